Background: an optimization exercise with open tools, aiming at small area. Do not read the settings as production practice. RTL that was checked went through simulation tests only; none was proved equivalent to the original. The runs stand in the order in which they began. Some may have run side by side, so a run need not build on the results above it, and the first need not be the original design. Not every run is shown, and edits may drop behaviour that the tests do not exercise. Function not checked in runs 1 to 5: the RTL went through the layout flow alone. No activity file was given, so power comes from the tool's default toggle rates.

File: flow/config.mk
export PLATFORM = sky130hd
export DESIGN_NAME = lbmem
export DESIGN_NICKNAME = lbmem
export VERILOG_FILES = /design/flow/design.v
export SDC_FILE = /design/flow/constraint.sdc
export NUM_CORES = 4
export LEC_CHECK = 0
export CAP_MARGIN = 20
export CORE_MARGIN = 2
export CORE_UTILIZATION = 40
export SETUP_SLACK_MARGIN = 0.2
export SLEW_MARGIN = 20
File: flow/run.sh
#!/bin/bash
# synth_recipe.tcl (not shown) runs the flow's synth.tcl, then flattens the netlist and writes it again
# the make line also repeats each setting of config.mk as NAME=value (left out here)
make -C /OpenROAD-flow-scripts/flow DESIGN_CONFIG=/design/flow/config.mk WORK_HOME=/design/flow/orfs CLKGATE_MAP_FILE= SYNTH_SCRIPT=/design/flow/synth_recipe.tcl finish
File: flow/constraint.sdc
create_clock -name core_clock -period 8.0 [get_ports {CLK}]
set_input_delay 1.6000 -clock core_clock [delete_from_list [all_inputs] [get_ports {CLK}]]
set_output_delay 1.6000 -clock core_clock [all_outputs]
set_load 0.01 [all_outputs]
File: flow/design.v
module lbmem(input CLK, input RESET, input [7:0] wdata, input wen, output [7:0] rdata, output valid);
  reg [7:0] data [0:63];
  reg state;
  reg [2:0] cnt;
  reg [5:0] waddr;
  wire [5:0] raddr;
  always @(posedge CLK or posedge RESET) begin
    if (RESET) begin
        state <= 1'b0;
        cnt <= 5'h0;
        waddr <= 6'h0;
    end else begin
      if (state==1'b0) begin
        cnt <= cnt + {3'h0,wen};
        state <= (cnt==3'h7 & wen);  
      end
      else begin
        cnt <= wen ? cnt : cnt-1'b1;
        state <= (cnt!=3'h1 | wen);
      end
      if (wen) begin
        data[waddr] <= wdata;
        waddr <= waddr+1'b1;
      end
    end
  end
  assign valid = (state & (cnt!=3'h1 | wen)) | (cnt == 3'h7 & wen); 
  assign raddr = waddr - {2'h0, (wen ? cnt : cnt-1'b1)};
  assign rdata = data[raddr];
endmodule
==> summary.txt, run 1 <==
Setup path
  – Beginning of the critical path: wen
  – Worst R2R Path Depth: 2
  – Origin of the critical flop-to-flop path: waddr[5]
  – R2r endpoint: data[54][6]
  – Setup crit end kind: output pin
  – Crit Path Category: in -> out
  – Crit-path max FO: 10
  – R2R setup slack: 4.72 ns
  – WP data required: 6.40 ns
  – CP Data Arrival Time: 6.27 ns
  – CP startpoint kind: input pin

Drt
  – Residual DRC count: 0
  – WL final: 78800 um
  – Via count: 14600
  – DRT Pass-1 Iters: 8
  – Starting DRC count in detailed routing: 2693
  – Mean routed wirelength per cell: 35.1 um
  – Via density: roughly 6.5
  – Routed Antenna Nets: 0

CTS
  – CTS Buf Count: 53
  – Worst-skew pair later-pin latency: 0.64 ns
  – Depth of the CTS H-tree: 2
  – Max Root-Sink Buffers: 3
  – Root Buffer: clkbuf_16
  – Hold buffers post-CTS: 0
  – CTS tree: yes
  – Worst-path clk slew: 0.06 ns
  – Clock tree sinks: 522

Yosys
  – Syn Nets: 1408
  – Sequential area share after synthesis: 74.3%
  – Post-synthesis mux area share: 2.02%
  – Yosys Warn Count: 2
  – Mapped Cells: 1384
  – XOR/XNOR Fraction of Synth Area: 0.613%
  – Ys flop type: edfxtp_1
  – Synthesized area per cell: 15.2 um2
  – Yosys reg bits: 522
  – Area leader, netlist: edfxtp_1
  – Synth async-reset ratio: 1.92%
  – Synth unique cells: 80
  – Largest cells by area after synthesis: edfxtp_1, a22oi_1, nor2_1
  – Combinational family with the most area after synthesis: compound AO/OA/AOI/OAI gates
  – Synth Area in Compound Gates: roughly 12%
  – Post-Synth Simple-Gate Area: 8.62%
  – Synth top area share: 73.1%
  – Post-Syn Area: 21000 um2
  – Post-Synth Adder-Cell Area: 0.809%
  – EDFF count, synth: 512

Placed design
  – Hpwl dp: between 50000 and 60000 um
  – Global placer's final weighted congestion: 1.02
  – Pre-CTS setup slack: -0.110 ns
  – Dpl cells: 2139
  – Buffers on Ports: 19

Global routing
  – Largest net degree at the start of global routing: 65
  – All-Layer GR Usage: 29.2%
  – First-pass GRT wire length: about 110000 um
  – Initial antenna violation count: 0
  – Vias in the first global route: 13900
  – Global route overflow: 0

STA
  – Setup slack after layout: 0.129 ns
  – Setup_tns: 0 ns
  – Final hold violation count: 0
  – Fmax: 127 MHz
  – Final Skew: 0.0572 ns
  – RSZ-0062 raised after global routing: yes
  – Worst Max-Slew Pin Slew: 1.22 ns
  – Final min period: 7.87 ns
  – Worst rel slew slack: 18.4%
  – Final setup vio count: 0
  – Period utilization: 98.4%
  – Slew Limit Fails: 0

Cells and area
  – Layout fillers: roughly 4400
  – Synthesis-to-layout area growth: 18.4%
  – Finished Layout Cells: 2245
  – Ant. Diodes: 0
  – Share of cells above drive strength 1: 19.5%
  – # nets final: roughly 1500

Floorplanning
  – Die Wd: 233 um
  – Core footprint: roughly 52000 um2
  – Die area: 54400 um2
  – # rows: 84
  – Die Y: between 200 and 250 um
  – Initial Util: 40.2%
  – Io pins: 20

Job
  – Max-capacitance violation count: 0

Status
  – Outcome: timing/DRC/antenna clean

Hold path
  – Worst Hold Class: reg -> reg
  – Hold Crit Endpoint: waddr[0]
  – Hold Startpoint: waddr[0]
  – Hold-critical path depth: 1
per-stage QoR:
| step | utilization [%] | cell area [um2] | hold WS [ns] |
|---|---|---|---|
| 4_1_cts | 47.3 | 24700 | 0.550 |
| 6_report | 47.7 | 24900 | 0.557 |
| 5_1_grt | 47.7 | 24900 | 0.572 |
| 2_1_floorplan | - | 21000 | 0.498 |
| 3_5_place_dp | 43.9 | 23000 | 0.541 |
| 3_3_place_gp | 43.9 | 22900 | 0.518 |
layout make-up:
cell class                 count  area, um2  share of cell area (%)
tap                          688        861                    3.46
clock inverter                35        353                    1.42
sequential                   522      15600                    62.8
inverter                      10       37.5                   0.151
timing repair buffer         164       1450                    5.83
multi-input combinational    763       5200                    20.9
clock buffer                  63       1360                    5.48
worst max-delay path by stage:
stage / to / slack (ns) / cells after the start
3_3_place_gp: rdata[6] / -0.13 / 15
2_1_floorplan: rdata[5] / 1.72 / 12
6_report: rdata[6] / 0.13 / 13
3_5_place_dp: rdata[6] / -0.11 / 15
5_1_grt: rdata[6] / 0.08 / 15
4_1_cts: rdata[6] / 0.11 / 15
critical path: stages:
cell	delay [ns]
clkdlybuf4s50_1	0.48
buf_4	0.17
mux2_2	0.38
fa_2	0.49
xnor2_4	0.32
buf_6	0.22
mux4_2	0.51
a222oi_1	0.45
nor3_1	0.19
nor4b_2	0.31
nand4_1	0.23
a2111o_1	0.40
clkdlybuf4s50_1	0.50
per-layer routing:
metal | wire length (um) | up-vias | share of wire [%] | track usage [%]
met4 | 4190 | 0 | 5.3 | 13.2
met5 | 0 | - | 0 | 0
li1 | - | 5811 | - | -
met3 | 10600 | 223 | 13 | 7.76
met1 | 29300 | 7304 | 37 | 39.5
met2 | 34700 | 1233 | 44 | 44.3
repair_timing:
item,CTS,global route
buffers inserted,4,4
hold endpoints to repair,0,0
endpoints found under the setup margin,8,8
gates resized for setup,8,20
pin swaps,3,8
flip-flops by register name (all words and copies together) (netlist names):
| register | flops |
|---|---|
| data | 512 |
| waddr | 6 |
| state | 1 |
| cnt | 3 |
synth_stat cells (6+ instances only):
| cell type | instances |
|---|---|
| a211oi_1 | 10 |
| a21oi_1 | 54 |
| a221oi_1 | 22 |
| a222oi_1 | 14 |
| a22o_1 | 22 |
| a22oi_1 | 67 |
| a31oi_1 | 21 |
| a32o_1 | 7 |
| a32oi_1 | 15 |
| and3_1 | 18 |
| buf_1 | 11 |
| buf_2 | 23 |
| buf_4 | 6 |
| clkbuf_1 | 48 |
| dfrtp_1 | 10 |
| edfxtp_1 | 512 |
| ha_1 | 12 |
| inv_1 | 10 |
| mux2_2 | 15 |
| mux2i_1 | 21 |
| nand2_1 | 93 |
| nand2b_1 | 6 |
| nand3_1 | 60 |
| nand4_1 | 24 |
| nor2_1 | 112 |
| nor2b_1 | 10 |
| nor3_1 | 17 |
| nor3b_1 | 6 |
| nor4_1 | 10 |
| o21ai_0 | 22 |
| o22ai_1 | 9 |
| xnor2_1 | 7 |
logic make-up (layout without fill, tap and decap cells):
group | Yosys count | in the layout
xor+xnor | 13 | 13
fa+ha+maj | 13 | 13
compound gates | 319 | 319
buf+inv | 99 | 272
flops | 522 | 522
mux | 38 | 38
simple gates | 380 | 380
cell usage in the layout (no fill, tap or decap), types with 19 or more instances in the layout:
master and instances:
clkbuf_16 53, a22oi_1 67, buf_4 128, edfxtp_1 512, o21ai_0 21, nor2_1 95
a22o_1 22, a221oi_1 21, nand3_1 60, a31oi_1 19, mux2i_1 20, nand2_1 93
nand4_1 24, a21oi_1 54
Power of run 1 is left out: the tool's default activity adds up to more than one toggle a clock period on the data nets, which glitch-free logic cannot reach.
==> run 2: changes to the inputs <==
==> flow/design.v (replaced) <==
module lbmem(input CLK, input RESET, input [7:0] wdata, input wen, output [7:0] rdata, output valid);
  reg [7:0] sr [0:63];
  reg state;
  reg [2:0] cnt;
  integer i;
  wire we = wen & ~RESET;
  always @(posedge CLK) begin
    if (we) begin
      sr[0] <= wdata;
      for (i = 1; i < 64; i = i + 1)
        sr[i] <= sr[i-1];
    end
  end
  always @(posedge CLK or posedge RESET) begin
    if (RESET) begin
      state <= 1'b0;
      cnt <= 3'h0;
    end else begin
      if (state == 1'b0) begin
        cnt <= cnt + {2'h0, wen};
        state <= (cnt == 3'h7 & wen);
      end else begin
        cnt <= wen ? cnt : cnt - 1'b1;
        state <= (cnt != 3'h1 | wen);
      end
    end
  end
  assign valid = (state & (cnt != 3'h1 | wen)) | (cnt == 3'h7 & wen);
  wire [2:0] sel = wen ? cnt - 3'd1 : cnt - 3'd2;
  reg [7:0] rd;
  always @(*) begin
    case (sel)
      3'd0: rd = sr[0];
      3'd1: rd = sr[1];
      3'd2: rd = sr[2];
      3'd3: rd = sr[3];
      3'd4: rd = sr[4];
      3'd5: rd = sr[5];
      3'd6: rd = sr[6];
      default: rd = sr[63];
    endcase
  end
  assign rdata = rd;
endmodule
==> run 2 against run 1 <==
Compared with the run above:
- still clean on timing, DRC and antenna
- via count decreased by 59%
- clock-buffer cell count decreased by 8
- maximum frequency increased by 22%
- final area decreased by 25%
- area after synthesis decreased by 21%
- setup slack improved by 1.4 ns
- global-route usage decreased by 20 points
- synthesized cell count decreased by 54%
- register-to-register slack improved by 1.6 ns
- non-clock buffer count decreased by 140
- critical path type unchanged
- largest cell class unchanged
==> summary.txt, run 2 <==
Status
  – Outcome: timing/DRC/antenna clean

Placed design
  – Dpl cells: 1188 (-44%)
  – Global placer's final weighted congestion: 0.757 (-26%)
  – Pre-CTS setup slack: 1.53 ns (+1.64 ns)
  – Hpwl dp: 9980 um (-81%)
  – Buffers on Ports: 19 (unchanged)

Setup path
  – Crit-path max FO: 22 (+12)
  – CP startpoint kind: input pin
  – CP delay by family, top: buffers and inverters
  – Slowest CP cell: ha_1
  – Setup crit end kind: output pin
  – WP buf/inv: 2 (-2)
  – CP Data Arrival Time: 4.87 ns (-1.40 ns)
  – Most common cell on crit path: clkdlybuf4s50_1
  – Critical Path, Cell by Cell: clkdlybuf4s50_1 -> ha_1 -> and3b_1 -> a32oi_1 -> o21ai_0 -> mux2i_1 -> o221ai_1 -> clkdlybuf4s50_1
  – Crit Path Category: in -> out
  – WP data required: 6.40 ns (about the same)
  – Critical path's largest stage delay: 0.93 ns (+0.42 ns)

CTS
  – Worst-skew pair later-pin latency: 0.54 ns (-0.10 ns)
  – CTS tree: yes
  – Worst-path clk slew: 0.06 ns (about the same)
  – Post-CTS Setup Inserts: 0 (-4)
  – Clock tree sinks: 516 (-1.1%)
  – Number of gates resized after cts: 0 (-8)
  – CTS Buf Count: 45 (-15%)
  – Root Buffer: clkbuf_16
  – Hold buffers post-CTS: 0 (unchanged)
  – Depth of the CTS H-tree: 2 (unchanged)
  – Max Root-Sink Buffers: 3 (unchanged)

Drt
  – Starting DRC count in detailed routing: 541 (-80%)
  – WL final: 20900 um (-73%)
  – DRT Pass-1 Iters: 5 (-3)
  – Via count: 5928 (-59%)
  – Via density: 4.68 (-28%)
  – Mean routed wirelength per cell: 16.5 um (-53%)
  – Routed Antenna Nets: 0 (unchanged)
  – Residual DRC count: 0 (unchanged)

Yosys
  – Yosys Warn Count: 2 (unchanged)
  – Synth top area share: 93.1% (+20 points)
  – Yosys reg bits: 516 (-1.1%)
  – Syn Nets: 657 (-53%)
  – Post-Syn Area: 16500 um2 (-21%)
  – EDFF count, synth: 512 (unchanged)
  – Mapped Cells: 641 (-54%)
  – Largest cells by area after synthesis: edfxtp_1, mux2i_1, mux2_2
  – Synth unique cells: 41 (-49%)
  – Ys flop type: edfxtp_1
  – Synth async-reset ratio: 0.775% (-1.1 points)
  – Synth cell count leaders: edfxtp_1, mux2i_1, mux2_2
  – Most common cell in the netlist: edfxtp_1
  – Area leader, netlist: edfxtp_1
  – Synthesized area per cell: 25.8 um2 (+70%)
  – Sequential area share after synthesis: 93.7% (+19 points)

Cells and area
  – Largest Register: sr
  – Regs by FF count: sr x512, cnt x3, state x1
  – Fin util: 46.0% (-1.7 points)
  – Most common cell after layout, fill and taps aside: edfxtp_1
  – Share of cells above drive strength 1: 11.5% (-7.9 points)
  – Synthesis-to-layout area growth: 13.7%
  – Max reg flops: 512 (unchanged)
  – Ant. Diodes: 0 (unchanged)
  – # nets final: 719 (-53%)
  – Commonest cells after routing, fill and taps aside: edfxtp_1, clkbuf_16, mux2i_1
  – Finished Layout Cells: 1268 (-44%)

Global routing
  – Vias in the first global route: 5702 (-59%)
  – First-pass GRT wire length: 32500 um (-70%)
  – Largest net degree at the start of global routing: 189 (+190%)
  – All-Layer GR Usage: 9.52% (-20 points)
  – Initial antenna violation count: 1 (+1)
  – Global route overflow: 0 (unchanged)

STA
  – Final hold slack: 0.414 ns (-0.143 ns)
  – Final min period: 6.47 ns (-1.40 ns)
  – Setup slack after layout: 1.53 ns (+1.40 ns)
  – Final setup vio count: 0 (unchanged)
  – Fmax: 154 MHz (+22%)
  – Slew Limit Fails: 0 (unchanged)
  – RSZ-0062 raised after global routing: no
  – Period utilization: 80.9% (-17 points)
  – Worst rel slew slack: 35.2% (+17 points)
  – Final Skew: 0.0144 ns (-0.0428 ns)
  – Worst Max-Slew Pin Slew: 0.972 ns (-0.247 ns)
  – Setup_tns: 0 ns (unchanged)
  – Final hold violation count: 0 (unchanged)

Floorplanning
  – Die Wd: 207 um (-11%)
  – Io pins: 20 (unchanged)
  – Die area: 42900 um2 (-21%)
  – Die Y: 207 um (-11%)
  – # rows: 74 (-12%)
  – Initial Util: 40.4% (+0.19 points)
  – Core footprint: 40800 um2 (-22%)

Pwr
  – Worst VDD drop: 0.000193 V
  – P per Cell Area: 313 nW/um2
  – Leak: 6.09 nW

Hold path
  – Worst Hold Class: reg -> reg

Job
  – Max-capacitance violation count: 0 (unchanged)
==> run 2: cell count changes in the layout (fill, tap and decap cells not counted), sizes merged, moves of 50 or more <==
cell	before	now
a22oi	67	0
nand3	60	3
buf	153	5
nand2	93	8
a21oi	54	4
nor2	113	3
==> run 2: worst paths after layout <==
check                           from         to  slack [ns]  depth (start not counted)
max                              wen   rdata[2]        1.53                          8
min                        sr[53][0]  sr[54][0]        0.41                          0
max reg2reg                   cnt[1]     cnt[1]        6.34                          4
min reg2reg                sr[53][0]  sr[54][0]        0.41                          0
max in group asynchronous      RESET     cnt[2]        6.51                          2
min in group asynchronous      RESET      state        1.34                          2
==> run 2: final cells by class <==
| class | instances | area [um2] |
|---|---|---|
| multi-input cells | 111 | 962 |
| clock buffers | 55 | 1210 |
| repair buffers | 24 | 253 |
| inverters | 5 | 18.8 |
| fillers | 3335 | 22100 |
| clock inverters | 25 | 193 |
| well taps | 532 | 666 |
| flip-flops and latches | 516 | 15500 |
==> run 2: through the flow <==
stage	power, W	cell area [um2]
6_report	0.00588	18800
5_1_grt	0.00613	18800
3_5_place_dp	0.00389	17400
3_3_place_gp	0.00388	17400
2_1_floorplan	0.00370	16500
4_1_cts	0.00597	18800
==> run 2: cell families (layout without fill, tap and decap cells) <==
kind of cell,count (synthesis),count (layout),synth area share [%]
flip-flops,516,516,93.7
buffers and inverters,14,109,0.500
AND/OR/NAND/NOR,28,28,0.985
AO/OA/AOI/OAI,36,36,1.59
adder cells (fa/ha/maj),5,5,0.379
multiplexers,38,38,2.39
XOR/XNOR,4,4,0.440
==> run 2: layer usage <==
layer / GRT usage [%] / up-vias / part of all wire, %
met4: 3.42 / 0 / 2.2
met2: 11.6 / 101 / 39
met3: 2.52 / 44 / 4.6
met1: 16.0 / 3058 / 54
met5: 0 / - / 0
li1: - / 2725 / -
==> run 2: where the power goes <==
group	total, W	internal [W]	leakage, nW	switching, W
clock	0.00205	0.00117	0.690	0.000884
combinational	0.000671	0.000306	0.544	0.000365
sequential	0.00316	0.00309	4.85	0.0000706
==> run 3: changes to the inputs <==
--- a/flow/config.mk
+++ b/flow/config.mk
@@ -7,6 +7,7 @@
 export LEC_CHECK = 0
 export CAP_MARGIN = 20
 export CORE_MARGIN = 2
-export CORE_UTILIZATION = 40
+export CORE_UTILIZATION = 60
+export CTS_BUF_LIST = sky130_fd_sc_hd__clkbuf_4 sky130_fd_sc_hd__clkbuf_8
 export SETUP_SLACK_MARGIN = 0.2
 export SLEW_MARGIN = 20
==> run 3 against run 2 <==
Compared with the run above:
- worst hold slack got worse by 0.020 ns
- clock skew is 0.016 ns higher
- largest power group unchanged
- sequential power barely moved
- critical endpoint is now rdata[5]
- critical path type unchanged
==> summary.txt, run 3 <==
CTS
  – Clock tree sinks: 516 (unchanged)
  – Post-CTS Setup Inserts: 0 (unchanged)
  – Worst-skew pair later-pin latency: 0.59 ns (+0.05 ns)
  – CTS Buf Count: 77 (+71%)
  – Root Buffer: clkbuf_8
  – Depth of the CTS H-tree: 3 (+1)
  – Number of gates resized after cts: 0 (unchanged)
  – CTS tree: yes
  – Max Root-Sink Buffers: 3 (unchanged)
  – Hold buffers post-CTS: 0 (unchanged)
  – Worst-path clk slew: 0.07 ns (about the same)

Yosys
  – Synth top area share: 93.1% (unchanged)
  – Sequential area share after synthesis: 93.7% (unchanged)
  – Synth async-reset ratio: 0.775% (unchanged)
  – Mapped Cells: 641 (unchanged)
  – Yosys Warn Count: 2 (unchanged)
  – Synth cell count leaders: edfxtp_1, mux2i_1, mux2_2
  – Syn Nets: 657 (unchanged)
  – Most common cell in the netlist: edfxtp_1
  – EDFF count, synth: 512 (unchanged)
  – Yosys reg bits: 516 (unchanged)
  – Largest cells by area after synthesis: edfxtp_1, mux2i_1, mux2_2
  – Synthesized area per cell: 25.8 um2 (unchanged)
  – Ys flop type: edfxtp_1
  – Post-Syn Area: 16500 um2 (unchanged)
  – Area leader, netlist: edfxtp_1
  – Synth unique cells: 41 (unchanged)

Setup path
  – Crit Path Category: in -> out
  – R2r endpoint: cnt[1]
  – CP Data Arrival Time: 4.78 ns (-0.09 ns)
  – Setup crit end kind: output pin
  – CP endpoint: rdata[5]
  – Worst R2R Path Depth: 4 (unchanged)
  – R2R setup slack: 6.37 ns (+0.03 ns)
  – WP data required: 6.40 ns (about the same)
  – Origin of the critical flop-to-flop path: cnt[1]
  – Beginning of the critical path: wen
  – CP startpoint kind: input pin
  – Crit-path max FO: 22 (unchanged)

Cells and area
  – Share of cells above drive strength 1: 18.2% (+6.7 points)
  – Regs by FF count: sr x512, cnt x3, state x1
  – # nets final: 750 (+4.3%)
  – Fin util: 69.3% (+23 points)
  – Synthesis-to-layout area growth: 13.1%
  – Most common cell after layout, fill and taps aside: edfxtp_1
  – Max reg flops: 512 (unchanged)
  – Ant. Diodes: 0 (unchanged)
  – Largest Register: sr
  – Commonest cells after routing, fill and taps aside: edfxtp_1, clkbuf_8, mux2i_1

Placed design
  – Buffers on Ports: 19 (unchanged)
  – Global placer's final weighted congestion: 0.787 (+4.0%)
  – Hpwl dp: 8990 um (-9.9%)

Pwr
  – Overall power: 0.00591 W (+0.45%)
  – Psw: 0.00135 W (+2.1%)
  – Worst VDD drop: 0.000202 V (+4.4%)
  – Sequential share of power: 53.5% (-0.3 points)
  – Internal Pwr Total: 0.00456 W (about the same)
  – Leak: 6.20 nW (+1.9%)
  – Clock power share: 35.3% (+0.5 points)
  – P per Cell Area: 317 nW/um2 (+0.99%)
  – Logic pwr share: 11.2% (-0.2 points)
  – Sw Share: 22.8% (+0.38 points)

STA
  – Slew Limit Fails: 0 (unchanged)
  – Final hold slack: 0.394 ns (-0.0200 ns)
  – Final Skew: 0.0305 ns (+0.0161 ns)
  – Setup_tns: 0 ns (unchanged)
  – Period utilization: 79.7% (-1.2 points)
  – Worst Max-Slew Pin Slew: 1.05 ns (+0.0798 ns)
  – Final min period: 6.38 ns (-0.0976 ns)
  – Final hold violation count: 0 (unchanged)
  – Fmax: 157 MHz (+1.5%)
  – Worst rel slew slack: 29.9% (-5.3 points)
  – RSZ-0062 raised after global routing: no
  – Final setup vio count: 0 (unchanged)

Drt
  – Routed Antenna Nets: 0 (unchanged)
  – Residual DRC count: 0 (unchanged)
  – Mean routed wirelength per cell: 18.1 um (+9.6%)
  – Via count: 6098 (+2.9%)
  – DRT Pass-1 Iters: 4 (-1)
  – WL final: 20500 um (-2.2%)
  – Starting DRC count in detailed routing: 576 (+6.5%)
  – Via density: 5.39 (+15%)

Global routing
  – First-pass GRT wire length: 32000 um (-1.5%)
  – Vias in the first global route: 5962 (+4.6%)
  – Initial antenna violation count: 0 (-1)
  – Global route overflow: 0 (unchanged)
  – Largest net degree at the start of global routing: 224 (+19%)
  – All-Layer GR Usage: 14.5% (+5.0 points)

Floorplanning
  – Die area: 28900 um2 (-33%)
  – Die Y: 170 um (-18%)
  – Die Wd: 170 um (-18%)
  – Io pins: 20 (unchanged)
  – Core footprint: 27000 um2 (-34%)
  – # rows: 60 (-19%)
  – Initial Util: 61.3% (+21 points)

Job
  – Max-capacitance violation count: 0 (unchanged)

Status
  – Outcome: timing/DRC/antenna clean

Hold path
  – Worst Hold Class: reg -> reg
-- run 3: cell counts after synthesis --
Identical to the previous run, type by type.
-- run 3: worst max-delay path: stages --
cell and delay [ns]:
clkdlybuf4s50_1 0.81, ha_1 0.92, nand3_1 0.33, o21ai_0 0.26, mux2i_1 0.10, o221ai_1 0.14, clkdlybuf4s50_1 0.61
-- run 3: worst min path at each step --
stage / slack (ns) / cells after the start / end / startpoint
2_1_floorplan: 0.40 / 0 / sr[10][0] / sr[9][0]
3_3_place_gp: 0.40 / 0 / sr[9][2] / sr[8][2]
3_5_place_dp: 0.40 / 0 / sr[18][3] / sr[17][3]
4_1_cts: 0.40 / 0 / sr[59][3] / sr[58][3]
5_1_grt: 0.40 / 0 / sr[33][1] / sr[32][1]
6_report: 0.39 / 0 / sr[59][3] / sr[58][3]
-- run 3: logic make-up (layout without fill, tap and decap cells) --
group	Yosys count	count (layout)	synth area share (%)
muxes	38	38	2.39
AOI/OAI and AO/OA	36	36	1.59
buffers and inverters	14	164	0.500
xor gates and xnor gates	4	4	0.440
adders and majority gates	5	5	0.379
and+or+nand+nor	28	28	0.985
DFF	516	516	93.7
-- run 3: final cells by class --
| type | count | area (um2) |
|---|---|---|
| Sequential cell | 516 | 15500 |
| Inverter | 5 | 18.8 |
| Multi-Input combinational cell | 111 | 962 |
| Tap cell | 341 | 427 |
| Fill cell | 1646 | 8280 |
| Clock buffer | 103 | 1270 |
| Clock inverter | 33 | 258 |
| Timing Repair Buffer | 23 | 265 |
-- run 3: through the flow --
stage | cells | worst slack (ns) | cell area, um2
4_1_cts | 1131 | 1.63 | 18600
5_1_grt | 1132 | 1.32 | 18700
6_report | 1132 | 1.62 | 18700
3_5_place_dp | 995 | 1.64 | 17100
2_1_floorplan | 641 | -1.92 | 16500
3_3_place_gp | 995 | 1.71 | 17100
-- run 3: power groups by stage --
stage / registers, W / logic [W] / clock network (W)
floorplan: 0.00321 / 0.000491 / 0
global placement: 0.00321 / 0.000653 / 0
detailed placement: 0.00322 / 0.000662 / 0
CTS: 0.00317 / 0.000666 / 0.00216
global route: 0.00317 / 0.000723 / 0.00228
finish: 0.00316 / 0.000662 / 0.00208
-- run 3: per-layer routing --
metal  vias up  global-route usage, %  part of all wire, %
met5         -                      0                    0
met4         0                   6.65                  2.1
met3        40                   4.09                  5.1
met2       128                   17.5                   40
met1      3130                   24.5                   53
li1       2800                      -                    -
==> run 4: changes to the inputs <==
--- a/flow/config.mk
+++ b/flow/config.mk
@@ -8,6 +8,8 @@
 export CAP_MARGIN = 20
 export CORE_MARGIN = 2
 export CORE_UTILIZATION = 60
-export CTS_BUF_LIST = sky130_fd_sc_hd__clkbuf_4 sky130_fd_sc_hd__clkbuf_8
+export CTS_BUF_LIST = sky130_fd_sc_hd__clkbuf_8
+export CTS_CLUSTER_DIAMETER = 50
+export CTS_CLUSTER_SIZE = 24
 export SETUP_SLACK_MARGIN = 0.2
 export SLEW_MARGIN = 20
==> run 4 against run 3 <==
Compared with the run above:
- maximum frequency up 0.11%
- clock skew fell by 0.0047 ns
- final area fell by 3.4%
- synthesized cell count did not move
- sequential power is essentially flat
- flip-flop and latch count did not move
- critical path type unchanged
- critical endpoint unchanged
==> summary.txt, run 4 <==
Yosys
  – Synthesized area per cell: 25.8 um2 (unchanged)
  – EDFF count, synth: 512 (unchanged)
  – Post-Syn Area: 16500 um2 (unchanged)
  – Synth unique cells: 41 (unchanged)
  – Largest cells by area after synthesis: edfxtp_1, mux2i_1, mux2_2
  – Area leader, netlist: edfxtp_1
  – Syn Nets: 657 (unchanged)
  – Synth top area share: 93.1% (unchanged)
  – Mapped Cells: 641 (unchanged)
  – Synth async-reset ratio: 0.775% (unchanged)
  – Ys flop type: edfxtp_1
  – Yosys reg bits: 516 (unchanged)
  – Most common cell in the netlist: edfxtp_1
  – Yosys Warn Count: 2 (unchanged)
  – Synth cell count leaders: edfxtp_1, mux2i_1, mux2_2
  – Sequential area share after synthesis: 93.7% (unchanged)

Floorplanning
  – Core footprint: 27000 um2 (unchanged)
  – Die Y: 170 um (unchanged)
  – Initial Util: 61.3% (unchanged)
  – Io pins: 20 (unchanged)
  – Die area: 28900 um2 (unchanged)
  – Die Wd: 170 um (unchanged)
  – # rows: 60 (unchanged)

Job
  – Max-capacitance violation count: 0 (unchanged)

STA
  – RSZ-0062 raised after global routing: no
  – Final Skew: 0.0258 ns (-0.00465 ns)
  – Final min period: 6.37 ns (-0.00733 ns)
  – Worst Max-Slew Pin Slew: 1.06 ns (+0.0102 ns)
  – Worst rel slew slack: 29.2% (-0.68 points)
  – Period utilization: 79.6% (-0.092 points)
  – Final setup vio count: 0 (unchanged)
  – Fmax: 157 MHz (+0.11%)
  – Setup_tns: 0 ns (unchanged)
  – Final hold violation count: 0 (unchanged)
  – Slew Limit Fails: 0 (unchanged)
  – Final hold slack: 0.404 ns (+0.00977 ns)

Drt
  – Via density: 5.46 (+1.3%)
  – Via count: 5803 (-4.8%)
  – WL final: 19600 um (-4.5%)
  – Routed Antenna Nets: 0 (unchanged)
  – Mean routed wirelength per cell: 18.4 um (+1.7%)
  – Residual DRC count: 0 (unchanged)
  – Starting DRC count in detailed routing: 552 (-4.2%)
  – DRT Pass-1 Iters: 4 (unchanged)

Setup path
  – Crit-path max FO: 22 (unchanged)
  – Crit Path Category: in -> out
  – CP startpoint kind: input pin
  – Setup crit end kind: output pin
  – WP data required: 6.40 ns (about the same)
  – R2R setup slack: 6.36 ns (about the same)
  – CP Data Arrival Time: 4.77 ns (about the same)

CTS
  – Worst-skew pair later-pin latency: 0.56 ns (-0.03 ns)
  – Root Buffer: clkbuf_8
  – Max Root-Sink Buffers: 3 (unchanged)
  – Post-CTS Setup Inserts: 0 (unchanged)
  – Hold buffers post-CTS: 0 (unchanged)
  – CTS Buf Count: 38 (-51%)
  – CTS tree: yes
  – Worst-path clk slew: 0.11 ns (+0.04 ns)
  – Number of gates resized after cts: 0 (unchanged)
  – Clock tree sinks: 516 (unchanged)
  – Depth of the CTS H-tree: 2 (-1)

Global routing
  – Initial antenna violation count: 0 (unchanged)
  – Global route overflow: 0 (unchanged)
  – Largest net degree at the start of global routing: 224 (unchanged)
  – All-Layer GR Usage: 13.5% (-1.0 points)
  – First-pass GRT wire length: 30200 um (-5.8%)
  – Vias in the first global route: 5524 (-7.3%)

Placed design
  – Global placer's final weighted congestion: 0.787 (unchanged)
  – Hpwl dp: 8990 um (unchanged)
  – Buffers on Ports: 19 (unchanged)

Cells and area
  – Share of cells above drive strength 1: 12.3% (-5.9 points)
  – Max reg flops: 512 (unchanged)
  – Largest Register: sr
  – # nets final: 711 (-5.2%)
  – Commonest cells after routing, fill and taps aside: edfxtp_1, clkbuf_8, mux2i_1
  – Regs by FF count: sr x512, cnt x3, state x1
  – Most common cell after layout, fill and taps aside: edfxtp_1
  – Fin util: 66.9% (-2.4 points)
  – Ant. Diodes: 0 (unchanged)
  – Synthesis-to-layout area growth: 9.24%

Pwr
  – Sw Share: 24.3% (+1.5 points)
  – Sequential share of power: 59.4% (+5.9 points)
  – Psw: 0.00129 W (-4.2%)
  – Logic pwr share: 12.5% (+1.3 points)
  – Internal Pwr Total: 0.00403 W (-12%)
  – Leak: 5.85 nW (-5.6%)
  – P per Cell Area: 295 nW/um2 (-6.9%)
  – Clock power share: 28.2% (-7.1 points)
  – Worst VDD drop: 0.000273 V (+35%)

Status
  – Outcome: timing/DRC/antenna clean

Hold path
  – Worst Hold Class: reg -> reg
-- run 4: cell counts after synthesis --
No cell type changed its count.
-- run 4: final timing paths --
kind	from	end	depth (start not counted)
worst max-delay path	wen	rdata[5]	8
worst min-delay path	sr[17][6]	sr[18][6]	0
worst max register to register	cnt[1]	cnt[1]	4
worst min register to register	sr[17][6]	sr[18][6]	0
max in group asynchronous	RESET	cnt[1]	2
min in group asynchronous	RESET	cnt[0]	2
-- run 4: through the flow --
stage	setup slack [ns]	instance area (um2)	power [W]	instances
final	1.63	18000	0.00532	1063
after global routing	1.31	18000	0.00554	1063
after CTS	1.63	18000	0.00539	1062
after detailed placement	1.64	17100	0.00388	995
after global placement	1.71	17100	0.00387	995
after floorplan	-1.92	16500	0.00370	641
-- run 4: area by class of cell --
type                            instances  area (um2)
Clock buffer                           41         564
Clock inverter                         26         325
Fill cell                            1675        8910
Inverter                                5        18.8
Multi-Input combinational cell        111         962
Sequential cell                       516       15500
Tap cell                              341         427
Timing Repair Buffer                   23         265
-- run 4: power by group through the flow --
stage          logic, W  clock network (W)  registers (W)
3_3_place_gp   0.000653                  0        0.00321
5_1_grt        0.000724            0.00165        0.00317
6_report       0.000663            0.00150        0.00316
3_5_place_dp   0.000662                  0        0.00322
2_1_floorplan  0.000491                  0        0.00321
4_1_cts        0.000666            0.00156        0.00316
-- run 4: cells by family (layout without fill, tap and decap cells) --
kind of cell,count (synthesis),count (layout),share of synthesized area (%)
buf+inv,14,95,0.500
fa+ha+maj,5,5,0.379
xor+xnor,4,4,0.440
simple gates,28,28,0.985
compound gates,36,36,1.59
flops,516,516,93.7
mux,38,38,2.39
-- run 4: layer usage --
layer	vias up	share of wire, %	GRT usage [%]	routed length (um)
met5	-	0	0	0
met4	0	2.4	4.68	471
met3	39	4.5	3.02	877
met2	91	40	17.1	7740
met1	2978	54	23.2	10500
li1	2695	-	-	-
-- run 4: worst max-delay path, stage by stage --
cell and delay [ns]:
clkdlybuf4s50_1 0.81, ha_1 0.93, and3b_1 0.38, a32oi_1 0.07, o21ai_0 0.12, mux2i_1 0.10, o221ai_1 0.13, clkdlybuf4s50_1 0.61
==> run 5: changes to the inputs <==
==> flow/flow/run.sh (new file) <==
#!/bin/bash
# Standard ORFS layout, with the clock tree built without dummy loads and the
# port buffers taken as the smallest buffer. Full tool output goes to flow.log;
# ORFS's per-step logs stay under orfs/logs/.
set -euo pipefail
CTS="-sink_clustering_enable -repair_clock_nets -dont_use_dummy_load -buf_list sky130_fd_sc_hd__clkbuf_16 -sink_clustering_size 30 -sink_clustering_max_diameter 60"
bash standard.sh "CTS_ARGS=$CTS" "BUFFER_PORTS_ARGS=-buffer_cell sky130_fd_sc_hd__buf_1" finish > flow.log 2>&1
==> flow/standard.sh (new file) <==
#!/bin/bash
# synth_recipe.tcl (not shown) runs the flow's synth.tcl, then flattens the netlist and writes it again
# the make line also repeats each setting of config.mk as NAME=value (left out here)
make -C /OpenROAD-flow-scripts/flow DESIGN_CONFIG=/design/flow/config.mk WORK_HOME=/design/flow/orfs CLKGATE_MAP_FILE= SYNTH_SCRIPT=/design/flow/synth_recipe.tcl "${@:-finish}"
--- a/flow/config.mk
+++ b/flow/config.mk
@@ -8,8 +8,5 @@
 export CAP_MARGIN = 20
 export CORE_MARGIN = 2
 export CORE_UTILIZATION = 60
-export CTS_BUF_LIST = sky130_fd_sc_hd__clkbuf_8
-export CTS_CLUSTER_DIAMETER = 50
-export CTS_CLUSTER_SIZE = 24
 export SETUP_SLACK_MARGIN = 0.2
 export SLEW_MARGIN = 20
removed: flow/run.sh
==> run 5 against run 4 <==
Compared with the run above:
- utilization decreased by 0.48 points
- flip-flop and latch count did not move
- clock skew up 0.018 ns
- global-route usage grew 0.69 points
- register-to-register slack got worse by 0.03 ns
- sequential power about the same
- critical path depth shrank 3
- largest power group unchanged
==> summary.txt, run 5 <==
Job
  – Max-capacitance violation count: 0 (unchanged)

STA
  – Final Skew: 0.0443 ns (+0.0184 ns)
  – Worst Max-Slew Pin Slew: 1.01 ns (-0.0538 ns)
  – Period utilization: 71.5% (-8.2 points)
  – RSZ-0062 raised after global routing: no
  – Final hold violation count: 0 (unchanged)
  – Worst rel slew slack: 32.8% (+3.6 points)
  – Slew Limit Fails: 0 (unchanged)
  – Final min period: 5.72 ns (-0.653 ns)
  – Final setup vio count: 0 (unchanged)
  – Fmax: 175 MHz (+11%)

Yosys
  – Yosys reg bits: 516 (unchanged)
  – Synth cell count leaders: edfxtp_1, mux2i_1, mux2_2
  – Largest cells by area after synthesis: edfxtp_1, mux2i_1, mux2_2
  – Post-Syn Area: 16500 um2 (unchanged)
  – Synth async-reset ratio: 0.775% (unchanged)
  – Synth top area share: 93.1% (unchanged)
  – Synthesized area per cell: 25.8 um2 (unchanged)
  – Syn Nets: 657 (unchanged)
  – Sequential area share after synthesis: 93.7% (unchanged)
  – EDFF count, synth: 512 (unchanged)
  – Area leader, netlist: edfxtp_1
  – Ys flop type: edfxtp_1
  – Most common cell in the netlist: edfxtp_1
  – Yosys Warn Count: 2 (unchanged)
  – Synth unique cells: 41 (unchanged)
  – Mapped Cells: 641 (unchanged)

Floorplanning
  – Die Wd: 170 um (unchanged)
  – # rows: 60 (unchanged)
  – Core footprint: 27000 um2 (unchanged)
  – Initial Util: 61.3% (unchanged)
  – Die area: 28900 um2 (unchanged)
  – Io pins: 20 (unchanged)
  – Die Y: 170 um (unchanged)

Drt
  – Residual DRC count: 0 (unchanged)
  – Routed Antenna Nets: 0 (unchanged)
  – Starting DRC count in detailed routing: 662 (+20%)
  – Mean routed wirelength per cell: 19.5 um (+5.8%)
  – DRT Pass-1 Iters: 5 (+1)
  – Via density: 5.63 (+3.2%)
  – WL final: 20100 um (+2.7%)
  – Via count: 5812 (+0.16%)

Cells and area
  – Layout fillers: 1650 (-1.5%)
  – Largest Register: sr
  – Multi-input logic area: 962 um2 (unchanged)
  – Reg area: 15500 um2 (unchanged)
  – # nets final: 708 (-0.42%)
  – Regs by FF count: sr x512, cnt x3, state x1
  – Share of cells above drive strength 1: 8.55% (-3.8 points)
  – Max reg flops: 512 (unchanged)
  – Finished Layout Cells: 1032 (-2.9%)
  – Commonest cells after routing, fill and taps aside: edfxtp_1, clkbuf_16, mux2i_1
  – Synthesis-to-layout area growth: 8.45%
  – Most common cell after layout, fill and taps aside: edfxtp_1

Global routing
  – All-Layer GR Usage: 14.2% (+0.69 points)
  – Routing usage on met1: 25.3% (+2.1 points)
  – First-pass GRT wire length: 31600 um (+4.8%)
  – Vias in the first global route: 5522 (-0.036%)
  – Met2 global-route usage: 17.6% (+0.44 points)
  – Met3 usage: 2.91% (-0.12 points)
  – Initial antenna violation count: 0 (unchanged)
  – Global route overflow: 0 (unchanged)
  – GR peak layer: met1
  – Largest net degree at the start of global routing: 249 (+11%)

Hold path
  – Hold Crit Endpoint: sr[62][7]
  – Worst Hold Class: reg -> reg
  – Hold-critical path depth: 0 (unchanged)
  – Hold Startpoint: sr[61][7]

CTS
  – Worst-skew pair later-pin latency: 0.51 ns (-0.05 ns)
  – Number of gates resized after cts: 0 (unchanged)
  – CTS tree: yes
  – Worst-path clk slew: 0.09 ns (-0.02 ns)
  – Root Buffer: clkbuf_16
  – CTS Buf Count: 35 (-7.9%)
  – Post-CTS Setup Inserts: 0 (unchanged)
  – Clock tree sinks: 516 (unchanged)
  – Depth of the CTS H-tree: 2 (unchanged)
  – Max Root-Sink Buffers: 3 (unchanged)
  – Hold buffers post-CTS: 0 (unchanged)

Placed design
  – Buffers on Ports: 19 (unchanged)
  – Hpwl dp: 9210 um (+2.4%)
  – Dpl cells: 995 (unchanged)
  – Global placer's final weighted congestion: 0.818 (+4.0%)

Pwr
  – Worst VDD drop: 0.000192 V (-30%)
  – Internal Pwr Total: 0.00410 W (+1.9%)
  – Leak: 5.78 nW (-1.3%)
  – Overall power: 0.00529 W (-0.60%)
  – Sequential share of power: 59.8% (+0.4 points)
  – Psw: 0.00118 W (-8.3%)
  – P per Cell Area: 295 nW/um2 (+0.12%)
  – Logic pwr share: 11.2% (-1.3 points)
  – Clock power share: 28.9% (+0.7 points)
  – Sw Share: 22.4% (-1.9 points)

Setup path
  – CP Data Arrival Time: 4.12 ns (-0.65 ns)
  – WP data required: 6.40 ns (about the same)
  – R2r endpoint: cnt[1]
  – Crit-path max FO: 20 (-9.1%)
  – CP startpoint kind: input pin
  – Origin of the critical flop-to-flop path: cnt[1]
  – R2R setup slack: 6.33 ns (-0.03 ns)
  – Setup crit end kind: output pin
  – Worst R2R Path Depth: 4 (unchanged)
  – Crit Path Category: in -> out

Status
  – Outcome: timing/DRC/antenna clean
run 5: per-layer routing:
metal  part of all wire (%)  vias up
li1                       -     2665
met1                     54     3003
met2                     40      108
met3                    4.1       36
met4                    2.2        0
met5                      0        -
run 5: power by group through the flow:
stage                     registers (W)  logic (W)  clock network, W
after global routing            0.00317   0.000649           0.00169
after detailed placement        0.00322   0.000597                 0
after floorplan                 0.00321   0.000491                 0
after CTS                       0.00316   0.000600           0.00159
final                           0.00316   0.000594           0.00153
after global placement          0.00321   0.000577                 0
run 5: per-stage QoR:
| step | setup WS (ns) | TNS (ns) | hold slack, ns | instance area (um2) | util [%] |
|---|---|---|---|---|---|
| 4_1_cts | 2.25 | 0 | 0.393 | 17900 | 66.3 |
| 3_3_place_gp | 2.43 | 0 | 0.404 | 17000 | 63.1 |
| 2_1_floorplan | -1.92 | -984.72 | 0.400 | 16500 | - |
| 6_report | 2.28 | 0 | 0.392 | 17900 | 66.4 |
| 3_5_place_dp | 2.26 | 0 | 0.405 | 17000 | 63.1 |
| 5_1_grt | 2.00 | 0 | 0.401 | 17900 | 66.4 |
run 5: critical path, cell delays in order:
cell and delay (ns):
buf_1 0.71, mux2i_1 0.86, nand2b_1 0.35, o221ai_1 0.36, buf_1 0.21
run 5: worst max-delay path by stage:
stage	from	endpoint	slack [ns]	depth (start not counted)
finish	wen	rdata[5]	2.28	5
global route	wen	rdata[5]	2.00	8
CTS	wen	rdata[5]	2.25	5
detailed placement	wen	rdata[5]	2.26	5
global placement	wen	rdata[5]	2.43	8
floorplan	wen	sr[0][0]	-1.92	3
run 5: cells by family (layout without fill, tap and decap cells):
group                    Yosys count  after routing  synth area share [%]
AND/OR/NAND/NOR                   28             28                 0.985
AO/OA/AOI/OAI                     36             36                  1.59
other                              0              1                     0
buffers and inverters             14             63                 0.500
XOR/XNOR                           4              4                 0.440
adder cells (fa/ha/maj)            5              5                 0.379
flip-flops                       516            516                  93.7
multiplexers                      38             38                  2.39
run 5: area by class of cell:
cell class | count | share of cell area [%]
Antenna cell | 1 | 0.0140
Inverter | 5 | 0.105
Timing Repair Buffer | 23 | 0.817
Tap cell | 341 | 2.38
Clock buffer | 35 | 4.89
Multi-Input combinational cell | 111 | 5.37
Sequential cell | 516 | 86.4
==> run 6: changes to the inputs <==
--- a/flow/design.v
+++ b/flow/design.v
@@ -26,19 +26,32 @@
     end
   end
   assign valid = (state & (cnt != 3'h1 | wen)) | (cnt == 3'h7 & wen);
-  wire [2:0] sel = wen ? cnt - 3'd1 : cnt - 3'd2;
+  wire [7:0] c1;   
+  genvar j;
+  generate
+    for (j = 0; j < 8; j = j + 1) begin : dec
+      assign c1[j] = (cnt == j);
+    end
+  endgenerate
+  wire [7:0] hit;
+  generate
+    for (j = 0; j < 8; j = j + 1) begin : sel
+      assign hit[j] = wen ? c1[(j + 1) % 8] : c1[(j + 2) % 8];
+    end
+  endgenerate
+  wire [7:0] w [0:7];
+  generate
+    for (j = 0; j < 7; j = j + 1) begin : src
+      assign w[j] = sr[j];
+    end
+  endgenerate
+  assign w[7] = sr[63];
   reg [7:0] rd;
+  integer k;
   always @(*) begin
-    case (sel)
-      3'd0: rd = sr[0];
-      3'd1: rd = sr[1];
-      3'd2: rd = sr[2];
-      3'd3: rd = sr[3];
-      3'd4: rd = sr[4];
-      3'd5: rd = sr[5];
-      3'd6: rd = sr[6];
-      default: rd = sr[63];
-    endcase
+    rd = 8'h00;
+    for (k = 0; k < 8; k = k + 1)
+      rd = rd | (w[k] & {8{hit[k]}});
   end
   assign rdata = rd;
 endmodule
==> flow/flow/run.sh (replaced) <==
#!/bin/bash
# Standard ORFS layout, with the clock tree built without dummy loads and the
# port buffers taken as the smallest buffer. Full tool output goes to flow.log;
# ORFS's per-step logs stay under orfs/logs/.
set -euo pipefail
CTS="-sink_clustering_enable -repair_clock_nets -dont_use_dummy_load -buf_list sky130_fd_sc_hd__clkbuf_16 -sink_clustering_size 40 -sink_clustering_max_diameter 60"
bash standard.sh "CTS_ARGS=$CTS" "BUFFER_PORTS_ARGS=-buffer_cell sky130_fd_sc_hd__buf_1" finish > flow.log 2>&1
--- a/flow/config.mk
+++ b/flow/config.mk
@@ -5,8 +5,9 @@
 export SDC_FILE = /design/flow/constraint.sdc
 export NUM_CORES = 4
 export LEC_CHECK = 0
+export ABC_AREA = 1
 export CAP_MARGIN = 20
 export CORE_MARGIN = 2
-export CORE_UTILIZATION = 60
+export CORE_UTILIZATION = 75
 export SETUP_SLACK_MARGIN = 0.2
 export SLEW_MARGIN = 20
==> run 6 against run 5 <==
Compared with the run above:
- the run now fails in clock tree synthesis
- area after synthesis shrank 1.3%
- synthesized cell count grew 7.8%
==> summary.txt, run 6 <==
Status
  – Outcome: aborted with a tool error
  – Stage reached: clock tree synthesis
  – First Error: [ERROR DPL-0033] detailed placement checks failed during check placement.

Yosys
  – Sequential area share after synthesis: 94.9% (+1.2 points)
  – Most common cell in the netlist: edfxtp_1
  – EDFF count, synth: 512 (unchanged)
  – Ys flop type: edfxtp_1
  – Yosys reg bits: 516 (unchanged)
  – Synthesized area per cell: 23.6 um2 (-8.4%)
  – Synth cell count leaders: edfxtp_1, nand2_1, nand3_1
  – Area leader, netlist: edfxtp_1
  – Synth top area share: 94.3% (+1.2 points)
  – Largest cells by area after synthesis: edfxtp_1, nand2_1, nand3_1
  – Yosys Warn Count: 2 (unchanged)
  – Synth unique cells: 15 (-63%)
  – Synth async-reset ratio: 0.775% (unchanged)
  – Post-Syn Area: 16300 um2 (-1.3%)
  – Mapped Cells: 691 (+7.8%)
  – Syn Nets: 709 (+7.9%)

Floorplanning
  – Die Y: 151 um (-11%)
  – Initial Util: 77.1% (+16 points)
  – # rows: 53 (-12%)
  – Io pins: 20 (unchanged)
  – Die Wd: 151 um (-11%)

CTS
  – Hold buffers post-CTS: 0 (unchanged)
  – Root Buffer: clkbuf_16
  – Clock tree sinks: 516 (unchanged)
  – Number of gates resized after cts: 0 (unchanged)
  – Post-CTS Setup Inserts: 0 (unchanged)
  – Max Root-Sink Buffers: 3 (unchanged)
  – Depth of the CTS H-tree: 1 (-1)
  – CTS Buf Count: 26 (-26%)

Placed design
  – Global placer's final weighted congestion: 0.753 (-7.9%)
  – Buffers on Ports: 19 (unchanged)
  – Hpwl dp: 10100 um (+9.3%)
  – Post-DP Area: 16800 um2 (-1.4%)
  – Dpl cells: 985 (-1.0%)
run 6: logic make-up after synthesis:
group	count (synthesis)	share of synthesized area (%)
buf+inv	8	0.276
fa+ha+maj	7	0.537
xor+xnor	2	0.107
flops	516	94.9
compound gates	6	0.200
simple gates	152	3.96
run 6: stage by stage:
| stage | utilization [%] | setup slack (ns) |
|---|---|---|
| global placement | 79.2 | 3.24 |
| detailed placement | 79.2 | 3.19 |
| floorplan | - | -1.71 |
run 6: worst max path at each step:
stage,cells after the start,slack (ns),endpoint
floorplan,3,-1.71,sr[0][0]
global placement,7,3.24,rdata[0]
detailed placement,7,3.19,rdata[0]
==> run 7: changes to the inputs <==
==> flow/flow/run.sh (replaced) <==
#!/bin/bash
# Standard ORFS layout, with the clock tree built without dummy loads and the
# port buffers taken as the smallest buffer. Full tool output goes to flow.log;
# ORFS's per-step logs stay under orfs/logs/.
set -euo pipefail
CTS="-sink_clustering_enable -repair_clock_nets -dont_use_dummy_load -buf_list sky130_fd_sc_hd__clkbuf_8 -sink_clustering_size 20 -sink_clustering_max_diameter 40"
bash standard.sh "CTS_ARGS=$CTS" "BUFFER_PORTS_ARGS=-buffer_cell sky130_fd_sc_hd__buf_1" finish > flow.log 2>&1
==> run 7 against run 6 <==
Compared with the run above:
- the run now finishes clean
- synthesized cell count did not move
- area after synthesis stayed put
==> summary.txt, run 7 <==
Cells and area
  – Max reg flops: 512
  – Share of cells above drive strength 1: 7.93%
  – Commonest cells after routing, fill and taps aside: edfxtp_1, nand2_1, nand3_1, clkbuf_8, buf_1
  – Most common cell after layout, fill and taps aside: edfxtp_1
  – Design area: 17400 um2
  – # nets final: 777
  – Largest Register: sr
  – Ant. Diodes: 0
  – Layout fillers: around 860
  – Regs by FF count: sr x512, cnt x3, state x1
  – Synthesis-to-layout area growth: 6.85%
  – Fin util: 82.4%

Setup path
  – Crit Path Category: in -> out
  – WP data required: about 6.4 ns
  – R2R setup slack: about 6.6 ns
  – R2r endpoint: cnt[1]
  – Setup crit end kind: output pin
  – CP Data Arrival Time: between 3 and 4 ns
  – CP startpoint kind: input pin
  – Origin of the critical flop-to-flop path: cnt[0]
  – Worst R2R Path Depth: 4
  – Crit-path max FO: 12

Hold path
  – Worst Hold Class: reg -> reg
  – Hold-critical path depth: 0
  – Hold Startpoint: sr[8][2]
  – Hold Crit Endpoint: sr[9][2]

Yosys
  – XOR/XNOR Fraction of Synth Area: 0.107% (unchanged)
  – EDFF count, synth: 512 (unchanged)
  – Synth unique cells: 15 (unchanged)
  – Mapped Cells: 691 (unchanged)
  – Syn Nets: 709 (unchanged)
  – Post-synthesis mux area share: 0% (unchanged)
  – Post-Synth Adder-Cell Area: 0.537% (unchanged)
  – Post-Syn Area: 16300 um2 (unchanged)
  – Yosys reg bits: 516 (unchanged)
  – Yosys Warn Count: 2 (unchanged)
  – Area leader, netlist: edfxtp_1
  – Combinational family with the most area after synthesis: simple AND/OR/NAND/NOR gates
  – Largest cells by area after synthesis: edfxtp_1, nand2_1, nand3_1
  – Sequential area share after synthesis: 94.9% (unchanged)
  – Most common cell in the netlist: edfxtp_1
  – Ys flop type: edfxtp_1
  – Post-Synth Simple-Gate Area: 3.96% (unchanged)
  – Synth async-reset ratio: 0.775% (unchanged)
  – Synthesized area per cell: 23.6 um2 (unchanged)
  – Synth cell count leaders: edfxtp_1, nand2_1, nand3_1
  – Synth top area share: 94.3% (unchanged)
  – Synth Area in Compound Gates: 0.200% (unchanged)

STA
  – Fmax: 207 MHz
  – RSZ-0062 raised after global routing: no
  – Worst Max-Slew Pin Slew: about 0.96 ns
  – Final setup vio count: 0
  – Final hold slack: 0.387 ns
  – Period utilization: 60.3%
  – Final hold violation count: 0
  – Slew Limit Fails: 0
  – Final Skew: 0.0371 ns
  – Final min period: 4.83 ns
  – Setup_tns: 0 ns
  – Worst rel slew slack: 35.8%

Global routing
  – Largest net degree at the start of global routing: 242
  – All-Layer GR Usage: 18.6%
  – Initial antenna violation count: 0
  – First-pass GRT wire length: around 31000 um
  – Vias in the first global route: about 6000
  – Global route overflow: 0

CTS
  – Worst-skew pair later-pin latency: 0.58 ns
  – Hold buffers post-CTS: 0 (unchanged)
  – Max Root-Sink Buffers: 3 (unchanged)
  – Worst-path clk slew: 0.09 ns
  – CTS tree: yes
  – Depth of the CTS H-tree: 2 (+1)
  – CTS Buf Count: 46 (+77%)
  – Number of gates resized after cts: 0 (unchanged)
  – Root Buffer: clkbuf_8
  – Post-CTS Setup Inserts: 0 (unchanged)
  – Clock tree sinks: 516 (unchanged)

Drt
  – Via density: between 5 and 6
  – Mean routed wirelength per cell: 20.0 um
  – Uppermost routed layer: met4
  – DRT Pass-1 Iters: 5
  – Met2 wire length: ~9200 um
  – Routed Antenna Nets: 0
  – WL final: approximately 21000 um
  – M1 wire length: 9930 um
  – Via count: 6057
  – Starting DRC count in detailed routing: 503
  – Routed met3 length: 1110 um
  – Residual DRC count: 0

Status
  – Outcome: timing/DRC/antenna clean

Placed design
  – Hpwl dp: 10100 um (unchanged)
  – Buffers on Ports: 19 (unchanged)
  – Post-DP Area: 16800 um2 (unchanged)
  – Global placer's final weighted congestion: 0.753 (unchanged)

Floorplanning
  – Die area: 22900 um2
  – Io pins: 20 (unchanged)
  – Die Y: 151 um (unchanged)
  – # rows: 53 (unchanged)
  – Initial Util: 77.1% (unchanged)
  – Die Wd: 151 um (unchanged)
  – Core footprint: 21200 um2

Pwr
  – Worst VDD drop: roughly 0.0002 V
  – Leak: between 5 and 6 nW
  – P per Cell Area: 269 nW/um2

Job
  – Max-capacitance violation count: 0
## run 7: final cells by class
| class | count | area (um2) | share of cell area [%] |
|---|---|---|---|
| Inverter | 5 | 31.3 | 0.180 |
| Sequential cell | 516 | 15500 | 88.8 |
| Multi-Input combinational cell | 167 | 791 | 4.54 |
| Tap cell | 275 | 344 | 1.98 |
| Timing Repair Buffer | 23 | 146 | 0.840 |
| Clock buffer | 46 | 633 | 3.63 |
## run 7: cell families after synthesis
logic type      count (synthesis)
compound gates                  6
xor+xnor                        2
fa+ha+maj                       7
simple gates                  152
flops                         516
buf+inv                         8
## run 7: power breakdown
part | switching (W) | internal, W | total [W] | leakage, nW
Combinational | 0.000212 | 0.0000818 | 0.000294 | 0.550
Clock | 0.000727 | 0.000513 | 0.00124 | 0.331
Sequential | 0.0000547 | 0.00309 | 0.00315 | 4.85
Total | 0.000994 | 0.00369 | 0.00468 | 5.73
## run 7: metal layers
metal | vias to the layer above | global-route usage [%]
li1 | 2777 | -
met1 | 3060 | 29.7
met2 | 175 | 26.6
met3 | 45 | 4.61
met4 | 0 | 5.65
met5 | - | 0
## run 7: how the worst max path moves through the flow
stage,to,start,cells past startpoint
6_report,rdata[0],wen,7
5_1_grt,rdata[0],wen,7
4_1_cts,rdata[0],wen,7
3_5_place_dp,rdata[0],wen,7
3_3_place_gp,rdata[0],wen,7
2_1_floorplan,sr[0][0],wen,3
## run 7: critical path, cell delays in order
cell,delay [ns]
buf_1,0.66
nand2_1,0.38
nand3_1,0.15
nand2_1,0.06
nor2_1,0.12
nand2_1,0.09
buf_1,0.15
## run 7: metrics by stage
step / power (W) / cells / setup WS (ns)
global placement: 0.00347 / 985 / 3.24
floorplan: 0.00342 / 691 / -1.71
finish: 0.00468 / 1032 / 3.17
detailed placement: 0.00349 / 985 / 3.19
global route: 0.00487 / 1032 / 3.04
CTS: 0.00471 / 1031 / 3.21
==> run 8: changes to the inputs <==
==> flow/flow/run.sh (replaced) <==
#!/bin/bash
# Standard ORFS layout with three changes:
#  - synthesis maps the logic with an area-oriented ABC script and without
#    Yosys's adder extraction (registers are unchanged: same synthesis script,
#    only the combinational mapping differs);
#  - the clock tree is built without dummy loads, from one buffer size;
#  - the port buffers are the smallest buffer.
# Full tool output goes to flow.log; ORFS's per-step logs stay under orfs/logs/.
set -euo pipefail
W=$PWD
rm -rf "$W/myscripts"
cp -r "$FLOW_HOME/scripts" "$W/myscripts"
printf 'strash\ndch\namap\ntopo\n' > "$W/myscripts/abc_area.script"
CTS="-sink_clustering_enable -repair_clock_nets -dont_use_dummy_load -buf_list sky130_fd_sc_hd__clkbuf_16 -sink_clustering_size 26 -sink_clustering_max_diameter 45"
bash standard.sh "SCRIPTS_DIR=$W/myscripts" "ADDER_MAP_FILE=" "ABC_AREA=1" "CTS_ARGS=$CTS" \
  "BUFFER_PORTS_ARGS=-buffer_cell sky130_fd_sc_hd__buf_1" finish > "$W/flow.log" 2>&1
--- a/flow/config.mk
+++ b/flow/config.mk
@@ -8,6 +8,6 @@
 export ABC_AREA = 1
 export CAP_MARGIN = 20
 export CORE_MARGIN = 2
-export CORE_UTILIZATION = 75
+export CORE_UTILIZATION = 70
 export SETUP_SLACK_MARGIN = 0.2
 export SLEW_MARGIN = 20
==> run 8 against run 7 <==
Compared with the run above:
- critical path depth unchanged
- total power rose by 9.3%
- via count is 7.6% lower
- sequential share of layout area shrank 0.22 points
- register-to-register slack got worse by 0.03 ns
- cell count fell by 8.7%
- synthesized cell count fell by 14%
- clock power rose by 35%
- critical path type unchanged
==> summary.txt, run 8 <==
STA
  – RSZ-0062 raised after global routing: no
  – Slew Limit Fails: 0 (unchanged)
  – Worst Max-Slew Pin Slew: 1.08 ns (+0.122 ns)
  – Setup_tns: 0 ns (unchanged)
  – Worst rel slew slack: 27.1% (-8.7 points)
  – Final setup vio count: 0 (unchanged)
  – Period utilization: 72.0% (+12 points)
  – Final hold violation count: 0 (unchanged)
  – Final min period: 5.76 ns (+0.937 ns)
  – Fmax: 174 MHz (-16%)
  – Final Skew: 0.0313 ns (-0.00580 ns)

Yosys
  – Synth cell count leaders: edfxtp_1, a22oi_1, nand2_1
  – EDFF count, synth: 512 (unchanged)
  – Sequential area share after synthesis: 97.2% (+2.2 points)
  – Synth Area in Compound Gates: 1.68% (+1.5 points)
  – Synth top area share: 96.5% (+2.2 points)
  – Synth async-reset ratio: 0.775% (unchanged)
  – Combinational family with the most area after synthesis: compound AO/OA/AOI/OAI gates
  – Post-synthesis mux area share: 0% (unchanged)
  – Area leader, netlist: edfxtp_1
  – Syn Nets: 604 (-15%)
  – Most common cell in the netlist: edfxtp_1
  – Largest cells by area after synthesis: edfxtp_1, a22oi_1, dfrtp_1
  – Synthesized area per cell: 26.9 um2 (+14%)
  – Post-Synth Adder-Cell Area: 0% (-0.54 points)
  – Ys flop type: edfxtp_1
  – Yosys reg bits: 516 (unchanged)
  – XOR/XNOR Fraction of Synth Area: 0% (-0.11 points)
  – Post-Syn Area: 15900 um2 (-2.3%)
  – Post-Synth Simple-Gate Area: 0.998% (-3.0 points)
  – Yosys Warn Count: 2 (unchanged)
  – Mapped Cells: 593 (-14%)
  – Synth unique cells: 17 (+2)

Setup path
  – Origin of the critical flop-to-flop path: cnt[2]
  – CP delay by family, top: simple AND/OR/NAND/NOR gates
  – WP data required: 6.40 ns (about the same)
  – Most common cell on crit path: buf_1
  – Worst R2R Path Depth: 4 (unchanged)
  – Beginning of the critical path: wen
  – Setup crit end kind: output pin
  – Critical path's largest stage delay: 0.85 ns (+0.19 ns)
  – WP buf/inv: 2 (unchanged)
  – Critical Path, Cell by Cell: buf_1 -> or2_0 -> nand2_1 -> nor3_1 -> a22oi_1 -> nand4_1 -> buf_1
  – R2R setup slack: 6.60 ns (-0.03 ns)
  – CP startpoint kind: input pin
  – CP Data Arrival Time: 4.16 ns (+0.93 ns)
  – Crit Path Category: in -> out
  – Critical path depth in cells: 7 (unchanged)
  – Slowest CP cell: nor3_1
  – Crit-path max FO: 8 (-4)

CTS
  – Worst-path clk slew: 0.08 ns (about the same)
  – Max Root-Sink Buffers: 3 (unchanged)
  – Worst-skew pair later-pin latency: 0.53 ns (-0.05 ns)
  – Post-CTS Setup Inserts: 0 (unchanged)
  – Number of gates resized after cts: 0 (unchanged)
  – CTS tree: yes
  – Depth of the CTS H-tree: 2 (unchanged)
  – CTS Buf Count: 40 (-13%)
  – Hold buffers post-CTS: 0 (unchanged)
  – Clock tree sinks: 516 (unchanged)
  – Root Buffer: clkbuf_16

Cells and area
  – Largest Register: sr
  – Share of cells above drive strength 1: 7.76% (-0.16 points)
  – # nets final: 670 (-14%)
  – Most common cell after layout, fill and taps aside: edfxtp_1
  – Fin util: 77.6% (-4.7 points)
  – Synthesis-to-layout area growth: 9.65%
  – Ant. Diodes: 0 (unchanged)
  – Design area: 17500 um2 (+0.25%)
  – Commonest cells after routing, fill and taps aside: edfxtp_1, clkbuf_16, buf_1
  – Max reg flops: 512 (unchanged)
  – Regs by FF count: sr x512, cnt x3, state x1

Floorplanning
  – Die Y: 155 um (+2.3%)
  – Die Wd: 155 um (+2.3%)
  – Initial Util: 70.8% (-6.3 points)
  – Io pins: 20 (unchanged)
  – # rows: 55 (+3.8%)
  – Die area: 24000 um2 (+4.6%)
  – Core footprint: 22500 um2 (+6.4%)

Global routing
  – All-Layer GR Usage: 18.0% (-0.60 points)
  – Initial antenna violation count: 0 (unchanged)
  – Met3 usage: 3.28% (-1.3 points)
  – Met2 global-route usage: 26.3% (-0.31 points)
  – First-pass GRT wire length: 32100 um (+2.6%)
  – Global route overflow: 0 (unchanged)
  – Largest net degree at the start of global routing: 209 (-14%)
  – Vias in the first global route: 5535 (-5.5%)
  – Routing usage on met1: 29.2% (-0.50 points)
  – GR peak layer: met1

Placed design
  – Buffers on Ports: 19 (unchanged)
  – Global placer's final weighted congestion: 0.768 (+1.9%)
  – Hpwl dp: 9120 um (-9.4%)
  – Post-DP Area: 16400 um2 (-1.9%)

Pwr
  – Worst VDD drop: 0.000177 V (-12%)
  – P per Cell Area: 293 nW/um2 (+9.0%)
  – Leak: 5.55 nW (-3.3%)

Hold path
  – Worst Hold Class: reg -> reg
  – Hold Startpoint: sr[62][6]
  – Hold-critical path depth: 0 (unchanged)

Drt
  – Starting DRC count in detailed routing: 616 (+22%)
  – Via density: 5.94 (+1.3%)
  – WL final: 21400 um (+3.8%)
  – Routed Antenna Nets: 0 (unchanged)
  – DRT Pass-1 Iters: 7 (+2)
  – Via count: 5599 (-7.6%)
  – Mean routed wirelength per cell: 22.7 um (+14%)
  – Residual DRC count: 0 (unchanged)

Job
  – Max-capacitance violation count: 0 (unchanged)

Status
  – Outcome: timing/DRC/antenna clean
-- run 8: changes by cell type in the layout (fill, tap and decap cells not counted), moves of 4 or more --
| cell | before | now |
|---|---|---|
| a222oi_1 | 0 | 8 |
| a22oi_1 | 0 | 16 |
| buf_4 | 1 | 5 |
| clkbuf_16 | 0 | 40 |
| clkbuf_8 | 46 | 0 |
| clkinv_1 | 0 | 5 |
| ha_1 | 7 | 0 |
| nand2_1 | 80 | 15 |
| nand2_2 | 7 | 0 |
| nand3_1 | 46 | 1 |
| nand4_1 | 0 | 8 |
| nor2_1 | 18 | 6 |
-- run 8: path summary, 6_finish.rpt --
check                            end
setup / recovery            rdata[4]
max in group asynchronous     cnt[1]
hold / removal             sr[63][6]
setup reg to reg               state
hold reg to reg            sr[63][6]
min in group asynchronous      state
-- run 8: through the flow --
stage / setup slack [ns] / power, W / hold slack, ns / cells
2_1_floorplan: -1.60 / 0.00339 / 0.400 / 593
3_3_place_gp: 2.57 / 0.00347 / 0.406 / 902
3_5_place_dp: 2.35 / 0.00348 / 0.405 / 902
4_1_cts: 2.34 / 0.00516 / 0.393 / 942
5_1_grt: 2.05 / 0.00529 / 0.404 / 942
6_report: 2.24 / 0.00511 / 0.395 / 942
-- run 8: cell type report --
| class | instances | area [um2] |
|---|---|---|
| multi-input cells | 70 | 454 |
| clock buffers | 40 | 1000 |
| repair buffers | 25 | 129 |
| inverters | 6 | 48.8 |
| well taps | 285 | 357 |
| fillers | 1075 | 5040 |
| flip-flops and latches | 516 | 15500 |
-- run 8: worst reg2reg max path, stage by stage (launching register included) --
cell      delay, ns
dfrtp_1        0.52
clkinv_1       0.21
nand3_1        0.17
nor2_1         0.05
o21ai_0        0.33
-- run 8: cells by family (layout without fill, tap and decap cells) --
| family | count (synthesis) | in the layout |
|---|---|---|
| buffers and inverters | 7 | 71 |
| AO/OA/AOI/OAI | 35 | 35 |
| flip-flops | 516 | 516 |
| AND/OR/NAND/NOR | 35 | 35 |
-- run 8: layer usage --
metal / vias to the layer above / part of all wire [%]
met2: 111 / 45
met3: 37 / 3.6
met4: 0 / 2.1
met5: - / 0
met1: 2916 / 49
li1: 2535 / -
-- run 8: where the power goes --
| part | total [W] | switching [W] | internal [W] |
|---|---|---|---|
| registers | 0.00315 | 0.0000538 | 0.00309 |
| clock network | 0.00168 | 0.000797 | 0.000882 |
| logic | 0.000288 | 0.000204 | 0.0000841 |
| total | 0.00511 | 0.00106 | 0.00406 |
==> run 9: changes to the inputs <==
--- a/flow/flow/run.sh
+++ b/flow/flow/run.sh
@@ -11,6 +11,6 @@
 rm -rf "$W/myscripts"
 cp -r "$FLOW_HOME/scripts" "$W/myscripts"
 printf 'strash\ndch\namap\ntopo\n' > "$W/myscripts/abc_area.script"
-CTS="-sink_clustering_enable -repair_clock_nets -dont_use_dummy_load -buf_list sky130_fd_sc_hd__clkbuf_16 -sink_clustering_size 26 -sink_clustering_max_diameter 45"
+CTS="-sink_clustering_enable -repair_clock_nets -dont_use_dummy_load -buf_list sky130_fd_sc_hd__clkbuf_8 -sink_clustering_size 22 -sink_clustering_max_diameter 45"
 bash standard.sh "SCRIPTS_DIR=$W/myscripts" "ADDER_MAP_FILE=" "ABC_AREA=1" "CTS_ARGS=$CTS" \
   "BUFFER_PORTS_ARGS=-buffer_cell sky130_fd_sc_hd__buf_1" finish > "$W/flow.log" 2>&1
==> run 9 against run 8 <==
Compared with the run above:
- area after synthesis unchanged
- sequential power about the same
- flip-flop and latch count unchanged
- register-to-register slack better by 0.04 ns
- first-iteration DRC count shrank 10%
- synthesized cell count stayed put
- critical path depth is the same
- largest power group unchanged
- highest routed layer unchanged
==> summary.txt, run 9 <==
Floorplanning
  – Core footprint: 22500 um2 (unchanged)
  – Initial Util: 70.8% (unchanged)
  – Die area: 24000 um2 (unchanged)
  – Die Wd: 155 um (unchanged)
  – # rows: 55 (unchanged)
  – Io pins: 20 (unchanged)
  – Die Y: 155 um (unchanged)

STA
  – Worst Max-Slew Pin Slew: 1.15 ns (+0.0701 ns)
  – Fmax: 173 MHz (-0.37%)
  – Slew Limit Fails: 0 (unchanged)
  – Final min period: 5.78 ns (+0.0215 ns)
  – Final setup vio count: 0 (unchanged)
  – Worst rel slew slack: 22.2% (-4.9 points)
  – Final hold violation count: 0 (unchanged)
  – Period utilization: 72.3% (+0.27 points)
  – Final Skew: 0.0369 ns (+0.00555 ns)
  – RSZ-0062 raised after global routing: no

Status
  – Outcome: timing/DRC/antenna clean

Drt
  – Routed Antenna Nets: 0 (unchanged)
  – WL final: 19100 um (-11%)
  – Via density: 5.85 (-1.6%)
  – Residual DRC count: 0 (unchanged)
  – Via count: 5508 (-1.6%)
  – Mean routed wirelength per cell: 20.3 um (-11%)
  – Starting DRC count in detailed routing: 554 (-10%)
  – DRT Pass-1 Iters: 6 (-1)

Yosys
  – Largest cells by area after synthesis: edfxtp_1, a22oi_1, dfrtp_1
  – Syn Nets: 604 (unchanged)
  – Synth cell count leaders: edfxtp_1, a22oi_1, nand2_1
  – Yosys reg bits: 516 (unchanged)
  – Synthesized area per cell: 26.9 um2 (unchanged)
  – Synth top area share: 96.5% (unchanged)
  – EDFF count, synth: 512 (unchanged)
  – Yosys Warn Count: 2 (unchanged)
  – Ys flop type: edfxtp_1
  – Synth unique cells: 17 (unchanged)
  – Most common cell in the netlist: edfxtp_1
  – Area leader, netlist: edfxtp_1
  – Mapped Cells: 593 (unchanged)
  – Synth async-reset ratio: 0.775% (unchanged)
  – Sequential area share after synthesis: 97.2% (unchanged)
  – Post-Syn Area: 15900 um2 (unchanged)

Pwr
  – Sequential share of power: 68.6% (+7.1 points)
  – Leak: 5.34 nW (-3.7%)
  – Clock power share: 25.0% (-7.8 points)
  – Psw: 0.000952 W (-9.8%)
  – P per Cell Area: 269 nW/um2 (-8.2%)
  – Logic pwr share: 6.3% (+0.7 points)
  – Sw Share: 20.8% (+0.17 points)
  – Internal Pwr Total: 0.00362 W (-11%)
  – Worst VDD drop: 0.000160 V (-9.9%)

Setup path
  – CP startpoint kind: input pin
  – WP data required: 6.40 ns (about the same)
  – Crit-path max FO: 8 (unchanged)
  – Crit Path Category: in -> out
  – Setup crit end kind: output pin
  – CP Data Arrival Time: 4.18 ns (+0.02 ns)

Placed design
  – Buffers on Ports: 19 (unchanged)
  – Post-DP Area: 16400 um2 (unchanged)
  – Global placer's final weighted congestion: 0.768 (unchanged)
  – Hpwl dp: 9120 um (unchanged)

CTS
  – CTS tree: yes
  – CTS Buf Count: 40 (unchanged)
  – Hold buffers post-CTS: 0 (unchanged)
  – Post-CTS Setup Inserts: 0 (unchanged)
  – Depth of the CTS H-tree: 2 (unchanged)
  – Root Buffer: clkbuf_8
  – Clock tree sinks: 516 (unchanged)
  – Max Root-Sink Buffers: 3 (unchanged)
  – Number of gates resized after cts: 0 (unchanged)
  – Worst-skew pair later-pin latency: 0.55 ns (+0.02 ns)
  – Worst-path clk slew: 0.10 ns (+0.02 ns)

Job
  – Max-capacitance violation count: 0 (unchanged)

Hold path
  – Worst Hold Class: reg -> reg

Cells and area
  – Commonest cells after routing, fill and taps aside: edfxtp_1, clkbuf_8, buf_1
  – Largest Register: sr
  – Fin util: 75.6% (-2.0 points)
  – Design area: 17000 um2 (-2.6%)
  – Max reg flops: 512 (unchanged)
  – Ant. Diodes: 0 (unchanged)
  – # nets final: 670 (unchanged)
  – Regs by FF count: sr x512, cnt x3, state x1
  – Most common cell after layout, fill and taps aside: edfxtp_1
  – Synthesis-to-layout area growth: 6.82%
  – Share of cells above drive strength 1: 7.76% (unchanged)

Global routing
  – Met3 usage: 3.56% (+0.28 points)
  – Routing usage on met1: 27.4% (-1.7 points)
  – First-pass GRT wire length: 28900 um (-9.8%)
  – All-Layer GR Usage: 16.0% (-2.0 points)
  – Largest net degree at the start of global routing: 209 (unchanged)
  – Global route overflow: 0 (unchanged)
  – Initial antenna violation count: 0 (unchanged)
  – Vias in the first global route: 5169 (-6.6%)
  – GR peak layer: met1
  – Met2 global-route usage: 21.2% (-5.1 points)
[run 9: cell counts after synthesis]
No cell type changed its count.
[run 9: final cells by class]
class,count,area (um2)
flip-flops and latches,516,15500
inverters,6,48.8
fillers,1129,5490
clock buffers,40,551
repair buffers,25,129
well taps,285,357
multi-input cells,70,454
[run 9: stage by stage]
stage | setup slack, ns | cells | hold WS, ns | TNS [ns] | power (W)
global route | 2.05 | 942 | 0.383 | 0 | 0.00475
global placement | 2.57 | 902 | 0.406 | 0 | 0.00347
detailed placement | 2.35 | 902 | 0.405 | 0 | 0.00348
floorplan | -1.60 | 593 | 0.400 | -820.27 | 0.00339
CTS | 2.34 | 942 | 0.387 | 0 | 0.00462
finish | 2.22 | 942 | 0.384 | 0 | 0.00457
[run 9: cell families (layout without fill, tap and decap cells)]
| family | Yosys count | count (layout) | share of synthesized area [%] |
|---|---|---|---|
| DFF | 516 | 516 | 97.2 |
| AOI/OAI and AO/OA | 35 | 35 | 1.68 |
| and+or+nand+nor | 35 | 35 | 0.998 |
| buffers and inverters | 7 | 71 | 0.165 |
[run 9: final timing paths]
| check | cells past startpoint | start | to | slack (ns) |
|---|---|---|---|---|
| worst max-delay path | 7 | wen | rdata[2] | 2.22 |
| worst min-delay path | 0 | sr[14][4] | sr[15][4] | 0.38 |
| worst max register to register | 5 | cnt[1] | cnt[2] | 6.64 |
| worst min register to register | 0 | sr[14][4] | sr[15][4] | 0.38 |
| max in group asynchronous | 2 | RESET | cnt[1] | 6.84 |
| min in group asynchronous | 2 | RESET | state | 1.00 |
[run 9: power groups by stage]
stage | combinational (W) | sequential (W) | clock (W)
3_5_place_dp | 0.000283 | 0.00319 | 0
6_report | 0.000289 | 0.00314 | 0.00115
5_1_grt | 0.000320 | 0.00315 | 0.00128
3_3_place_gp | 0.000271 | 0.00319 | 0
4_1_cts | 0.000282 | 0.00314 | 0.00120
2_1_floorplan | 0.000189 | 0.00320 | 0
[run 9: per-layer routing]
layer / part of all wire, % / vias to the layer above
li1: - / 2528
met1: 52 / 2819
met2: 42 / 132
met3: 4.8 / 29
met4: 1.5 / 0
met5: 0 / -
[run 9: worst max-delay path, stage by stage]
cell	delay (ns)
buf_1	0.49
or2_0	0.45
nand2_1	0.18
nor3_1	0.88
a22oi_1	0.22
nand4_1	0.17
buf_1	0.18
==> run 10: changes to the inputs <==
--- a/flow/flow/run.sh
+++ b/flow/flow/run.sh
@@ -11,6 +11,6 @@
 rm -rf "$W/myscripts"
 cp -r "$FLOW_HOME/scripts" "$W/myscripts"
 printf 'strash\ndch\namap\ntopo\n' > "$W/myscripts/abc_area.script"
-CTS="-sink_clustering_enable -repair_clock_nets -dont_use_dummy_load -buf_list sky130_fd_sc_hd__clkbuf_8 -sink_clustering_size 22 -sink_clustering_max_diameter 45"
+CTS="-sink_clustering_enable -repair_clock_nets -dont_use_dummy_load -buf_list sky130_fd_sc_hd__clkbuf_4 -sink_clustering_size 10 -sink_clustering_max_diameter 40"
 bash standard.sh "SCRIPTS_DIR=$W/myscripts" "ADDER_MAP_FILE=" "ABC_AREA=1" "CTS_ARGS=$CTS" \
   "BUFFER_PORTS_ARGS=-buffer_cell sky130_fd_sc_hd__buf_1" finish > "$W/flow.log" 2>&1
==> run 10 against run 9 <==
Compared with the run above:
- synthesized cell count is the same
- sequential share of layout area increased by 0.57 points
- non-clock buffer count is the same
- final area is 0.62% lower
- flip-flop and latch count unchanged
- worst hold slack worse by 0.031 ns
- still clean on timing, DRC and antenna
- area after synthesis did not move
- clock power down 9.6%
- sequential power hardly changed
- setup slack gained 0.0099 ns
==> summary.txt, run 10 <==
Cells and area
  – Synthesis-to-layout area growth: 6.16%
  – Share of cells above drive strength 1: 10.4% (+2.6 points)
  – Max reg flops: 512 (unchanged)
  – Most common cell after layout, fill and taps aside: edfxtp_1
  – Regs by FF count: sr x512, cnt x3, state x1
  – Largest Register: sr
  – Layout fillers: 1159 (+2.7%)
  – # nets final: 689 (+2.8%)
  – Commonest cells after routing, fill and taps aside: edfxtp_1, clkbuf_4, buf_1

CTS
  – Root Buffer: clkbuf_4
  – Depth of the CTS H-tree: 2 (unchanged)
  – Post-CTS Setup Inserts: 0 (unchanged)
  – Clock tree sinks: 516 (unchanged)
  – Hold buffers post-CTS: 0 (unchanged)
  – Worst-skew pair later-pin latency: 0.70 ns (+0.15 ns)
  – Number of gates resized after cts: 0 (unchanged)
  – CTS tree: yes
  – CTS Buf Count: 59 (+48%)
  – Worst-path clk slew: 0.10 ns (about the same)
  – Max Root-Sink Buffers: 3 (unchanged)

STA
  – Fmax: 173 MHz (+0.17%)
  – Final min period: 5.77 ns (-0.00992 ns)
  – Final hold violation count: 0 (unchanged)
  – RSZ-0062 raised after global routing: no
  – Final Skew: 0.0765 ns (+0.0396 ns)
  – Worst Max-Slew Pin Slew: 1.11 ns (-0.0407 ns)
  – Final setup vio count: 0 (unchanged)
  – Setup slack after layout: 2.23 ns (+0.00992 ns)
  – Slew Limit Fails: 0 (unchanged)
  – Period utilization: 72.2% (-0.12 points)
  – Worst rel slew slack: 24.9% (+2.7 points)
  – Setup_tns: 0 ns (unchanged)

Floorplanning
  – Die Wd: 155 um (unchanged)
  – # rows: 55 (unchanged)
  – Die Y: 155 um (unchanged)
  – Io pins: 20 (unchanged)
  – Die area: 24000 um2 (unchanged)
  – Core footprint: 22500 um2 (unchanged)
  – Initial Util: 70.8% (unchanged)

Global routing
  – Initial antenna violation count: 1 (+1)
  – Met3 usage: 3.67% (+0.11 points)
  – First-pass GRT wire length: 29400 um (+1.7%)
  – Vias in the first global route: 5339 (+3.3%)
  – Routing usage on met1: 28.2% (+0.77 points)
  – Met2 global-route usage: 20.6% (-0.64 points)
  – GR peak layer: met1
  – Global route overflow: 0 (unchanged)
  – All-Layer GR Usage: 16.2% (+0.25 points)
  – Largest net degree at the start of global routing: 209 (unchanged)

Pwr
  – Internal Pwr Total: 0.00351 W (-3.1%)
  – Psw: 0.000959 W (+0.72%)
  – P per Cell Area: 264 nW/um2 (-1.7%)
  – Logic pwr share: 6.4% (about the same)
  – Leak: 5.32 nW (-0.30%)
  – Worst VDD drop: 0.000160 V (about the same)
  – Sw Share: 21.4% (+0.64 points)
  – Sequential share of power: 70.2% (+1.6 points)
  – Clock power share: 23.3% (-1.7 points)

Hold path
  – Hold-critical path depth: 0 (unchanged)
  – Worst Hold Class: reg -> reg

Yosys
  – Most common cell in the netlist: edfxtp_1
  – Mapped Cells: 593 (unchanged)
  – Post-Syn Area: 15900 um2 (unchanged)
  – Synthesized area per cell: 26.9 um2 (unchanged)
  – Largest cells by area after synthesis: edfxtp_1, a22oi_1, dfrtp_1
  – Area leader, netlist: edfxtp_1
  – Yosys reg bits: 516 (unchanged)
  – Sequential area share after synthesis: 97.2% (unchanged)
  – Synth async-reset ratio: 0.775% (unchanged)
  – Syn Nets: 604 (unchanged)
  – Synth cell count leaders: edfxtp_1, a22oi_1, nand2_1
  – Synth unique cells: 17 (unchanged)
  – Yosys Warn Count: 2 (unchanged)
  – EDFF count, synth: 512 (unchanged)
  – Ys flop type: edfxtp_1
  – Synth top area share: 96.5% (unchanged)

Setup path
  – CP Data Arrival Time: 4.17 ns (about the same)
  – R2R setup slack: 6.62 ns (-0.02 ns)
  – Crit Path Category: in -> out
  – CP startpoint kind: input pin
  – CP endpoint: rdata[4]
  – Worst R2R Path Depth: 4 (-1)
  – Origin of the critical flop-to-flop path: cnt[2]
  – WP data required: 6.40 ns (about the same)
  – Setup crit end kind: output pin
  – R2r endpoint: state
  – Crit-path max FO: 8 (unchanged)
  – Beginning of the critical path: wen

Placed design
  – Pre-CTS setup slack: 2.35 ns (unchanged)
  – Hpwl dp: 9120 um (unchanged)
  – Global placer's final weighted congestion: 0.768 (unchanged)
  – Buffers on Ports: 19 (unchanged)

Status
  – Outcome: timing/DRC/antenna clean

Drt
  – Starting DRC count in detailed routing: 552 (-0.36%)
  – Routed Antenna Nets: 0 (unchanged)
  – Residual DRC count: 0 (unchanged)
  – Via density: 5.86 (+0.18%)
  – Via count: 5635 (+2.3%)
  – Mean routed wirelength per cell: 20.1 um (-1.2%)
  – WL final: 19300 um (+0.87%)
  – DRT Pass-1 Iters: 5 (-1)

Job
  – Max-capacitance violation count: 0 (unchanged)
[run 10: cell count changes in the layout (fill, tap and decap cells not counted)]
cell / delta
diode_2: +1
clkbuf_4: +59
clkbuf_8: -40
[run 10: critical path: stages]
cell	delay (ns)
buf_1	0.49
or2_0	0.45
nand2_1	0.18
nor3_1	0.87
a22oi_1	0.22
nand4_1	0.19
buf_1	0.17
[run 10: worst min path at each step]
stage                      endpoint  slack, ns       from
final                     sr[15][4]       0.35  sr[14][4]
after global routing      sr[15][4]       0.33  sr[14][4]
after CTS                 sr[15][4]       0.33  sr[14][4]
after detailed placement  sr[17][3]       0.40  sr[16][3]
after global placement    sr[34][6]       0.41  sr[33][6]
after floorplan           sr[10][0]       0.40   sr[9][0]
[run 10: kinds of logic after synthesis]
logic type | Yosys count | share of synthesized area [%]
buffers and inverters | 7 | 0.165
DFF | 516 | 97.2
and+or+nand+nor | 35 | 0.998
AOI/OAI and AO/OA | 35 | 1.68
[run 10: metal layers]
| layer | vias to the layer above | share of wire [%] |
|---|---|---|
| li1 | 2589 | - |
| met5 | - | 0 |
| met1 | 2857 | 52 |
| met2 | 146 | 40 |
| met3 | 43 | 5.1 |
| met4 | 0 | 2.3 |
[run 10: cell type report]
class	instances	area (um2)	area share, %
Antenna cell	1	2.50	0.0148
Clock buffer	59	443	2.62
Inverter	6	48.8	0.289
Multi-Input combinational cell	70	454	2.69
Sequential cell	516	15500	91.5
Tap cell	285	357	2.11
Timing Repair Buffer	25	129	0.762
[run 10: power groups by stage]
stage / Combinational [W] / Sequential (W) / Clock, W
2_1_floorplan: 0.000189 / 0.00320 / 0
3_3_place_gp: 0.000271 / 0.00319 / 0
3_5_place_dp: 0.000283 / 0.00319 / 0
4_1_cts: 0.000282 / 0.00314 / 0.00110
5_1_grt: 0.000320 / 0.00315 / 0.00119
6_report: 0.000288 / 0.00314 / 0.00104
[run 10: per-stage QoR]
step | hold slack, ns | util (%) | total power (W) | cells | instance area (um2)
detailed placement | 0.405 | 73.1 | 0.00348 | 902 | 16400
floorplan | 0.400 | - | 0.00339 | 593 | 16000
finish | 0.353 | 75.1 | 0.00447 | 962 | 16900
global placement | 0.406 | 73.1 | 0.00347 | 902 | 16400
global route | 0.330 | 75.1 | 0.00466 | 962 | 16900
CTS | 0.331 | 75.0 | 0.00452 | 961 | 16900
==> run 11: changes to the inputs <==
--- a/flow/flow/run.sh
+++ b/flow/flow/run.sh
@@ -11,6 +11,6 @@
 rm -rf "$W/myscripts"
 cp -r "$FLOW_HOME/scripts" "$W/myscripts"
 printf 'strash\ndch\namap\ntopo\n' > "$W/myscripts/abc_area.script"
-CTS="-sink_clustering_enable -repair_clock_nets -dont_use_dummy_load -buf_list sky130_fd_sc_hd__clkbuf_4 -sink_clustering_size 10 -sink_clustering_max_diameter 40"
+CTS="-sink_clustering_enable -repair_clock_nets -dont_use_dummy_load -buf_list sky130_fd_sc_hd__clkbuf_8 -sink_clustering_size 18 -sink_clustering_max_diameter 60"
 bash standard.sh "SCRIPTS_DIR=$W/myscripts" "ADDER_MAP_FILE=" "ABC_AREA=1" "CTS_ARGS=$CTS" \
   "BUFFER_PORTS_ARGS=-buffer_cell sky130_fd_sc_hd__buf_1" finish > "$W/flow.log" 2>&1
==> run 11 against run 10 <==
Compared with the run above:
- sequential share of layout area shrank 0.20 points
- critical path type unchanged
- routed wire length shrank 2.0%
- via count fell by 2.4%
- sequential power about the same
- clock-buffer cell count decreased by 24
- worst hold slack gained 0.037 ns
==> summary.txt, run 11 <==
Status
  – Outcome: timing/DRC/antenna clean

Yosys
  – Most common cell in the netlist: edfxtp_1
  – Largest cells by area after synthesis: edfxtp_1, a22oi_1, dfrtp_1
  – Yosys Warn Count: 2 (unchanged)
  – Sequential area share after synthesis: 97.2% (unchanged)
  – Synth async-reset ratio: 0.775% (unchanged)
  – Synth top area share: 96.5% (unchanged)
  – Area leader, netlist: edfxtp_1
  – Post-Syn Area: 15900 um2 (unchanged)
  – EDFF count, synth: 512 (unchanged)
  – Synth unique cells: 17 (unchanged)
  – Mapped Cells: 593 (unchanged)
  – Synth cell count leaders: edfxtp_1, a22oi_1, nand2_1
  – Synthesized area per cell: 26.9 um2 (unchanged)
  – Syn Nets: 604 (unchanged)
  – Yosys reg bits: 516 (unchanged)
  – Ys flop type: edfxtp_1

Cells and area
  – Largest Register: sr
  – Ant. Diodes: 0 (-1)
  – Layout fillers: 1134 (-2.2%)
  – # nets final: 665 (-3.5%)
  – Most common cell after layout, fill and taps aside: edfxtp_1
  – Reg area: 15500 um2 (unchanged)
  – Multi-input logic area: 454 um2 (unchanged)
  – Max reg flops: 512 (unchanged)
  – Synthesis-to-layout area growth: 6.39%
  – Regs by FF count: sr x512, cnt x3, state x1
  – Share of cells above drive strength 1: 7.06% (-3.3 points)
  – Commonest cells after routing, fill and taps aside: edfxtp_1, clkbuf_8, buf_1

Setup path
  – R2R setup slack: 6.60 ns (-0.02 ns)
  – Worst R2R Path Depth: 4 (unchanged)
  – R2r endpoint: state
  – Crit-path max FO: 8 (unchanged)
  – WP data required: 6.40 ns (about the same)
  – Crit Path Category: in -> out
  – CP startpoint kind: input pin
  – Setup crit end kind: output pin
  – CP Data Arrival Time: 4.18 ns (about the same)
  – Origin of the critical flop-to-flop path: cnt[2]

Pwr
  – Sw Share: 20.8% (-0.63 points)
  – Internal Pwr Total: 0.00357 W (+1.6%)
  – Clock power share: 23.9% (+0.6 points)
  – Logic pwr share: 6.4% (about the same)
  – P per Cell Area: 266 nW/um2 (+0.62%)
  – Overall power: 0.00451 W (+0.83%)
  – Psw: 0.000938 W (-2.1%)
  – Leak: 5.30 nW (-0.37%)
  – Sequential share of power: 69.6% (-0.6 points)
  – Worst VDD drop: 0.000172 V (+7.8%)

Drt
  – Routed Antenna Nets: 0 (unchanged)
  – WL final: 18900 um (-2.0%)
  – Via density: 5.87 (+0.19%)
  – DRT Pass-1 Iters: 6 (+1)
  – Via count: 5499 (-2.4%)
  – Mean routed wirelength per cell: 20.2 um (+0.59%)
  – Residual DRC count: 0 (unchanged)
  – Starting DRC count in detailed routing: 488 (-12%)

CTS
  – Worst-path clk slew: 0.10 ns (about the same)
  – Worst-skew pair later-pin latency: 0.54 ns (-0.16 ns)
  – Max Root-Sink Buffers: 3 (unchanged)
  – CTS tree: yes
  – Number of gates resized after cts: 0 (unchanged)
  – Clock tree sinks: 516 (unchanged)
  – Root Buffer: clkbuf_8
  – CTS Buf Count: 35 (-41%)
  – Depth of the CTS H-tree: 2 (unchanged)
  – Post-CTS Setup Inserts: 0 (unchanged)
  – Hold buffers post-CTS: 0 (unchanged)

Global routing
  – First-pass GRT wire length: 28600 um (-2.6%)
  – Initial antenna violation count: 0 (-1)
  – Largest net degree at the start of global routing: 209 (unchanged)
  – All-Layer GR Usage: 15.8% (-0.45 points)
  – Vias in the first global route: 5170 (-3.2%)
  – Global route overflow: 0 (unchanged)

STA
  – Slew Limit Fails: 0 (unchanged)
  – Worst rel slew slack: 22.8% (-2.1 points)
  – RSZ-0062 raised after global routing: no
  – Final min period: 5.78 ns (+0.00174 ns)
  – Setup_tns: 0 ns (unchanged)
  – Final hold violation count: 0 (unchanged)
  – Final setup vio count: 0 (unchanged)
  – Period utilization: 72.2% (about the same)
  – Fmax: 173 MHz (about the same)
  – Final Skew: 0.0475 ns (-0.0290 ns)
  – Worst Max-Slew Pin Slew: 1.15 ns (+0.0317 ns)

Floorplanning
  – Io pins: 20 (unchanged)
  – Die Y: 155 um (unchanged)
  – Die area: 24000 um2 (unchanged)
  – Die Wd: 155 um (unchanged)
  – Initial Util: 70.8% (unchanged)
  – # rows: 55 (unchanged)
  – Core footprint: 22500 um2 (unchanged)

Hold path
  – Hold-critical path depth: 0 (unchanged)
  – Hold Crit Endpoint: sr[15][4]
  – Worst Hold Class: reg -> reg
  – Hold Startpoint: sr[14][4]

Job
  – Max-capacitance violation count: 0 (unchanged)

Placed design
  – Buffers on Ports: 19 (unchanged)
  – Global placer's final weighted congestion: 0.768 (unchanged)
  – Hpwl dp: 9120 um (unchanged)
run 11: cell counts after synthesis:
Identical to the previous run, type by type.
run 11: cell families after synthesis:
| logic type | count (synthesis) | synth area share, % |
|---|---|---|
| flip-flops | 516 | 97.2 |
| AND/OR/NAND/NOR | 35 | 0.998 |
| AO/OA/AOI/OAI | 35 | 1.68 |
| buffers and inverters | 7 | 0.165 |
run 11: how the worst max path moves through the flow:
stage	startpoint	end	slack [ns]	cells past startpoint
finish	wen	rdata[4]	2.22	7
global placement	wen	rdata[0]	2.57	7
floorplan	wen	sr[0][0]	-1.60	2
global route	wen	rdata[0]	2.05	7
detailed placement	wen	rdata[0]	2.35	7
CTS	wen	rdata[0]	2.34	7
run 11: layer usage:
layer	global-route usage, %	vias to the layer above	routed length [um]
li1	-	2516	-
met1	27.5	2813	9870
met2	20.8	139	7710
met3	3.08	31	951
met4	4.94	0	388
met5	0	-	0
run 11: worst max-delay path, cell delays in order:
cell	delay, ns
buf_1	0.49
or2_0	0.45
nand2_1	0.18
nor3_1	0.88
a22oi_1	0.22
nand4_1	0.19
buf_1	0.17
run 11: area by class of cell:
class / instances / share of cell area, %
sequential: 516 / 91.3
clock buffer: 35 / 2.84
multi-input combinational: 70 / 2.68
tap: 285 / 2.10
timing repair buffer: 25 / 0.761
inverter: 6 / 0.288
run 11: power by group through the flow:
| stage | registers (W) | clock network [W] | logic, W |
|---|---|---|---|
| finish | 0.00314 | 0.00108 | 0.000289 |
| global route | 0.00315 | 0.00121 | 0.000320 |
| CTS | 0.00314 | 0.00114 | 0.000282 |
| detailed placement | 0.00319 | 0 | 0.000283 |
| global placement | 0.00319 | 0 | 0.000271 |
| floorplan | 0.00320 | 0 | 0.000189 |
run 11: stage by stage:
stage	area (um2)	utilization (%)	hold WS, ns	std cells	setup WS [ns]
2_1_floorplan	16000	-	0.400	593	-1.60
3_3_place_gp	16400	73.1	0.406	902	2.57
3_5_place_dp	16400	73.1	0.405	902	2.35
4_1_cts	16900	75.2	0.382	937	2.34
5_1_grt	16900	75.3	0.386	937	2.05
6_report	16900	75.3	0.390	937	2.22
==> run 12: changes to the inputs <==
--- a/flow/flow/run.sh
+++ b/flow/flow/run.sh
@@ -11,6 +11,6 @@
 rm -rf "$W/myscripts"
 cp -r "$FLOW_HOME/scripts" "$W/myscripts"
 printf 'strash\ndch\namap\ntopo\n' > "$W/myscripts/abc_area.script"
-CTS="-sink_clustering_enable -repair_clock_nets -dont_use_dummy_load -buf_list sky130_fd_sc_hd__clkbuf_8 -sink_clustering_size 18 -sink_clustering_max_diameter 60"
+CTS="-sink_clustering_enable -repair_clock_nets -dont_use_dummy_load -buf_list sky130_fd_sc_hd__clkbuf_2 -sink_clustering_size 6 -sink_clustering_max_diameter 30"
 bash standard.sh "SCRIPTS_DIR=$W/myscripts" "ADDER_MAP_FILE=" "ABC_AREA=1" "CTS_ARGS=$CTS" \
   "BUFFER_PORTS_ARGS=-buffer_cell sky130_fd_sc_hd__buf_1" finish > "$W/flow.log" 2>&1
==> run 12 against run 11 <==
Compared with the run above:
- still clean
- synthesized cell count stayed put
- global-route usage is 1.1 points higher
- sequential share of layout area is 0.11 points lower
- critical path type unchanged
==> summary.txt, run 12 <==
Status
  – Outcome: timing/DRC/antenna clean

Global routing
  – Global route overflow: 0 (unchanged)
  – Largest net degree at the start of global routing: 209 (unchanged)
  – Vias in the first global route: 5673 (+9.7%)
  – Initial antenna violation count: 1 (+1)
  – First-pass GRT wire length: 30500 um (+6.3%)
  – All-Layer GR Usage: 16.9% (+1.1 points)

Yosys
  – Synthesized area per cell: 26.9 um2 (unchanged)
  – Syn Nets: 604 (unchanged)
  – Synth top area share: 96.5% (unchanged)
  – Post-Syn Area: 15900 um2 (unchanged)
  – Ys flop type: edfxtp_1
  – Sequential area share after synthesis: 97.2% (unchanged)
  – Mapped Cells: 593 (unchanged)
  – Yosys Warn Count: 2 (unchanged)
  – Area leader, netlist: edfxtp_1
  – EDFF count, synth: 512 (unchanged)
  – Synth async-reset ratio: 0.775% (unchanged)
  – Yosys reg bits: 516 (unchanged)
  – Synth cell count leaders: edfxtp_1, a22oi_1, nand2_1
  – Most common cell in the netlist: edfxtp_1
  – Largest cells by area after synthesis: edfxtp_1, a22oi_1, dfrtp_1
  – Synth unique cells: 17 (unchanged)

STA
  – Worst Max-Slew Pin Slew: 1.09 ns (-0.0515 ns)
  – Worst rel slew slack: 26.5% (+3.7 points)
  – Final Skew: 0.123 ns (+0.0756 ns)
  – Final setup vio count: 0 (unchanged)
  – Final hold violation count: 0 (unchanged)
  – Setup_tns: 0 ns (unchanged)
  – Final min period: 5.75 ns (-0.0237 ns)
  – Slew Limit Fails: 0 (unchanged)
  – Period utilization: 71.9% (-0.30 points)
  – RSZ-0062 raised after global routing: no
  – Fmax: 174 MHz (+0.41%)

Cells and area
  – Synthesis-to-layout area growth: 6.52%
  – Share of cells above drive strength 1: 15.5% (+8.4 points)
  – Design area: 17000 um2 (+0.13%)
  – # nets final: 730 (+9.8%)
  – Max reg flops: 512 (unchanged)
  – Commonest cells after routing, fill and taps aside: edfxtp_1, clkbuf_2, buf_1
  – Regs by FF count: sr x512, cnt x3, state x1
  – Most common cell after layout, fill and taps aside: edfxtp_1
  – Fin util: 75.4% (+0.095 points)
  – Finished Layout Cells: 1003 (+7.0%)
  – Largest Register: sr

Setup path
  – CP startpoint kind: input pin
  – R2r endpoint: state
  – Setup crit end kind: output pin
  – CP Data Arrival Time: 4.15 ns (-0.03 ns)
  – Worst R2R Path Depth: 4 (unchanged)
  – Crit Path Category: in -> out
  – Origin of the critical flop-to-flop path: cnt[2]
  – WP data required: 6.40 ns (about the same)
  – Beginning of the critical path: wen
  – Crit-path max FO: 8 (unchanged)
  – R2R setup slack: 6.60 ns (about the same)

Drt
  – Routed Antenna Nets: 0 (unchanged)
  – DRT Pass-1 Iters: 5 (-1)
  – WL final: 19800 um (+4.6%)
  – Via density: 5.82 (-0.75%)
  – Residual DRC count: 0 (unchanged)
  – Starting DRC count in detailed routing: 614 (+26%)
  – Via count: 5842 (+6.2%)
  – Mean routed wirelength per cell: 19.7 um (-2.3%)

Floorplanning
  – Die Wd: 155 um (unchanged)
  – Io pins: 20 (unchanged)
  – Die Y: 155 um (unchanged)
  – Die area: 24000 um2 (unchanged)
  – Initial Util: 70.8% (unchanged)
  – # rows: 55 (unchanged)
  – Core footprint: 22500 um2 (unchanged)

CTS
  – CTS Buf Count: 100 (+190%)
  – Worst-skew pair later-pin latency: 0.85 ns (+0.31 ns)
  – CTS tree: yes
  – Post-CTS Setup Inserts: 0 (unchanged)
  – Clock tree sinks: 516 (unchanged)
  – Depth of the CTS H-tree: 3 (+1)
  – Number of gates resized after cts: 0 (unchanged)
  – Worst-path clk slew: 0.11 ns (about the same)
  – Hold buffers post-CTS: 0 (unchanged)
  – Root Buffer: clkbuf_2
  – Max Root-Sink Buffers: 3 (unchanged)

Hold path
  – Worst Hold Class: reg -> reg
  – Hold Startpoint: sr[50][3]
  – Hold Crit Endpoint: sr[51][3]
  – Hold-critical path depth: 0 (unchanged)

Pwr
  – Leak: 5.47 nW (+3.1%)
  – Overall power: 0.00453 W (+0.42%)
  – Worst VDD drop: 0.000147 V (-15%)
  – P per Cell Area: 267 nW/um2 (+0.29%)

Placed design
  – Dpl cells: 902 (unchanged)
  – Global placer's final weighted congestion: 0.768 (unchanged)
  – Hpwl dp: 9120 um (unchanged)
  – Buffers on Ports: 19 (unchanged)
  – Post-DP Area: 16400 um2 (unchanged)

Job
  – Max-capacitance violation count: 0 (unchanged)
==> run 12: cell count changes in the layout (fill, tap and decap cells not counted), sizes merged <==
cell and change:
clkbuf +65, diode +1
==> run 12: how the worst max path moves through the flow <==
stage,end
after floorplan,sr[0][0]
after global placement,rdata[0]
after detailed placement,rdata[0]
after CTS,rdata[0]
after global routing,rdata[0]
final,rdata[4]
==> run 12: routing by layer <==
| metal | up-vias | share of wire [%] | wire length, um | global-route usage [%] |
|---|---|---|---|---|
| met5 | - | 0 | 0 | 0 |
| met4 | 0 | 1.8 | 357 | 7.36 |
| met3 | 31 | 5.6 | 1120 | 4.71 |
| met2 | 189 | 41 | 8050 | 20.7 |
| met1 | 2950 | 52 | 10300 | 28.9 |
| li1 | 2672 | - | - | - |
==> run 12: logic make-up after synthesis <==
kind of cell	share of synthesized area, %
flops	97.2
simple gates	0.998
buf+inv	0.165
compound gates	1.68
==> run 12: critical path: stages <==
cell and delay (ns):
buf_1 0.49, or2_0 0.44, nand2_1 0.18, nor3_1 0.86, a22oi_1 0.21, nand4_1 0.18, buf_1 0.17
==> run 12: report_power, final <==
| part | internal [W] | total [W] | leakage [nW] | switching, W |
|---|---|---|---|---|
| logic | 0.0000841 | 0.000287 | 0.199 | 0.000203 |
| clock network | 0.000324 | 0.00110 | 0.415 | 0.000775 |
| registers | 0.00309 | 0.00314 | 4.85 | 0.0000502 |
==> run 12: layout make-up <==
cell class / instances / area [um2]
Sequential cell: 516 / 15500
Fill cell: 1190 / 5540
Clock buffer: 100 / 500
Multi-Input combinational cell: 70 / 454
Tap cell: 285 / 357
Timing Repair Buffer: 25 / 129
Inverter: 6 / 48.8
Antenna cell: 1 / 2.50
==> run 12: through the flow <==
stage                     setup slack, ns  hold WS, ns
after floorplan                     -1.60        0.400
after global placement               2.57        0.406
after detailed placement             2.35        0.405
after CTS                            2.34        0.308
after global routing                 2.05        0.329
final                                2.25        0.323
==> run 13: changes to the inputs <==
--- a/flow/flow/run.sh
+++ b/flow/flow/run.sh
@@ -11,6 +11,6 @@
 rm -rf "$W/myscripts"
 cp -r "$FLOW_HOME/scripts" "$W/myscripts"
 printf 'strash\ndch\namap\ntopo\n' > "$W/myscripts/abc_area.script"
-CTS="-sink_clustering_enable -repair_clock_nets -dont_use_dummy_load -buf_list sky130_fd_sc_hd__clkbuf_2 -sink_clustering_size 6 -sink_clustering_max_diameter 30"
+CTS="-sink_clustering_enable -repair_clock_nets -dont_use_dummy_load -buf_list sky130_fd_sc_hd__clkbuf_4 -sink_clustering_size 12 -sink_clustering_max_diameter 50"
 bash standard.sh "SCRIPTS_DIR=$W/myscripts" "ADDER_MAP_FILE=" "ABC_AREA=1" "CTS_ARGS=$CTS" \
   "BUFFER_PORTS_ARGS=-buffer_cell sky130_fd_sc_hd__buf_1" finish > "$W/flow.log" 2>&1
==> run 13 against run 12 <==
Compared with the run above:
- final area decreased by 0.78%
- critical path depth is the same
- cell count shrank 5.1%
- first-iteration DRC count shrank 21%
- via count down 4.2%
- clock-buffer cell count shrank 51
- sequential share of layout area rose by 0.72 points
- non-clock buffer count stayed put
- clock power fell by 12%
- maximum frequency barely moved
- sequential power about the same
- area after synthesis unchanged
- largest cell class unchanged
==> summary.txt, run 13 <==
Yosys
  – Syn Nets: 604 (unchanged)
  – Most common cell in the netlist: edfxtp_1
  – Synth unique cells: 17 (unchanged)
  – Largest cells by area after synthesis: edfxtp_1, a22oi_1, dfrtp_1
  – Ys flop type: edfxtp_1
  – Area leader, netlist: edfxtp_1
  – Sequential area share after synthesis: 97.2% (unchanged)
  – Yosys reg bits: 516 (unchanged)
  – Mapped Cells: 593 (unchanged)
  – EDFF count, synth: 512 (unchanged)
  – Yosys Warn Count: 2 (unchanged)
  – Synth top area share: 96.5% (unchanged)
  – Synth cell count leaders: edfxtp_1, a22oi_1, nand2_1
  – Post-Syn Area: 15900 um2 (unchanged)
  – Synthesized area per cell: 26.9 um2 (unchanged)
  – Synth async-reset ratio: 0.775% (unchanged)

Drt
  – WL final: 19100 um (-3.5%)
  – Mean routed wirelength per cell: 20.1 um (+1.7%)
  – Routed Antenna Nets: 0 (unchanged)
  – Via density: 5.88 (+0.96%)
  – Via count: 5598 (-4.2%)
  – Residual DRC count: 0 (unchanged)
  – DRT Pass-1 Iters: 5 (unchanged)
  – Starting DRC count in detailed routing: 486 (-21%)

Pwr
  – P per Cell Area: 261 nW/um2 (-2.1%)
  – Worst VDD drop: 0.000160 V (+9.0%)
  – Leak: 5.28 nW (-3.5%)

Cells and area
  – Commonest cells after routing, fill and taps aside: edfxtp_1, clkbuf_4, buf_1
  – Synthesis-to-layout area growth: 5.69%
  – Design area: 16800 um2 (-0.78%)
  – Largest Register: sr
  – Layout fillers: 1174 (-1.3%)
  – Regs by FF count: sr x512, cnt x3, state x1
  – Max reg flops: 512 (unchanged)
  – # nets final: 679 (-7.0%)
  – Most common cell after layout, fill and taps aside: edfxtp_1
  – Share of cells above drive strength 1: 9.01% (-6.5 points)

Hold path
  – Hold-critical path depth: 0 (unchanged)
  – Worst Hold Class: reg -> reg
  – Hold Startpoint: sr[15][1]
  – Hold Crit Endpoint: sr[16][1]

STA
  – Slew Limit Fails: 0 (unchanged)
  – Fmax: 174 MHz (about the same)
  – Worst Max-Slew Pin Slew: 1.11 ns (+0.0154 ns)
  – Worst rel slew slack: 25.2% (-1.2 points)
  – Final hold slack: 0.379 ns (+0.0555 ns)
  – Setup_tns: 0 ns (unchanged)
  – Final Skew: 0.0741 ns (-0.0490 ns)
  – Final min period: 5.75 ns (-0.00266 ns)
  – Final setup vio count: 0 (unchanged)
  – Final hold violation count: 0 (unchanged)
  – Period utilization: 71.9% (about the same)
  – RSZ-0062 raised after global routing: no

CTS
  – Depth of the CTS H-tree: 2 (-1)
  – Number of gates resized after cts: 0 (unchanged)
  – Worst-skew pair later-pin latency: 0.67 ns (-0.18 ns)
  – Post-CTS Setup Inserts: 0 (unchanged)
  – Clock tree sinks: 516 (unchanged)
  – Root Buffer: clkbuf_4
  – CTS Buf Count: 49 (-51%)
  – Max Root-Sink Buffers: 3 (unchanged)
  – Worst-path clk slew: 0.11 ns (about the same)
  – Hold buffers post-CTS: 0 (unchanged)
  – CTS tree: yes

Global routing
  – First-pass GRT wire length: 29100 um (-4.5%)
  – All-Layer GR Usage: 16.0% (-0.84 points)
  – Initial antenna violation count: 1 (unchanged)
  – Vias in the first global route: 5252 (-7.4%)
  – Largest net degree at the start of global routing: 209 (unchanged)
  – Global route overflow: 0 (unchanged)

Placed design
  – Hpwl dp: 9120 um (unchanged)
  – Buffers on Ports: 19 (unchanged)
  – Post-DP Area: 16400 um2 (unchanged)
  – Global placer's final weighted congestion: 0.768 (unchanged)

Floorplanning
  – Initial Util: 70.8% (unchanged)
  – Die Y: 155 um (unchanged)
  – Die area: 24000 um2 (unchanged)
  – Core footprint: 22500 um2 (unchanged)
  – # rows: 55 (unchanged)
  – Die Wd: 155 um (unchanged)
  – Io pins: 20 (unchanged)

Setup path
  – R2r endpoint: state
  – Worst R2R Path Depth: 4 (unchanged)
  – R2R setup slack: 6.62 ns (+0.02 ns)
  – Crit-path max FO: 8 (unchanged)
  – WP data required: 6.40 ns (about the same)
  – CP Data Arrival Time: 4.15 ns (about the same)
  – Crit Path Category: in -> out
  – CP startpoint kind: input pin
  – Origin of the critical flop-to-flop path: cnt[2]
  – Setup crit end kind: output pin

Status
  – Outcome: timing/DRC/antenna clean

Job
  – Max-capacitance violation count: 0 (unchanged)
==> run 13: worst max path at each step <==
stage,start,to,slack [ns],depth (start not counted)
floorplan,wen,sr[0][0],-1.60,2
global placement,wen,rdata[0],2.57,7
detailed placement,wen,rdata[0],2.35,7
CTS,wen,rdata[0],2.34,7
global route,wen,rdata[0],2.05,7
finish,wen,rdata[4],2.25,7
==> run 13: cell type report <==
class	count	area, um2	share of cell area, %
inverters	6	48.8	0.290
flip-flops and latches	516	15500	91.9
repair buffers	25	129	0.766
clock buffers	49	368	2.19
diodes	1	2.50	0.0149
multi-input cells	70	454	2.70
well taps	285	357	2.12
==> run 13: cells by family after synthesis <==
logic type,Yosys count,share of synthesized area [%]
AO/OA/AOI/OAI,35,1.68
buffers and inverters,7,0.165
flip-flops,516,97.2
AND/OR/NAND/NOR,35,0.998
==> run 13: metal layers <==
layer | share of wire [%] | track usage (%) | vias up
met1 | 52 | 28.2 | 2855
met3 | 4.5 | 3.17 | 36
met4 | 2.1 | 5.78 | 0
met5 | 0 | 0 | -
met2 | 41 | 20.5 | 138
li1 | - | - | 2569
==> run 13: where the power goes <==
part	internal (W)	total, W	switching, W
combinational	0.0000842	0.000289	0.000205
sequential	0.00309	0.00314	0.0000502
clock	0.000283	0.000969	0.000686
==> run 13: critical path, cell delays in order <==
cell     delay [ns]
buf_1          0.49
or2_0          0.44
nand2_1        0.18
nor3_1         0.84
a22oi_1        0.22
nand4_1        0.19
buf_1          0.17
==> run 13: stage by stage <==
stage                     utilization (%)  std cells  setup WS [ns]  power, W
after floorplan                         -        593          -1.60   0.00339
after global placement               73.1        902           2.57   0.00347
after detailed placement             73.1        902           2.35   0.00348
after CTS                            74.7        951           2.34   0.00445
after global routing                 74.8        952           2.05   0.00458
final                                74.8        952           2.25   0.00440
==> run 14: changes to the inputs <==
--- a/flow/config.mk
+++ b/flow/config.mk
@@ -8,6 +8,6 @@
 export ABC_AREA = 1
 export CAP_MARGIN = 20
 export CORE_MARGIN = 2
-export CORE_UTILIZATION = 70
+export CORE_UTILIZATION = 80
 export SETUP_SLACK_MARGIN = 0.2
 export SLEW_MARGIN = 20
==> run 14 against run 13 <==
Compared with the run above:
- the flow now stops in detailed placement
- synthesized cell count unchanged
- area after synthesis did not move
==> summary.txt, run 14 <==
Yosys
  – Largest cells by area after synthesis: edfxtp_1, a22oi_1, dfrtp_1
  – EDFF count, synth: 512 (unchanged)
  – Sequential area share after synthesis: 97.2% (unchanged)
  – Mapped Cells: 593 (unchanged)
  – Synth unique cells: 17 (unchanged)
  – Synth top area share: 96.5% (unchanged)
  – Ys flop type: edfxtp_1
  – Synthesized area per cell: 26.9 um2 (unchanged)
  – Most common cell in the netlist: edfxtp_1
  – Synth async-reset ratio: 0.775% (unchanged)
  – Yosys Warn Count: 2 (unchanged)
  – Post-Syn Area: 15900 um2 (unchanged)
  – Synth cell count leaders: edfxtp_1, a22oi_1, nand2_1
  – Yosys reg bits: 516 (unchanged)
  – Area leader, netlist: edfxtp_1
  – Syn Nets: 604 (unchanged)

Placed design
  – Global placer's final weighted congestion: 0.818 (+6.5%)
  – Buffers on Ports: 19 (unchanged)
  – Hpwl dp: 14200 um (+56%)

Floorplanning
  – Die Y: 145 um (-6.3%)
  – # rows: 51 (-7.3%)
  – Initial Util: 81.6% (+11 points)
  – Io pins: 20 (unchanged)
  – Die Wd: 145 um (-6.3%)

Status
  – Outcome: aborted with a tool error
  – First Error: [ERROR DPL-0033] detailed placement checks failed during check placement.
  – Stage reached: detailed placement
## run 14: cell counts after synthesis
Identical to the previous run, type by type.
## run 14: worst max-delay path by stage
stage | startpoint | to | cells past startpoint
global placement | wen | rdata[5] | 7
floorplan | wen | sr[0][0] | 2
## run 14: logic make-up after synthesis
group           synth area share [%]
compound gates                  1.68
flops                           97.2
simple gates                   0.998
buf+inv                        0.165
## run 14: metrics by stage
stage	TNS [ns]	instance area (um2)	hold WS (ns)	worst slack (ns)	std cells
after floorplan	-820.27	16000	0.400	-1.60	593
after global placement	0	16400	0.404	2.67	880
==> run 15: changes to the inputs <==
--- a/flow/config.mk
+++ b/flow/config.mk
@@ -6,8 +6,8 @@
 export NUM_CORES = 4
 export LEC_CHECK = 0
 export ABC_AREA = 1
-export CAP_MARGIN = 20
+export CAP_MARGIN = 5
 export CORE_MARGIN = 2
-export CORE_UTILIZATION = 80
+export CORE_UTILIZATION = 70
 export SETUP_SLACK_MARGIN = 0.2
-export SLEW_MARGIN = 20
+export SLEW_MARGIN = 5
==> run 15 against run 14 <==
Compared with the run above:
- now clean on timing, DRC and antenna
- synthesized cell count unchanged
- area after synthesis unchanged
==> summary.txt, run 15 <==
Job
  – Max-capacitance violation count: 0

Floorplanning
  – Core footprint: approximately 23000 um2
  – # rows: 55 (+7.8%)
  – Io pins: 20 (unchanged)
  – Initial Util: 70.8% (-11 points)
  – Die area: between 20000 and 25000 um2
  – Die Wd: 155 um (+6.7%)
  – Die Y: 155 um (+6.7%)

Pwr
  – Overall power: 0.00439 W
  – Worst VDD drop: approximately 0.00016 V
  – P per Cell Area: 261 nW/um2
  – Leak: 5.27 nW

Yosys
  – Largest cells by area after synthesis: edfxtp_1, a22oi_1, dfrtp_1
  – Combinational family with the most area after synthesis: compound AO/OA/AOI/OAI gates
  – Syn Nets: 604 (unchanged)
  – Synth top area share: 96.5% (unchanged)
  – Post-Synth Simple-Gate Area: 0.998% (unchanged)
  – Area leader, netlist: edfxtp_1
  – Synthesized area per cell: 26.9 um2 (unchanged)
  – Synth Area in Compound Gates: 1.68% (unchanged)
  – Yosys reg bits: 516 (unchanged)
  – Post-Syn Area: 15900 um2 (unchanged)
  – Mapped Cells: 593 (unchanged)
  – Most common cell in the netlist: edfxtp_1
  – Synth async-reset ratio: 0.775% (unchanged)
  – Yosys Warn Count: 2 (unchanged)
  – Sequential area share after synthesis: 97.2% (unchanged)
  – Post-Synth Adder-Cell Area: 0% (unchanged)
  – Ys flop type: edfxtp_1
  – Synth cell count leaders: edfxtp_1, a22oi_1, nand2_1
  – Post-synthesis mux area share: 0% (unchanged)
  – XOR/XNOR Fraction of Synth Area: 0% (unchanged)
  – Synth unique cells: 17 (unchanged)
  – EDFF count, synth: 512 (unchanged)

Cells and area
  – Layout fillers: 1177
  – Most common cell after layout, fill and taps aside: edfxtp_1
  – Largest Register: sr
  – Commonest cells after routing, fill and taps aside: edfxtp_1, clkbuf_4, buf_1
  – Synthesis-to-layout area growth: 5.56%
  – Share of cells above drive strength 1: 8.56%
  – Regs by FF count: sr x512, cnt x3, state x1
  – Max reg flops: 512
  – # nets final: ~680

Setup path
  – WP data required: approximately 6.4 ns
  – Crit-path max FO: 8
  – Beginning of the critical path: wen
  – Most common cell on crit path: buf_1
  – CP delay by family, top: simple AND/OR/NAND/NOR gates
  – WP buf/inv: 2
  – Critical path's largest stage delay: 0.84 ns
  – CP Data Arrival Time: slightly above 4 ns
  – Setup crit end kind: output pin
  – Origin of the critical flop-to-flop path: cnt[2]
  – Slowest CP cell: nor3_1
  – Critical Path, Cell by Cell: buf_1 -> or2_0 -> nand2_1 -> nor3_1 -> a22oi_1 -> nand4_1 -> buf_1
  – CP startpoint kind: input pin
  – Crit Path Category: in -> out

STA
  – Period utilization: 70.8%
  – Setup slack after layout: ~2.3 ns
  – Fmax: 177 MHz
  – Final Skew: just under 0.08 ns
  – Final min period: between 5 and 6 ns
  – Setup_tns: 0 ns
  – Worst Max-Slew Pin Slew: 1.18 ns
  – Final hold violation count: 0
  – Final setup vio count: 0
  – Worst rel slew slack: a little over a fifth
  – RSZ-0062 raised after global routing: no
  – Slew Limit Fails: 0
  – Final hold slack: 0.371 ns

Global routing
  – Initial antenna violation count: 1
  – Largest net degree at the start of global routing: 209
  – Vias in the first global route: 5252
  – Global route overflow: 0
  – All-Layer GR Usage: 16.0%
  – First-pass GRT wire length: between 20000 and 30000 um

Drt
  – Via density: 5.88
  – Mean routed wirelength per cell: 20.1 um
  – DRT Pass-1 Iters: 5
  – Residual DRC count: 0
  – Routed Antenna Nets: 0
  – WL final: 19100 um
  – Via count: 5598
  – Starting DRC count in detailed routing: between 400 and 500

Status
  – Outcome: timing/DRC/antenna clean

Hold path
  – Hold Startpoint: sr[57][6]
  – Worst Hold Class: reg -> reg

CTS
  – Hold buffers post-CTS: 0
  – Number of gates resized after cts: 0
  – CTS tree: yes
  – Worst-skew pair later-pin latency: between 0.6 and 0.7 ns
  – Max Root-Sink Buffers: 3
  – Worst-path clk slew: 0.11 ns
  – CTS Buf Count: 49
  – Root Buffer: clkbuf_4
  – Post-CTS Setup Inserts: 0
  – Depth of the CTS H-tree: 2
  – Clock tree sinks: 516

Placed design
  – Hpwl dp: 9120 um (-36%)
  – Pre-CTS setup slack: between 2 and 2.5 ns
  – Global placer's final weighted congestion: 0.768 (-6.1%)
  – Buffers on Ports: 19 (unchanged)
==> run 15: layer usage <==
metal,routed length (um),share of wire [%],global-route usage (%),vias to the layer above
li1,-,-,-,2566
met1,10100,53,28.2,2856
met2,7770,41,20.5,139
met3,840,4.4,3.17,37
met4,410,2.1,5.78,0
met5,0,0,0,-
==> run 15: cell families after synthesis <==
group                  count (synthesis)
AOI/OAI and AO/OA                     35
buffers and inverters                  7
and+or+nand+nor                       35
DFF                                  516
==> run 15: worst paths after layout <==
path,depth (start not counted),slack [ns],end
min in group asynchronous,2,0.87,state
max in group asynchronous,2,6.98,cnt[1]
worst min-delay path,0,0.37,sr[58][6]
worst max-delay path,7,2.34,rdata[1]
worst min register to register,0,0.37,sr[58][6]
worst max register to register,4,6.70,state
==> run 15: cell type report <==
class	count	area (um2)	area share (%)
Antenna cell	1	2.50	0.0149
Multi-Input combinational cell	70	434	2.58
Inverter	6	48.8	0.290
Tap cell	285	357	2.12
Clock buffer	49	368	2.19
Timing Repair Buffer	25	129	0.766
Sequential cell	516	15500	92.0
==> run 15: power breakdown <==
group / switching, W / internal, W
combinational: 0.000201 / 0.0000815
clock: 0.000688 / 0.000283
sequential: 0.0000486 / 0.00309
total: 0.000938 / 0.00345
==> run 15: worst register-to-register path, cell delays in order, from the launching register on <==
cell and delay [ns]:
dfrtp_1 0.51, clkinv_1 0.19, nand3_1 0.15, nor2_1 0.05, o21ai_0 0.30
==> run 15: through the flow <==
stage	cell area, um2	std cells	utilization, %
after CTS	16800	951	74.7
final	16800	952	74.7
after global placement	16400	902	73.1
after detailed placement	16400	902	73.1
after global routing	16800	952	74.7
after floorplan	16000	593	-
==> run 16: changes to the inputs <==
--- a/flow/design.v
+++ b/flow/design.v
@@ -1,21 +1,22 @@
 module lbmem(input CLK, input RESET, input [7:0] wdata, input wen, output [7:0] rdata, output valid);
   reg [7:0] sr [0:63];
+  reg pol;
   reg state;
   reg [2:0] cnt;
   integer i;
   wire we = wen & ~RESET;
   always @(posedge CLK) begin
-    if (we) begin
-      sr[0] <= wdata;
-      for (i = 1; i < 64; i = i + 1)
-        sr[i] <= sr[i-1];
-    end
+    sr[0] <= we ? ~(wdata ^ {8{pol}}) : ~sr[0];
+    for (i = 1; i < 64; i = i + 1)
+      sr[i] <= we ? ~sr[i-1] : ~sr[i];
   end
   always @(posedge CLK or posedge RESET) begin
     if (RESET) begin
+      pol <= 1'b0;
       state <= 1'b0;
       cnt <= 3'h0;
     end else begin
+      pol <= ~pol;
       if (state == 1'b0) begin
         cnt <= cnt + {2'h0, wen};
         state <= (cnt == 3'h7 & wen);
@@ -53,5 +54,5 @@
     for (k = 0; k < 8; k = k + 1)
       rd = rd | (w[k] & {8{hit[k]}});
   end
-  assign rdata = rd;
+  assign rdata = rd ^ {8{pol}};
 endmodule
--- a/flow/config.mk
+++ b/flow/config.mk
@@ -6,8 +6,8 @@
 export NUM_CORES = 4
 export LEC_CHECK = 0
 export ABC_AREA = 1
-export CAP_MARGIN = 5
+export CAP_MARGIN = 20
 export CORE_MARGIN = 2
 export CORE_UTILIZATION = 70
 export SETUP_SLACK_MARGIN = 0.2
-export SLEW_MARGIN = 5
+export SLEW_MARGIN = 20
==> run 16 against run 15 <==
Compared with the run above:
- critical path type unchanged
- critical endpoint is now rdata[7]
- register-to-register slack worse by 0.36 ns
- cell count up 56%
- critical path depth up 7
- final area down 10%
- first-iteration DRC count up 34%
- clock skew down 0.016 ns
- clock power up 0.5%
- largest cell class unchanged
- area after synthesis down 11%
- flip-flop and latch count up 1
- combinational power rose to 2.7 times the previous value
==> summary.txt, run 16 <==
Status
  – Outcome: timing/DRC/antenna clean

Floorplanning
  – Initial Util: 70.8% (about the same)
  – Die Wd: 146 um (-5.5%)
  – Die Y: 146 um (-5.5%)
  – # rows: 52 (-5.5%)
  – Core footprint: 20000 um2 (-11%)
  – Io pins: 20 (unchanged)
  – Die area: 21400 um2 (-11%)

CTS
  – Post-CTS Setup Inserts: 0 (unchanged)
  – Hold buffers post-CTS: 0 (unchanged)
  – Clock tree sinks: 517 (+0.19%)
  – Worst-skew pair later-pin latency: 0.68 ns (about the same)
  – Max Root-Sink Buffers: 3 (unchanged)
  – Depth of the CTS H-tree: 2 (unchanged)
  – Worst-path clk slew: 0.11 ns (about the same)
  – Number of gates resized after cts: 0 (unchanged)
  – CTS Buf Count: 49 (unchanged)
  – Root Buffer: clkbuf_4
  – CTS tree: yes

Drt
  – Residual DRC count: 0 (unchanged)
  – Starting DRC count in detailed routing: 622 (+34%)
  – WL final: 22500 um (+18%)
  – Routed Antenna Nets: 0 (unchanged)
  – Via count: 9349 (+67%)
  – DRT Pass-1 Iters: 6 (+1)
  – Mean routed wirelength per cell: 15.2 um (-24%)
  – Via density: 6.31 (+7.3%)

Placed design
  – Dpl cells: 1430 (+59%)
  – Global placer's final weighted congestion: 0.830 (+8.1%)
  – Post-DP Area: 14700 um2 (-11%)
  – Hpwl dp: 11900 um (+31%)
  – Buffers on Ports: 19 (unchanged)

STA
  – RSZ-0062 raised after global routing: no
  – Worst Max-Slew Pin Slew: 1.15 ns (-0.0296 ns)
  – Final hold violation count: 0 (unchanged)
  – Period utilization: 73.2% (+2.4 points)
  – Final setup vio count: 0 (unchanged)
  – Slew Limit Fails: 0 (unchanged)
  – Final Skew: 0.0630 ns (-0.0157 ns)
  – Worst rel slew slack: 23.1% (+2.2 points)
  – Final min period: 5.86 ns (+0.192 ns)
  – Fmax: 171 MHz (-3.3%)

Cells and area
  – Finished Layout Cells: 1482 (+56%)
  – Most common cell after layout, fill and taps aside: o22ai_1
  – Largest Register: sr
  – Synthesis-to-layout area growth: 6.34%
  – Layout fillers: 1433 (+22%)
  – Max reg flops: 512 (unchanged)
  – Regs by FF count: sr x512, cnt x3
  – Share of cells above drive strength 1: 4.79% (-3.8 points)
  – Design area: 15100 um2 (-10%)
  – # nets final: 1223 (+80%)
  – Commonest cells after routing, fill and taps aside: o22ai_1, dfxtp_1, clkbuf_4

Yosys
  – Yosys reg bits: 517 (+0.19%)
  – Syn Nets: 1149 (+90%)
  – Synth async-reset ratio: 0.967% (+0.19 points)
  – Area leader, netlist: dfxtp_1
  – EDFF count, synth: 0 (-100%)
  – Ys flop type: dfxtp_1
  – Post-Syn Area: 14200 um2 (-11%)
  – Synth unique cells: 19 (+2)
  – Synth cell count leaders: o22ai_1, dfxtp_1, nor2_1
  – Synth top area share: 72.2% (-24 points)
  – Mapped Cells: 1138 (+92%)
  – Largest cells by area after synthesis: dfxtp_1, o22ai_1, a222oi_1
  – Synthesized area per cell: 12.5 um2 (-54%)
  – Most common cell in the netlist: o22ai_1
  – Yosys Warn Count: 2 (unchanged)
  – Sequential area share after synthesis: 73.1% (-24 points)

Setup path
  – Crit-path max FO: 7 (-1)
  – Worst R2R Path Depth: 3 (-1)
  – R2R setup slack: 6.34 ns (-0.36 ns)
  – Beginning of the critical path: wen
  – R2r endpoint: sr[0][4]
  – WP buf/inv: 5 (+3)
  – Critical Path, Cell by Cell: buf_1 -> clkinv_8 -> nor2b_1 -> nor2_1 -> nand3_1 -> clkinv_1 -> a222oi_1 -> clkinv_1 -> a221o_1 -> a221o_1 -> a21oi_1 -> nor2_1 -> a21oi_1 -> buf_1
  – CP endpoint: rdata[7]
  – Critical path's largest stage delay: 0.42 ns (-0.42 ns)
  – Origin of the critical flop-to-flop path: pol
  – Setup crit end kind: output pin
  – Slowest CP cell: a222oi_1
  – Critical path depth in cells: 14 (+7)
  – CP Data Arrival Time: 4.26 ns (+0.20 ns)
  – Crit Path Category: in -> out
  – CP delay by family, top: compound AO/OA/AOI/OAI gates
  – WP data required: 6.40 ns (about the same)
  – CP startpoint kind: input pin

Hold path
  – Worst Hold Class: reg -> reg

Global routing
  – All-Layer GR Usage: 20.7% (+4.7 points)
  – Initial antenna violation count: 1 (unchanged)
  – Vias in the first global route: 8670 (+65%)
  – First-pass GRT wire length: 38800 um (+33%)
  – Largest net degree at the start of global routing: 308 (+47%)
  – Global route overflow: 0 (unchanged)

Pwr
  – P per Cell Area: 343 nW/um2 (+31%)
  – Worst VDD drop: 0.000244 V (+53%)
  – Leak: 5.54 nW (+5.1%)

Job
  – Max-capacitance violation count: 0 (unchanged)
[run 16: cell types whose count changed in the layout (fill, tap and decap cells not counted), moves of 7 or more]
cell,delta
a22oi_1,-9
edfxtp_1,-512
clkinv_1,+7
a21oi_1,+12
dfxtp_1,+512
and3_1,+8
nand4_1,-8
o22ai_1,+513
nor2_1,+12
[run 16: worst register-to-register path, stage by stage, from the launching register on]
cell and delay, ns:
dfrtp_1 0.51, clkinv_1 0.56, o21ai_0 0.33, o22ai_1 0.11
[run 16: where the power goes]
group	internal, W	switching [W]	total, W
logic	0.000394	0.000368	0.000762
clock network	0.000283	0.000693	0.000977
registers	0.00313	0.000314	0.00344
total	0.00380	0.00137	0.00518
[run 16: cells by family (layout without fill, tap and decap cells)]
| kind of cell | count (synthesis) | in the layout | synth area share [%] |
|---|---|---|---|
| buf+inv | 15 | 87 | 0.397 |
| compound gates | 563 | 563 | 25.1 |
| simple gates | 43 | 43 | 1.36 |
| flops | 517 | 517 | 73.1 |
| other cells | 0 | 2 | 0 |
[run 16: layer usage]
| layer | track usage [%] | wire, um |
|---|---|---|
| met5 | 0 | 0 |
| met4 | 6.80 | 385 |
| met3 | 3.78 | 914 |
| met2 | 32.8 | 9810 |
| met1 | 29.3 | 11400 |
[run 16: layout make-up]
class,count,area [um2],share of cell area (%)
Sequential cell,517,10400,68.8
Antenna cell,2,5.00,0.0332
Tap cell,270,338,2.24
Timing Repair Buffer,24,158,1.04
Clock buffer,49,368,2.44
Inverter,14,72.6,0.481
Multi-Input combinational cell,606,3770,25.0
[run 16: worst min path at each step]
stage	slack (ns)	start	cells past startpoint	to
2_1_floorplan	0.43	sr[62][1]	1	sr[63][1]
5_1_grt	0.38	sr[31][5]	1	sr[32][5]
3_3_place_gp	0.43	sr[61][7]	1	sr[62][7]
4_1_cts	0.37	sr[33][5]	1	sr[34][5]
3_5_place_dp	0.44	sr[21][5]	1	sr[22][5]
6_report	0.37	sr[31][5]	1	sr[32][5]
[run 16: metrics by stage]
| step | util (%) | hold slack [ns] | setup WS [ns] | setup TNS [ns] | power [W] |
|---|---|---|---|---|---|
| after floorplan | - | 0.426 | -10.39 | -5266.95 | 0.00404 |
| after global placement | 73.2 | 0.431 | 2.27 | 0 | 0.00420 |
| after detailed placement | 73.2 | 0.435 | 2.18 | 0 | 0.00425 |
| after CTS | 75.1 | 0.372 | 2.18 | 0 | 0.00521 |
| after global routing | 75.3 | 0.380 | 1.95 | 0 | 0.00548 |
| final | 75.3 | 0.369 | 2.14 | 0 | 0.00518 |
==> run 17: changes to the inputs <==
--- a/flow/config.mk
+++ b/flow/config.mk
@@ -6,8 +6,9 @@
 export NUM_CORES = 4
 export LEC_CHECK = 0
 export ABC_AREA = 1
-export CAP_MARGIN = 20
+export CAP_MARGIN = 10
 export CORE_MARGIN = 2
 export CORE_UTILIZATION = 70
+export GPL_TIMING_DRIVEN = 0
 export SETUP_SLACK_MARGIN = 0.2
-export SLEW_MARGIN = 20
+export SLEW_MARGIN = 10
==> run 17 against run 16 <==
Compared with the run above:
- critical path type unchanged
- clock skew down 0.0082 ns
- via count up 1.8%
- critical path depth unchanged
- die area unchanged
- largest power group unchanged
- clock-buffer cell count unchanged
- clock power rose by 0.9%
- combinational power up 4.1%
==> summary.txt, run 17 <==
Yosys
  – Synth Area in Compound Gates: 25.1% (unchanged)
  – Synth async-reset ratio: 0.967% (unchanged)
  – Post-Synth Simple-Gate Area: 1.36% (unchanged)
  – Largest cells by area after synthesis: dfxtp_1, o22ai_1, a222oi_1
  – Ys flop type: dfxtp_1
  – Yosys reg bits: 517 (unchanged)
  – Synth unique cells: 19 (unchanged)
  – EDFF count, synth: 0 (unchanged)
  – Yosys Warn Count: 2 (unchanged)
  – Post-Syn Area: 14200 um2 (unchanged)
  – Synth cell count leaders: o22ai_1, dfxtp_1, nor2_1
  – Most common cell in the netlist: o22ai_1
  – Sequential area share after synthesis: 73.1% (unchanged)
  – Syn Nets: 1149 (unchanged)
  – Post-Synth Adder-Cell Area: 0% (unchanged)
  – XOR/XNOR Fraction of Synth Area: 0% (unchanged)
  – Area leader, netlist: dfxtp_1
  – Synthesized area per cell: 12.5 um2 (unchanged)
  – Mapped Cells: 1138 (unchanged)
  – Synth top area share: 72.2% (unchanged)
  – Post-synthesis mux area share: 0% (unchanged)
  – Combinational family with the most area after synthesis: compound AO/OA/AOI/OAI gates

Global routing
  – Initial antenna violation count: 1 (unchanged)
  – Global route overflow: 0 (unchanged)
  – All-Layer GR Usage: 21.7% (+0.98 points)
  – Largest net degree at the start of global routing: 137 (-56%)
  – Vias in the first global route: 8956 (+3.3%)
  – First-pass GRT wire length: 40300 um (+3.9%)

STA
  – Worst Max-Slew Pin Slew: 0.860 ns (-0.294 ns)
  – Final Skew: 0.0548 ns (-0.00824 ns)
  – RSZ-0062 raised after global routing: no
  – Worst rel slew slack: 42.7% (+20 points)
  – Final min period: 5.90 ns (+0.0417 ns)
  – Period utilization: 73.7% (+0.52 points)
  – Final setup vio count: 0 (unchanged)
  – Fmax: 170 MHz (-0.71%)
  – Final hold violation count: 0 (unchanged)
  – Slew Limit Fails: 0 (unchanged)
  – Final hold slack: 0.373 ns (+0.00447 ns)

Cells and area
  – # nets final: 1236 (+1.1%)
  – Max reg flops: 512 (unchanged)
  – Design area: 15400 um2 (+2.0%)
  – Most common cell after layout, fill and taps aside: o22ai_1
  – Largest Register: sr
  – Commonest cells after routing, fill and taps aside: o22ai_1, dfxtp_1, clkbuf_4
  – Fin util: 76.8% (+1.5 points)
  – Regs by FF count: sr x512, cnt x3
  – Synthesis-to-layout area growth: 8.44%
  – Share of cells above drive strength 1: 5.72% (+0.93 points)

Placed design
  – Buffers on Ports: 19 (unchanged)
  – Global placer's final weighted congestion: 0.802 (-3.3%)
  – Post-DP Area: 15000 um2 (+2.3%)
  – Hpwl dp: 13600 um (+14%)

Drt
  – Residual DRC count: 0 (unchanged)
  – Routed Antenna Nets: 0 (unchanged)
  – WL final: 23300 um (+3.7%)
  – Starting DRC count in detailed routing: 550 (-12%)
  – Via density: 6.37 (+1.0%)
  – Via count: 9521 (+1.8%)
  – Mean routed wirelength per cell: 15.6 um (+2.8%)
  – DRT Pass-1 Iters: 4 (-2)

Setup path
  – CP endpoint: rdata[7]
  – Beginning of the critical path: wen
  – Slowest CP cell: a222oi_1
  – Crit Path Category: in -> out
  – WP data required: 6.40 ns (about the same)
  – R2R setup slack: 6.31 ns (-0.03 ns)
  – Critical path's largest stage delay: 0.41 ns (about the same)
  – Critical Path, Cell by Cell: buf_1 -> clkinv_8 -> nor2b_1 -> nor2_1 -> nand3_1 -> clkinv_1 -> a222oi_1 -> clkinv_1 -> a221o_1 -> a221o_1 -> a21oi_1 -> nor2_1 -> a21oi_1 -> buf_1
  – CP Data Arrival Time: 4.30 ns (+0.04 ns)
  – Setup crit end kind: output pin
  – CP startpoint kind: input pin
  – R2r endpoint: sr[0][3]
  – Worst R2R Path Depth: 3 (unchanged)
  – Crit-path max FO: 7 (unchanged)
  – Origin of the critical flop-to-flop path: pol

CTS
  – CTS Buf Count: 49 (unchanged)
  – Hold buffers post-CTS: 0 (unchanged)
  – Post-CTS Setup Inserts: 0 (unchanged)
  – Depth of the CTS H-tree: 2 (unchanged)
  – Worst-skew pair later-pin latency: 0.70 ns (+0.02 ns)
  – Max Root-Sink Buffers: 3 (unchanged)
  – Clock tree sinks: 517 (unchanged)
  – Worst-path clk slew: 0.11 ns (about the same)
  – CTS tree: yes
  – Number of gates resized after cts: 0 (unchanged)
  – Root Buffer: clkbuf_4

Floorplanning
  – Die Y: 146 um (unchanged)
  – Die Wd: 146 um (unchanged)
  – Initial Util: 70.8% (unchanged)
  – Io pins: 20 (unchanged)
  – Core footprint: 20000 um2 (unchanged)
  – Die area: 21400 um2 (unchanged)
  – # rows: 52 (unchanged)

Pwr
  – Leak: 5.67 nW (+2.3%)
  – Worst VDD drop: 0.000238 V (-2.5%)
  – P per Cell Area: 339 nW/um2 (-1.3%)

Hold path
  – Hold Startpoint: sr[22][5]
  – Worst Hold Class: reg -> reg

Status
  – Outcome: timing/DRC/antenna clean

Job
  – Max-capacitance violation count: 0 (unchanged)
## run 17: cell counts after synthesis
No cell type changed its count.
## run 17: worst min-delay path by stage
stage / to / slack (ns) / depth (start not counted)
2_1_floorplan: sr[63][1] / 0.43 / 1
3_3_place_gp: sr[22][5] / 0.43 / 1
3_5_place_dp: sr[51][6] / 0.43 / 1
4_1_cts: sr[23][5] / 0.38 / 1
5_1_grt: sr[23][5] / 0.39 / 1
6_report: sr[23][5] / 0.37 / 1
## run 17: critical path: cells and delay by family
family | cells | cell delay [ns]
AO/OA/AOI/OAI | 5 | 1.26
AND/OR/NAND/NOR | 4 | 0.59
buffers and inverters | 5 | 0.84
## run 17: kinds of logic (layout without fill, tap and decap cells)
kind of cell           Yosys count  after routing
AO/OA/AOI/OAI                  563            563
flip-flops                     517            517
AND/OR/NAND/NOR                 43             43
other                            0              1
buffers and inverters           15            100
## run 17: area by class of cell
class / instances / area (um2)
diodes: 1 / 2.50
plain buffers: 1 / 3.75
clock buffers: 49 / 368
fillers: 1391 / 4650
inverters: 14 / 70.1
multi-input cells: 606 / 3770
flip-flops and latches: 517 / 10400
well taps: 270 / 338
repair buffers: 36 / 457
## run 17: power by group
group | internal, W | total (W) | switching [W]
combinational | 0.000409 | 0.000793 | 0.000384
sequential | 0.00312 | 0.00343 | 0.000310
clock | 0.000283 | 0.000986 | 0.000703
total | 0.00382 | 0.00521 | 0.00140
## run 17: per-layer routing
| layer | track usage [%] | vias to the layer above | wire length [um] |
|---|---|---|---|
| li1 | - | 4825 | - |
| met1 | 29.6 | 4510 | 11400 |
| met4 | 6.46 | 0 | 432 |
| met2 | 35.7 | 143 | 10600 |
| met5 | 0 | - | 0 |
| met3 | 4.06 | 43 | 916 |
## run 17: through the flow
stage          setup WS (ns)  TNS (ns)  power [W]  cells
2_1_floorplan         -10.39  -5266.95    0.00404   1138
3_3_place_gp          -17.65  -9007.26    0.00423   1427
3_5_place_dp            2.16         0    0.00427   1444
4_1_cts                 2.15         0    0.00525   1493
5_1_grt                 1.86         0    0.00551   1494
6_report                2.10         0    0.00521   1494
==> run 18: changes to the inputs <==
==> flow/config.mk (replaced) <==
export PLATFORM = sky130hd
export DESIGN_NAME = lbmem
export DESIGN_NICKNAME = lbmem
export VERILOG_FILES = /design/flow/design.v
export SDC_FILE = /design/flow/constraint.sdc
export NUM_CORES = 4
export LEC_CHECK = 0
export ABC_AREA = 1
export CAP_MARGIN = 20
export CORE_MARGIN = 2
export CORE_UTILIZATION = 78
export GPL_ROUTABILITY_DRIVEN = 0
export SETUP_SLACK_MARGIN = 0.2
export SLEW_MARGIN = 20
==> run 18 against run 17 <==
Compared with the run above:
- still clean
- sequential power hardly changed
- die area fell by 10%
- via count shrank 0.38%
- maximum frequency is 0.54% higher
- critical path depth unchanged
- clock skew rose by 0.012 ns
- clock-buffer cell count unchanged
- area after synthesis did not move
- setup slack improved by 0.032 ns
- register-to-register slack gained 0.05 ns
- non-clock buffer count fell by 11
- combinational power decreased by 3.4%
- critical path type unchanged
- critical endpoint unchanged
- largest power group unchanged
==> summary.txt, run 18 <==
Status
  – Outcome: timing/DRC/antenna clean

Drt
  – DRT Pass-1 Iters: 5 (+1)
  – WL final: 23800 um (+2.1%)
  – Routed Antenna Nets: 0 (unchanged)
  – Starting DRC count in detailed routing: 716 (+30%)
  – Via count: 9485 (-0.38%)
  – Residual DRC count: 0 (unchanged)
  – Mean routed wirelength per cell: 16.5 um (+5.8%)
  – Via density: 6.58 (+3.2%)

Yosys
  – Synthesized area per cell: 12.5 um2 (unchanged)
  – XOR/XNOR Fraction of Synth Area: 0% (unchanged)
  – Yosys reg bits: 517 (unchanged)
  – Area leader, netlist: dfxtp_1
  – Synth unique cells: 19 (unchanged)
  – Synth cell count leaders: o22ai_1, dfxtp_1, nor2_1
  – Synth top area share: 72.2% (unchanged)
  – Post-synthesis mux area share: 0% (unchanged)
  – Post-Synth Adder-Cell Area: 0% (unchanged)
  – Most common cell in the netlist: o22ai_1
  – Largest cells by area after synthesis: dfxtp_1, o22ai_1, a222oi_1
  – Mapped Cells: 1138 (unchanged)
  – Syn Nets: 1149 (unchanged)
  – EDFF count, synth: 0 (unchanged)
  – Ys flop type: dfxtp_1
  – Yosys Warn Count: 2 (unchanged)
  – Post-Syn Area: 14200 um2 (unchanged)
  – Post-Synth Simple-Gate Area: 1.36% (unchanged)
  – Synth async-reset ratio: 0.967% (unchanged)
  – Sequential area share after synthesis: 73.1% (unchanged)
  – Synth Area in Compound Gates: 25.1% (unchanged)
  – Combinational family with the most area after synthesis: compound AO/OA/AOI/OAI gates

Setup path
  – Crit-path max FO: 7 (unchanged)
  – Slowest CP cell: a222oi_1
  – CP startpoint kind: input pin
  – R2r endpoint: sr[0][1]
  – Critical Path, Cell by Cell: buf_1 -> clkinv_8 -> nor2b_1 -> nor2_1 -> nand3_1 -> clkinv_1 -> a222oi_1 -> clkinv_1 -> a221o_1 -> a221o_1 -> a21oi_1 -> nor2_1 -> a21oi_1 -> buf_1
  – CP Data Arrival Time: 4.26 ns (-0.04 ns)
  – Setup crit end kind: output pin
  – Origin of the critical flop-to-flop path: pol
  – WP data required: 6.40 ns (about the same)
  – Crit Path Category: in -> out
  – WP buf/inv: 5 (unchanged)
  – Critical path's largest stage delay: 0.41 ns (about the same)
  – CP delay by family, top: compound AO/OA/AOI/OAI gates
  – Worst R2R Path Depth: 3 (unchanged)
  – R2R setup slack: 6.36 ns (+0.05 ns)

Cells and area
  – Synthesis-to-layout area growth: 5.84%
  – Design area: 15000 um2 (-2.4%)
  – # nets final: 1225 (-0.89%)
  – Share of cells above drive strength 1: 4.95% (-0.77 points)
  – Commonest cells after routing, fill and taps aside: o22ai_1, dfxtp_1, clkbuf_4
  – Max reg flops: 512 (unchanged)
  – Most common cell after layout, fill and taps aside: o22ai_1
  – Largest Register: sr
  – Regs by FF count: sr x512, cnt x3

STA
  – Final min period: 5.86 ns (-0.0319 ns)
  – Slew Limit Fails: 0 (unchanged)
  – Final Skew: 0.0666 ns (+0.0119 ns)
  – Worst rel slew slack: 29.8% (-13 points)
  – Final hold slack: 0.370 ns (-0.00321 ns)
  – RSZ-0062 raised after global routing: no
  – Worst Max-Slew Pin Slew: 1.05 ns (+0.193 ns)
  – Final setup vio count: 0 (unchanged)
  – Final hold violation count: 0 (unchanged)
  – Period utilization: 73.3% (-0.40 points)
  – Fmax: 171 MHz (+0.54%)

CTS
  – Depth of the CTS H-tree: 2 (unchanged)
  – Worst-skew pair later-pin latency: 0.67 ns (-0.03 ns)
  – Root Buffer: clkbuf_4
  – Clock tree sinks: 517 (unchanged)
  – Hold buffers post-CTS: 0 (unchanged)
  – Worst-path clk slew: 0.12 ns (about the same)
  – Number of gates resized after cts: 0 (unchanged)
  – Post-CTS Setup Inserts: 0 (unchanged)
  – CTS tree: yes
  – Max Root-Sink Buffers: 3 (unchanged)
  – CTS Buf Count: 49 (unchanged)

Pwr
  – P per Cell Area: 346 nW/um2 (+2.3%)
  – Leak: 5.54 nW (-2.4%)
  – Worst VDD drop: 0.000285 V (+20%)

Floorplanning
  – Die area: 19300 um2 (-10%)
  – Die Wd: 139 um (-5.1%)
  – Io pins: 20 (unchanged)
  – # rows: 49 (-5.8%)
  – Initial Util: 79.3% (+8.5 points)
  – Core footprint: 17900 um2 (-11%)
  – Die Y: 139 um (-5.1%)

Hold path
  – Hold-critical path depth: 1 (unchanged)
  – Worst Hold Class: reg -> reg
  – Hold Crit Endpoint: sr[29][0]
  – Hold Startpoint: sr[28][0]

Placed design
  – Hpwl dp: 13600 um (-0.35%)
  – Post-DP Area: 14600 um2 (-2.5%)
  – Buffers on Ports: 19 (unchanged)

Global routing
  – Initial antenna violation count: 1 (unchanged)
  – Global route overflow: 0 (unchanged)
  – First-pass GRT wire length: 40400 um (+0.26%)
  – Vias in the first global route: 8728 (-2.5%)
  – All-Layer GR Usage: 24.2% (+2.5 points)
  – Largest net degree at the start of global routing: 197 (+44%)

Job
  – Max-capacitance violation count: 0 (unchanged)
run 18: how the worst max path moves through the flow:
stage	to	slack [ns]	start	cells past startpoint
3_3_place_gp	rdata[7]	2.24	wen	14
6_report	rdata[7]	2.14	wen	14
3_5_place_dp	rdata[7]	2.19	wen	14
5_1_grt	rdata[7]	1.90	wen	14
2_1_floorplan	sr[0][0]	-10.39	wen	4
4_1_cts	rdata[7]	2.16	wen	14
run 18: cells by family after synthesis:
group | Yosys count
AO/OA/AOI/OAI | 563
flip-flops | 517
AND/OR/NAND/NOR | 43
buffers and inverters | 15
run 18: final cells by class:
class,instances,area (um2)
Sequential cell,517,10400
Clock buffer,49,368
Timing Repair Buffer,26,140
Tap cell,229,287
Inverter,14,72.6
Fill cell,1052,2880
Antenna cell,1,2.50
Multi-Input combinational cell,606,3770
run 18: report_power, final:
group	switching [W]	internal, W	total, W
Clock	0.000700	0.000284	0.000984
Sequential	0.000328	0.00313	0.00345
Combinational	0.000373	0.000393	0.000766
Total	0.00140	0.00380	0.00520
run 18: stage by stage:
stage / std cells / TNS (ns) / setup WS, ns / utilization, % / total power, W
final: 1442 / 0 / 2.14 / 83.9 / 0.00520
after CTS: 1441 / 0 / 2.16 / 83.8 / 0.00522
after floorplan: 1138 / -5266.95 / -10.39 / - / 0.00404
after global placement: 1392 / 0 / 2.24 / 81.8 / 0.00420
after detailed placement: 1392 / 0 / 2.19 / 81.8 / 0.00426
after global routing: 1442 / 0 / 1.90 / 83.9 / 0.00547
run 18: routing by layer:
layer	vias to the layer above	global-route usage, %	part of all wire (%)
li1	4797	-	-
met1	4479	34.9	47
met2	167	38.0	46
met3	42	4.45	4.6
met4	0	7.39	1.7
met5	-	0	0
==> run 19: changes to the inputs <==
--- a/flow/config.mk
+++ b/flow/config.mk
@@ -9,6 +9,5 @@
 export CAP_MARGIN = 20
 export CORE_MARGIN = 2
 export CORE_UTILIZATION = 78
-export GPL_ROUTABILITY_DRIVEN = 0
 export SETUP_SLACK_MARGIN = 0.2
 export SLEW_MARGIN = 20
==> run 19 against run 18 <==
Compared with the run above:
- non-clock buffer count did not move
- combinational power barely moved
- clock power barely moved
- clock-buffer cell count did not move
- final area did not move
- maximum frequency did not move
- die area did not move
- sequential power barely moved
- global-route usage did not move
- setup slack did not move
- cell count did not move
==> summary.txt, run 19 <==
Drt
  – DRT Pass-1 Iters: 5 (unchanged)
  – Via density: 6.58 (unchanged)
  – Mean routed wirelength per cell: 16.5 um (unchanged)
  – Residual DRC count: 0 (unchanged)
  – Starting DRC count in detailed routing: 716 (unchanged)
  – Routed Antenna Nets: 0 (unchanged)
  – WL final: 23800 um (unchanged)
  – Via count: 9485 (unchanged)

Setup path
  – Setup crit end kind: output pin
  – CP startpoint kind: input pin
  – Slowest CP cell: a222oi_1
  – R2R setup slack: 6.36 ns (about the same)
  – Critical Path, Cell by Cell: buf_1 -> clkinv_8 -> nor2b_1 -> nor2_1 -> nand3_1 -> clkinv_1 -> a222oi_1 -> clkinv_1 -> a221o_1 -> a221o_1 -> a21oi_1 -> nor2_1 -> a21oi_1 -> buf_1
  – Worst R2R Path Depth: 3 (unchanged)
  – Critical path's largest stage delay: 0.41 ns (about the same)
  – Origin of the critical flop-to-flop path: pol
  – Crit Path Category: in -> out
  – CP Data Arrival Time: 4.26 ns (about the same)
  – WP data required: 6.40 ns (about the same)
  – R2r endpoint: sr[0][1]
  – Crit-path max FO: 7 (unchanged)

Cells and area
  – Largest Register: sr
  – Fin util: 83.9% (unchanged)
  – Commonest cells after routing, fill and taps aside: o22ai_1, dfxtp_1, clkbuf_4
  – Share of cells above drive strength 1: 4.95% (unchanged)
  – Regs by FF count: sr x512, cnt x3
  – Max reg flops: 512 (unchanged)
  – Layout fillers: 1052 (unchanged)
  – Synthesis-to-layout area growth: 5.84% (unchanged)
  – Design area: 15000 um2 (unchanged)
  – Reg area: 10400 um2 (unchanged)
  – # nets final: 1225 (unchanged)
  – Finished Layout Cells: 1442 (unchanged)
  – Multi-input logic area: 3770 um2 (unchanged)
  – Most common cell after layout, fill and taps aside: o22ai_1

STA
  – Slew Limit Fails: 0 (unchanged)
  – Worst Max-Slew Pin Slew: 1.05 ns (unchanged)
  – Worst rel slew slack: 29.8% (unchanged)
  – RSZ-0062 raised after global routing: no
  – Setup_tns: 0 ns (unchanged)
  – Final hold violation count: 0 (unchanged)
  – Fmax: 171 MHz (unchanged)
  – Final hold slack: 0.370 ns (unchanged)
  – Final Skew: 0.0666 ns (unchanged)
  – Final setup vio count: 0 (unchanged)
  – Period utilization: 73.3% (unchanged)
  – Final min period: 5.86 ns (unchanged)

Pwr
  – Worst VDD drop: 0.000285 V (unchanged)
  – P per Cell Area: 346 nW/um2 (unchanged)
  – Leak: 5.54 nW (unchanged)

Hold path
  – Hold-critical path depth: 1 (unchanged)
  – Worst Hold Class: reg -> reg
  – Hold Crit Endpoint: sr[29][0]
  – Hold Startpoint: sr[28][0]

Global routing
  – GR peak layer: met2
  – Initial antenna violation count: 1 (unchanged)
  – Routing usage on met1: 34.9% (unchanged)
  – First-pass GRT wire length: 40400 um (unchanged)
  – Global route overflow: 0 (unchanged)
  – Met3 usage: 4.45% (unchanged)
  – All-Layer GR Usage: 24.2% (unchanged)
  – Largest net degree at the start of global routing: 197 (unchanged)
  – Vias in the first global route: 8728 (unchanged)
  – Met2 global-route usage: 38.0% (unchanged)

CTS
  – Number of gates resized after cts: 0 (unchanged)
  – CTS tree: yes
  – Post-CTS Setup Inserts: 0 (unchanged)
  – Max Root-Sink Buffers: 3 (unchanged)
  – Hold buffers post-CTS: 0 (unchanged)
  – CTS Buf Count: 49 (unchanged)
  – Depth of the CTS H-tree: 2 (unchanged)
  – Worst-path clk slew: 0.12 ns (about the same)
  – Worst-skew pair later-pin latency: 0.67 ns (about the same)
  – Root Buffer: clkbuf_4
  – Clock tree sinks: 517 (unchanged)

Floorplanning
  – Io pins: 20 (unchanged)
  – Initial Util: 79.3% (unchanged)
  – Core footprint: 17900 um2 (unchanged)
  – # rows: 49 (unchanged)
  – Die Y: 139 um (unchanged)
  – Die Wd: 139 um (unchanged)
  – Die area: 19300 um2 (unchanged)

Yosys
  – Post-Syn Area: 14200 um2 (unchanged)
  – Yosys Warn Count: 2 (unchanged)
  – Sequential area share after synthesis: 73.1% (unchanged)
  – Synth async-reset ratio: 0.967% (unchanged)
  – Yosys reg bits: 517 (unchanged)
  – Most common cell in the netlist: o22ai_1
  – Synth cell count leaders: o22ai_1, dfxtp_1, nor2_1
  – Synth top area share: 72.2% (unchanged)
  – Mapped Cells: 1138 (unchanged)
  – Area leader, netlist: dfxtp_1
  – Ys flop type: dfxtp_1
  – Synth unique cells: 19 (unchanged)
  – Syn Nets: 1149 (unchanged)
  – Synthesized area per cell: 12.5 um2 (unchanged)
  – Largest cells by area after synthesis: dfxtp_1, o22ai_1, a222oi_1
  – EDFF count, synth: 0 (unchanged)

Placed design
  – Buffers on Ports: 19 (unchanged)
  – Hpwl dp: 13600 um (unchanged)
  – Post-DP Area: 14600 um2 (unchanged)
  – Global placer's final weighted congestion: ~0.84
  – Dpl cells: 1392 (unchanged)

Job
  – Max-capacitance violation count: 0 (unchanged)

Status
  – Outcome: timing/DRC/antenna clean
-- run 19: cell counts after synthesis --
No cell type changed its count.
-- run 19: metal layers --
metal	vias to the layer above	wire, um
met1	4479	11200
li1	4797	-
met4	0	406
met3	42	1090
met5	-	0
met2	167	11100
-- run 19: how the worst max path moves through the flow --
| stage | endpoint | startpoint | slack (ns) | cells past startpoint |
|---|---|---|---|---|
| after floorplan | sr[0][0] | wen | -10.39 | 4 |
| after global placement | rdata[7] | wen | 2.24 | 14 |
| after detailed placement | rdata[7] | wen | 2.19 | 14 |
| after CTS | rdata[7] | wen | 2.16 | 14 |
| after global routing | rdata[7] | wen | 1.90 | 14 |
| final | rdata[7] | wen | 2.14 | 14 |
-- run 19: critical path, delay by kind of cell --
family | cells | cell delay, ns
simple gates | 4 | 0.60
compound gates | 5 | 1.28
buf+inv | 5 | 0.79
-- run 19: logic make-up after synthesis --
family,share of synthesized area (%)
AO/OA/AOI/OAI,25.1
flip-flops,73.1
buffers and inverters,0.397
AND/OR/NAND/NOR,1.36
-- run 19: per-stage QoR --
step                setup slack (ns)  total power, W
finish                          2.14         0.00520
global route                    1.90         0.00547
CTS                             2.16         0.00522
detailed placement              2.19         0.00426
global placement                2.24         0.00420
floorplan                     -10.39         0.00404
-- run 19: area by class of cell --
type | instances | share of cell area, %
Multi-Input combinational cell | 606 | 25.1
Sequential cell | 517 | 69.1
Inverter | 14 | 0.483
Clock buffer | 49 | 2.45
Antenna cell | 1 | 0.0167
Tap cell | 229 | 1.91
Timing Repair Buffer | 26 | 0.933
-- run 19: power breakdown --
part	leakage, nW	internal, W	switching (W)	total, W
sequential	4.38	0.00313	0.000328	0.00345
combinational	0.935	0.000393	0.000373	0.000766
clock	0.225	0.000284	0.000700	0.000984
==> run 20: changes to the inputs <==
--- a/flow/config.mk
+++ b/flow/config.mk
@@ -9,5 +9,6 @@
 export CAP_MARGIN = 20
 export CORE_MARGIN = 2
 export CORE_UTILIZATION = 78
+export PLACE_DENSITY = 0.9
 export SETUP_SLACK_MARGIN = 0.2
 export SLEW_MARGIN = 20
==> run 20 against run 19 <==
Compared with the run above:
- still clean
- critical path depth unchanged
- via count grew 1.1%
- clock-buffer cell count is the same
- worst hold slack better by 0.013 ns
- maximum frequency barely moved
- combinational power rose by 1%
- final area hardly changed
- critical path type unchanged
- largest cell class unchanged
- largest power group unchanged
==> summary.txt, run 20 <==
Global routing
  – Met2 global-route usage: 42.7% (+4.7 points)
  – First-pass GRT wire length: 42600 um (+5.6%)
  – Global route overflow: 0 (unchanged)
  – Met3 usage: 4.45% (unchanged)
  – GR peak layer: met2
  – Vias in the first global route: 8973 (+2.8%)
  – Routing usage on met1: 35.8% (+0.81 points)
  – Largest net degree at the start of global routing: 272 (+38%)
  – Initial antenna violation count: 1 (unchanged)
  – All-Layer GR Usage: 26.0% (+1.8 points)

Floorplanning
  – Io pins: 20 (unchanged)
  – # rows: 49 (unchanged)
  – Die area: 19300 um2 (unchanged)
  – Die Wd: 139 um (unchanged)
  – Die Y: 139 um (unchanged)
  – Initial Util: 79.3% (unchanged)
  – Core footprint: 17900 um2 (unchanged)

Setup path
  – Worst R2R Path Depth: 3 (unchanged)
  – WP data required: 6.40 ns (about the same)
  – Critical Path, Cell by Cell: buf_1 -> clkinv_8 -> nor2b_1 -> nor2_1 -> nand3_1 -> clkinv_1 -> a222oi_1 -> clkinv_1 -> a221o_1 -> a221o_1 -> a21oi_1 -> nor2_1 -> a21oi_1 -> buf_1
  – Slowest CP cell: a222oi_1
  – R2R setup slack: 6.23 ns (-0.13 ns)
  – CP startpoint kind: input pin
  – CP Data Arrival Time: 4.27 ns (about the same)
  – Setup crit end kind: output pin
  – Crit-path max FO: 7 (unchanged)
  – Origin of the critical flop-to-flop path: pol
  – Critical path's largest stage delay: 0.42 ns (about the same)
  – R2r endpoint: sr[0][4]
  – Crit Path Category: in -> out

Hold path
  – Hold Crit Endpoint: sr[54][4]
  – Hold Startpoint: sr[53][4]
  – Worst Hold Class: reg -> reg
  – Hold-critical path depth: 1 (unchanged)

Yosys
  – Synthesized area per cell: 12.5 um2 (unchanged)
  – Largest cells by area after synthesis: dfxtp_1, o22ai_1, a222oi_1
  – Post-synthesis mux area share: 0% (unchanged)
  – Area leader, netlist: dfxtp_1
  – Post-Syn Area: 14200 um2 (unchanged)
  – Sequential area share after synthesis: 73.1% (unchanged)
  – Post-Synth Simple-Gate Area: 1.36% (unchanged)
  – Combinational family with the most area after synthesis: compound AO/OA/AOI/OAI gates
  – Ys flop type: dfxtp_1
  – Post-Synth Adder-Cell Area: 0% (unchanged)
  – Synth Area in Compound Gates: 25.1% (unchanged)
  – Synth cell count leaders: o22ai_1, dfxtp_1, nor2_1
  – Yosys Warn Count: 2 (unchanged)
  – Synth async-reset ratio: 0.967% (unchanged)
  – XOR/XNOR Fraction of Synth Area: 0% (unchanged)
  – Mapped Cells: 1138 (unchanged)
  – Syn Nets: 1149 (unchanged)
  – Yosys reg bits: 517 (unchanged)
  – EDFF count, synth: 0 (unchanged)
  – Synth unique cells: 19 (unchanged)
  – Synth top area share: 72.2% (unchanged)
  – Most common cell in the netlist: o22ai_1

Placed design
  – Buffers on Ports: 19 (unchanged)
  – Dpl cells: 1390 (-0.14%)
  – Hpwl dp: 14300 um (+5.5%)
  – Pre-CTS setup slack: 2.18 ns (-0.00671 ns)
  – Global placer's final weighted congestion: 0.858 (+2.2%)

STA
  – Final hold violation count: 0 (unchanged)
  – Final Skew: 0.0801 ns (+0.0135 ns)
  – Fmax: 170 MHz (about the same)
  – Slew Limit Fails: 0 (unchanged)
  – Setup slack after layout: 2.13 ns (-0.00369 ns)
  – Worst Max-Slew Pin Slew: 1.19 ns (+0.141 ns)
  – Final min period: 5.87 ns (+0.00369 ns)
  – RSZ-0062 raised after global routing: no
  – Period utilization: 73.4% (about the same)
  – Final setup vio count: 0 (unchanged)
  – Worst rel slew slack: 20.4% (-9.4 points)

Cells and area
  – # nets final: 1223 (-0.16%)
  – Most common cell after layout, fill and taps aside: o22ai_1
  – Regs by FF count: sr x512, cnt x3
  – Commonest cells after routing, fill and taps aside: o22ai_1, dfxtp_1, clkbuf_4
  – Max reg flops: 512 (unchanged)
  – Largest Register: sr
  – Fin util: 83.9% (about the same)
  – Finished Layout Cells: 1440 (-0.14%)
  – Share of cells above drive strength 1: 4.71% (-0.24 points)
  – Synthesis-to-layout area growth: 5.79% (about the same)

Pwr
  – Leak: 5.53 nW (about the same)
  – Overall power: 0.00524 W (+0.69%)
  – Worst VDD drop: 0.000228 V (-20%)
  – P per Cell Area: 349 nW/um2 (+0.74%)

Drt
  – Via count: 9588 (+1.1%)
  – Mean routed wirelength per cell: 17.6 um (+6.9%)
  – DRT Pass-1 Iters: 6 (+1)
  – Via density: 6.66 (+1.2%)
  – Starting DRC count in detailed routing: 867 (+21%)
  – Residual DRC count: 0 (unchanged)
  – Routed Antenna Nets: 0 (unchanged)
  – WL final: 25400 um (+6.7%)

CTS
  – Post-CTS Setup Inserts: 0 (unchanged)
  – Root Buffer: clkbuf_4
  – Worst-path clk slew: 0.11 ns (about the same)
  – CTS Buf Count: 49 (unchanged)
  – CTS tree: yes
  – Worst-skew pair later-pin latency: 0.71 ns (+0.04 ns)
  – Hold buffers post-CTS: 0 (unchanged)
  – Clock tree sinks: 517 (unchanged)
  – Max Root-Sink Buffers: 3 (unchanged)
  – Depth of the CTS H-tree: 2 (unchanged)
  – Number of gates resized after cts: 0 (unchanged)

Job
  – Max-capacitance violation count: 0 (unchanged)

Status
  – Outcome: timing/DRC/antenna clean
## run 20: how the worst max path moves through the flow
stage / start / depth (start not counted) / to
global route: wen / 14 / rdata[7]
global placement: wen / 14 / rdata[7]
finish: wen / 14 / rdata[7]
CTS: wen / 14 / rdata[7]
detailed placement: wen / 14 / rdata[7]
floorplan: wen / 4 / sr[0][0]
## run 20: cells by family after synthesis
family                 after synthesis
and+or+nand+nor                     43
buffers and inverters               15
AOI/OAI and AO/OA                  563
DFF                                517
## run 20: layout make-up
cell class | instances | area [um2]
antenna | 1 | 2.50
timing repair buffer | 24 | 141
inverter | 14 | 72.6
tap | 229 | 287
fill | 988 | 2890
sequential | 517 | 10400
multi-input combinational | 606 | 3770
clock buffer | 49 | 368
## run 20: where the power goes
part	total, W	internal [W]	switching, W
clock network	0.000997	0.000283	0.000714
logic	0.000776	0.000392	0.000384
registers	0.00347	0.00313	0.000340
total	0.00524	0.00380	0.00144
## run 20: critical path, delay by kind of cell
kind	cells	cell delay, ns
AOI/OAI and AO/OA	5	1.23
and+or+nand+nor	4	0.59
buffers and inverters	5	0.85
## run 20: layer usage
metal  vias to the layer above  routed length (um)
li1                       4805                   -
met1                      4528               11400
met2                       199               12400
met3                        56                1090
met4                         0                 569
met5                         -                   0
## run 20: through the flow
| step | setup TNS [ns] | hold slack (ns) | area (um2) |
|---|---|---|---|
| 4_1_cts | 0 | 0.377 | 15000 |
| 2_1_floorplan | -5266.95 | 0.426 | 14200 |
| 3_3_place_gp | 0 | 0.432 | 14600 |
| 3_5_place_dp | 0 | 0.436 | 14600 |
| 5_1_grt | 0 | 0.396 | 15000 |
| 6_report | 0 | 0.383 | 15000 |

what the ideal ports hide:
The flow's constraints put no driver on any port. The routed layouts listed below were extracted and timed again, unchanged, in two steps.
Step 1, drivers: a clkbuf_16 drives CLK and a buf_2 each remaining input, both assumed.
Step 2 adds t to the input delays and takes it off the output delays; t is the mean of the earliest and latest rising clock arrival at the registers after step 1. Input paths then give back, and output paths get back, about the clock's delay inside the block.
Three values: ideal ports, drivers, drivers and shift; two values: the first two.
| run | shift t [ns] | slack for setup (ns) | hold WS [ns] | worst setup path at the end | cell pins on the clock port's net |
|---|---|---|---|---|---|
| run 1 | 0.664 | 0.129 / 0.106 / 0.106 | 0.557 / 0.557 / 0.557 | input to output | 1 |
| run 2 | 0.585 | 1.526 / 1.505 / 1.505 | 0.414 / 0.414 / 0.414 | input to output | 1 |
| run 3 | 0.611 | 1.623 / 1.568 / 1.568 | 0.394 / 0.394 / 0.394 | input to output | 1 |
| run 4 | 0.598 | 1.631 / 1.575 / 1.575 | 0.404 / 0.404 / 0.404 | input to output | 1 |
| run 5 | 0.541 | 2.283 / 2.198 / 2.198 | 0.392 / 0.392 / 0.392 | input to output | 1 |
| run 7 | 0.603 | 3.174 / 3.139 / 3.139 | 0.387 / 0.387 / 0.387 | input to output | 1 |
| run 8 | 0.550 | 2.237 / 2.210 / 2.210 | 0.395 / 0.395 / 0.395 | input to output | 1 |
| run 9 | 0.569 | 2.216 / 2.189 / 2.189 | 0.384 / 0.384 / 0.384 | input to output | 1 |
| run 10 | 0.707 | 2.226 / 2.199 / 2.199 | 0.353 / 0.353 / 0.353 | input to output | 1 |
| run 11 | 0.563 | 2.224 / 2.197 / 2.197 | 0.390 / 0.390 / 0.390 | input to output | 1 |
| run 12 | 0.832 | 2.248 / 2.221 / 2.221 | 0.323 / 0.323 / 0.323 | input to output | 1 |
| run 13 | 0.675 | 2.250 / 2.223 / 2.223 | 0.379 / 0.379 / 0.379 | input to output | 1 |
| run 15 | 0.678 | 2.337 / 2.310 / 2.310 | 0.371 / 0.371 / 0.371 | input to output | 1 |
| run 16 | 0.694 | 2.145 / 2.123 / 2.123 | 0.369 / 0.369 / 0.369 | input to output | 1 |
| run 17 | 0.710 | 2.103 / 2.078 / 2.078 | 0.373 / 0.373 / 0.373 | input to output | 1 |
| run 18 | 0.679 | 2.135 / 2.113 / 2.113 | 0.370 / 0.370 / 0.370 | input to output | 1 |
| run 19 | 0.679 | 2.135 / 2.113 / 2.113 | 0.370 / 0.370 / 0.370 | input to output | 1 |
| run 20 | 0.716 | 2.131 / 2.104 / 2.104 | 0.383 / 0.383 / 0.383 | input to output | 1 |
After both steps every run listed still meets setup and hold. For run 5, which loses most, drivers alone change the setup slack by -0.085 ns; drivers and shift together by -0.085 ns.
